Source: an optimization exercise on an open RTL-to-GDS flow (aim: small area and a short achievable clock period). Production flows keep margins and buffers that such runs may drop.
RTL that was checked went through simulation tests only; none was proved equivalent to the original.
Order is by start time. A run may have started before the one above it ended, and the first run may already hold edits.
Not every run is shown, and edits may drop behaviour that the tests do not exercise.
For runs 2, 3, 9 and 18, only the layout was checked, not whether the RTL still works.
The clock cells of runs 5 to 22 come from the design's own scripts or RTL, not from TritonCTS.
The flow treats the clock pin as an ideal source. Dropping or thinning the clock tree relies on that and would not hold on a real chip.
Power and IR drop assume default switching activity.

==> design/flow/design.v <==
module alu_top (
    input             iClk,
    input      [31:0] iDataA,
    input      [31:0] iDataB,
    input      [3:0]  iAluOp,
    output reg [31:0] oData,
    output reg        oZero
  );
  reg [31:0] rDataA;
  reg [31:0] rDataB;
  reg [3:0]  rAluOp;
  wire [31:0] wData;
  wire        wZero;
  ALU u_alu (
        .iDataA(rDataA),
        .iDataB(rDataB),
        .iAluOp(rAluOp),
        .oData(wData),
        .oZero(wZero)
      );
  always @(posedge iClk)
  begin
    rDataA <= iDataA;
    rDataB <= iDataB;
    rAluOp <= iAluOp;
    oData  <= wData;
    oZero  <= wZero;
  end
endmodule

module AND (
    input [31:0] iDataA,
    input [31:0] iDataB,
    output [31:0] oData
    );
    assign oData = iDataA & iDataB;
    endmodule
module OR (
    input [31:0] iDataA,
    input [31:0] iDataB,
    output [31:0] oData
    );
    assign oData = iDataA | iDataB;
endmodule
module XOR (
    input [31:0] iDataA,
    input [31:0] iDataB,
    output [31:0] oData
    );
    assign oData = iDataA ^ iDataB;
endmodule
/*verilator lint_off DECLFILENAME*/
module mux2 (input wire i0, i1, j, output wire o);
  wire not_j, w1, w2;
  not (not_j, j);  
  and (w1, i0, not_j);
  and (w2, i1, j);
  or  (o, w1, w2);  
endmodule
module shifter_stage #(parameter DIST = 1) (
    input  wire [31:0]  i,
    input  wire         s,        
    /*verilator lint_off UNUSED*/
    input  wire [2:0]   func3,  
    /*verilator lint_on UNUSED*/
    input  wire         is_sra,   
    output wire [31:0] o
  );
  wire fill_bit;
  and (fill_bit, is_sra, i[31]);
  genvar k;
  generate
    for (k = 0; k < 32; k = k + 1)
    begin : bit_logic
      wire left_val, right_val, target_val;
      if (k < DIST)
        assign left_val = 1'b0;  
      else
        assign left_val = i[k - DIST];  
      if (k >= 32 - DIST)
        assign right_val = fill_bit;  
      else
        assign right_val = i[k + DIST];
      mux2 dir_mux (left_val, right_val, func3[2], target_val);  
      mux2 final_mux (i[k], target_val, s, o[k]);
    end
  endgenerate
endmodule
module barrelshifter32(
    input  wire [31:0] i,
    /*verilator lint_off UNUSED*/
    input  wire [31:0]  s,  
    /*verilator lint_on UNUSED*/
    input  wire [2:0]   func3,  
    input  wire         is_sra,  
    output wire [31:0] o
  );
  wire [31:0] t16, t8, t4, t2;
  shifter_stage #(.DIST(16)) s16 (i,   s[4], func3, is_sra, t16);
  shifter_stage #(.DIST(8))  s8  (t16, s[3], func3, is_sra, t8);
  shifter_stage #(.DIST(4))  s4  (t8,  s[2], func3, is_sra, t4);
  shifter_stage #(.DIST(2))  s2  (t4,  s[1], func3, is_sra, t2);
  shifter_stage #(.DIST(1))  s1  (t2,  s[0], func3, is_sra, o);
endmodule
/*verilator lint_on DECLFILENAME*/
/*verilator lint_off DECLFILENAME*/
module Comparator (
    input [31:0] iDataA,
    input [31:0] iDataB,
    output [2:0] oData
  );
  assign oData[0] = (iDataA > iDataB) ? 1'b1 : 1'b0;
  assign oData[1] = (iDataA == iDataB) ? 1'b1 : 1'b0;
  assign oData[2] = (iDataA < iDataB) ? 1'b1 : 1'b0;
endmodule
/*verilator lint_on DECLFILENAME*/
module LCA (
    input [31:0] iDataA,
    input [31:0] iDataB,
    input iCin,           
    output [31:0] oData,
    output oCout,         
    output oZero
  );
  wire [31:0] sum;
  wire c4, c8, c12, c16, c20, c24, c28;
  LCA4 bit0_3   (iDataA[3:0],   iDataB[3:0],   iCin, sum[3:0],   c4);
  LCA4 bit4_7   (iDataA[7:4],   iDataB[7:4],   c4,   sum[7:4],   c8);
  LCA4 bit8_11  (iDataA[11:8],  iDataB[11:8],  c8,   sum[11:8],  c12);
  LCA4 bit12_15 (iDataA[15:12], iDataB[15:12], c12,  sum[15:12], c16);
  LCA4 bit16_19 (iDataA[19:16], iDataB[19:16], c16,  sum[19:16], c20);
  LCA4 bit20_23 (iDataA[23:20], iDataB[23:20], c20,  sum[23:20], c24);
  LCA4 bit24_27 (iDataA[27:24], iDataB[27:24], c24,  sum[27:24], c28);
  LCA4 bit28_31 (iDataA[31:28], iDataB[31:28], c28,  sum[31:28], oCout);
  assign oData = sum;
  assign oZero = ~|sum;
endmodule
/*verilator lint_off DECLFILENAME*/
module LCA4 (
    input [3:0] a,
    input [3:0] b,
    input cin,
    output [3:0] s,
    output cout
  );
  wire [3:0] p, g;
  /*verilator lint_off UNOPTFLAT*/
  wire [4:0] c;
  assign g = a & b;
  assign p = a ^ b;
  assign c[0] = cin;
  assign c[1] = g[0] | (p[0] & c[0]);
  assign c[2] = g[1] | (p[1] & c[1]);
  assign c[3] = g[2] | (p[2] & c[2]);
  assign c[4] = g[3] | (p[3] & c[3]);  
  assign s = p ^ c[3:0];
  assign cout = c[4];
  /*verilator lint_on UNOPTFLAT*/
endmodule
/*verilator lint_on DECLFILENAME*/
module slt (
    input [31:0] iDataA,
    input [31:0] iDataB,
    output [31:0] oData
  );
  wire [31:0] invertB;
  wire [31:0] diff;
  /*verilator lint_off UNUSED*/
  wire oCout;  
  wire oZero;  
  assign invertB = ~iDataB;
  /*verilator lint_on UNUSED*/
  LCA sub (
        .iDataA(iDataA),
        .iDataB(invertB),
        .iCin(1'b1),
        .oData(diff),
        .oCout(oCout),
        .oZero(oZero)
    );
    /*verilator lint_off UNUSED*/
    wire [31:0] diff_unused = diff; 
    /*verilator lint_on UNUSED*/
    wire overflow;
    assign overflow = (iDataA[31] & !iDataB[31] & !diff[31]) | (!iDataA[31] & iDataB[31] & diff[31]);
  assign oData = {31'b0, diff[31] ^ overflow};  
endmodule
/*verilator lint_off DECLFILENAME*/
module setLessThanUnsigned (
    input [31:0] iDataA,
    input [31:0] iDataB,
    output [31:0] oData
  );
  /*verilator lint_off UNUSED*/
  wire [2:0] iSet;  
  /*verilator lint_on UNUSED*/
  Comparator SLTUcomp(
               .iDataA(iDataA),
               .iDataB(iDataB),
               .oData(iSet)
             );
  assign oData = (iSet[2] == 1) ? 32'b1 : 32'b0;
endmodule
/*verilator lint_on DECLFILENAME*/
module ALU (
    input [31:0] iDataA,  
    input [31:0] iDataB,  
    input [3:0] iAluOp,   
    output reg [31:0] oData,  
    output reg oZero
  );
  localparam ADD  = 4'b0000;
  localparam SUB  = 4'b1000;
  localparam SLL  = 4'b0001;
  localparam SRL  = 4'b1001;
  localparam SRA  = 4'b1101;
  localparam SLT  = 4'b0010;
  localparam SLTU = 4'b0011;
  localparam XOR  = 4'b0100;
  localparam OR   = 4'b0110;
  localparam AND  = 4'b0111;
  localparam BEQ  = 4'b1000;
  localparam BNE  = 4'b1100;
  localparam BLT  = 4'b1010;
  localparam BGE  = 4'b1110;
  wire is_sub = (iAluOp == SUB) || (iAluOp == BNE) || (iAluOp == BLT) || (iAluOp == BGE);
  wire [31:0] adder_b = is_sub ? ~iDataB : iDataB;   
  wire [31:0] wSum;
  /*verilator lint_off UNUSED*/
  wire wCout;  
  wire wAdderZero;  
  /*verilator lint_on UNUSED*/
  LCA u_adder (
        .iDataA(iDataA),
        .iDataB(adder_b),
        .iCin(is_sub),
        .oData(wSum),
        .oCout(wCout),
        .oZero(wAdderZero)
      );
  wire [31:0] shiftedRes;  
  wire [31:0] shamt;
  wire overflow;  
  assign overflow =| iDataB[31:5];  
  assign shamt = overflow ? 32'd31 : iDataB;  
  wire is_sra;  
  assign is_sra = (iAluOp == SRA);
  wire [2:0] derived_funct3 = (iAluOp == SLL) ? 3'b001 : 3'b101;
  barrelshifter32 shifting (
                    .i(iDataA),
                    .s(shamt),
                    .func3(derived_funct3),
                    .is_sra(is_sra),
                    .o(shiftedRes)
                  );
  wire [31:0] slt_res;
  slt SLTmod(
                .iDataA(iDataA),
                .iDataB(iDataB),
                .oData(slt_res)
              );
  wire [31:0] sltu_res;
  setLessThanUnsigned SLTUmod(
                        .iDataA(iDataA),
                        .iDataB(iDataB),
                        .oData(sltu_res)
                      );
  wire [31:0] wAnd;
  AND u_and (
        .iDataA(iDataA),
        .iDataB(iDataB),
        .oData(wAnd)
      );
  wire [31:0] wOr;
  OR u_or (
       .iDataA(iDataA),
       .iDataB(iDataB),
       .oData(wOr)
     );
  wire [31:0] wXor;
  XOR u_xor (
        .iDataA(iDataA),
        .iDataB(iDataB),
        .oData(wXor)
      );
  always @(*)
  begin
    oData = 32'b0;
    oZero = 1'b0;  
    case (iAluOp)
      ADD, SUB:
      begin
        oData = wSum;            
        oZero = ~|oData;
      end
      SLL, SRL, SRA:
      begin
        oData = shiftedRes;      
        oZero = ~|oData;
      end
      SLT:
      begin
        oData = slt_res;         
        oZero = ~|oData;
      end
      SLTU:
      begin
        oData = sltu_res;        
        oZero = ~|oData;
      end
      XOR:
      begin
        oData = wXor;            
        oZero = ~|oData;
      end
      OR:
      begin
        oData = wOr;             
        oZero = ~|oData;
      end
      AND:
      begin
        oData = wAnd;            
        oZero = ~|oData;
      end
      BNE:
      begin
        oData = wSum;     
        oZero = |oData;   
      end
      BLT:
      begin
        oData = wSum;        
        oZero = slt_res[0];  
      end
      BGE:
      begin
        oData = wSum;         
        oZero = ~slt_res[0];  
      end
      default:
      begin
        oData = 32'b0;
        oZero = ~|oData;
      end
    endcase
  end
endmodule
==> design/flow/run.sh <==
#!/bin/bash
# synth_recipe.tcl (not shown) runs the flow's synth.tcl, then flattens the netlist and writes it again
# the make line also repeats each setting of config.mk as NAME=value (left out here)
make -C /OpenROAD-flow-scripts/flow DESIGN_CONFIG=/design/flow/config.mk WORK_HOME=/design/flow/orfs CLKGATE_MAP_FILE= SYNTH_SCRIPT=/design/flow/synth_recipe.tcl finish
==> design/flow/config.mk <==
export PLATFORM = sky130hd
export DESIGN_NAME = alu_top
export DESIGN_NICKNAME = alu_top
export VERILOG_FILES = /design/flow/design.v
export SDC_FILE = /design/flow/constraint.sdc
export NUM_CORES = 4
export LEC_CHECK = 0
export CAP_MARGIN = 20
export CORE_MARGIN = 2
export CORE_UTILIZATION = 40
export SLEW_MARGIN = 20
==> design/flow/constraint.sdc <==
create_clock -name core_clock -period 15.0 [get_ports {iClk}]
set_input_delay 3.0000 -clock core_clock [delete_from_list [all_inputs] [get_ports {iClk}]]
set_output_delay 3.0000 -clock core_clock [all_outputs]
set_load 0.01 [all_outputs]
==> results of run 1 <==
==> layer usage <==
metal	track usage	routed length, um
met1	0.579	26200
met2	0.554	24400
met3	0.130	9260
met4	0.187	3830
met5	0	0
==> sequential cells by signal, indices dropped and copies added (netlist names) <==
name / cells
rDataB: 32
oData: 32
rAluOp: 4
rDataA: 32
oZero: 1
==> kinds of logic after synthesis <==
family | after synthesis
flip-flops | 101
XOR/XNOR | 34
AO/OA/AOI/OAI | 535
AND/OR/NAND/NOR | 546
adder cells (fa/ha/maj) | 127
multiplexers | 21
buffers and inverters | 208
==> worst max-delay path by stage <==
stage,from,to,slack (ps),cells past startpoint
2_1_floorplan,rAluOp[3]$_DFF_P_,oZero$_DFF_P_,20,46
3_3_place_gp,rAluOp[0]$_DFF_P_,oZero$_DFF_P_,270,42
3_5_place_dp,rAluOp[0]$_DFF_P_,oZero$_DFF_P_,80,42
4_1_cts,rAluOp[0]$_DFF_P_,oZero$_DFF_P_,20,42
5_1_grt,rAluOp[0]$_DFF_P_,oZero$_DFF_P_,-80,42
6_report,rAluOp[0]$_DFF_P_,oZero$_DFF_P_,470,41
==> power by group <==
| group | leakage (nW) | total, mW | internal (mW) | switching (mW) |
|---|---|---|---|---|
| sequential | 0.849 | 0.317 | 0.292 | 0.0250 |
| combinational | 4.01 | 0.334 | 0.132 | 0.202 |
| clock | 0.148 | 0.250 | 0.134 | 0.117 |
==> per-stage QoR <==
step	setup TNS, ps	std cells
global route	-77.3	1992
detailed placement	0	1975
floorplan	0	1572
finish	0	1993
CTS	0	1991
global placement	0	1975
==> what timing repair did <==
item	CTS	global route
gates resized for setup	0	8
endpoints found under the hold margin	0	0
hold buffers	0	0
buffers inserted	0	1
setup endpoints to repair	0	1
==> worst max-delay path: cells and delay by family (launching register included) <==
kind	cells	cell delay (ps)
XOR/XNOR	1	180
adder cells (fa/ha/maj)	30	12530
AO/OA/AOI/OAI	4	600
buffers and inverters	2	210
AND/OR/NAND/NOR	4	570
flip-flops	1	310
==> cells in the final DEF, fill, tap and decap left out, types with 32 or more instances in the layout <==
| cell type | instances |
|---|---|
| a211oi_1 | 32 |
| a21oi_1 | 136 |
| buf_4 | 48 |
| clkdlybuf4s50_1 | 101 |
| dfxtp_1 | 99 |
| ha_1 | 97 |
| inv_1 | 85 |
| nand2_1 | 155 |
| nand3_1 | 62 |
| nor2_1 | 130 |
| nor3_1 | 58 |
| nor4_1 | 32 |
| o21ai_0 | 119 |
| xnor2_1 | 33 |
==> cell type report <==
cell class                      count  area share
Antenna cell                        1    0.000191
Tap cell                          378      0.0361
Clock inverter                      7     0.00668
Sequential cell                   101       0.154
Inverter                           85      0.0243
Multi-Input combinational cell   1263       0.657
Timing Repair Buffer              149       0.105
Clock buffer                        9      0.0172
==> flow_metrics.tcl, run 1 <==
set metrics [dict create \
    h-tree-depth 3 \
    final-hold-violation-count 0 \
    synth_top_family_by_area "compound AO/OA/AOI/OAI gates" \
    nNetsFinal 1805 \
    grt_use_total 0.408 \
    cts_tree "done" \
    yosysUniqueCellTypes 94 \
    synthesis.area_sq_um 11500 \
    timing.fmax_mhz 68.8 \
    worst_slew_pin_slew_ps 1210 \
    synth_seq_cells 101 \
    dp_worst_setup_slack_ps 84.8 \
    p_leak_nw 5.01 \
    synth.area.mux_share 0.0214 \
    worstHoldPathType "register to register" \
    yosysTopAreaCell "dfxtp_1" \
    grt_pass1_vias 12500 \
    synth.most_common_cell "nand2_1" \
    num_rows 61 \
    synth_fp_nets 1768 \
    grt_overflow 0 \
    slew_viol_final 0 \
    seqCellArea_sq_um 2020 \
    boundaryPins 102 \
    r2r_end "oZero$_DFF_P_" \
    final_antenna_net_count 0 \
    end_kind "register" \
    ys_seq_area_frac 0.176 \
    cp.arrival_ps 14750 \
    synth-simple-area-share 0.234 \
    clock-root-buffer "clkbuf_16" \
    yosys.area_share.adder 0.158 \
    viasPerCell 6.98 \
    drt_pass1_iterations 7 \
    power.density_nw_per_um2 68.8 \
    die_area_sq_um 30000 \
    clk_path_buf_depth 2 \
    fin_crit_sh 0.969 \
    multi_input_area_sq_um 8610 \
    setup_slack_ps 472 \
    ys_top_cells_by_count "155 x nand2_1, 136 x a21oi_1, 130 x nor2_1, 119 x o21ai_0, 101 x dfxtp_1" \
    critPathSlowestCell "fa_1" \
    dr.first_iter.drc_count 2751 \
    synth_top_area_frac 0.176 \
    crit_required_ps 15220 \
    io_buffers 101 \
    place_area_sq_um 12800 \
    totalWireLength_um 63700 \
    drc 0 \
    initial_core_util 0.409 \
    start_kind "register" \
    clk_pin_slew_ps 70 \
    status "complete, no violations" \
    clkSinkCount 101 \
    dieWidth_um 173 \
    dp.final_hpwl_um 48700 \
    yosysWarnings 2 \
    slowest_delay_ps 450 \
    min_period_ps 14530 \
    fin_area_sq_um 13100 \
    finalSetupViolCount 0 \
    die_h_um 173 \
    crit_fanout 4 \
    synth-edff-count 0 \
    synthArstFlopShare 0 \
    slew-limit-headroom 0.192 \
    crit_type "register to register" \
    drive_above_1_share 0.0750 \
    crit_top_cell "fa_1" \
    clk_latency_ps 360 \
    coreArea_sq_um 28000 \
    antenna_found_initial 1 \
    vias 13900 \
    totalPowerFinal_uw 902 \
    timing.hold.ws_ps 820 \
    skew_ps 14.6 \
    synth_ff_type "dfxtp_1" \
    rr_startpoint "rAluOp[0]$_DFF_P_" \
    ys_top_cells_by_area "dfxtp_1 18%, ha_1 11%, a21oi_1 5.9%" \
    syn_to_final_growth_pct 14.4 \
    syn_avg_cell_area_sq_um 7.29 \
    drt-wirelength-per-cell_um 32.0 \
    holdPathEnd "oData[0]$_DFF_P_" \
    grt_max_degree 59 \
    r2r_cells 41 \
    holdCritStartpoint "rAluOp[1]$_DFF_P_" \
    r2r_slack_ps 470 \
    synth-xor-area-share 0.0260 \
    ir_drop_uv 49.7 \
    cap_viol_max_count 0 \
    synth_cells 1572 \
    place.gp.congestion 1.04 \
    utilization 0.468 \
    cts-buffers-inserted 9 \
    grt_pass1_wl_um 90400 \
    nFillCells 2878 \
    holdPathStages 3 \
    synth_compound_area_frac 0.307 \
]
==> run 2, diff against run 1 <==
==> design/flow/design.v (replaced) <==
module alu_top (
    input             iClk,
    input      [31:0] iDataA,
    input      [31:0] iDataB,
    input      [3:0]  iAluOp,
    output reg [31:0] oData,
    output reg        oZero
  );
  reg [31:0] rDataA;
  reg [31:0] rDataB;
  reg [3:0]  rAluOp;
  wire [31:0] wData;
  wire        wZero;
  ALU u_alu (
        .iDataA(rDataA),
        .iDataB(rDataB),
        .iAluOp(rAluOp),
        .oData(wData),
        .oZero(wZero)
      );
  always @(posedge iClk)
  begin
    rDataA <= iDataA;
    rDataB <= iDataB;
    rAluOp <= iAluOp;
    oData  <= wData;
    oZero  <= wZero;
  end
endmodule

module ALU (
    input  [31:0] iDataA,  
    input  [31:0] iDataB,  
    input  [3:0]  iAluOp,  
    output [31:0] oData,   
    output        oZero
  );
  wire [31:0] a  = iDataA;
  wire [31:0] b  = iDataB;
  wire [3:0]  op = iAluOp;
  wire op_sum  = ~op[0] & (op[3] | (~op[2] & ~op[1]));
  wire op_sll  = (op == 4'b0001);
  wire op_sr   = op[3] & ~op[1] & op[0];           
  wire op_sra  = (op == 4'b1101);
  wire op_slt  = (op == 4'b0010);
  wire op_sltu = (op == 4'b0011);
  wire op_xor  = (op == 4'b0100);
  wire op_or   = (op == 4'b0110);
  wire op_and  = (op == 4'b0111);
  wire op_eqz  = ~op[2] & ~op[1] & ~op[0];          
  wire op_bne  = (op == 4'b1100);
  wire op_blt  = (op == 4'b1010);
  wire op_bge  = (op == 4'b1110);
  wire op_none = (op == 4'b0101) | (op == 4'b1011) | (op == 4'b1111);
  wire sub = op[3] | (~op[2] & op[1]);
  wire [31:0] bx = b ^ {32{sub}};
  wire [31:0] p  = a ^ bx;
  wire [31:0] g  = a & bx;
  wire [31:0] gl [0:5];
  wire [31:0] pl [0:5];
  assign gl[0] = {g[31:1], g[0] | (p[0] & sub)};
  assign pl[0] = p;
  genvar l, i;
  generate
    for (l = 0; l < 5; l = l + 1) begin : lvl
      for (i = 0; i < 32; i = i + 1) begin : bit_
        if (((i >> l) & 1) == 1) begin : comb
          localparam integer J = ((i >> l) << l) - 1;
          assign gl[l+1][i] = gl[l][i] | (pl[l][i] & gl[l][J]);
          assign pl[l+1][i] = pl[l][i] & pl[l][J];
        end else begin : pass
          assign gl[l+1][i] = gl[l][i];
          assign pl[l+1][i] = pl[l][i];
        end
      end
    end
  endgenerate
  wire [31:0] cgen = gl[5];                  
  wire [31:0] cin_v = {cgen[30:0], sub};     
  wire [31:0] sum = p ^ cin_v;
  wire cout = cgen[31];
  wire ltu = ~cout;
  wire lts = (a[31] ^ b[31]) ? a[31] : ltu;
  wire [31:0] kz = {a[30:0] | bx[30:0], sub};
  wire sum_zero = ~|(p ^ kz);
  wire ovf = |b[31:5];
  wire [31:0] r;
  generate
    for (i = 0; i < 32; i = i + 1) begin : rev_in
      assign r[i] = op_sll ? a[31-i] : a[i];
    end
  endgenerate
  wire fill = op_sra & a[31];
  wire [31:0] s0 = b[0] ? {fill,       r[31:1]}  : r;
  wire [31:0] s1 = b[1] ? {{2{fill}},  s0[31:2]} : s0;
  wire [31:0] s2 = b[2] ? {{4{fill}},  s1[31:4]} : s1;
  wire [31:0] s3 = b[3] ? {{8{fill}},  s2[31:8]} : s2;
  wire [31:0] sr = b[4] ? {{16{fill}}, s3[31:16]} : s3;
  wire shift_zero = ovf ? ~(fill | r[31]) : ~|sr;
  wire sel_p = op_xor | op_or;
  wire sel_g = op_or | op_and;
  wire [31:0] lg = ({32{sel_p}} & p) | ({32{sel_g}} & g);
  wire logic_zero = ~|lg;
  wire sel_r  = op_sr  & ~ovf;
  wire sel_l  = op_sll & ~ovf;
  wire [31:0] sr_rev;
  generate
    for (i = 0; i < 32; i = i + 1) begin : rev_out
      assign sr_rev[i] = sr[31-i];
    end
  endgenerate
  wire ov_r  = op_sr  & ovf;    
  wire ov_l  = op_sll & ovf;    
  wire lt_bit = (op_slt & lts) | (op_sltu & ltu);
  wire [31:0] other = ({32{sel_r}} & sr) | ({32{sel_l}} & sr_rev) | lg
                    | {32{ov_r & fill}}
                    | {ov_l & a[0], 30'b0, (ov_r & a[31]) | lt_bit};
  assign oData = ({32{op_sum}} & sum) | other;
  assign oZero = (op_eqz & sum_zero)
               | (op_bne & ~sum_zero)
               | (op_blt & lts)
               | (op_bge & ~lts)
               | (op_slt & ~lts)
               | (op_sltu & ~ltu)
               | ((op_sll | op_sr) & shift_zero)
               | ((op_xor | op_or | op_and) & logic_zero)
               | op_none;
endmodule
--- a/design/flow/config.mk
+++ b/design/flow/config.mk
@@ -5,6 +5,7 @@
 export SDC_FILE = /design/flow/constraint.sdc
 export NUM_CORES = 4
 export LEC_CHECK = 0
+export ABC_AREA = 1
 export CAP_MARGIN = 20
 export CORE_MARGIN = 2
 export CORE_UTILIZATION = 40
==> run 2 against run 1 <==
Sequential share of layout area is 4.2 points higher. Count of clock-buffer cells in the layout stayed put. Routed wire length is 49% lower. Synthesized area is 23% lower. Global-route usage is 13 points lower. Flip-flop and latch count stayed put. Clock skew is 6.6 ps higher. Setup slack better by 10000 ps. Largest cell class unchanged.
==> flow_metrics.tcl, run 2 <==
set metrics [dict create \
    ir_drop_uv 58.4 \
    final_antenna_net_count 0 \
    grt_pass1_vias 8534 \
    yosysTopAreaCell "dfxtp_1" \
    io_buffers 101 \
    status "complete, no violations" \
    synth_seq_cells 101 \
    grt_use_total 0.274 \
    synth-edff-count 0 \
    tns_ps 0 \
    clk_pin_slew_ps 100 \
    cts_tree "done" \
    pwr-share-clk 0.272 \
    min_period_ps 4270 \
    synth.most_common_cell "nand2_1" \
    place_inst 1651 \
    fin_crit_sh 0.285 \
    switchingPower_uw 373 \
    cts.hold.buffers_added 0 \
    vias 9490 \
    final-hold-violation-count 0 \
    slew-limit-headroom 0.258 \
    end_kind "output port" \
    rr_startpoint "rAluOp[3]$_DFF_P_" \
    yosysUniqueCellTypes 51 \
    drt-wirelength-per-cell_um 19.6 \
    die_area_sq_um 23400 \
    endpoint "oData[0]" \
    clock-root-buffer "clkbuf_16" \
    top_regs "oData x32, rDataA x32, rDataB x32" \
    synth_fp_nets 1458 \
    skew_ps 21.2 \
    combPwrFrac 0.392 \
    worst_slew_pin_slew_ps 1110 \
    crit_chain "clkdlybuf4s50_1" \
    rsz0062_at_grt "false" \
    diodes 0 \
    synthesis.area_sq_um 8870 \
    path_delay_family "buffers and inverters" \
    totalWireLength_um 32700 \
    post_cts_buffers 0 \
    dp.final_hpwl_um 26100 \
    synthArstFlopShare 0 \
    r2r_cells 19 \
    dieWidth_um 153 \
    cts-buffers-inserted 9 \
    ys_top_cells_by_count "288 x nand2_1, 275 x nand3_1, 144 x inv_1, 101 x dfxtp_1, 65 x nor2_1" \
    cts_resized 0 \
    drt_pass1_iterations 6 \
    grt_pass1_wl_um 49400 \
    worstHoldPathType "register to register" \
    antenna_found_initial 0 \
    dr.first_iter.drc_count 1282 \
    coreArea_sq_um 21800 \
    p_leak_nw 4.98 \
    drive_above_1_share 0.0756 \
    swShare 0.401 \
    die_h_um 153 \
    crit_fanout 1 \
    internal_power_uw 557 \
    r2r_end "oData[17]$_DFF_P_" \
    boundaryPins 102 \
    power_frac_seq 0.336 \
    ys_top_cells_by_area "dfxtp_1 23%, nand3_1 16%, nand2_1 12%" \
    ys_seq_area_frac 0.228 \
    stdcell_count 1668 \
    totalPowerFinal_uw 929 \
    critPathBufInv 1 \
    slew_viol_final 0 \
    initial_core_util 0.406 \
    crit_required_ps 12000 \
    syn_avg_cell_area_sq_um 6.71 \
    path_depth 1 \
    place_area_sq_um 9960 \
    nNetsFinal 1520 \
    critPathSlowestCell "clkdlybuf4s50_1" \
    fin_area_sq_um 10300 \
    cp.arrival_ps 1270 \
    synth_ff_type "dfxtp_1" \
    crit_type "register to output port" \
    timing.fmax_mhz 234 \
    final_cell_mix "288 x nand2_1, 275 x nand3_1, 144 x inv_1, 101 x clkdlybuf4s50_1, 101 x dfxtp_1" \
    place.gp.congestion 1.04 \
    grt_overflow 0 \
    final_common_cell "nand2_1" \
    start_kind "register" \
    drc 0 \
    synth_top_area_frac 0.228 \
    synth_cells 1321 \
    num_rows 54 \
    clk_path_buf_depth 2 \
    clkSinkCount 101 \
    h-tree-depth 3 \
    startpoint "oData[0]$_DFF_P_" \
    clk_latency_ps 380 \
    cap_viol_max_count 0 \
    finalSetupViolCount 0 \
    viasPerCell 5.69 \
    r2r_slack_ps 10800 \
    syn_to_final_growth_pct 16.2 \
    grt_max_degree 41 \
    yosysWarnings 2 \
    power.density_nw_per_um2 90.2 \
    slowest_delay_ps 540 \
]
[run 2: per-layer routing]
layer  up-vias  wire [um]  GRT usage
met5         -          0          0
met4         0       2010      0.152
met3        96       3300     0.0567
met2       564      12800      0.382
met1      4267      14600      0.392
li1       4563          -          -
[run 2: power groups by stage]
stage	clock network [mW]	registers [mW]	logic [mW]
6_report	0.252	0.312	0.364
5_1_grt	0.268	0.315	0.399
4_1_cts	0.257	0.313	0.355
3_5_place_dp	0	0.319	0.354
3_3_place_gp	0	0.318	0.352
2_1_floorplan	0	0.321	0.223
[run 2: metrics by stage]
step	worst slack, ps	hold slack (ps)	utilization
2_1_floorplan	11210	567	-
3_3_place_gp	10950	709	0.457
3_5_place_dp	10860	692	0.457
4_1_cts	10720	712	0.471
5_1_grt	10470	768	0.472
6_report	10730	705	0.472
[run 2: worst min-delay path by stage]
stage / startpoint / end / slack (ps) / cells after the start
after global routing: rDataB[31]$_DFF_P_ / oZero$_DFF_P_ / 770 / 5
after floorplan: rDataA[0]$_DFF_P_ / oData[31]$_DFF_P_ / 570 / 2
final: rDataB[31]$_DFF_P_ / oZero$_DFF_P_ / 710 / 5
after global placement: rDataB[31]$_DFF_P_ / oZero$_DFF_P_ / 710 / 5
after detailed placement: rAluOp[0]$_DFF_P_ / oZero$_DFF_P_ / 690 / 4
after CTS: rAluOp[0]$_DFF_P_ / oZero$_DFF_P_ / 710 / 4
[run 2: cells by family (layout without fill, tap and decap cells)]
family                     Yosys count  count (layout)  share of synthesized area
and+or+nand+nor                    737             737                      0.405
buffers and inverters              211             278                      0.102
adders and majority gates           68              68                      0.100
AOI/OAI and AO/OA                  147             147                      0.108
DFF                                101             101                      0.228
xor gates and xnor gates            57              57                     0.0563
[run 2: cell type report]
cell class	count	area [sq um]
inverters	150	563
multi-input cells	1009	5940
well taps	280	350
flip-flops and latches	101	2020
clock buffers	9	225
fillers	2240	11500
clock inverters	7	88.8
repair buffers	112	1110
==> run 3, diff against run 2 <==
--- a/design/flow/config.mk
+++ b/design/flow/config.mk
@@ -5,7 +5,6 @@
 export SDC_FILE = /design/flow/constraint.sdc
 export NUM_CORES = 4
 export LEC_CHECK = 0
-export ABC_AREA = 1
 export CAP_MARGIN = 20
 export CORE_MARGIN = 2
 export CORE_UTILIZATION = 40
==> run 3 against run 2 <==
Flip-flop and latch count unchanged. Global-route usage fell by 0.96 points. Critical path type is now register to register. Critical endpoint is now oZero$_DFF_P_. Clock power shrank 4%. Largest power group unchanged.
==> flow_metrics.tcl, run 3 <==
set metrics [dict create \
    status "complete, no violations" \
    die_area_sq_um 22200 \
    skew_ps 15.2 \
    clock-root-buffer "clkbuf_16" \
    cap_viol_max_count 0 \
    ir_drop_uv 53.5 \
    grt_pass1_vias 6929 \
    slew_viol_final 0 \
    start_kind "register" \
    grt_pass1_wl_um 43500 \
    place_area_sq_um 9450 \
    drt-wirelength-per-cell_um 23.2 \
    path_delay_family "compound AO/OA/AOI/OAI gates" \
    io_buffers 101 \
    yosysTopAreaCell "dfxtp_1" \
    worstHoldPathType "register to register" \
    cts_tree "done" \
    synth-edff-count 0 \
    post_cts_buffers 0 \
    synth_top_area_frac 0.240 \
    crit_top_cell "a31oi_1" \
    stdcell_count 1251 \
    dp_worst_setup_slack_ps 10160 \
    synth_cells 918 \
    crit_type "register to register" \
    grt_use_total 0.265 \
    crit_fanout 32 \
    syn_avg_cell_area_sq_um 9.16 \
    cts-buffers-inserted 9 \
    crit_chain "and2b_2 -> nor2_4 -> buf_4 -> xnor2_1 -> inv_1 -> ha_1 -> a211oi_1 -> o21ai_0 -> a21o_1 -> a2bb2oi_1 -> o211ai_1 -> a31oi_1 -> a21oi_1 -> a31oi_1 -> nor2_1 -> or4_1" \
    rsz0062_at_grt "false" \
    syn_to_final_growth_pct 15.9 \
    h-tree-depth 3 \
    die_h_um 149 \
    grt_max_degree 40 \
    yosysUniqueCellTypes 78 \
    seqCellArea_sq_um 2020 \
    synth.most_common_cell "dfxtp_1" \
    diodes 0 \
    initial_core_util 0.404 \
    boundaryPins 102 \
    slowest_delay_ps 590 \
    totalWireLength_um 29000 \
    viasPerCell 6.02 \
    place_inst 1236 \
    vias 7525 \
    yosysWarnings 2 \
    cp.arrival_ps 5180 \
    drc 0 \
    dr.first_iter.drc_count 854 \
    critPathSlowestCell "dfxtp_1" \
    tns_ps 0 \
    cts.hold.buffers_added 0 \
    ys_top_cells_by_count "101 x dfxtp_1, 71 x xnor2_1, 69 x inv_1, 63 x ha_1, 62 x mux2i_1" \
    clkSinkCount 101 \
    timing.fmax_mhz 202 \
    fin_crit_sh 0.330 \
    synth_ff_type "dfxtp_1" \
    place.gp.congestion 0.979 \
    finalSetupViolCount 0 \
    worst_slew_pin_slew_ps 1130 \
    end_kind "register" \
    num_rows 53 \
    critPathBufInv 2 \
    nFillCells 2047 \
    drive_above_1_share 0.0707 \
    final_cell_mix "101 x clkdlybuf4s50_1, 99 x dfxtp_1, 71 x xnor2_1, 69 x inv_1, 63 x ha_1" \
    multi_input_area_sq_um 5730 \
    power.density_nw_per_um2 94.7 \
    ys_seq_area_frac 0.240 \
    crit_required_ps 15230 \
    nNetsFinal 1109 \
    final_antenna_net_count 0 \
    final-hold-violation-count 0 \
    top_regs "oData x32, rDataA x32, rDataB x32" \
    setup_slack_ps 10050 \
    grt_overflow 0 \
    clk_pin_slew_ps 70 \
    dp.final_hpwl_um 23100 \
    cts_resized 0 \
    r2r_slack_ps 10050 \
    coreArea_sq_um 20800 \
    clk_latency_ps 360 \
    min_period_ps 4950 \
    antenna_found_initial 0 \
    clk_path_buf_depth 2 \
    slew-limit-headroom 0.246 \
    fin_area_sq_um 9750 \
    ys_top_cells_by_area "dfxtp_1 24%, ha_1 9.4%, xnor2_1 7.4%" \
    drt_pass1_iterations 8 \
    final_common_cell "clkdlybuf4s50_1" \
    synth_seq_cells 101 \
    synthArstFlopShare 0 \
    synth_fp_nets 1055 \
    dieWidth_um 149 \
    synthesis.area_sq_um 8410 \
    p_leak_nw 3.98 \
]
run 3: cell count changes in the layout (fill, tap and decap cells not counted), moves of 15 or more:
cell     change
nand3_1    -263
nand2_1    -244
inv_1       -75
xnor2_1     +69
mux2i_1     +62
xor2_1      -47
nand3_2     -44
a21oi_1     +21
mux4_1      +19
nor2_1      -16
nand2_2     -15
run 3: worst register-to-register path, delay by kind of cell, from the launching register on:
kind / cells / cell delay, ps
flops: 1 / 590
simple gates: 4 / 950
xor+xnor: 1 / 300
buf+inv: 2 / 520
fa+ha+maj: 1 / 350
compound gates: 8 / 2090
run 3: path summary, 6_finish.rpt:
kind / from / end / cells after the start
max: rAluOp[2]$_DFF_P_ / oZero$_DFF_P_ / 16
min: rAluOp[1]$_DFF_P_ / oZero$_DFF_P_ / 2
min reg2reg: rAluOp[1]$_DFF_P_ / oZero$_DFF_P_ / 2
max reg2reg: rAluOp[2]$_DFF_P_ / oZero$_DFF_P_ / 16
run 3: where the power goes:
group          leakage [nW]  internal [mW]  switching [mW]  total, mW
Clock                 0.150          0.134           0.107      0.241
Sequential            0.850          0.295          0.0201      0.315
Combinational          2.98          0.163           0.204      0.367
run 3: per-stage QoR:
stage	hold WS [ps]	util	power (mW)
after global placement	710	0.454	0.680
after floorplan	648	-	0.545
after detailed placement	723	0.454	0.679
after CTS	733	0.468	0.923
after global routing	772	0.468	0.970
final	728	0.468	0.923
run 3: logic make-up after synthesis:
family / share of synthesized area
AO/OA/AOI/OAI: 0.190
AND/OR/NAND/NOR: 0.125
buffers and inverters: 0.0809
flip-flops: 0.240
multiplexers: 0.172
XOR/XNOR: 0.0855
adder cells (fa/ha/maj): 0.106
run 3: cell type report:
class	instances	area share
multi-input cells	679	0.587
repair buffers	112	0.112
flip-flops and latches	101	0.208
inverters	69	0.0266
clock inverters	5	0.00616
well taps	275	0.0353
clock buffers	10	0.0245
run 3: metal layers:
layer | track usage | vias up | routed length (um)
met4 | 0.111 | 0 | 1270
met1 | 0.372 | 3556 | 12900
met3 | 0.0459 | 65 | 2370
met2 | 0.401 | 409 | 12500
met5 | 0 | - | 0
li1 | - | 3495 | -
==> run 4, diff against run 3 <==
--- a/design/flow/design.v
+++ b/design/flow/design.v
@@ -53,38 +53,165 @@
   wire op_bge  = (op == 4'b1110);
   wire op_none = (op == 4'b0101) | (op == 4'b1011) | (op == 4'b1111);
   wire sub = op[3] | (~op[2] & op[1]);
+  wire [31:0] x  = a ^ b;
+  wire [31:0] p  = x ^ {32{sub}};
+  wire [31:0] g  = a & ~p;
   wire [31:0] bx = b ^ {32{sub}};
-  wire [31:0] p  = a ^ bx;
-  wire [31:0] g  = a & bx;
-  wire [31:0] gl [0:5];
-  wire [31:0] pl [0:5];
-  assign gl[0] = {g[31:1], g[0] | (p[0] & sub)};
-  assign pl[0] = p;
-  genvar l, i;
-  generate
-    for (l = 0; l < 5; l = l + 1) begin : lvl
-      for (i = 0; i < 32; i = i + 1) begin : bit_
-        if (((i >> l) & 1) == 1) begin : comb
-          localparam integer J = ((i >> l) << l) - 1;
-          assign gl[l+1][i] = gl[l][i] | (pl[l][i] & gl[l][J]);
-          assign pl[l+1][i] = pl[l][i] & pl[l][J];
-        end else begin : pass
-          assign gl[l+1][i] = gl[l][i];
-          assign pl[l+1][i] = pl[l][i];
-        end
-      end
-    end
-  endgenerate
-  wire [31:0] cgen = gl[5];                  
-  wire [31:0] cin_v = {cgen[30:0], sub};     
-  wire [31:0] sum = p ^ cin_v;
+  wire g0_0 = g[0] | (p[0] & sub);
+  wire p0_0 = p[0];
+  wire g0_1 = g[1];
+  wire p0_1 = p[1];
+  wire g0_2 = g[2];
+  wire p0_2 = p[2];
+  wire g0_3 = g[3];
+  wire p0_3 = p[3];
+  wire g0_4 = g[4];
+  wire p0_4 = p[4];
+  wire g0_5 = g[5];
+  wire p0_5 = p[5];
+  wire g0_6 = g[6];
+  wire p0_6 = p[6];
+  wire g0_7 = g[7];
+  wire p0_7 = p[7];
+  wire g0_8 = g[8];
+  wire p0_8 = p[8];
+  wire g0_9 = g[9];
+  wire p0_9 = p[9];
+  wire g0_10 = g[10];
+  wire p0_10 = p[10];
+  wire g0_11 = g[11];
+  wire p0_11 = p[11];
+  wire g0_12 = g[12];
+  wire p0_12 = p[12];
+  wire g0_13 = g[13];
+  wire p0_13 = p[13];
+  wire g0_14 = g[14];
+  wire p0_14 = p[14];
+  wire g0_15 = g[15];
+  wire p0_15 = p[15];
+  wire g0_16 = g[16];
+  wire p0_16 = p[16];
+  wire g0_17 = g[17];
+  wire p0_17 = p[17];
+  wire g0_18 = g[18];
+  wire p0_18 = p[18];
+  wire g0_19 = g[19];
+  wire p0_19 = p[19];
+  wire g0_20 = g[20];
+  wire p0_20 = p[20];
+  wire g0_21 = g[21];
+  wire p0_21 = p[21];
+  wire g0_22 = g[22];
+  wire p0_22 = p[22];
+  wire g0_23 = g[23];
+  wire p0_23 = p[23];
+  wire g0_24 = g[24];
+  wire p0_24 = p[24];
+  wire g0_25 = g[25];
+  wire p0_25 = p[25];
+  wire g0_26 = g[26];
+  wire p0_26 = p[26];
+  wire g0_27 = g[27];
+  wire p0_27 = p[27];
+  wire g0_28 = g[28];
+  wire p0_28 = p[28];
+  wire g0_29 = g[29];
+  wire p0_29 = p[29];
+  wire g0_30 = g[30];
+  wire p0_30 = p[30];
+  wire g0_31 = g[31];
+  wire p0_31 = p[31];
+  wire gn1 = g0_1 | (p0_1 & g0_0);
+  wire gn2 = g0_3 | (p0_3 & g0_2);
+  wire pn2 = p0_3 & p0_2;
+  wire gn3 = g0_5 | (p0_5 & g0_4);
+  wire pn3 = p0_5 & p0_4;
+  wire gn4 = g0_7 | (p0_7 & g0_6);
+  wire pn4 = p0_7 & p0_6;
+  wire gn5 = g0_9 | (p0_9 & g0_8);
+  wire pn5 = p0_9 & p0_8;
+  wire gn6 = g0_11 | (p0_11 & g0_10);
+  wire pn6 = p0_11 & p0_10;
+  wire gn7 = g0_13 | (p0_13 & g0_12);
+  wire pn7 = p0_13 & p0_12;
+  wire gn8 = g0_15 | (p0_15 & g0_14);
+  wire pn8 = p0_15 & p0_14;
+  wire gn9 = g0_17 | (p0_17 & g0_16);
+  wire pn9 = p0_17 & p0_16;
+  wire gn10 = g0_19 | (p0_19 & g0_18);
+  wire pn10 = p0_19 & p0_18;
+  wire gn11 = g0_21 | (p0_21 & g0_20);
+  wire pn11 = p0_21 & p0_20;
+  wire gn12 = g0_23 | (p0_23 & g0_22);
+  wire pn12 = p0_23 & p0_22;
+  wire gn13 = g0_25 | (p0_25 & g0_24);
+  wire pn13 = p0_25 & p0_24;
+  wire gn14 = g0_27 | (p0_27 & g0_26);
+  wire pn14 = p0_27 & p0_26;
+  wire gn15 = g0_29 | (p0_29 & g0_28);
+  wire pn15 = p0_29 & p0_28;
+  wire gn16 = g0_31 | (p0_31 & g0_30);
+  wire pn16 = p0_31 & p0_30;
+  wire gn17 = gn2 | (pn2 & gn1);
+  wire gn18 = gn4 | (pn4 & gn3);
+  wire pn18 = pn4 & pn3;
+  wire gn19 = gn6 | (pn6 & gn5);
+  wire pn19 = pn6 & pn5;
+  wire gn20 = gn8 | (pn8 & gn7);
+  wire pn20 = pn8 & pn7;
+  wire gn21 = gn10 | (pn10 & gn9);
+  wire pn21 = pn10 & pn9;
+  wire gn22 = gn12 | (pn12 & gn11);
+  wire pn22 = pn12 & pn11;
+  wire gn23 = gn14 | (pn14 & gn13);
+  wire pn23 = pn14 & pn13;
+  wire gn24 = gn16 | (pn16 & gn15);
+  wire pn24 = pn16 & pn15;
+  wire gn25 = gn18 | (pn18 & gn17);
+  wire gn26 = gn20 | (pn20 & gn19);
+  wire pn26 = pn20 & pn19;
+  wire gn27 = gn22 | (pn22 & gn21);
+  wire pn27 = pn22 & pn21;
+  wire gn28 = gn24 | (pn24 & gn23);
+  wire pn28 = pn24 & pn23;
+  wire gn29 = gn26 | (pn26 & gn25);
+  wire gn30 = gn28 | (pn28 & gn27);
+  wire pn30 = pn28 & pn27;
+  wire gn31 = gn30 | (pn30 & gn29);
+  wire gn32 = gn27 | (pn27 & gn29);
+  wire gn33 = gn19 | (pn19 & gn25);
+  wire gn34 = gn21 | (pn21 & gn29);
+  wire gn35 = gn23 | (pn23 & gn32);
+  wire gn36 = gn3 | (pn3 & gn17);
+  wire gn37 = gn5 | (pn5 & gn25);
+  wire gn38 = gn7 | (pn7 & gn33);
+  wire gn39 = gn9 | (pn9 & gn29);
+  wire gn40 = gn11 | (pn11 & gn34);
+  wire gn41 = gn13 | (pn13 & gn32);
+  wire gn42 = gn15 | (pn15 & gn35);
+  wire gn43 = g0_2 | (p0_2 & gn1);
+  wire gn44 = g0_4 | (p0_4 & gn17);
+  wire gn45 = g0_6 | (p0_6 & gn36);
+  wire gn46 = g0_8 | (p0_8 & gn25);
+  wire gn47 = g0_10 | (p0_10 & gn37);
+  wire gn48 = g0_12 | (p0_12 & gn33);
+  wire gn49 = g0_14 | (p0_14 & gn38);
+  wire gn50 = g0_16 | (p0_16 & gn29);
+  wire gn51 = g0_18 | (p0_18 & gn39);
+  wire gn52 = g0_20 | (p0_20 & gn34);
+  wire gn53 = g0_22 | (p0_22 & gn40);
+  wire gn54 = g0_24 | (p0_24 & gn32);
+  wire gn55 = g0_26 | (p0_26 & gn41);
+  wire gn56 = g0_28 | (p0_28 & gn35);
+  wire gn57 = g0_30 | (p0_30 & gn42);
+  wire [31:0] cgen = {gn31, gn57, gn42, gn56, gn35, gn55, gn41, gn54, gn32, gn53, gn40, gn52, gn34, gn51, gn39, gn50, gn29, gn49, gn38, gn48, gn33, gn47, gn37, gn46, gn25, gn45, gn36, gn44, gn17, gn43, gn1, g0_0};
+  wire [31:0] sum = p ^ {cgen[30:0], sub};
   wire cout = cgen[31];
   wire ltu = ~cout;
   wire lts = (a[31] ^ b[31]) ? a[31] : ltu;
-  wire [31:0] kz = {a[30:0] | bx[30:0], sub};
-  wire sum_zero = ~|(p ^ kz);
   wire ovf = |b[31:5];
   wire [31:0] r;
+  genvar i;
   generate
     for (i = 0; i < 32; i = i + 1) begin : rev_in
       assign r[i] = op_sll ? a[31-i] : a[i];
@@ -96,11 +223,9 @@
   wire [31:0] s2 = b[2] ? {{4{fill}},  s1[31:4]} : s1;
   wire [31:0] s3 = b[3] ? {{8{fill}},  s2[31:8]} : s2;
   wire [31:0] sr = b[4] ? {{16{fill}}, s3[31:16]} : s3;
-  wire shift_zero = ovf ? ~(fill | r[31]) : ~|sr;
   wire sel_p = op_xor | op_or;
   wire sel_g = op_or | op_and;
   wire [31:0] lg = ({32{sel_p}} & p) | ({32{sel_g}} & g);
-  wire logic_zero = ~|lg;
   wire sel_r  = op_sr  & ~ovf;
   wire sel_l  = op_sll & ~ovf;
   wire [31:0] sr_rev;
@@ -116,13 +241,6 @@
                     | {32{ov_r & fill}}
                     | {ov_l & a[0], 30'b0, (ov_r & a[31]) | lt_bit};
   assign oData = ({32{op_sum}} & sum) | other;
-  assign oZero = (op_eqz & sum_zero)
-               | (op_bne & ~sum_zero)
-               | (op_blt & lts)
-               | (op_bge & ~lts)
-               | (op_slt & ~lts)
-               | (op_sltu & ~ltu)
-               | ((op_sll | op_sr) & shift_zero)
-               | ((op_xor | op_or | op_and) & logic_zero)
-               | op_none;
+  wire dz = ~|oData;
+  assign oZero = op_bne ? ~dz : (op_blt | op_bge) ? (lts ^ op[2]) : dz;
 endmodule
==> design/flow/flow/run.sh (new file) <==
#!/bin/bash
# Own layout flow: the standard ORFS flow (standard.sh) with three changes:
#  - Yosys's final ABC mapping uses flow/map.abc (delay-targeted map with area
#    recovery) instead of ORFS's abc_speed script;
#  - ports are buffered with buf_1 instead of the default buffer cell;
#  - repair_timing aims for extra setup slack (SETUP_SLACK_MARGIN).
# Everything else (synthesis script, register names, SDC, clock period, PDN,
# tap cells, CTS, routing) is the standard flow. The make output goes to
# flow_make.log; ORFS writes each tool's own log under orfs/logs/.
set -euo pipefail
HERE=$(pwd)
cat > "$HERE/own_synth.tcl" <<EOT
# Same synthesis as synth_recipe.tcl; only the script given to the final abc call differs.
proc abc {args} {
  set i [lsearch -exact \$args -script]
  if {\$i >= 0} { lset args [expr {\$i + 1}] $HERE/flow/map.abc }
  yosys abc {*}\$args
}
source $HERE/synth_recipe.tcl
EOT
MARGIN=$(cat "$HERE/flow/margin.txt")
bash standard.sh "SYNTH_SCRIPT=$HERE/own_synth.tcl" \
  "BUFFER_PORTS_ARGS=-buffer_cell sky130_fd_sc_hd__buf_1" \
  "SETUP_SLACK_MARGIN=$MARGIN" finish > "$HERE/flow_make.log" 2>&1
==> design/flow/flow/map.abc (new file) <==
strash
dch
map -D 2500
topo
stime -c
buffer -c
upsize -D 2500
dnsize -D 2500
==> design/flow/flow/margin.txt (new file) <==
11.5
==> design/flow/standard.sh (new file) <==
#!/bin/bash
# synth_recipe.tcl (not shown) runs the flow's synth.tcl, then flattens the netlist and writes it again
# the make line also repeats each setting of config.mk as NAME=value (left out here)
make -C /OpenROAD-flow-scripts/flow DESIGN_CONFIG=/design/flow/config.mk WORK_HOME=/design/flow/orfs CLKGATE_MAP_FILE= SYNTH_SCRIPT=/design/flow/synth_recipe.tcl "${@:-finish}"
removed: design/flow/run.sh
==> run 4 against run 3 <==
First-iteration DRC count is 11% higher. Register-to-register slack better by 1200 ps. Cell area is 15% lower. Critical endpoint is now oData[11]. Setup slack better by 1200 ps. Sequential share of layout area is 3.9 points higher. Non-clock buffer count is 18 higher. Count of clock-buffer cells in the layout is 1 higher. Worst hold slack worse by 100 ps. Sequential power is 2% lower. Synthesized area is 18% lower. Maximum frequency is 30% higher.
==> flow_metrics.tcl, run 4 <==
set metrics [dict create \
    num_rows 47 \
    path_delay_family "flip-flops" \
    cp.arrival_ps 800 \
    synth_cells 1061 \
    synth-edff-count 0 \
    grt_pass1_wl_um 37500 \
    end_kind "output port" \
    crit_fanout 1 \
    synthesis.area_sq_um 6860 \
    grt_overflow 0 \
    startpoint "oData[11]$_DFF_P_" \
    multi_input_area_sq_um 4510 \
    boundaryPins 102 \
    dr.first_iter.drc_count 952 \
    start_kind "register" \
    clock-root-buffer "clkbuf_16" \
    die_h_um 135 \
    drt_pass1_iterations 5 \
    place_area_sq_um 7370 \
    antenna_found_initial 0 \
    synth_ff_type "dfxtp_1" \
    tns_ps 0 \
    final_cell_mix "258 x nand2_1, 96 x nor2_1, 92 x o21ai_0, 90 x dfxtp_1, 82 x inv_1" \
    slowest_delay_ps 330 \
    final_antenna_net_count 0 \
    r2r_end "oZero$_DFF_P_" \
    viasPerCell 5.55 \
    final-hold-violation-count 0 \
    drc 0 \
    clk_path_buf_depth 2 \
    timing.fmax_mhz 263 \
    synth_top_area_frac 0.295 \
    h-tree-depth 3 \
    top_regs "oData x32, rDataA x32, rDataB x32" \
    clkSinkCount 101 \
    holdCritStartpoint "rAluOp[3]$_DFF_P_" \
    cap_viol_max_count 0 \
    synthArstFlopShare 0 \
    synth_seq_cells 101 \
    grt_use_total 0.274 \
    dp.final_hpwl_um 19200 \
    crit_chain "buf_6" \
    yosysUniqueCellTypes 59 \
    slew-limit-headroom 0.454 \
    stdcell_count 1373 \
    rr_startpoint "rAluOp[1]$_DFF_P_" \
    io_buffers 101 \
    place.gp.congestion 1.01 \
    fin_area_sq_um 8240 \
    synth.most_common_cell "nand2_1" \
    dieWidth_um 135 \
    cts.hold.buffers_added 0 \
    ys_top_cells_by_area "dfxtp_1 29%, nand2_1 14%, o21ai_0 9.6%" \
    p_leak_nw 3.65 \
    totalPowerFinal_uw 817 \
    crit_type "register to output port" \
    syn_avg_cell_area_sq_um 6.47 \
    endpoint "oData[11]" \
    yosysTopAreaCell "dfxtp_1" \
    yosysWarnings 1 \
    syn_to_final_growth_pct 20.1 \
    cts_tree "done" \
    grt_pass1_vias 6577 \
    initial_core_util 0.411 \
    min_period_ps 3800 \
    worstHoldPathType "register to register" \
    grt_max_degree 67 \
    skew_ps 11.1 \
    finalSetupViolCount 0 \
    die_area_sq_um 18200 \
    drive_above_1_share 0.143 \
    fin_crit_sh 0.253 \
    nFillCells 1750 \
    seqCellArea_sq_um 2040 \
    worst_slew_pin_slew_ps 809 \
    rsz0062_at_grt "true" \
    ys_seq_area_frac 0.295 \
    r2r_cells 19 \
    cts-buffers-inserted 9 \
    path_depth 1 \
    ys_top_cells_by_count "263 x nand2_1, 131 x o21ai_0, 102 x nor2_1, 101 x dfxtp_1, 86 x inv_1" \
    r2r_slack_ps 11210 \
    vias 7624 \
    diodes 0 \
    coreArea_sq_um 16700 \
    drt-wirelength-per-cell_um 19.0 \
    power.density_nw_per_um2 99.1 \
    slew_viol_final 0 \
    status "complete, no violations" \
    critPathBufInv 1 \
    totalWireLength_um 26000 \
    crit_required_ps 12000 \
    synth_fp_nets 1130 \
    final_common_cell "nand2_1" \
    ir_drop_uv 83.4 \
    nNetsFinal 1217 \
    critPathSlowestCell "dfxtp_2" \
    clk_pin_slew_ps 70 \
    place_inst 1338 \
    clk_latency_ps 360 \
]
[run 4: cell count changes in the layout (fill, tap and decap cells not counted), moves of 17 or more]
| cell | previous run | this run |
|---|---|---|
| mux4_1 | 19 | 0 |
| nor2_1 | 49 | 96 |
| o21ai_1 | 1 | 35 |
| buf_1 | 0 | 68 |
| clkdlybuf4s50_1 | 101 | 0 |
| nand2_1 | 44 | 258 |
| buf_2 | 0 | 27 |
| o21ai_0 | 40 | 92 |
| mux2i_1 | 62 | 5 |
| o22ai_1 | 4 | 21 |
| ha_1 | 63 | 0 |
| xnor2_1 | 71 | 23 |
| nand3_1 | 12 | 33 |
[run 4: worst min path at each step]
| stage | endpoint | slack [ps] | cells past startpoint |
|---|---|---|---|
| floorplan | oZero$_DFF_P_ | 560 | 2 |
| finish | oZero$_DFF_P_ | 620 | 2 |
| global placement | oZero$_DFF_P_ | 620 | 2 |
| global route | oZero$_DFF_P_ | 710 | 2 |
| CTS | oZero$_DFF_P_ | 600 | 2 |
| detailed placement | oZero$_DFF_P_ | 620 | 2 |
[run 4: per-layer routing]
| layer | global-route usage | vias up | wire length [um] |
|---|---|---|---|
| li1 | - | 3762 | - |
| met1 | 0.386 | 3415 | 11500 |
| met2 | 0.403 | 394 | 10900 |
| met3 | 0.0571 | 53 | 2460 |
| met4 | 0.123 | 0 | 1090 |
| met5 | 0 | - | 0 |
[run 4: logic make-up after synthesis]
family | Yosys count | share of synthesized area
AND/OR/NAND/NOR | 453 | 0.272
AO/OA/AOI/OAI | 295 | 0.259
buffers and inverters | 149 | 0.0866
flip-flops | 101 | 0.295
XOR/XNOR | 58 | 0.0801
multiplexers | 5 | 0.00729
[run 4: metrics by stage]
step	utilization	hold WS [ps]	worst slack, ps
2_1_floorplan	-	561	11670
3_3_place_gp	0.441	619	10410
3_5_place_dp	0.441	620	10410
4_1_cts	0.473	596	11200
5_1_grt	0.494	705	10930
6_report	0.494	624	11200
[run 4: power by group]
group	internal (mW)	leakage (nW)	switching, mW
clock	0.113	0.134	0.101
sequential	0.294	0.850	0.0160
combinational	0.105	2.67	0.188
[run 4: repair_timing]
action,4_1_cts,5_1_grt
pin swaps,1,16
gates resized for setup,81,81
cloned,1,4
buffers inserted,5,9
setup endpoints to repair,55,42
[run 4: cell type report]
class                   instances  area share
clock buffers                  11      0.0282
well taps                     220      0.0334
inverters                      93      0.0448
flip-flops and latches        101       0.247
multi-input cells             811       0.547
repair inverters                2     0.00121
clock inverters                 5     0.00440
repair buffers                130      0.0946
==> run 5, diff against run 4 <==
--- a/design/flow/flow/run.sh
+++ b/design/flow/flow/run.sh
@@ -3,9 +3,12 @@
 #  - Yosys's final ABC mapping uses flow/map.abc (delay-targeted map with area
 #    recovery) instead of ORFS's abc_speed script;
 #  - ports are buffered with buf_1 instead of the default buffer cell;
-#  - repair_timing aims for extra setup slack (SETUP_SLACK_MARGIN).
+#  - repair_timing aims for extra setup slack (SETUP_SLACK_MARGIN);
+#  - the clock is distributed by flow/own_cts.tcl (run as the CTS step's
+#    PRE_CTS_TCL hook) instead of TritonCTS: four clkbuf_16, each driving a
+#    quarter of the flip-flops, so every flip-flop sees one buffer stage.
 # Everything else (synthesis script, register names, SDC, clock period, PDN,
-# tap cells, CTS, routing) is the standard flow. The make output goes to
+# tap cells, placement, routing) is the standard flow. The make output goes to
 # flow_make.log; ORFS writes each tool's own log under orfs/logs/.
 set -euo pipefail
 HERE=$(pwd)
@@ -21,4 +24,4 @@
 MARGIN=$(cat "$HERE/flow/margin.txt")
 bash standard.sh "SYNTH_SCRIPT=$HERE/own_synth.tcl" \
   "BUFFER_PORTS_ARGS=-buffer_cell sky130_fd_sc_hd__buf_1" \
-  "SETUP_SLACK_MARGIN=$MARGIN" finish > "$HERE/flow_make.log" 2>&1
+  "SETUP_SLACK_MARGIN=$MARGIN" "PRE_CTS_TCL=$HERE/flow/own_cts.tcl" finish > "$HERE/flow_make.log" 2>&1
==> design/flow/flow/margin.txt (replaced) <==
11.4
==> design/flow/flow/own_cts.tcl (new file) <==
# Clock distribution without TritonCTS. The flip-flops are split into NCLK
# groups by position (halves in x, then halves in y); the clock port drives one
# clkbuf_16 per group, placed at the group's centre, and each buffer drives its
# group's clock pins. All flip-flops see one buffer stage, so skew stays small.
set nclk 4
set block [ord::get_db_block]
set dbu [$block getDbUnitsPerMicron]
set flops {}
foreach inst [$block getInsts] {
  if {[[$inst getMaster] isSequential]} {
    set loc [$inst getLocation]
    lappend flops [list [$inst getName] [lindex $loc 0] [lindex $loc 1]]
  }
}
proc split_half {items idx} {
  set s [lsort -integer -index $idx $items]
  set h [expr {[llength $s] / 2}]
  return [list [lrange $s 0 [expr {$h - 1}]] [lrange $s $h end]]
}
set groups {}
foreach half [split_half $flops 1] {
  if {$nclk == 4} {
    foreach q [split_half $half 2] { lappend groups $q }
  } else {
    lappend groups $half
  }
}
set k 0
foreach g $groups {
  set xs 0; set ys 0; set pins {}
  foreach f $g {
    set xs [expr {$xs + [lindex $f 1]}]; set ys [expr {$ys + [lindex $f 2]}]
    lappend pins [get_pins "[lindex $f 0]/CLK"]
  }
  set cx [expr {double($xs) / [llength $g] / $dbu}]
  set cy [expr {double($ys) / [llength $g] / $dbu}]
  set b [insert_buffer -buffer_cell sky130_fd_sc_hd__clkbuf_16 -net iClk -load_pins $pins \
           -location [list $cx $cy] -buffer_name clkbuf_own_$k -net_name clknet_own_$k]
  set buf [$block findInst [get_full_name $b]]
  foreach it [$buf getITerms] {
    set nt [$it getNet]
    if {$nt ne "NULL"} { $nt setSigType CLOCK }
  }
  puts "own clock buffer [$buf getName] at $cx $cy drives [llength $g] flip-flops"
  incr k
}
proc clock_tree_synthesis {args} { puts "clock_tree_synthesis skipped: clock buffered by the own flow" }
==> run 5 against run 4 <==
Still clean on timing, DRC and antenna. Worst hold slack improved by 22 ps. Register-to-register slack got worse by 40 ps. Critical path depth rose by 22. Combinational power rose by 6.8%. Critical endpoint is now oZero$_DFF_P_. Largest power group is now combinational cells. Highest routed layer unchanged.
==> flow_metrics.tcl, run 5 <==
set metrics [dict create \
    syn_avg_cell_area_sq_um 6.47 \
    holdPathStages 2 \
    synth.most_common_cell "nand2_1" \
    slew-limit-headroom 0.425 \
    worst_slew_pin_slew_ps 851 \
    holdPathEnd "oZero$_DFF_P_" \
    worstHoldPathType "register to register" \
    io_buffers 101 \
    totalWireLength_um 25900 \
    grt_pass1_vias 6502 \
    ir_drop_uv 97.9 \
    grt_max_degree 67 \
    die_area_sq_um 18200 \
    clk_pin_slew_ps 90 \
    tns_ps 0 \
    place.gp.congestion 1.01 \
    min_period_ps 3830 \
    dp.final_hpwl_um 19200 \
    cts.hold.buffers_added 0 \
    num_rows 47 \
    syn_to_final_growth_pct 21.8 \
    r2r_cells 23 \
    viasPerCell 5.63 \
    rsz0062_at_grt "true" \
    end_kind "register" \
    r2r_end "oZero$_DFF_P_" \
    drt_pass1_iterations 5 \
    ys_top_cells_by_count "263 x nand2_1, 131 x o21ai_0, 102 x nor2_1, 101 x dfxtp_1, 86 x inv_1" \
    antenna_found_initial 0 \
    nNetsFinal 1222 \
    dr.first_iter.drc_count 893 \
    vias 7716 \
    swShare 0.373 \
    boundaryPins 102 \
    yosysWarnings 1 \
    synth_fp_nets 1130 \
    timing.fmax_mhz 261 \
    drive_above_1_share 0.163 \
    nFillCells 1730 \
    crit_type "register to register" \
    place_area_sq_um 7370 \
    clk_latency_ps 160 \
    top_regs "oData x32, rDataA x32, rDataB x32" \
    cap_viol_max_count 0 \
    fin_crit_sh 0.255 \
    drt-wirelength-per-cell_um 18.9 \
    totalPowerFinal_uw 736 \
    final_common_cell "nand2_1" \
    drc 0 \
    r2r_slack_ps 11170 \
    p_leak_nw 3.66 \
    holdCritStartpoint "rAluOp[3]$_DFF_P_" \
    synth_seq_cells 101 \
    slew_viol_final 0 \
    synthArstFlopShare 0 \
    die_h_um 135 \
    synth_ff_type "dfxtp_1" \
    synth_cells 1061 \
    crit_fanout 6 \
    cp.arrival_ps 3910 \
    pwr-share-clk 0.152 \
    power_frac_seq 0.423 \
    power.density_nw_per_um2 88.0 \
    synth-edff-count 0 \
    initial_core_util 0.411 \
    combPwrFrac 0.425 \
    status "complete, no violations" \
    timing.hold.ws_ps 646 \
    synthesis.area_sq_um 6860 \
    internal_power_uw 461 \
    final_cell_mix "255 x nand2_1, 93 x nor2_1, 91 x o21ai_0, 82 x inv_1, 81 x dfxtp_1" \
    final_antenna_net_count 0 \
    dieWidth_um 135 \
    synth_top_area_frac 0.295 \
    yosysUniqueCellTypes 59 \
    grt_pass1_wl_um 37100 \
    utilization 0.500 \
    final-hold-violation-count 0 \
    grt_use_total 0.263 \
    fin_area_sq_um 8360 \
    start_kind "register" \
    switchingPower_uw 275 \
    ys_seq_area_frac 0.295 \
    rr_startpoint "rAluOp[1]$_DFF_P_" \
    diodes 0 \
    coreArea_sq_um 16700 \
    grt_overflow 0 \
    skew_ps 16.2 \
    crit_required_ps 15090 \
    finalSetupViolCount 0 \
    yosysTopAreaCell "dfxtp_1" \
    ys_top_cells_by_area "dfxtp_1 29%, nand2_1 14%, o21ai_0 9.6%" \
]
run 5: cell counts after synthesis:
Identical to the previous run, type by type.
run 5: timing repair:
item                                   4_1_cts  5_1_grt
gates cloned                                 1        4
gates resized for setup                     49      188
pin swaps                                    1       25
endpoints found under the hold margin        0        0
setup endpoints to repair                   17       35
setup buffers                                4       20
run 5: cell type report, clock buffers not listed:
| class | count | area [sq um] | share of cell area |
|---|---|---|---|
| multi-input cells | 811 | 4630 | 0.555 |
| flip-flops and latches | 101 | 2050 | 0.245 |
| repair buffers | 140 | 918 | 0.110 |
| inverters | 93 | 369 | 0.0442 |
| well taps | 220 | 275 | 0.0329 |
| repair inverters | 2 | 10.0 | 0.00120 |
run 5: critical path, cell delays in order, from the launching register on:
cell,delay [ps]
dfxtp_2,370
inv_2,80
o21ai_4,180
buf_12,170
clkinvlp_4,160
o21ai_2,210
nand2_2,100
o21ai_4,90
nand3_2,110
o211ai_4,140
nand3_2,130
nand2_4,110
inv_1,80
o21ai_0,320
a21oi_1,110
o21ai_0,130
o2111ai_1,230
nor4_1,310
nand3_1,130
nor2_2,130
nand4_1,120
nor2_2,150
a21oi_1,50
o22ai_1,130
run 5: power by group through the flow:
stage                     clock, mW  combinational, mW  sequential [mW]
after floorplan                   0              0.170            0.317
after global placement            0              0.249            0.314
after detailed placement          0              0.248            0.314
after CTS                    0.0889              0.260            0.315
after global routing          0.126              0.339            0.313
final                         0.112              0.313            0.311
run 5: logic make-up after synthesis:
logic type             Yosys count  synth area share
AO/OA/AOI/OAI                  295             0.259
AND/OR/NAND/NOR                453             0.272
XOR/XNOR                        58            0.0801
buffers and inverters          149            0.0866
multiplexers                     5           0.00729
flip-flops                     101             0.295
run 5: worst max-delay path by stage:
stage / slack [ps] / startpoint / endpoint
after floorplan: 11670 / oData[0]$_DFF_P_ / oData[0]
after global placement: 10410 / rDataB[4]$_DFF_P_ / oZero$_DFF_P_
after global routing: 10880 / rAluOp[1]$_DFF_P_ / oZero$_DFF_P_
after detailed placement: 10410 / rDataB[4]$_DFF_P_ / oZero$_DFF_P_
final: 11170 / rAluOp[1]$_DFF_P_ / oZero$_DFF_P_
after CTS: 11230 / rAluOp[0]$_DFF_P_ / oZero$_DFF_P_
run 5: stage by stage:
stage | setup WS [ps] | std cells
finish | 11170 | 1371
global placement | 10410 | 1338
floorplan | 11670 | 1061
detailed placement | 10410 | 1338
CTS | 11230 | 1347
global route | 10880 | 1371
run 5: layer usage:
layer | vias to the layer above | global-route usage | wire length (um)
li1 | 3764 | - | -
met1 | 3467 | 0.388 | 11300
met2 | 425 | 0.397 | 11000
met3 | 60 | 0.0315 | 2540
met4 | 0 | 0.0926 | 1090
met5 | - | 0 | 0
==> run 6, diff against run 5 <==
==> design/flow/flow/run.sh (replaced) <==
#!/bin/bash
# Own layout flow: the standard ORFS flow (standard.sh) with these changes:
#  - Yosys's final ABC mapping uses flow/map.abc (delay-targeted map with area
#    recovery) instead of ORFS's abc_speed script;
#  - ports are buffered with buf_1 instead of the default buffer cell;
#  - repair_timing aims for extra setup slack (SETUP_SLACK_MARGIN);
#  - the clock is distributed by flow/own_cts.tcl (run as the CTS step's
#    PRE_CTS_TCL hook) instead of TritonCTS: four clkbuf_16, each driving a
#    quarter of the flip-flops, so every flip-flop sees one buffer stage;
#  - the repair after global routing is skipped (SKIP_INCREMENTAL_REPAIR), as
#    it mostly upsized cells for paths it could not speed up.
# Everything else (synthesis script, register names, SDC, clock period, PDN,
# tap cells, placement, routing) is the standard flow. The make output goes to
# flow_make.log; ORFS writes each tool's own log under orfs/logs/.
set -euo pipefail
HERE=$(pwd)
cat > "$HERE/own_synth.tcl" <<EOT
# Same synthesis as synth_recipe.tcl; only the script given to the final abc call differs.
proc abc {args} {
  set i [lsearch -exact \$args -script]
  if {\$i >= 0} { lset args [expr {\$i + 1}] $HERE/flow/map.abc }
  yosys abc {*}\$args
}
source $HERE/synth_recipe.tcl
EOT
MARGIN=$(cat "$HERE/flow/margin.txt")
bash standard.sh "SYNTH_SCRIPT=$HERE/own_synth.tcl" \
  "BUFFER_PORTS_ARGS=-buffer_cell sky130_fd_sc_hd__buf_1" \
  "SETUP_SLACK_MARGIN=$MARGIN" "PRE_CTS_TCL=$HERE/flow/own_cts.tcl" \
  SKIP_INCREMENTAL_REPAIR=1 finish > "$HERE/flow_make.log" 2>&1
==> run 6 against run 5 <==
Still clean. Sequential power is essentially flat. Register-to-register slack lost 40 ps. Combinational power shrank 14%. Clock skew shrank 3.0 ps. Synthesized area is the same. Cell area shrank 7.9%. Setup slack lost 38 ps. Die area is the same. Flip-flop and latch count is the same. Highest routed layer unchanged.
==> flow_metrics.tcl, run 6 <==
set metrics [dict create \
    status "complete, no violations" \
    grt_max_degree 67 \
    timing.fmax_mhz 259 \
    viasPerCell 5.47 \
    worstHoldPathType "register to register" \
    slowest_delay_ps 390 \
    r2r_cells 25 \
    grt_overflow 0 \
    crit_top_cell "nor2_1" \
    synth_ff_type "dfxtp_1" \
    syn_avg_cell_area_sq_um 6.47 \
    critPathSlowestCell "dfxtp_1" \
    synth_cells 1061 \
    final_common_cell "nand2_1" \
    drt_pass1_iterations 5 \
    final_cell_mix "260 x nand2_1, 116 x o21ai_0, 101 x nor2_1, 101 x buf_1, 98 x dfxtp_1" \
    start_kind "register" \
    skew_ps 13.2 \
    multi_input_area_sq_um 4370 \
    drt-wirelength-per-cell_um 18.3 \
    diodes 0 \
    grt_pass1_wl_um 37100 \
    vias 7371 \
    dr.first_iter.drc_count 826 \
    switchingPower_uw 257 \
    seqCellArea_sq_um 2030 \
    coreArea_sq_um 16700 \
    min_period_ps 3860 \
    final_antenna_net_count 0 \
    yosysUniqueCellTypes 59 \
    drc 0 \
    synth_fp_nets 1130 \
    cp.arrival_ps 3950 \
    timing.hold.ws_ps 599 \
    ys_seq_area_frac 0.295 \
    synth_seq_cells 101 \
    finalSetupViolCount 0 \
    cts_resized 49 \
    power.density_nw_per_um2 89.2 \
    combPwrFrac 0.390 \
    yosysWarnings 1 \
    holdCritStartpoint "rAluOp[3]$_DFF_P_" \
    worst_slew_pin_slew_ps 896 \
    critPathBufInv 4 \
    crit_type "register to register" \
    power_frac_seq 0.448 \
    boundaryPins 102 \
    swShare 0.374 \
    slew-limit-headroom 0.402 \
    holdPathEnd "oZero$_DFF_P_" \
    internal_power_uw 430 \
    synthArstFlopShare 0 \
    tns_ps 0 \
    r2r_slack_ps 11140 \
    final-hold-violation-count 0 \
    end_kind "register" \
    initial_core_util 0.411 \
    ir_drop_uv 97.8 \
    rr_startpoint "rAluOp[0]$_DFF_P_" \
    die_area_sq_um 18200 \
    ys_top_cells_by_count "263 x nand2_1, 131 x o21ai_0, 102 x nor2_1, 101 x dfxtp_1, 86 x inv_1" \
    synth_top_area_frac 0.295 \
    clk_latency_ps 160 \
    synth-edff-count 0 \
    totalPowerFinal_uw 687 \
    cts.hold.buffers_added 0 \
    fin_crit_sh 0.258 \
    die_h_um 135 \
    r2r_end "oZero$_DFF_P_" \
    io_buffers 101 \
    drive_above_1_share 0.0630 \
    clk_pin_slew_ps 90 \
    dieWidth_um 135 \
    dp.final_hpwl_um 19200 \
    ys_top_cells_by_area "dfxtp_1 29%, nand2_1 14%, o21ai_0 9.6%" \
    grt_pass1_vias 6502 \
    cap_viol_max_count 0 \
    grt_use_total 0.263 \
    holdPathStages 2 \
    syn_to_final_growth_pct 12.2 \
    antenna_found_initial 0 \
    place.gp.congestion 1.01 \
    top_regs "oData x32, rDataA x32, rDataB x32" \
    p_leak_nw 3.31 \
    path_delay_family "simple AND/OR/NAND/NOR gates" \
    synth.most_common_cell "nand2_1" \
    num_rows 47 \
    slew_viol_final 0 \
    yosysTopAreaCell "dfxtp_1" \
    totalWireLength_um 24600 \
    nFillCells 1780 \
    crit_fanout 66 \
    pwr-share-clk 0.162 \
    crit_required_ps 15090 \
    nNetsFinal 1198 \
    post_cts_buffers 4 \
    synthesis.area_sq_um 6860 \
]
[run 6: cell counts after synthesis]
No cell type changed its count.
[run 6: per-layer routing]
layer / up-vias / global-route usage / wire length, um
met5: - / 0 / 0
met4: 0 / 0.0926 / 1010
met3: 50 / 0.0315 / 2120
met2: 355 / 0.397 / 10200
met1: 3255 / 0.388 / 11300
li1: 3711 / - / -
[run 6: stage by stage]
stage,cells,util,setup WS (ps),cell area [sq um]
6_report,1347,0.461,11140,7700
5_1_grt,1347,0.461,10550,7700
4_1_cts,1347,0.461,11230,7700
3_5_place_dp,1338,0.441,10410,7370
3_3_place_gp,1338,0.441,10410,7370
2_1_floorplan,1061,-,11670,6860
[run 6: final cells by class, clock buffers not listed]
| type | instances | share of cell area |
|---|---|---|
| repair buffers | 118 | 0.0739 |
| multi-input cells | 811 | 0.568 |
| inverters | 93 | 0.0466 |
| flip-flops and latches | 101 | 0.263 |
| well taps | 220 | 0.0357 |
[run 6: cells by family (layout without fill, tap and decap cells)]
kind of cell           Yosys count  in the layout  share of synthesized area
AND/OR/NAND/NOR                453            453                      0.272
buffers and inverters          149            215                     0.0866
AO/OA/AOI/OAI                  295            295                      0.259
flip-flops                     101            101                      0.295
multiplexers                     5              5                    0.00729
XOR/XNOR                        58             58                     0.0801
[run 6: worst max path at each step]
stage / cells past startpoint / end / from
4_1_cts: 23 / oZero$_DFF_P_ / rAluOp[0]$_DFF_P_
2_1_floorplan: 0 / oData[0] / oData[0]$_DFF_P_
3_5_place_dp: 14 / oZero$_DFF_P_ / rDataB[4]$_DFF_P_
5_1_grt: 19 / oZero$_DFF_P_ / rAluOp[0]$_DFF_P_
3_3_place_gp: 14 / oZero$_DFF_P_ / rDataB[4]$_DFF_P_
6_report: 25 / oZero$_DFF_P_ / rAluOp[0]$_DFF_P_
[run 6: power by group through the flow]
stage                     clock [mW]  sequential, mW  combinational, mW
final                          0.111           0.308              0.268
after global placement             0           0.314              0.249
after CTS                     0.0889           0.315              0.260
after global routing           0.126           0.311              0.294
after floorplan                    0           0.317              0.170
after detailed placement           0           0.314              0.248
[run 6: worst min-delay path: cells and delay by family, from the launching register on]
| family | cells | cell delay [ps] |
|---|---|---|
| flip-flops | 1 | 360 |
| AO/OA/AOI/OAI | 2 | 190 |
==> run 7, diff against run 6 <==
==> design/flow/flow/run.sh (replaced) <==
#!/bin/bash
# Own layout flow: the standard ORFS flow (standard.sh) with these changes:
#  - Yosys's final ABC mapping uses flow/map.abc (delay-targeted map with area
#    recovery) instead of ORFS's abc_speed script;
#  - ports are buffered with buf_1 instead of the default buffer cell;
#  - repair_timing aims for extra setup slack (SETUP_SLACK_MARGIN), with the
#    margins in flow/params.sh: one up to CTS, one for the repair after global
#    routing (which works on the worst path only, or is skipped);
#  - the clock is distributed by flow/own_cts.tcl (run as the CTS step's
#    PRE_CTS_TCL hook) instead of TritonCTS: four clkbuf_16, each driving a
#    quarter of the flip-flops, so every flip-flop sees one buffer stage.
# Everything else (synthesis script, register names, SDC, clock period, PDN,
# tap cells, placement, routing) is the standard flow. The make output goes to
# flow_make_*.log; ORFS writes each tool's own log under orfs/logs/.
set -euo pipefail
HERE=$(pwd)
source "$HERE/flow/params.sh"
cat > "$HERE/own_synth.tcl" <<EOT
# Same synthesis as synth_recipe.tcl; only the script given to the final abc call differs.
proc abc {args} {
  set i [lsearch -exact \$args -script]
  if {\$i >= 0} { lset args [expr {\$i + 1}] $HERE/flow/map.abc }
  yosys abc {*}\$args
}
source $HERE/synth_recipe.tcl
EOT
COMMON=("SYNTH_SCRIPT=$HERE/own_synth.tcl"
  "BUFFER_PORTS_ARGS=-buffer_cell sky130_fd_sc_hd__buf_1"
  "PRE_CTS_TCL=$HERE/flow/own_cts.tcl")
bash standard.sh "${COMMON[@]}" "SETUP_SLACK_MARGIN=$MARGIN_CTS" cts > "$HERE/flow_make_cts.log" 2>&1
if [[ "$MARGIN_GRT" == skip ]]; then
  bash standard.sh "${COMMON[@]}" "SETUP_SLACK_MARGIN=$MARGIN_CTS" SKIP_INCREMENTAL_REPAIR=1 finish > "$HERE/flow_make_finish.log" 2>&1
else
  bash standard.sh "${COMMON[@]}" "SETUP_SLACK_MARGIN=$MARGIN_GRT" TNS_END_PERCENT=0 finish > "$HERE/flow_make_finish.log" 2>&1
fi
==> design/flow/flow/params.sh (new file) <==
MARGIN_CTS=11.6
MARGIN_GRT=11.0
--- a/design/flow/config.mk
+++ b/design/flow/config.mk
@@ -7,5 +7,5 @@
 export LEC_CHECK = 0
 export CAP_MARGIN = 20
 export CORE_MARGIN = 2
-export CORE_UTILIZATION = 40
+export CORE_UTILIZATION = 50
 export SLEW_MARGIN = 20
removed: design/flow/flow/margin.txt
==> run 7 against run 6 <==
Register-to-register slack improved by 120 ps. First-iteration DRC count rose by 12%. Global-route usage rose by 6.3 points. Cell area is 2.7% higher. Via count increased by 3.4%. Worst hold slack gained 9.1 ps. Maximum frequency is 3.3% higher. Combinational power rose by 7%. Synthesized area unchanged. Largest power group unchanged. Highest routed layer unchanged.
==> flow_metrics.tcl, run 7 <==
set metrics [dict create \
    synthesis.area_sq_um 6860 \
    place_inst 1292 \
    final-hold-violation-count 0 \
    slowest_delay_ps 420 \
    tns_ps 0 \
    combPwrFrac 0.404 \
    top_regs "oData x32, rDataA x32, rDataB x32" \
    io_buffers 101 \
    drive_above_1_share 0.123 \
    rr_startpoint "rAluOp[0]$_DFF_P_" \
    nNetsFinal 1205 \
    fin_crit_sh 0.249 \
    p_leak_nw 3.51 \
    initial_core_util 0.514 \
    synth.most_common_cell "nand2_1" \
    worst_slew_pin_slew_ps 868 \
    dieWidth_um 121 \
    stdcell_count 1310 \
    power_frac_seq 0.440 \
    final_cell_mix "260 x nand2_1, 102 x o21ai_0, 97 x nor2_1, 91 x dfxtp_1, 84 x inv_1" \
    finalSetupViolCount 0 \
    grt_use_total 0.326 \
    place.gp.congestion 1.04 \
    cts.hold.buffers_added 0 \
    crit_required_ps 15090 \
    syn_to_final_growth_pct 15.3 \
    ys_seq_area_frac 0.295 \
    place_area_sq_um 7300 \
    vias 7621 \
    synth_ff_type "dfxtp_1" \
    r2r_cells 21 \
    dp.final_hpwl_um 19100 \
    diodes 0 \
    synth_top_area_frac 0.295 \
    grt_pass1_wl_um 37100 \
    final_common_cell "nand2_1" \
    synth_seq_cells 101 \
    synth_fp_nets 1130 \
    boundaryPins 102 \
    ys_top_cells_by_count "263 x nand2_1, 131 x o21ai_0, 102 x nor2_1, 101 x dfxtp_1, 86 x inv_1" \
    skew_ps 13.6 \
    yosysTopAreaCell "dfxtp_1" \
    setup_slack_ps 11260 \
    cp.arrival_ps 3830 \
    rsz0062_at_grt "false" \
    synth-edff-count 0 \
    drt-wirelength-per-cell_um 18.9 \
    synthArstFlopShare 0 \
    min_period_ps 3740 \
    slew_viol_final 0 \
    viasPerCell 5.82 \
    r2r_end "oZero$_DFF_P_" \
    yosysWarnings 1 \
    power.density_nw_per_um2 89.4 \
    dp_worst_setup_slack_ps 10430 \
    syn_avg_cell_area_sq_um 6.47 \
    timing.fmax_mhz 267 \
    num_rows 42 \
    holdCritStartpoint "rAluOp[3]$_DFF_P_" \
    nFillCells 1339 \
    grt_max_degree 67 \
    die_h_um 121 \
    pwr-share-clk 0.156 \
    drt_pass1_iterations 6 \
    crit_fanout 66 \
    yosysUniqueCellTypes 59 \
    timing.hold.ws_ps 608 \
    slew-limit-headroom 0.414 \
    switchingPower_uw 264 \
    worstHoldPathType "register to register" \
    start_kind "register" \
    totalWireLength_um 24800 \
    grt_pass1_vias 6733 \
    coreArea_sq_um 13300 \
    critPathSlowestCell "o21ai_0" \
    ys_top_cells_by_area "dfxtp_1 29%, nand2_1 14%, o21ai_0 9.6%" \
    dr.first_iter.drc_count 927 \
    die_area_sq_um 14700 \
    drc 0 \
    swShare 0.374 \
    holdPathEnd "oZero$_DFF_P_" \
    r2r_slack_ps 11260 \
    end_kind "register" \
    synth_cells 1061 \
    crit_type "register to register" \
    clk_pin_slew_ps 90 \
    clk_latency_ps 160 \
    cap_viol_max_count 0 \
    ir_drop_uv 110 \
    holdPathStages 2 \
    grt_overflow 0 \
    antenna_found_initial 0 \
    crit_chain "inv_1 -> nor2_2 -> nand2_2 -> buf_12 -> nand2_1 -> o21ai_0 -> mux2i_1 -> nand2_1 -> o21ai_1 -> o21ai_0 -> o21ai_0 -> nand2_1 -> nand3_1 -> o2111ai_1 -> nor4_1 -> nand3_1 -> nor2_1 -> nand4_1 -> nor2_2 -> a21oi_1 -> o22ai_1" \
    final_antenna_net_count 0 \
    fin_area_sq_um 7910 \
    status "complete, no violations" \
    internal_power_uw 443 \
]
[run 7: worst max-delay path, delay by kind of cell (launching register included)]
family	cells	cell delay, ps
AOI/OAI and AO/OA	7	1230
muxes	1	190
DFF	1	370
buffers and inverters	2	280
and+or+nand+nor	11	1590
[run 7: cell type report, clock buffers not listed]
class                      count  area (sq um)  area share
multi-input combinational    811          4490       0.567
timing repair buffer         123           689      0.0871
sequential                   101          2040       0.257
inverter                      93           365      0.0462
tap                          176           220      0.0278
timing repair inverter         2          10.0     0.00127
[run 7: how the worst max path moves through the flow]
stage / endpoint / slack [ps] / start / cells past startpoint
after floorplan: oData[0] / 11670 / oData[0]$_DFF_P_ / 0
after global placement: oZero$_DFF_P_ / 10250 / rDataB[4]$_DFF_P_ / 15
after detailed placement: oZero$_DFF_P_ / 10430 / rDataB[4]$_DFF_P_ / 15
after CTS: oZero$_DFF_P_ / 11310 / rAluOp[2]$_DFF_P_ / 23
after global routing: oZero$_DFF_P_ / 11000 / rAluOp[0]$_DFF_P_ / 23
final: oZero$_DFF_P_ / 11260 / rAluOp[0]$_DFF_P_ / 21
[run 7: kinds of logic after synthesis]
| group | share of synthesized area |
|---|---|
| AO/OA/AOI/OAI | 0.259 |
| XOR/XNOR | 0.0801 |
| buffers and inverters | 0.0866 |
| flip-flops | 0.295 |
| multiplexers | 0.00729 |
| AND/OR/NAND/NOR | 0.272 |
[run 7: what timing repair did]
| item | CTS | global route |
|---|---|---|
| cloned | 2 | 1 |
| endpoints found under the setup margin | 64 | 1 |
| pin swaps | 4 | 7 |
| setup buffers | 6 | 5 |
| resized for setup | 103 | 40 |
[run 7: per-layer routing]
metal  share of wire  GRT usage
met5               0          0
met4           0.050      0.127
met3           0.095     0.0489
met2            0.42      0.509
met1            0.43      0.454
[run 7: per-stage QoR]
stage	util	total power [mW]
4_1_cts	0.579	0.671
5_1_grt	0.593	0.745
3_3_place_gp	0.547	0.564
3_5_place_dp	0.547	0.562
2_1_floorplan	-	0.487
6_report	0.593	0.707
[run 7: power groups by stage]
stage,combinational (mW),sequential (mW),clock [mW]
6_report,0.286,0.311,0.110
5_1_grt,0.311,0.314,0.120
4_1_cts,0.265,0.317,0.0889
3_3_place_gp,0.247,0.316,0
3_5_place_dp,0.245,0.317,0
2_1_floorplan,0.170,0.317,0
==> run 8, diff against run 7 <==
==> design/flow/flow/params.sh (replaced) <==
MARGIN_CTS=11.6
MARGIN_GRT=skip
==> run 8 against run 7 <==
Largest power group unchanged. First-iteration DRC count grew 0.86%. Synthesized area unchanged. Core utilization decreased by 1.4 points. Flip-flop and latch count unchanged. Die area stayed put. Register-to-register slack got worse by 130 ps. Via count fell by 0.45%. Global-route usage is the same. Power decreased by 1.8%. Critical endpoint unchanged. Highest routed layer unchanged. Critical path depth rose by 1.
==> flow_metrics.tcl, run 8 <==
set metrics [dict create \
    status "complete, no violations" \
    grt_overflow 0 \
    nNetsFinal 1199 \
    syn_to_final_growth_pct 12.6 \
    initial_core_util 0.514 \
    startpoint "rAluOp[2]$_DFF_P_" \
    synth-edff-count 0 \
    final-hold-violation-count 0 \
    final_cell_mix "260 x nand2_1, 110 x o21ai_0, 100 x nor2_1, 94 x dfxtp_1, 85 x inv_1" \
    drive_above_1_share 0.0966 \
    ys_seq_area_frac 0.295 \
    synth_fp_nets 1130 \
    crit_fanout 66 \
    vias 7587 \
    grt_use_total 0.326 \
    slowest_delay_ps 390 \
    diodes 0 \
    synthesis.area_sq_um 6860 \
    p_leak_nw 3.45 \
    synth_seq_cells 101 \
    rr_startpoint "rAluOp[2]$_DFF_P_" \
    syn_avg_cell_area_sq_um 6.47 \
    final_common_cell "nand2_1" \
    endpoint "oZero$_DFF_P_" \
    dr.first_iter.drc_count 935 \
    crit_chain "nor2_1 -> nand2_2 -> buf_12 -> nand2_1 -> o21ai_0 -> nand2_1 -> o21ai_0 -> nand2_1 -> o21ai_0 -> o21ai_0 -> nand2_1 -> a31oi_2 -> o22ai_1 -> a2111oi_1 -> o21ai_1 -> nor4_2 -> nand4_1 -> nor2_1 -> nand4_1 -> nor2_1 -> a21oi_1 -> o22ai_1" \
    synth.most_common_cell "nand2_1" \
    slew_viol_final 0 \
    power.density_nw_per_um2 89.9 \
    skew_ps 11.7 \
    critPathBufInv 1 \
    ir_drop_uv 109 \
    grt_pass1_wl_um 37100 \
    end_kind "register" \
    fin_area_sq_um 7730 \
    critPathSlowestCell "dfxtp_1" \
    clk_pin_slew_ps 90 \
    fin_crit_sh 0.258 \
    min_period_ps 3870 \
    die_area_sq_um 14700 \
    slew-limit-headroom 0.391 \
    num_rows 42 \
    path_delay_family "compound AO/OA/AOI/OAI gates" \
    crit_required_ps 15090 \
    drt_pass1_iterations 6 \
    ys_top_cells_by_area "dfxtp_1 29%, nand2_1 14%, o21ai_0 9.6%" \
    top_regs "oData x32, rDataA x32, rDataB x32" \
    final_antenna_net_count 0 \
    r2r_cells 22 \
    worst_slew_pin_slew_ps 902 \
    place_area_sq_um 7300 \
    yosysTopAreaCell "dfxtp_1" \
    timing.fmax_mhz 258 \
    die_h_um 121 \
    drt-wirelength-per-cell_um 18.8 \
    dieWidth_um 121 \
    coreArea_sq_um 13300 \
    worstHoldPathType "register to register" \
    totalWireLength_um 24500 \
    post_cts_buffers 6 \
    start_kind "register" \
    antenna_found_initial 0 \
    holdCritStartpoint "rAluOp[3]$_DFF_P_" \
    place.gp.congestion 1.04 \
    crit_type "register to register" \
    synth_top_area_frac 0.295 \
    path_depth 22 \
    drc 0 \
    r2r_slack_ps 11130 \
    cts.hold.buffers_added 0 \
    synthArstFlopShare 0 \
    cp.arrival_ps 3960 \
    grt_pass1_vias 6733 \
    yosysUniqueCellTypes 59 \
    cts_resized 103 \
    clk_latency_ps 160 \
    cap_viol_max_count 0 \
    synth_ff_type "dfxtp_1" \
    yosysWarnings 1 \
    ys_top_cells_by_count "263 x nand2_1, 131 x o21ai_0, 102 x nor2_1, 101 x dfxtp_1, 86 x inv_1" \
    r2r_end "oZero$_DFF_P_" \
    finalSetupViolCount 0 \
    synth_cells 1061 \
    tns_ps 0 \
    io_buffers 101 \
    boundaryPins 102 \
    grt_max_degree 67 \
    dp.final_hpwl_um 19100 \
    viasPerCell 5.82 \
]
==> run 8: cell counts after synthesis <==
No cell type changed its count.
==> run 8: cell type report, clock buffers not listed <==
| cell class | count | area, sq um |
|---|---|---|
| fill | 1347 | 5620 |
| inverter | 93 | 359 |
| multi-input combinational | 811 | 4370 |
| sequential | 101 | 2030 |
| tap | 176 | 220 |
| timing repair buffer | 118 | 643 |
| timing repair inverter | 1 | 5.00 |
==> run 8: logic make-up after synthesis <==
group	synth area share
AOI/OAI and AO/OA	0.259
DFF	0.295
muxes	0.00729
buffers and inverters	0.0866
xor gates and xnor gates	0.0801
and+or+nand+nor	0.272
==> run 8: metal layers <==
| metal | vias up | track usage | part of all wire |
|---|---|---|---|
| met5 | - | 0 | 0 |
| met4 | 0 | 0.127 | 0.048 |
| met3 | 63 | 0.0489 | 0.10 |
| met2 | 416 | 0.509 | 0.42 |
| met1 | 3379 | 0.454 | 0.43 |
| li1 | 3729 | - | - |
==> run 8: worst min path at each step <==
stage | endpoint | slack, ps | depth (start not counted)
after detailed placement | oZero$_DFF_P_ | 620 | 2
after floorplan | oZero$_DFF_P_ | 560 | 2
after global placement | oZero$_DFF_P_ | 620 | 2
final | oZero$_DFF_P_ | 600 | 2
after global routing | oZero$_DFF_P_ | 620 | 2
after CTS | oZero$_DFF_P_ | 580 | 2
==> run 8: metrics by stage <==
step                      setup slack [ps]   util  power [mW]  hold slack [ps]  cells
after global placement               10250  0.547       0.564              618   1292
after global routing                 10760  0.579       0.733              622   1304
after floorplan                      11670      -       0.487              561   1061
final                                11130  0.579       0.694              605   1304
after detailed placement             10430  0.547       0.562              622   1292
after CTS                            11310  0.579       0.671              583   1304
==> run 8: worst min-delay path: cells and delay by family, from the launching register on <==
kind | cells | cell delay [ps]
DFF | 1 | 370
AOI/OAI and AO/OA | 2 | 200
==> run 8: power breakdown <==
group	switching [mW]	leakage [nW]	total, mW	internal [mW]
combinational	0.179	2.55	0.274	0.0953
sequential	0.0179	0.850	0.311	0.293
clock	0.0607	0.0493	0.109	0.0488
total	0.257	3.45	0.694	0.437
==> run 9, diff against run 8 <==
--- a/design/flow/design.v
+++ b/design/flow/design.v
@@ -209,6 +209,8 @@
   wire cout = cgen[31];
   wire ltu = ~cout;
   wire lts = (a[31] ^ b[31]) ? a[31] : ltu;
+  wire [31:0] kz = {a[30:0] | bx[30:0], sub};
+  wire sum_zero = ~|(p ^ kz);
   wire ovf = |b[31:5];
   wire [31:0] r;
   genvar i;
@@ -223,9 +225,11 @@
   wire [31:0] s2 = b[2] ? {{4{fill}},  s1[31:4]} : s1;
   wire [31:0] s3 = b[3] ? {{8{fill}},  s2[31:8]} : s2;
   wire [31:0] sr = b[4] ? {{16{fill}}, s3[31:16]} : s3;
+  wire shift_zero = ovf ? ~(fill | r[31]) : ~|sr;
   wire sel_p = op_xor | op_or;
   wire sel_g = op_or | op_and;
   wire [31:0] lg = ({32{sel_p}} & p) | ({32{sel_g}} & g);
+  wire logic_zero = ~|lg;
   wire sel_r  = op_sr  & ~ovf;
   wire sel_l  = op_sll & ~ovf;
   wire [31:0] sr_rev;
@@ -241,6 +245,13 @@
                     | {32{ov_r & fill}}
                     | {ov_l & a[0], 30'b0, (ov_r & a[31]) | lt_bit};
   assign oData = ({32{op_sum}} & sum) | other;
-  wire dz = ~|oData;
-  assign oZero = op_bne ? ~dz : (op_blt | op_bge) ? (lts ^ op[2]) : dz;
+  assign oZero = (op_eqz & sum_zero)
+               | (op_bne & ~sum_zero)
+               | (op_blt & lts)
+               | (op_bge & ~lts)
+               | (op_slt & ~lts)
+               | (op_sltu & ~ltu)
+               | ((op_sll | op_sr) & shift_zero)
+               | ((op_xor | op_or | op_and) & logic_zero)
+               | op_none;
 endmodule
==> design/flow/flow/params.sh (replaced) <==
MARGIN_CTS=11.4
MARGIN_GRT=skip
--- a/design/flow/config.mk
+++ b/design/flow/config.mk
@@ -7,5 +7,5 @@
 export LEC_CHECK = 0
 export CAP_MARGIN = 20
 export CORE_MARGIN = 2
-export CORE_UTILIZATION = 50
+export CORE_UTILIZATION = 40
 export SLEW_MARGIN = 20
==> run 9 against run 8 <==
Critical endpoint is now oData[23]$_DFF_P_. Sequential power hardly changed. Still clean on timing, DRC and antenna. Sequential share of layout area is 1.6 points lower. Routed wire length is 11% higher.
==> flow_metrics.tcl, run 9 <==
set metrics [dict create \
    skew_ps 18.9 \
    synthesis.area_sq_um 7470 \
    yosysWarnings 1 \
    slew_viol_final 0 \
    r2r_slack_ps 11300 \
    cts_resized 17 \
    yosysTopAreaCell "dfxtp_1" \
    tns_ps 0 \
    ir_drop_uv 101 \
    final_cell_mix "232 x nand2_1, 142 x o21ai_0, 134 x nor2_1, 130 x inv_1, 101 x buf_1" \
    synth.most_common_cell "nand2_1" \
    synth_top_area_frac 0.271 \
    syn_to_final_growth_pct 9.56 \
    p_leak_nw 3.60 \
    grt_pass1_vias 7390 \
    die_h_um 141 \
    drc 0 \
    status "complete, no violations" \
    synth-edff-count 0 \
    synth_seq_cells 101 \
    multi_input_area_sq_um 4690 \
    r2r_end "oData[23]$_DFF_P_" \
    viasPerCell 5.57 \
    crit_required_ps 15000 \
    ys_seq_area_frac 0.271 \
    timing.fmax_mhz 271 \
    coreArea_sq_um 18100 \
    grt_max_degree 67 \
    drive_above_1_share 0.0638 \
    yosysUniqueCellTypes 63 \
    clk_latency_ps 170 \
    r2r_cells 18 \
    syn_avg_cell_area_sq_um 6.38 \
    grtUsageMet3 0.0425 \
    fin_crit_sh 0.246 \
    synth_ff_type "dfxtp_1" \
    drt-wirelength-per-cell_um 18.6 \
    ys_top_cells_by_area "dfxtp_1 27%, nand2_1 12%, o21ai_0 9.8%" \
    cap_viol_max_count 0 \
    die_area_sq_um 19800 \
    grt_overflow 0 \
    worst_slew_pin_slew_ps 875 \
    crit_fanout 15 \
    busiest_layer "met2" \
    dieWidth_um 141 \
    synth_cells 1172 \
    final_common_cell "nand2_1" \
    totalWireLength_um 27200 \
    vias 8173 \
    worstHoldPathType "register to register" \
    post_cts_buffers 6 \
    slew-limit-headroom 0.416 \
    timing.hold.ws_ps 730 \
    top_regs "oData x32, rDataA x32, rDataB x32" \
    nFillCells 1991 \
    initial_core_util 0.412 \
    synth_fp_nets 1241 \
    use_met2 0.398 \
    synthArstFlopShare 0 \
    diodes 0 \
    cp.arrival_ps 3690 \
    end_kind "register" \
    use_met1 0.389 \
    min_period_ps 3700 \
    start_kind "register" \
    nNetsFinal 1310 \
    grt_use_total 0.268 \
    cts.hold.buffers_added 0 \
    clk_pin_slew_ps 100 \
    antenna_found_initial 0 \
    num_rows 49 \
    crit_type "register to register" \
    final-hold-violation-count 0 \
    finalSetupViolCount 0 \
    dp.final_hpwl_um 21800 \
    seqCellArea_sq_um 2020 \
    place.gp.congestion 1.01 \
    rr_startpoint "rAluOp[1]$_DFF_P_" \
    power.density_nw_per_um2 85.7 \
    boundaryPins 102 \
    drt_pass1_iterations 6 \
    endpoint "oData[23]$_DFF_P_" \
    ys_top_cells_by_count "233 x nand2_1, 147 x o21ai_0, 134 x nor2_1, 131 x inv_1, 101 x dfxtp_1" \
    dr.first_iter.drc_count 971 \
    io_buffers 101 \
    final_antenna_net_count 0 \
    grt_pass1_wl_um 41700 \
    startpoint "rAluOp[1]$_DFF_P_" \
]
## run 9: final cells by class, clock buffers not listed
cell class | count | share of cell area
inverter | 142 | 0.0662
multi-input combinational | 874 | 0.572
sequential | 101 | 0.247
tap | 229 | 0.0350
timing repair buffer | 117 | 0.0665
timing repair inverter | 1 | 0.000611
## run 9: worst max-delay path, cell delays in order, from the launching register on
cell and delay (ps):
dfxtp_1 420, inv_2 90, o21ai_4 230, buf_12 210, buf_4 130, xor2_2 140, inv_1 50, nor2_1 240
nor2_1 180, nand2_1 130, nor2_2 60, a211oi_2 270, nand2_2 120, a31oi_1 310, nor3_1 90, nor2_1 220
a31oi_1 110, a21oi_1 290, o221ai_1 230
## run 9: report_power, final
group / switching (mW) / total (mW) / leakage, nW / internal (mW)
logic: 0.189 / 0.279 / 2.70 / 0.0902
registers: 0.0158 / 0.309 / 0.850 / 0.293
clock network: 0.0644 / 0.113 / 0.0493 / 0.0489
total: 0.269 / 0.702 / 3.60 / 0.432
## run 9: kinds of logic after synthesis
kind of cell              after synthesis  share of synthesized area
DFF                                   101                      0.271
and+or+nand+nor                       490                      0.286
xor gates and xnor gates               57                     0.0748
buffers and inverters                 197                      0.105
AOI/OAI and AO/OA                     322                      0.257
muxes                                   5                    0.00670
## run 9: per-stage QoR
step	util	area [sq um]	total power, mW	setup WS [ps]	instances
after floorplan	-	7470	0.501	11670	1172
after global placement	0.439	7960	0.582	10980	1456
after detailed placement	0.439	7960	0.581	10850	1456
after CTS	0.451	8190	0.677	11400	1468
after global routing	0.451	8190	0.749	10930	1468
final	0.451	8190	0.702	11300	1468
## run 9: worst min path at each step
stage | startpoint | endpoint | slack, ps | cells after the start
6_report | rAluOp[3]$_DFF_P_ | oData[0]$_DFF_P_ | 730 | 3
5_1_grt | rAluOp[3]$_DFF_P_ | oData[0]$_DFF_P_ | 760 | 3
4_1_cts | rAluOp[3]$_DFF_P_ | oData[0]$_DFF_P_ | 710 | 3
3_5_place_dp | rAluOp[1]$_DFF_P_ | oZero$_DFF_P_ | 750 | 3
3_3_place_gp | rAluOp[2]$_DFF_P_ | oData[0]$_DFF_P_ | 740 | 3
2_1_floorplan | rDataA[0]$_DFF_P_ | oData[31]$_DFF_P_ | 550 | 2
## run 9: routing by layer
layer | wire, um | part of all wire
met1 | 12300 | 0.45
met4 | 1280 | 0.047
met3 | 2580 | 0.095
met2 | 11100 | 0.41
met5 | 0 | 0
==> run 10, diff against run 9 <==
--- a/design/flow/design.v
+++ b/design/flow/design.v
@@ -209,8 +209,7 @@
   wire cout = cgen[31];
   wire ltu = ~cout;
   wire lts = (a[31] ^ b[31]) ? a[31] : ltu;
-  wire [31:0] kz = {a[30:0] | bx[30:0], sub};
-  wire sum_zero = ~|(p ^ kz);
+  wire sum_zero = ~|sum;
   wire ovf = |b[31:5];
   wire [31:0] r;
   genvar i;
@@ -225,7 +224,14 @@
   wire [31:0] s2 = b[2] ? {{4{fill}},  s1[31:4]} : s1;
   wire [31:0] s3 = b[3] ? {{8{fill}},  s2[31:8]} : s2;
   wire [31:0] sr = b[4] ? {{16{fill}}, s3[31:16]} : s3;
-  wire shift_zero = ovf ? ~(fill | r[31]) : ~|sr;
+  wire [4:0] sh = b[4:0] | {5{ovf}};
+  wire [31:0] keep;
+  generate
+    for (i = 0; i < 32; i = i + 1) begin : keep_m
+      assign keep[i] = (sh <= i);
+    end
+  endgenerate
+  wire shift_zero = ~|(r & keep);
   wire sel_p = op_xor | op_or;
   wire sel_g = op_or | op_and;
   wire [31:0] lg = ({32{sel_p}} & p) | ({32{sel_g}} & g);
==> run 10 against run 9 <==
Still clean. Register-to-register slack improved by 40 ps. Setup slack got worse by 2.7 ps. Synthesized cell count decreased by 3.2%. Critical path depth decreased by 17. Core utilization decreased by 0.28 points. Critical path type is now register to output port. Critical endpoint is now oData[25].
==> flow_metrics.tcl, run 10 <==
set metrics [dict create \
    yosysTopAreaCell "dfxtp_1" \
    grt_use_total 0.270 \
    final_cell_mix "253 x nand2_1, 172 x o21ai_0, 103 x inv_1, 101 x buf_1, 100 x dfxtp_1" \
    viasPerCell 5.66 \
    grt_pass1_vias 7045 \
    fin_crit_sh 0.247 \
    cp.arrival_ps 700 \
    cts.hold.buffers_added 0 \
    startpoint "oData[25]$_DFF_P_" \
    critPathSlowestCell "dfxtp_1" \
    coreArea_sq_um 17900 \
    die_area_sq_um 19300 \
    ir_drop_uv 101 \
    finalSetupViolCount 0 \
    drive_above_1_share 0.0485 \
    ys_top_cells_by_area "dfxtp_1 28%, nand2_1 13%, o21ai_0 12%" \
    syn_avg_cell_area_sq_um 6.42 \
    grt_pass1_wl_um 41000 \
    vias 8076 \
    initial_core_util 0.407 \
    final-hold-violation-count 0 \
    synth_cells 1134 \
    antenna_found_initial 0 \
    clk_latency_ps 160 \
    crit_type "register to output port" \
    place_inst 1415 \
    path_depth 1 \
    timing.fmax_mhz 270 \
    ys_seq_area_frac 0.278 \
    slew-limit-headroom 0.347 \
    min_period_ps 3700 \
    r2r_slack_ps 11340 \
    io_buffers 101 \
    slew_viol_final 0 \
    nFillCells 1931 \
    final_common_cell "nand2_1" \
    yosysUniqueCellTypes 52 \
    ys_top_cells_by_count "256 x nand2_1, 173 x o21ai_0, 103 x inv_1, 101 x dfxtp_1, 101 x nor2_1" \
    slowest_delay_ps 370 \
    yosysWarnings 1 \
    crit_required_ps 12000 \
    status "complete, no violations" \
    cap_viol_max_count 0 \
    worstHoldPathType "register to register" \
    rr_startpoint "rAluOp[2]$_DFF_P_" \
    crit_chain "buf_1" \
    synth_seq_cells 101 \
    tns_ps 0 \
    dieWidth_um 139 \
    start_kind "register" \
    r2r_end "oZero$_DFF_P_" \
    top_regs "oData x32, rDataA x32, rDataB x32" \
    drt-wirelength-per-cell_um 19.2 \
    place.gp.congestion 1.01 \
    skew_ps 15.1 \
    setup_slack_ps 11300 \
    synth.most_common_cell "nand2_1" \
    dr.first_iter.drc_count 1020 \
    endpoint "oData[25]" \
    power.density_nw_per_um2 89.7 \
    r2r_cells 16 \
    synth_ff_type "dfxtp_1" \
    synth-edff-count 0 \
    final_antenna_net_count 0 \
    p_leak_nw 3.48 \
    totalPowerFinal_uw 720 \
    synthesis.area_sq_um 7280 \
    synthArstFlopShare 0 \
    diodes 0 \
    post_cts_buffers 6 \
    syn_to_final_growth_pct 10.2 \
    drt_pass1_iterations 7 \
    end_kind "output port" \
    synth_fp_nets 1203 \
    dp_worst_setup_slack_ps 10960 \
    drc 0 \
    stdcell_count 1426 \
    worst_slew_pin_slew_ps 976 \
    boundaryPins 102 \
    synth_top_area_frac 0.278 \
    clk_pin_slew_ps 100 \
    crit_fanout 1 \
    cts_resized 19 \
    num_rows 49 \
    totalWireLength_um 27300 \
    critPathBufInv 1 \
    dp.final_hpwl_um 21800 \
    die_h_um 139 \
    grt_overflow 0 \
    nNetsFinal 1268 \
    grt_max_degree 66 \
    path_delay_family "flip-flops" \
]
run 10: changes by cell type in the layout (fill, tap and decap cells not counted), moves of 17 or more:
cell     change
a21oi_1     -17
xor2_1      +27
inv_1       -27
nand2_1     +21
o21ai_0     +30
nor2_1      -37
run 10: area by class of cell, clock buffers not listed:
class	count	area [sq um]	share of cell area
multi-input cells	865	4660	0.581
flip-flops and latches	101	2020	0.252
inverters	110	413	0.0514
repair buffers	117	541	0.0673
well taps	229	287	0.0357
run 10: routing by layer:
layer / track usage / vias up / part of all wire
met5: 0 / - / 0
met4: 0.106 / 0 / 0.049
met3: 0.0497 / 66 / 0.11
met2: 0.396 / 497 / 0.40
met1: 0.391 / 3542 / 0.44
li1: - / 3971 / -
run 10: through the flow:
step / utilization / hold slack (ps) / cell area [sq um]
2_1_floorplan: - / 571 / 7280
3_3_place_gp: 0.434 / 637 / 7770
3_5_place_dp: 0.434 / 626 / 7770
4_1_cts: 0.448 / 629 / 8030
5_1_grt: 0.448 / 691 / 8030
6_report: 0.448 / 638 / 8030
run 10: logic make-up (layout without fill, tap and decap cells):
family / Yosys count / in the layout / synth area share
compound gates: 326 / 326 / 0.265
xor+xnor: 77 / 77 / 0.0972
buf+inv: 168 / 231 / 0.0907
simple gates: 458 / 458 / 0.264
mux: 4 / 4 / 0.00550
flops: 101 / 101 / 0.278
run 10: worst register-to-register path: stages (launching register included):
cell and delay [ps]:
dfxtp_1 410, inv_2 80, a21oi_4 210, buf_12 200, xnor2_1 260, nor2_1 120, a21oi_1 220, o221ai_1 170
a221oi_1 300, and2_4 240, o21ai_1 140, a21oi_1 240, xor2_1 150, nor4_1 380, nand4_1 160, nor2_1 170
o2111ai_1 110
run 10: report_power, final:
part           internal (mW)  total, mW  switching [mW]
registers              0.296      0.312          0.0160
clock network         0.0489      0.113          0.0636
logic                 0.0943      0.296           0.202
total                  0.439      0.720           0.281
run 10: worst min path at each step:
stage	start	to	slack, ps	depth (start not counted)
after floorplan	rAluOp[2]$_DFF_P_	oZero$_DFF_P_	570	2
after global placement	rAluOp[2]$_DFF_P_	oZero$_DFF_P_	640	2
after detailed placement	rAluOp[2]$_DFF_P_	oZero$_DFF_P_	630	2
after CTS	rAluOp[2]$_DFF_P_	oZero$_DFF_P_	630	2
after global routing	rAluOp[2]$_DFF_P_	oZero$_DFF_P_	690	2
final	rAluOp[2]$_DFF_P_	oZero$_DFF_P_	640	2
==> run 11, diff against run 10 <==
==> design/flow/flow/params.sh (replaced) <==
MARGIN_CTS=11.4
MARGIN_GRT=11.3
==> run 11 against run 10 <==
Largest cell class unchanged. Synthesized cell count is the same. Routed wire length rose by 2.1%. Power increased by 2.8%. Critical path depth unchanged. Still clean on timing, DRC and antenna. Register-to-register slack improved by 70 ps. Synthesized area did not move. Final cell count is 1.1% higher. Maximum frequency is 0.26% lower.
==> flow_metrics.tcl, run 11 <==
set metrics [dict create \
    holdPathStages 3 \
    ys_top_cells_by_area "dfxtp_1 28%, nand2_1 13%, o21ai_0 12%" \
    r2r_slack_ps 11410 \
    min_period_ps 3710 \
    vias 8216 \
    viasPerCell 5.70 \
    yosys.area_share.adder 0 \
    io_buffers 101 \
    holdCritStartpoint "rAluOp[2]$_DFF_P_" \
    synth_seq_cells 101 \
    synth-simple-area-share 0.264 \
    yosysWarnings 1 \
    power.density_nw_per_um2 88.9 \
    die_area_sq_um 19300 \
    coreArea_sq_um 17900 \
    synth_cells 1134 \
    final-hold-violation-count 0 \
    clk_latency_ps 160 \
    crit_fanout 1 \
    grt_overflow 0 \
    crit_required_ps 12000 \
    end_kind "output port" \
    ir_drop_uv 101 \
    yosysUniqueCellTypes 52 \
    yosysTopAreaCell "dfxtp_1" \
    r2r_cells 20 \
    ys_top_cells_by_count "256 x nand2_1, 173 x o21ai_0, 103 x inv_1, 101 x dfxtp_1, 101 x nor2_1" \
    finalSetupViolCount 0 \
    slowest_delay_ps 380 \
    initial_core_util 0.407 \
    synth.area.mux_share 0.00550 \
    synth_top_area_frac 0.278 \
    synth_compound_area_frac 0.265 \
    totalWireLength_um 27900 \
    die_h_um 139 \
    dieWidth_um 139 \
    slew-limit-headroom 0.330 \
    num_rows 49 \
    nNetsFinal 1283 \
    rsz0062_at_grt "true" \
    p_leak_nw 3.60 \
    worst_slew_pin_slew_ps 1000 \
    final_cell_mix "246 x nand2_1, 171 x o21ai_0, 103 x inv_1, 101 x buf_1, 98 x dfxtp_1" \
    synth.most_common_cell "nand2_1" \
    cp.arrival_ps 710 \
    path_delay_family "flip-flops" \
    timing.fmax_mhz 270 \
    syn_avg_cell_area_sq_um 6.42 \
    synth_fp_nets 1203 \
    skew_ps 16.6 \
    synth-xor-area-share 0.0972 \
    cap_viol_max_count 0 \
    ys_seq_area_frac 0.278 \
    critPathBufInv 1 \
    start_kind "register" \
    r2r_end "oZero$_DFF_P_" \
    final_common_cell "nand2_1" \
    drive_above_1_share 0.0833 \
    holdPathEnd "oZero$_DFF_P_" \
    slew_viol_final 0 \
    grt_use_total 0.270 \
    synthArstFlopShare 0 \
    synth_top_family_by_area "compound AO/OA/AOI/OAI gates" \
    final_antenna_net_count 0 \
    crit_chain "buf_1" \
    synth-edff-count 0 \
    fin_crit_sh 0.247 \
    synthesis.area_sq_um 7280 \
    grt_pass1_vias 7045 \
    dr.first_iter.drc_count 1022 \
    tns_ps 0 \
    top_regs "oData x32, rDataA x32, rDataB x32" \
    diodes 0 \
    dp.final_hpwl_um 21800 \
    status "complete, no violations" \
    totalPowerFinal_uw 740 \
    worstHoldPathType "register to register" \
    grt_pass1_wl_um 41000 \
    critPathSlowestCell "dfxtp_1" \
    grt_max_degree 66 \
    synth_ff_type "dfxtp_1" \
    rr_startpoint "rAluOp[2]$_DFF_P_" \
    clk_pin_slew_ps 100 \
    drt-wirelength-per-cell_um 19.4 \
    place.gp.congestion 1.01 \
    antenna_found_initial 0 \
    drt_pass1_iterations 6 \
    boundaryPins 102 \
    drc 0 \
    crit_type "register to output port" \
    syn_to_final_growth_pct 14.3 \
]
-- run 11: cell counts after synthesis --
No cell type changed its count.
-- run 11: worst max path at each step --
stage	from	endpoint	slack (ps)	cells past startpoint
2_1_floorplan	oData[0]$_DFF_P_	oData[0]	11670	0
3_3_place_gp	rAluOp[2]$_DFF_P_	oZero$_DFF_P_	10910	19
3_5_place_dp	rAluOp[2]$_DFF_P_	oZero$_DFF_P_	10960	22
4_1_cts	rAluOp[2]$_DFF_P_	oZero$_DFF_P_	11410	19
5_1_grt	rAluOp[2]$_DFF_P_	oZero$_DFF_P_	11210	18
6_report	oData[25]$_DFF_P_	oData[25]	11290	1
-- run 11: where the power goes --
part / switching, mW / internal (mW)
logic: 0.211 / 0.104
clock network: 0.0642 / 0.0489
registers: 0.0165 / 0.296
-- run 11: kinds of logic (layout without fill, tap and decap cells) --
kind of cell           Yosys count  after routing
buffers and inverters          168            246
XOR/XNOR                        77             77
AND/OR/NAND/NOR                458            458
multiplexers                     4              4
AO/OA/AOI/OAI                  326            326
flip-flops                     101            101
-- run 11: area by class of cell, clock buffers not listed --
type | instances | area, sq um
tap | 229 | 287
multi-input combinational | 865 | 4820
inverter | 110 | 415
fill | 1907 | 9580
sequential | 101 | 2030
timing repair buffer | 132 | 673
-- run 11: repair_timing --
| action | 4_1_cts | 5_1_grt |
|---|---|---|
| buffers inserted | 6 | 14 |
| gates cloned | 1 | 1 |
| resized for setup | 19 | 39 |
| endpoints found under the setup margin | 31 | 29 |
| endpoints found under the hold margin | 0 | 0 |
| hold buffers | 0 | 0 |
| pin swaps | 5 | 15 |
-- run 11: through the flow --
| stage | utilization | instances | hold WS (ps) | area, sq um | setup slack, ps |
|---|---|---|---|---|---|
| final | 0.465 | 1441 | 662 | 8320 | 11290 |
| after global routing | 0.465 | 1441 | 690 | 8320 | 11210 |
| after CTS | 0.448 | 1426 | 629 | 8030 | 11410 |
| after detailed placement | 0.434 | 1415 | 626 | 7770 | 10960 |
| after global placement | 0.434 | 1415 | 637 | 7770 | 10910 |
| after floorplan | - | 1134 | 571 | 7280 | 11670 |
-- run 11: layer usage --
layer	vias up	wire, um	GRT usage
li1	4000	-	-
met3	65	2840	0.0497
met2	480	11500	0.396
met4	0	1270	0.106
met1	3671	12200	0.391
met5	-	0	0
-- run 11: worst register-to-register path, cell delays in order, from the launching register on --
cell and delay (ps):
dfxtp_4 390, inv_4 50, a21oi_4 270, buf_12 180, buf_4 120, xor2_2 250, nand2_2 100, o211ai_2 100
nand4_1 120, nand2_2 110, nand3_1 70, and2_4 170, buf_4 150, o21ai_1 300, xor2_1 230, nor2b_1 150
nand4_1 120, nor3_1 230, nand4_1 110, nor2_1 160, o2111ai_1 110
==> run 12, diff against run 11 <==
==> design/flow/flow/params.sh (replaced) <==
MARGIN_CTS=11.2
MARGIN_GRT=skip
==> run 12 against run 11 <==
Still clean on timing, DRC and antenna. Clock skew about the same. Worst hold slack got worse by 31 ps. Flip-flop and latch count unchanged. Global-route usage shrank 0.19 points. Die area did not move. Largest cell class unchanged.
==> flow_metrics.tcl, run 12 <==
set metrics [dict create \
    status "complete, no violations" \
    synth_cells 1134 \
    boundaryPins 102 \
    final-hold-violation-count 0 \
    fin_crit_sh 0.263 \
    totalPowerFinal_uw 710 \
    io_buffers 101 \
    end_kind "register" \
    fin_area_sq_um 7910 \
    dieWidth_um 139 \
    totalWireLength_um 27200 \
    power_frac_seq 0.439 \
    initial_core_util 0.407 \
    ys_seq_area_frac 0.278 \
    pwr-share-clk 0.158 \
    rr_startpoint "rAluOp[1]$_DFF_P_" \
    switchingPower_uw 278 \
    coreArea_sq_um 17900 \
    swShare 0.392 \
    place_area_sq_um 7770 \
    die_h_um 139 \
    synth_top_area_frac 0.278 \
    synthArstFlopShare 0 \
    start_kind "register" \
    startpoint "rAluOp[1]$_DFF_P_" \
    ys_top_cells_by_area "dfxtp_1 28%, nand2_1 13%, o21ai_0 12%" \
    path_delay_family "simple AND/OR/NAND/NOR gates" \
    nNetsFinal 1263 \
    yosysWarnings 1 \
    holdCritStartpoint "rAluOp[2]$_DFF_P_" \
    dr.first_iter.drc_count 1107 \
    finalSetupViolCount 0 \
    num_rows 49 \
    p_leak_nw 3.44 \
    post_cts_buffers 2 \
    syn_to_final_growth_pct 8.61 \
    final_common_cell "nand2_1" \
    grt_max_degree 66 \
    drc 0 \
    nFillCells 1944 \
    yosysUniqueCellTypes 52 \
    grt_pass1_wl_um 40800 \
    internal_power_uw 432 \
    viasPerCell 5.62 \
    drt-wirelength-per-cell_um 19.1 \
    top_regs "oData x32, rDataA x32, rDataB x32" \
    grt_overflow 0 \
    crit_fanout 36 \
    synth_fp_nets 1203 \
    cap_viol_max_count 0 \
    ys_top_cells_by_count "256 x nand2_1, 173 x o21ai_0, 103 x inv_1, 101 x dfxtp_1, 101 x nor2_1" \
    grt_use_total 0.268 \
    crit_type "register to register" \
    synthesis.area_sq_um 7280 \
    power.density_nw_per_um2 89.8 \
    slew-limit-headroom 0.333 \
    worst_slew_pin_slew_ps 997 \
    slowest_delay_ps 460 \
    grt_pass1_vias 7033 \
    cp.arrival_ps 3990 \
    drt_pass1_iterations 5 \
    dp.final_hpwl_um 21800 \
    min_period_ps 3940 \
    ir_drop_uv 101 \
    synth-edff-count 0 \
    cts_resized 7 \
    timing.fmax_mhz 254 \
    worstHoldPathType "register to register" \
    clk_pin_slew_ps 100 \
    crit_top_cell "nand2_1" \
    combPwrFrac 0.403 \
    vias 7982 \
    stdcell_count 1421 \
    yosysTopAreaCell "dfxtp_1" \
    slew_viol_final 0 \
    synth_seq_cells 101 \
    synth.most_common_cell "nand2_1" \
    die_area_sq_um 19300 \
    tns_ps 0 \
    clk_latency_ps 160 \
    place_inst 1415 \
    synth_ff_type "dfxtp_1" \
    diodes 0 \
    cts.hold.buffers_added 0 \
    antenna_found_initial 0 \
    place.gp.congestion 1.01 \
    crit_required_ps 15050 \
    drive_above_1_share 0.0369 \
    critPathBufInv 1 \
    final_antenna_net_count 0 \
    final_cell_mix "255 x nand2_1, 172 x o21ai_0, 103 x inv_1, 101 x buf_1, 101 x dfxtp_1" \
    critPathSlowestCell "xnor2_1" \
    syn_avg_cell_area_sq_um 6.42 \
    skew_ps 16.3 \
    crit_chain "a21oi_4 -> buf_8 -> or2_2 -> nand2_1 -> nand2_1 -> nand2_1 -> nand3_1 -> o211ai_2 -> nand4_1 -> nand2_1 -> nand3_1 -> and2_4 -> xnor2_1 -> nand2_1 -> nor4_1 -> nand4_1 -> nor3_1 -> nand4_1 -> nor2_1 -> o2111ai_1" \
]
## run 12: worst paths after layout
check,slack [ps],depth (start not counted),to
worst min register to register,630,2,oZero$_DFF_P_
worst max register to register,11060,20,oZero$_DFF_P_
worst max-delay path,11060,20,oZero$_DFF_P_
worst min-delay path,630,2,oZero$_DFF_P_
## run 12: per-stage QoR
stage / hold slack, ps / utilization / setup WS [ps]
floorplan: 571 / - / 11670
global placement: 637 / 0.434 / 10910
detailed placement: 626 / 0.434 / 10960
CTS: 629 / 0.442 / 11170
global route: 691 / 0.442 / 10660
finish: 632 / 0.442 / 11060
## run 12: layout make-up, clock buffers not listed
cell class | instances | area (sq um) | area share
Sequential cell | 101 | 2020 | 0.256
Tap cell | 229 | 287 | 0.0362
Inverter | 110 | 413 | 0.0522
Timing Repair Buffer | 112 | 469 | 0.0593
Multi-Input combinational cell | 865 | 4620 | 0.584
## run 12: worst reg2reg max path: cells and delay by family (launching register included)
kind | cells | cell delay [ps]
AO/OA/AOI/OAI | 3 | 320
XOR/XNOR | 1 | 460
buffers and inverters | 1 | 210
flip-flops | 1 | 450
AND/OR/NAND/NOR | 15 | 2370
## run 12: kinds of logic (layout without fill, tap and decap cells)
logic type / count (synthesis) / count (layout) / synth area share
flip-flops: 101 / 101 / 0.278
buffers and inverters: 168 / 226 / 0.0907
XOR/XNOR: 77 / 77 / 0.0972
AO/OA/AOI/OAI: 326 / 326 / 0.265
multiplexers: 4 / 4 / 0.00550
AND/OR/NAND/NOR: 458 / 458 / 0.264
## run 12: power by group through the flow
stage | clock network [mW] | registers [mW] | logic (mW)
2_1_floorplan | 0 | 0.322 | 0.178
6_report | 0.112 | 0.312 | 0.286
3_3_place_gp | 0 | 0.318 | 0.277
4_1_cts | 0.0889 | 0.318 | 0.276
3_5_place_dp | 0 | 0.318 | 0.274
5_1_grt | 0.129 | 0.315 | 0.312
## run 12: routing by layer
layer | track usage | wire length [um] | part of all wire | up-vias
met4 | 0.109 | 1290 | 0.048 | 0
met1 | 0.391 | 12300 | 0.45 | 3525
li1 | - | - | - | 3961
met3 | 0.0466 | 2550 | 0.094 | 66
met5 | 0 | 0 | 0 | -
met2 | 0.390 | 11000 | 0.40 | 430
==> run 13, diff against run 12 <==
==> design/flow/flow/params.sh (replaced) <==
MARGIN_CTS=11.8
MARGIN_GRT=skip
==> run 13 against run 12 <==
Still clean on timing, DRC and antenna. Setup slack improved by 290 ps. Critical path depth fell by 8. First-iteration DRC count fell by 2.6%. Sequential power rose by 3%. Synthesized area did not move. Cell area rose by 11%. Die area did not move. Via count rose by 3.6%. Critical path type unchanged. Largest power group is now combinational cells.
==> flow_metrics.tcl, run 13 <==
set metrics [dict create \
    synthArstFlopShare 0 \
    clk_pin_slew_ps 100 \
    cap_viol_max_count 0 \
    drc 0 \
    yosysTopAreaCell "dfxtp_1" \
    yosysWarnings 1 \
    num_rows 49 \
    crit_chain "inv_1 -> nand2_1 -> nor2_1 -> clkinv_2 -> o22ai_1 -> nor4_1 -> nand4_1 -> o31ai_1 -> a41oi_1 -> o21ai_0 -> nor2_1 -> o2111ai_1" \
    cts_resized 146 \
    fin_crit_sh 0.243 \
    clk_latency_ps 170 \
    syn_to_final_growth_pct 20.3 \
    synth_cells 1134 \
    drt-wirelength-per-cell_um 19.9 \
    synthesis.area_sq_um 7280 \
    cp.arrival_ps 3690 \
    tns_ps 0 \
    fin_area_sq_um 8760 \
    diodes 0 \
    post_cts_buffers 24 \
    final_common_cell "nand2_1" \
    initial_core_util 0.407 \
    dp_worst_setup_slack_ps 10810 \
    timing.fmax_mhz 274 \
    antenna_found_initial 0 \
    worst_slew_pin_slew_ps 1030 \
    syn_avg_cell_area_sq_um 6.42 \
    finalSetupViolCount 0 \
    yosysUniqueCellTypes 52 \
    start_kind "register" \
    synth-edff-count 0 \
    final-hold-violation-count 0 \
    grt_pass1_wl_um 43800 \
    crit_type "register to register" \
    grt_max_degree 66 \
    grt_pass1_vias 7539 \
    dr.first_iter.drc_count 1078 \
    synth_top_area_frac 0.278 \
    synth.most_common_cell "nand2_1" \
    vias 8269 \
    ys_seq_area_frac 0.278 \
    crit_top_cell "nor2_1" \
    final_antenna_net_count 0 \
    critPathBufInv 2 \
    min_period_ps 3650 \
    status "complete, no violations" \
    final_cell_mix "246 x nand2_1, 166 x o21ai_0, 101 x inv_1, 94 x nor2_1, 68 x buf_1" \
    boundaryPins 102 \
    place.gp.congestion 0.997 \
    dieWidth_um 139 \
    holdCritStartpoint "rAluOp[1]$_DFF_P_" \
    top_regs "oData x32, rDataA x32, rDataB x32" \
    path_delay_family "simple AND/OR/NAND/NOR gates" \
    r2r_slack_ps 11350 \
    power.density_nw_per_um2 89.3 \
    coreArea_sq_um 17900 \
    die_area_sq_um 19300 \
    slowest_delay_ps 730 \
    startpoint "rAluOp[3]$_DFF_P_" \
    viasPerCell 5.73 \
    ir_drop_uv 106 \
    worstHoldPathType "register to register" \
    ys_top_cells_by_area "dfxtp_1 28%, nand2_1 13%, o21ai_0 12%" \
    end_kind "register" \
    grt_overflow 0 \
    crit_required_ps 15040 \
    slew-limit-headroom 0.311 \
    nNetsFinal 1286 \
    synth_fp_nets 1203 \
    ys_top_cells_by_count "256 x nand2_1, 173 x o21ai_0, 103 x inv_1, 101 x dfxtp_1, 101 x nor2_1" \
    p_leak_nw 3.81 \
    drt_pass1_iterations 6 \
    drive_above_1_share 0.147 \
    setup_slack_ps 11350 \
    rr_startpoint "rAluOp[3]$_DFF_P_" \
    skew_ps 19.9 \
    grt_use_total 0.287 \
    dp.final_hpwl_um 22300 \
    slew_viol_final 0 \
    synth_seq_cells 101 \
    synth_ff_type "dfxtp_1" \
    crit_fanout 25 \
    die_h_um 139 \
    place_area_sq_um 7800 \
    cts.hold.buffers_added 0 \
    io_buffers 101 \
    critPathSlowestCell "nor2_1" \
    totalWireLength_um 28700 \
]
==> run 13: cell counts after synthesis <==
Identical to the previous run, type by type.
==> run 13: worst paths after layout <==
kind                                 endpoint  depth (start not counted)
worst min register to register  oZero$_DFF_P_                          3
worst max register to register  oZero$_DFF_P_                         12
worst min-delay path            oZero$_DFF_P_                          3
worst max-delay path            oZero$_DFF_P_                         12
==> run 13: routing by layer <==
| metal | vias to the layer above | routed length, um | GRT usage |
|---|---|---|---|
| li1 | 4006 | - | - |
| met1 | 3743 | 13000 | 0.427 |
| met2 | 464 | 12200 | 0.442 |
| met3 | 56 | 2620 | 0.0307 |
| met4 | 0 | 962 | 0.0787 |
| met5 | - | 0 | 0 |
==> run 13: report_power, final <==
part           switching (mW)  total [mW]  internal (mW)
clock                  0.0652       0.114         0.0490
combinational           0.213       0.348          0.134
sequential             0.0208       0.320          0.300
==> run 13: cell families after synthesis <==
family | count (synthesis) | share of synthesized area
compound gates | 326 | 0.265
xor+xnor | 77 | 0.0972
buf+inv | 168 | 0.0907
flops | 101 | 0.278
mux | 4 | 0.00550
simple gates | 458 | 0.264
==> run 13: through the flow <==
step	utilization	power [mW]	std cells	hold slack (ps)
floorplan	-	0.504	1134	563
global placement	0.436	0.597	1413	618
detailed placement	0.436	0.596	1413	618
CTS	0.489	0.751	1444	643
global route	0.489	0.824	1444	720
finish	0.489	0.782	1444	665
==> run 13: final cells by class, clock buffers not listed <==
| type | count | area (sq um) |
|---|---|---|
| flip-flops and latches | 101 | 2070 |
| inverters | 110 | 418 |
| fillers | 1851 | 9140 |
| multi-input cells | 865 | 4880 |
| repair buffers | 135 | 1010 |
| well taps | 229 | 287 |
==> run 13: worst min-delay path, stage by stage (launching register included) <==
cell,delay (ps)
dfxtp_4,400
nor3_1,70
nand2_1,60
o2111ai_1,90
==> run 14, diff against run 13 <==
==> design/flow/flow/params.sh (replaced) <==
MARGIN_CTS=12.0
MARGIN_GRT=skip
==> run 14 against run 13 <==
Core utilization shrank 0.36 points. Cell area down 0.73%. Combinational power about the same. Global-route usage decreased by 0.87 points. Largest cell class unchanged. Critical endpoint unchanged. Clock skew fell by 11 ps. Flip-flop and latch count is the same. First-iteration DRC count grew 3.8%. Highest routed layer unchanged. Setup slack got worse by 52 ps.
==> flow_metrics.tcl, run 14 <==
set metrics [dict create \
    power.density_nw_per_um2 89.4 \
    coreArea_sq_um 17900 \
    drt_pass1_iterations 6 \
    r2r_slack_ps 11300 \
    cts_resized 153 \
    worstHoldPathType "register to register" \
    final_cell_mix "248 x nand2_1, 149 x o21ai_0, 101 x inv_1, 97 x nor2_1, 68 x buf_1" \
    antenna_found_initial 0 \
    tns_ps 0 \
    yosysWarnings 1 \
    synthesis.area_sq_um 7280 \
    fin_crit_sh 0.247 \
    dieWidth_um 139 \
    ys_top_cells_by_area "dfxtp_1 28%, nand2_1 13%, o21ai_0 12%" \
    utilization 0.486 \
    vias 8235 \
    dp_worst_setup_slack_ps 10920 \
    worst_slew_pin_slew_ps 1010 \
    synth_top_area_frac 0.278 \
    syn_to_final_growth_pct 19.4 \
    crit_fanout 9 \
    initial_core_util 0.407 \
    synth_fp_nets 1203 \
    synthArstFlopShare 0 \
    top_regs "oData x32, rDataA x32, rDataB x32" \
    diodes 0 \
    status "complete, no violations" \
    crit_type "register to register" \
    post_cts_buffers 21 \
    min_period_ps 3700 \
    ys_top_cells_by_count "256 x nand2_1, 173 x o21ai_0, 103 x inv_1, 101 x dfxtp_1, 101 x nor2_1" \
    synth_cells 1134 \
    startpoint "rDataB[8]$_DFF_P_" \
    r2r_end "oZero$_DFF_P_" \
    final-hold-violation-count 0 \
    grt_pass1_vias 7369 \
    yosysUniqueCellTypes 52 \
    totalWireLength_um 28100 \
    grt_use_total 0.279 \
    boundaryPins 102 \
    p_leak_nw 3.79 \
    syn_avg_cell_area_sq_um 6.42 \
    slew-limit-headroom 0.327 \
    dr.first_iter.drc_count 1119 \
    end_kind "register" \
    die_area_sq_um 19300 \
    skew_ps 9.17 \
    cp.arrival_ps 3770 \
    num_rows 49 \
    grt_overflow 0 \
    drt-wirelength-per-cell_um 19.5 \
    start_kind "register" \
    slew_viol_final 0 \
    synth_ff_type "dfxtp_1" \
    rr_startpoint "rDataB[8]$_DFF_P_" \
    drive_above_1_share 0.144 \
    final_common_cell "nand2_1" \
    cts.hold.buffers_added 0 \
    synth-edff-count 0 \
    synth.most_common_cell "nand2_1" \
    timing.fmax_mhz 270 \
    ir_drop_uv 101 \
    finalSetupViolCount 0 \
    grt_max_degree 66 \
    setup_slack_ps 11300 \
    viasPerCell 5.71 \
    r2r_cells 15 \
    cap_viol_max_count 0 \
    drc 0 \
    ys_seq_area_frac 0.278 \
    io_buffers 101 \
    grt_pass1_wl_um 42700 \
    nNetsFinal 1284 \
    yosysTopAreaCell "dfxtp_1" \
    clk_latency_ps 160 \
    clk_pin_slew_ps 90 \
    crit_required_ps 15070 \
    endpoint "oZero$_DFF_P_" \
    die_h_um 139 \
    dp.final_hpwl_um 22100 \
    place.gp.congestion 1.02 \
    synth_seq_cells 101 \
    final_antenna_net_count 0 \
]
## run 14: cell type report, clock buffers not listed
cell class                      count  area (sq um)
Fill cell                        1875          9210
Multi-Input combinational cell    865          4860
Sequential cell                   101          2070
Timing Repair Buffer              133           961
Inverter                          110           415
Tap cell                          229           287
## run 14: critical path: stages, from the launching register on
cell and delay [ps]:
dfxtp_1 330, nor4_1 270, inv_1 70, nor4_1 150, nand4_1 510, nor2_2 480
nor2_1 100, nand4_1 80, nand2_1 60, a21oi_1 130, o221ai_1 120, nor4_1 700
a41oi_1 300, o21ai_0 150, nor2_1 70, o2111ai_1 80
## run 14: worst min-delay path by stage
stage / from / endpoint / cells after the start
finish: rAluOp[2]$_DFF_P_ / oData[0]$_DFF_P_ / 3
floorplan: rAluOp[2]$_DFF_P_ / oZero$_DFF_P_ / 2
CTS: rAluOp[2]$_DFF_P_ / oData[0]$_DFF_P_ / 3
detailed placement: rAluOp[2]$_DFF_P_ / oZero$_DFF_P_ / 2
global placement: rAluOp[2]$_DFF_P_ / oZero$_DFF_P_ / 2
global route: rAluOp[2]$_DFF_P_ / oData[0]$_DFF_P_ / 3
## run 14: report_power, final
group | internal (mW) | leakage, nW | switching (mW) | total [mW]
logic | 0.133 | 2.88 | 0.214 | 0.347
registers | 0.300 | 0.858 | 0.0193 | 0.319
clock network | 0.0489 | 0.0493 | 0.0626 | 0.112
## run 14: layer usage
layer | part of all wire | global-route usage | wire (um) | up-vias
met5 | 0 | 0 | 0 | -
met4 | 0.037 | 0.0776 | 1050 | 0
met3 | 0.096 | 0.0297 | 2710 | 67
met2 | 0.42 | 0.423 | 11800 | 489
met1 | 0.45 | 0.418 | 12600 | 3667
li1 | - | - | - | 4012
## run 14: metrics by stage
| step | total power [mW] | instances | cell area, sq um | hold WS (ps) |
|---|---|---|---|---|
| floorplan | 0.507 | 1134 | 7350 | 550 |
| global placement | 0.602 | 1415 | 7840 | 594 |
| detailed placement | 0.598 | 1415 | 7840 | 594 |
| CTS | 0.749 | 1442 | 8700 | 669 |
| global route | 0.818 | 1442 | 8700 | 742 |
| finish | 0.777 | 1442 | 8700 | 689 |
## run 14: cells by family after synthesis
| family | synth area share |
|---|---|
| AO/OA/AOI/OAI | 0.265 |
| XOR/XNOR | 0.0972 |
| buffers and inverters | 0.0907 |
| AND/OR/NAND/NOR | 0.264 |
| multiplexers | 0.00550 |
| flip-flops | 0.278 |
==> run 15, diff against run 14 <==
==> design/flow/flow/params.sh (replaced) <==
MARGIN_CTS=11.6
MARGIN_GRT=skip
==> run 15 against run 14 <==
Still clean. Power shrank 5.7%. Flip-flop and latch count unchanged. Routed wire length down 2.1%. Core utilization is 2.9 points lower. Cell area fell by 6.0%. Critical path depth fell by 14. Critical path type is now register to output port. Largest power group is now sequential cells.
==> flow_metrics.tcl, run 15 <==
set metrics [dict create \
    place_area_sq_um 7770 \
    critPathSlowestCell "dfxtp_2" \
    fin_crit_sh 0.242 \
    boundaryPins 102 \
    fin_area_sq_um 8170 \
    crit_fanout 1 \
    switchingPower_uw 285 \
    cap_viol_max_count 0 \
    grt_max_degree 66 \
    grt_pass1_wl_um 41300 \
    swShare 0.388 \
    dieWidth_um 139 \
    num_rows 49 \
    die_area_sq_um 19300 \
    synth_top_area_frac 0.278 \
    dp.final_hpwl_um 21800 \
    internal_power_uw 448 \
    ys_top_cells_by_count "256 x nand2_1, 173 x o21ai_0, 103 x inv_1, 101 x dfxtp_1, 101 x nor2_1" \
    synth_cells 1134 \
    vias 8099 \
    grt_pass1_vias 7090 \
    crit_type "register to output port" \
    nFillCells 1911 \
    dr.first_iter.drc_count 1043 \
    top_regs "oData x32, rDataA x32, rDataB x32" \
    totalWireLength_um 27500 \
    p_leak_nw 3.64 \
    tns_ps 0 \
    pwr-share-clk 0.155 \
    final-hold-violation-count 0 \
    path_depth 1 \
    synth.most_common_cell "nand2_1" \
    cp.arrival_ps 630 \
    place_inst 1415 \
    cts.hold.buffers_added 0 \
    initial_core_util 0.407 \
    path_delay_family "flip-flops" \
    final_common_cell "nand2_1" \
    slowest_delay_ps 360 \
    multi_input_area_sq_um 4690 \
    cts_resized 70 \
    final_cell_mix "251 x nand2_1, 172 x o21ai_0, 103 x inv_1, 96 x nor2_1, 93 x dfxtp_1" \
    synthArstFlopShare 0 \
    end_kind "output port" \
    slew-limit-headroom 0.315 \
    place.gp.congestion 1.01 \
    yosysWarnings 1 \
    drc 0 \
    ys_top_cells_by_area "dfxtp_1 28%, nand2_1 13%, o21ai_0 12%" \
    synth_fp_nets 1203 \
    r2r_cells 20 \
    crit_required_ps 12000 \
    synthesis.area_sq_um 7280 \
    worstHoldPathType "register to register" \
    stdcell_count 1431 \
    ys_seq_area_frac 0.278 \
    viasPerCell 5.66 \
    timing.fmax_mhz 275 \
    final_antenna_net_count 0 \
    post_cts_buffers 11 \
    yosysTopAreaCell "dfxtp_1" \
    coreArea_sq_um 17900 \
    nNetsFinal 1273 \
    totalPowerFinal_uw 733 \
    combPwrFrac 0.419 \
    grt_overflow 0 \
    syn_to_final_growth_pct 12.2 \
    synth_ff_type "dfxtp_1" \
    drt-wirelength-per-cell_um 19.2 \
    diodes 0 \
    die_h_um 139 \
    crit_chain "buf_6" \
    worst_slew_pin_slew_ps 1020 \
    status "complete, no violations" \
    power.density_nw_per_um2 89.7 \
    clk_pin_slew_ps 100 \
    power_frac_seq 0.426 \
    grt_use_total 0.271 \
    skew_ps 17.0 \
    synth_seq_cells 101 \
    start_kind "register" \
    yosysUniqueCellTypes 52 \
    min_period_ps 3630 \
    holdPathStages 2 \
    syn_avg_cell_area_sq_um 6.42 \
    io_buffers 101 \
    seqCellArea_sq_um 2030 \
    drive_above_1_share 0.0907 \
    critPathBufInv 1 \
    finalSetupViolCount 0 \
    drt_pass1_iterations 6 \
    synth-edff-count 0 \
    ir_drop_uv 101 \
    slew_viol_final 0 \
    antenna_found_initial 0 \
    clk_latency_ps 160 \
]
[run 15: changes by cell type in the layout (fill, tap and decap cells not counted), moves of 6 or more]
cell	before	now
buf_6	36	6
buf_2	0	28
dfxtp_1	65	93
dfxtp_2	35	8
o21ai_0	149	172
o21ai_1	23	3
buf_4	24	18
[run 15: path summary, 6_finish.rpt]
kind / startpoint / endpoint / slack, ps
setup / recovery: oData[25]$_DFF_P_ / oData[25] / 11370
setup reg to reg: rAluOp[2]$_DFF_P_ / oZero$_DFF_P_ / 11390
hold reg to reg: rAluOp[2]$_DFF_P_ / oZero$_DFF_P_ / 630
hold / removal: rAluOp[2]$_DFF_P_ / oZero$_DFF_P_ / 630
[run 15: stage by stage]
stage | hold WS (ps) | util | setup slack [ps]
final | 633 | 0.457 | 11370
after global routing | 682 | 0.457 | 11080
after CTS | 615 | 0.457 | 11500
after detailed placement | 626 | 0.434 | 10960
after global placement | 637 | 0.434 | 10910
after floorplan | 571 | - | 11670
[run 15: cell type report, clock buffers not listed]
class,count,area share
multi-input cells,865,0.574
well taps,229,0.0351
flip-flops and latches,101,0.249
inverters,110,0.0505
repair buffers,122,0.0796
[run 15: logic make-up after synthesis]
logic type             share of synthesized area
AO/OA/AOI/OAI                              0.265
XOR/XNOR                                  0.0972
buffers and inverters                     0.0907
flip-flops                                 0.278
multiplexers                             0.00550
AND/OR/NAND/NOR                            0.264
[run 15: routing by layer]
layer / global-route usage / up-vias / wire length [um]
met1: 0.395 / 3629 / 12400
met4: 0.0925 / 0 / 1130
met5: 0 / - / 0
met3: 0.0452 / 66 / 2670
met2: 0.404 / 430 / 11300
li1: - / 3974 / -
[run 15: power by group through the flow]
stage	combinational (mW)	sequential (mW)	clock [mW]
2_1_floorplan	0.178	0.322	0
6_report	0.307	0.312	0.114
3_5_place_dp	0.274	0.318	0
4_1_cts	0.295	0.319	0.0889
3_3_place_gp	0.277	0.318	0
5_1_grt	0.332	0.315	0.127
==> run 16, diff against run 15 <==
==> design/flow/flow/map.abc (replaced) <==
strash
dch
map -D 2500
topo
stime -c
==> run 16 against run 15 <==
Routed wire length up 4.9%. Global-route usage up 3.6 points. Clock power about the same. Final cell count up 0.42%. Highest routed layer is now met5. Core utilization up 4.0 points. Flip-flop and latch count unchanged. First-iteration DRC count up 1.6%. Worst hold slack better by 44 ps. Maximum frequency down 6.8%. Sequential power about the same. Combinational power up 7.2%.
==> flow_metrics.tcl, run 16 <==
set metrics [dict create \
    status "complete, no violations" \
    die_h_um 136 \
    min_period_ps 3900 \
    grt_use_total 0.307 \
    synth.most_common_cell "nand2_1" \
    grt_max_degree 66 \
    drc 0 \
    crit_type "register to register" \
    dr.first_iter.drc_count 1060 \
    clk_pin_slew_ps 90 \
    start_kind "register" \
    synth_ff_type "dfxtp_1" \
    synth-edff-count 0 \
    rr_startpoint "rAluOp[2]$_DFF_P_" \
    grt_pass1_vias 7402 \
    crit_fanout 65 \
    power.density_nw_per_um2 89.2 \
    die_area_sq_um 18500 \
    ys_top_cells_by_area "dfxtp_1 29%, nand2_1 14%, o21ai_0 13%" \
    totalWireLength_um 28900 \
    grt_pass1_wl_um 43500 \
    cap_viol_max_count 0 \
    yosysWarnings 1 \
    skew_ps 19.6 \
    initial_core_util 0.406 \
    p_leak_nw 3.44 \
    final-hold-violation-count 0 \
    synth_top_area_frac 0.290 \
    cts_resized 120 \
    stdcell_count 1437 \
    r2r_slack_ps 11100 \
    place_inst 1412 \
    yosysUniqueCellTypes 34 \
    cts.hold.buffers_added 0 \
    boundaryPins 102 \
    synthesis.area_sq_um 6970 \
    holdCritStartpoint "rAluOp[0]$_DFF_P_" \
    clk_latency_ps 170 \
    diodes 0 \
    slew_viol_final 0 \
    viasPerCell 5.83 \
    cp.arrival_ps 3910 \
    drt-wirelength-per-cell_um 20.1 \
    num_rows 48 \
    vias 8382 \
    drive_above_1_share 0.122 \
    yosysTopAreaCell "dfxtp_1" \
    worstHoldPathType "register to register" \
    final_common_cell "nand2_1" \
    tns_ps 0 \
    drt_pass1_iterations 6 \
    dieWidth_um 136 \
    setup_slack_ps 11100 \
    finalSetupViolCount 0 \
    startpoint "rAluOp[2]$_DFF_P_" \
    grt_overflow 0 \
    dp.final_hpwl_um 22100 \
    timing.fmax_mhz 257 \
    coreArea_sq_um 17200 \
    syn_avg_cell_area_sq_um 6.48 \
    io_buffers 101 \
    dp_worst_setup_slack_ps 10650 \
    nNetsFinal 1283 \
    synth_cells 1076 \
    crit_required_ps 15020 \
    syn_to_final_growth_pct 22.3 \
    post_cts_buffers 18 \
    synthArstFlopShare 0 \
    synth_seq_cells 101 \
    ir_drop_uv 99.8 \
    ys_seq_area_frac 0.290 \
    final_antenna_net_count 0 \
    slew-limit-headroom 0.379 \
    ys_top_cells_by_count "257 x nand2_1, 176 x o21ai_0, 110 x clkinv_1, 101 x dfxtp_1, 101 x nor2_1" \
    fin_crit_sh 0.260 \
    worst_slew_pin_slew_ps 928 \
    synth_fp_nets 1145 \
    place.gp.congestion 1.02 \
    top_regs "oData x32, rDataA x32, rDataB x32" \
    final_cell_mix "249 x nand2_1, 166 x o21ai_0, 104 x clkinv_1, 97 x nor2_1, 89 x dfxtp_1" \
    end_kind "register" \
    antenna_found_initial 1 \
]
run 16: logic make-up (layout without fill, tap and decap cells):
group | count (synthesis) | in the layout | synth area share
AND/OR/NAND/NOR | 458 | 458 | 0.274
AO/OA/AOI/OAI | 326 | 326 | 0.274
buffers and inverters | 110 | 246 | 0.0592
multiplexers | 4 | 4 | 0.00574
flip-flops | 101 | 101 | 0.290
XOR/XNOR | 77 | 77 | 0.0968
run 16: power breakdown:
part | internal (mW) | switching, mW | total (mW)
combinational | 0.117 | 0.211 | 0.329
clock | 0.0491 | 0.0673 | 0.116
sequential | 0.297 | 0.0186 | 0.315
run 16: area by class of cell, clock buffers not listed:
type	count	area, sq um
Fill cell	1787	8650
Multi-Input combinational cell	865	4850
Sequential cell	101	2040
Timing Repair Buffer	132	830
Inverter	110	424
Tap cell	225	282
run 16: critical path, stage by stage (launching register included):
cell and delay [ps]:
dfxtp_4 360, buf_4 130, nor2_1 330, nand2_4 440, nand2_1 300, o21ai_0 180
clkinv_1 90, o21ai_0 130, o21ai_0 280, o21ai_0 210, nand2_1 90, o21ai_0 170
o21ai_0 380, nor2_1 90, nor4_1 370, o211ai_1 170
run 16: metal layers:
| metal | GRT usage | routed length, um | part of all wire | vias to the layer above |
|---|---|---|---|---|
| li1 | - | - | - | 4027 |
| met1 | 0.443 | 12700 | 0.44 | 3815 |
| met2 | 0.473 | 12400 | 0.43 | 463 |
| met3 | 0.0343 | 2480 | 0.086 | 75 |
| met4 | 0.108 | 1320 | 0.046 | 2 |
| met5 | 0 | 12 | 0.00042 | - |
run 16: through the flow:
step / cell area, sq um / util / power, mW / hold WS, ps
6_report: 8520 / 0.496 / 0.761 / 676
5_1_grt: 8520 / 0.496 / 0.801 / 744
4_1_cts: 8520 / 0.496 / 0.728 / 660
3_5_place_dp: 7780 / 0.453 / 0.595 / 624
3_3_place_gp: 7770 / 0.453 / 0.597 / 636
2_1_floorplan: 7040 / - / 0.498 / 584
run 16: path summary, 6_finish.rpt:
| kind | cells after the start | end |
|---|---|---|
| worst min-delay path | 3 | oData[0]$_DFF_P_ |
| worst max-delay path | 15 | oData[0]$_DFF_P_ |
| worst max register to register | 15 | oData[0]$_DFF_P_ |
| worst min register to register | 3 | oData[0]$_DFF_P_ |
==> run 17, diff against run 16 <==
--- a/design/flow/design.v
+++ b/design/flow/design.v
@@ -209,7 +209,6 @@
   wire cout = cgen[31];
   wire ltu = ~cout;
   wire lts = (a[31] ^ b[31]) ? a[31] : ltu;
-  wire sum_zero = ~|sum;
   wire ovf = |b[31:5];
   wire [31:0] r;
   genvar i;
@@ -224,18 +223,9 @@
   wire [31:0] s2 = b[2] ? {{4{fill}},  s1[31:4]} : s1;
   wire [31:0] s3 = b[3] ? {{8{fill}},  s2[31:8]} : s2;
   wire [31:0] sr = b[4] ? {{16{fill}}, s3[31:16]} : s3;
-  wire [4:0] sh = b[4:0] | {5{ovf}};
-  wire [31:0] keep;
-  generate
-    for (i = 0; i < 32; i = i + 1) begin : keep_m
-      assign keep[i] = (sh <= i);
-    end
-  endgenerate
-  wire shift_zero = ~|(r & keep);
   wire sel_p = op_xor | op_or;
   wire sel_g = op_or | op_and;
   wire [31:0] lg = ({32{sel_p}} & p) | ({32{sel_g}} & g);
-  wire logic_zero = ~|lg;
   wire sel_r  = op_sr  & ~ovf;
   wire sel_l  = op_sll & ~ovf;
   wire [31:0] sr_rev;
@@ -251,13 +241,6 @@
                     | {32{ov_r & fill}}
                     | {ov_l & a[0], 30'b0, (ov_r & a[31]) | lt_bit};
   assign oData = ({32{op_sum}} & sum) | other;
-  assign oZero = (op_eqz & sum_zero)
-               | (op_bne & ~sum_zero)
-               | (op_blt & lts)
-               | (op_bge & ~lts)
-               | (op_slt & ~lts)
-               | (op_sltu & ~ltu)
-               | ((op_sll | op_sr) & shift_zero)
-               | ((op_xor | op_or | op_and) & logic_zero)
-               | op_none;
+  wire dz = ~|oData;
+  assign oZero = op_bne ? ~dz : (op_blt | op_bge) ? (lts ^ op[2]) : dz;
 endmodule
==> design/flow/flow/map.abc (replaced) <==
strash
dch
map -D 2500
topo
stime -c
buffer -c
upsize -D 2500
dnsize -D 2500
==> run 17 against run 16 <==
Largest power group is now sequential cells. Critical path type unchanged. Combinational power fell by 17%. Maximum frequency rose by 0.48%. Register-to-register slack improved by 20 ps. Synthesized cell count fell by 1.4%. Die area fell by 1.5%. Critical endpoint is now oZero$_DFF_P_. Clock skew fell by 6.5 ps. Via count fell by 12%. Still clean on timing, DRC and antenna.
==> flow_metrics.tcl, run 17 <==
set metrics [dict create \
    status "complete, no violations" \
    swShare 0.371 \
    slew_viol_final 0 \
    drive_above_1_share 0.0949 \
    worst_slew_pin_slew_ps 876 \
    grt_pass1_wl_um 37100 \
    die_h_um 135 \
    ys_top_cells_by_area "dfxtp_1 29%, nand2_1 14%, o21ai_0 9.6%" \
    ys_top_cells_by_count "263 x nand2_1, 131 x o21ai_0, 102 x nor2_1, 101 x dfxtp_1, 86 x inv_1" \
    yosysUniqueCellTypes 59 \
    syn_to_final_growth_pct 13.1 \
    num_rows 47 \
    combPwrFrac 0.394 \
    diodes 0 \
    final_common_cell "nand2_1" \
    nNetsFinal 1198 \
    fin_crit_sh 0.259 \
    vias 7410 \
    cts_resized 88 \
    finalSetupViolCount 0 \
    dr.first_iter.drc_count 822 \
    place_area_sq_um 7370 \
    timing.fmax_mhz 258 \
    cts.hold.buffers_added 0 \
    fin_area_sq_um 7760 \
    power_frac_seq 0.445 \
    coreArea_sq_um 16700 \
    slew-limit-headroom 0.416 \
    p_leak_nw 3.43 \
    cp.arrival_ps 3970 \
    crit_chain "inv_2 -> o21ai_4 -> buf_12 -> clkinvlp_4 -> o21ai_1 -> nand2_1 -> o21ai_2 -> nand3_2 -> o211ai_2 -> nand3_1 -> nand2_2 -> inv_1 -> o21ai_0 -> a21oi_1 -> o21ai_0 -> o2111ai_1 -> nor4_1 -> nand3_1 -> nor2_1 -> nand4_1 -> nor2_1 -> a21oi_1 -> o22ai_1" \
    worstHoldPathType "register to register" \
    synthesis.area_sq_um 6860 \
    viasPerCell 5.50 \
    crit_type "register to register" \
    place.gp.congestion 1.01 \
    syn_avg_cell_area_sq_um 6.47 \
    final_antenna_net_count 0 \
    grt_max_degree 67 \
    synthArstFlopShare 0 \
    final-hold-violation-count 0 \
    synth-edff-count 0 \
    io_buffers 101 \
    boundaryPins 102 \
    clk_pin_slew_ps 90 \
    utilization 0.465 \
    synth.most_common_cell "nand2_1" \
    dieWidth_um 135 \
    crit_required_ps 15090 \
    post_cts_buffers 4 \
    totalWireLength_um 24600 \
    power.density_nw_per_um2 89.1 \
    skew_ps 13.1 \
    yosysTopAreaCell "dfxtp_1" \
    grt_overflow 0 \
    initial_core_util 0.411 \
    antenna_found_initial 0 \
    switchingPower_uw 256 \
    drt_pass1_iterations 6 \
    grt_use_total 0.263 \
    cap_viol_max_count 0 \
    synth_fp_nets 1130 \
    slowest_delay_ps 350 \
    tns_ps 0 \
    totalPowerFinal_uw 692 \
    crit_fanout 6 \
    drc 0 \
    start_kind "register" \
    die_area_sq_um 18200 \
    end_kind "register" \
    drt-wirelength-per-cell_um 18.3 \
    min_period_ps 3880 \
    synth_cells 1061 \
    yosysWarnings 1 \
    timing.hold.ws_ps 607 \
    internal_power_uw 436 \
    ir_drop_uv 97.8 \
    grt_pass1_vias 6502 \
    synth_seq_cells 101 \
    synth_top_area_frac 0.295 \
    critPathSlowestCell "dfxtp_1" \
    top_regs "oData x32, rDataA x32, rDataB x32" \
    ys_seq_area_frac 0.295 \
    dp.final_hpwl_um 19200 \
    pwr-share-clk 0.161 \
    final_cell_mix "260 x nand2_1, 116 x o21ai_0, 101 x nor2_1, 95 x dfxtp_1, 85 x inv_1" \
    clk_latency_ps 160 \
    synth_ff_type "dfxtp_1" \
]
==> run 17: cell families (layout without fill, tap and decap cells) <==
group / after synthesis / count (layout) / synth area share
XOR/XNOR: 58 / 58 / 0.0801
AND/OR/NAND/NOR: 453 / 453 / 0.272
flip-flops: 101 / 101 / 0.295
buffers and inverters: 149 / 215 / 0.0866
AO/OA/AOI/OAI: 295 / 295 / 0.259
multiplexers: 5 / 5 / 0.00729
==> run 17: final cells by class, clock buffers not listed <==
class / instances / area [sq um]
fill: 1769 / 8940
inverter: 93 / 359
multi-input combinational: 811 / 4370
sequential: 101 / 2030
tap: 220 / 275
timing repair buffer: 118 / 629
==> run 17: final timing paths <==
| path | cells past startpoint | end | startpoint | slack, ps |
|---|---|---|---|---|
| worst max-delay path | 23 | oZero$_DFF_P_ | rAluOp[1]$_DFF_P_ | 11120 |
| worst max register to register | 23 | oZero$_DFF_P_ | rAluOp[1]$_DFF_P_ | 11120 |
| worst min-delay path | 2 | oZero$_DFF_P_ | rAluOp[3]$_DFF_P_ | 610 |
| worst min register to register | 2 | oZero$_DFF_P_ | rAluOp[3]$_DFF_P_ | 610 |
==> run 17: power by group through the flow <==
stage / Sequential [mW] / Combinational, mW / Clock [mW]
global placement: 0.314 / 0.249 / 0
finish: 0.308 / 0.273 / 0.111
global route: 0.311 / 0.300 / 0.126
CTS: 0.315 / 0.265 / 0.0889
detailed placement: 0.314 / 0.248 / 0
floorplan: 0.317 / 0.170 / 0
==> run 17: critical path, delay by kind of cell (launching register included) <==
family	cells	cell delay [ps]
AND/OR/NAND/NOR	9	1300
AO/OA/AOI/OAI	10	1640
flip-flops	1	350
buffers and inverters	4	490
==> run 17: stage by stage <==
step | cells | setup WS [ps]
global placement | 1338 | 10410
global route | 1347 | 10550
CTS | 1347 | 11230
floorplan | 1061 | 11670
finish | 1347 | 11120
detailed placement | 1338 | 10410
==> run 17: routing by layer <==
layer  global-route usage  wire [um]
met1                0.388      11300
met2                0.397      10200
met5                    0          0
met4               0.0926       1020
met3               0.0315       2070
==> run 18, diff against run 17 <==
--- a/design/flow/design.v
+++ b/design/flow/design.v
@@ -209,6 +209,7 @@
   wire cout = cgen[31];
   wire ltu = ~cout;
   wire lts = (a[31] ^ b[31]) ? a[31] : ltu;
+  wire sum_zero = ~|sum;
   wire ovf = |b[31:5];
   wire [31:0] r;
   genvar i;
@@ -223,9 +224,11 @@
   wire [31:0] s2 = b[2] ? {{4{fill}},  s1[31:4]} : s1;
   wire [31:0] s3 = b[3] ? {{8{fill}},  s2[31:8]} : s2;
   wire [31:0] sr = b[4] ? {{16{fill}}, s3[31:16]} : s3;
+  wire shift_zero = ovf ? ~(fill | r[31]) : ~|sr;
   wire sel_p = op_xor | op_or;
   wire sel_g = op_or | op_and;
   wire [31:0] lg = ({32{sel_p}} & p) | ({32{sel_g}} & g);
+  wire logic_zero = ~|lg;
   wire sel_r  = op_sr  & ~ovf;
   wire sel_l  = op_sll & ~ovf;
   wire [31:0] sr_rev;
@@ -241,6 +244,13 @@
                     | {32{ov_r & fill}}
                     | {ov_l & a[0], 30'b0, (ov_r & a[31]) | lt_bit};
   assign oData = ({32{op_sum}} & sum) | other;
-  wire dz = ~|oData;
-  assign oZero = op_bne ? ~dz : (op_blt | op_bge) ? (lts ^ op[2]) : dz;
+  assign oZero = (op_eqz & sum_zero)
+               | (op_bne & ~sum_zero)
+               | (op_blt & lts)
+               | (op_bge & ~lts)
+               | (op_slt & ~lts)
+               | (op_sltu & ~ltu)
+               | ((op_sll | op_sr) & shift_zero)
+               | ((op_xor | op_or | op_and) & logic_zero)
+               | op_none;
 endmodule
==> run 18 against run 17 <==
Largest cell class unchanged. Synthesized area up 5.1%. Register-to-register slack gained 110 ps. Synthesized cell count up 2.7%. First-iteration DRC count decreased by 1.9%. Combinational power increased by about 30%. Flip-flop and latch count unchanged. Maximum frequency rose by 2.8%. Final cell count is 4.7% higher.
==> flow_metrics.tcl, run 18 <==
set metrics [dict create \
    status "complete, no violations" \
    timing.fmax_mhz 265 \
    seqCellArea_sq_um 2030 \
    vias 7937 \
    synth.most_common_cell "nand2_1" \
    synth_top_family_by_area "compound AO/OA/AOI/OAI gates" \
    final_cell_mix "261 x nand2_1, 115 x o21ai_0, 95 x dfxtp_1, 94 x inv_1, 88 x nor2_1" \
    worst_slew_pin_slew_ps 976 \
    cap_viol_max_count 0 \
    crit_fanout 66 \
    clk_pin_slew_ps 100 \
    yosysWarnings 1 \
    synth_ff_type "dfxtp_1" \
    synth_seq_cells 101 \
    die_area_sq_um 19100 \
    synthArstFlopShare 0 \
    cts_resized 98 \
    slew_viol_final 0 \
    dp.final_hpwl_um 21400 \
    cts.hold.buffers_added 0 \
    skew_ps 12.4 \
    synth_top_area_frac 0.280 \
    tns_ps 0 \
    place_area_sq_um 7710 \
    final_antenna_net_count 0 \
    drt_pass1_iterations 6 \
    place_inst 1374 \
    nNetsFinal 1252 \
    yosys.area_share.adder 0 \
    nFillCells 1873 \
    io_buffers 101 \
    drc 0 \
    dr.first_iter.drc_count 806 \
    syn_to_final_growth_pct 17.5 \
    final-hold-violation-count 0 \
    final_common_cell "nand2_1" \
    synth_compound_area_frac 0.262 \
    synth-edff-count 0 \
    slew-limit-headroom 0.341 \
    end_kind "register" \
    p_leak_nw 3.77 \
    start_kind "register" \
    crit_required_ps 15080 \
    synthesis.area_sq_um 7210 \
    viasPerCell 5.63 \
    top_regs "oData x32, rDataA x32, rDataB x32" \
    synth_cells 1090 \
    num_rows 49 \
    fin_area_sq_um 8470 \
    place.gp.congestion 0.969 \
    dieWidth_um 138 \
    clk_latency_ps 160 \
    stdcell_count 1410 \
    multi_input_area_sq_um 4770 \
    totalWireLength_um 27300 \
    fin_crit_sh 0.252 \
    totalPowerFinal_uw 778 \
    drt-wirelength-per-cell_um 19.4 \
    crit_type "register to register" \
    ir_drop_uv 94.1 \
    syn_avg_cell_area_sq_um 6.62 \
    worstHoldPathType "register to register" \
    grt_overflow 0 \
    yosysUniqueCellTypes 61 \
    synth_fp_nets 1159 \
    post_cts_buffers 27 \
    grt_pass1_vias 7157 \
    ys_top_cells_by_area "dfxtp_1 28%, nand2_1 14%, o21ai_0 8.5%" \
    synth-simple-area-share 0.256 \
    die_h_um 138 \
    synth-xor-area-share 0.109 \
    synth.area.mux_share 0.00416 \
    grt_use_total 0.272 \
    grt_max_degree 67 \
    antenna_found_initial 0 \
    min_period_ps 3770 \
    timing.hold.ws_ps 655 \
    ys_top_cells_by_count "269 x nand2_1, 123 x o21ai_0, 101 x dfxtp_1, 95 x inv_1, 92 x nor2_1" \
    power.density_nw_per_um2 91.8 \
    boundaryPins 102 \
    yosysTopAreaCell "dfxtp_1" \
    ys_seq_area_frac 0.280 \
    coreArea_sq_um 17800 \
    cp.arrival_ps 3860 \
    grt_pass1_wl_um 41100 \
    finalSetupViolCount 0 \
    diodes 0 \
    initial_core_util 0.404 \
    drive_above_1_share 0.126 \
]
-- run 18: cell types whose count changed after synthesis, moves of 9 or more --
cell and change:
a22oi_1 +10, a211oi_1 +12, nand3_1 -13, xor2_1 +30, inv_1 +9, a21oi_1 -11, nor2_1 -10
-- run 18: metal layers --
metal | vias up | wire length (um) | GRT usage
met4 | 0 | 981 | 0.0811
met1 | 3660 | 11800 | 0.382
met5 | - | 0 | 0
met3 | 49 | 2230 | 0.0357
met2 | 376 | 12400 | 0.437
li1 | 3852 | - | -
-- run 18: worst paths after layout --
check | depth (start not counted) | slack [ps] | to | startpoint
worst max register to register | 16 | 11230 | oZero$_DFF_P_ | rAluOp[0]$_DFF_P_
worst min register to register | 3 | 650 | oData[0]$_DFF_P_ | rAluOp[2]$_DFF_P_
worst min-delay path | 3 | 650 | oData[0]$_DFF_P_ | rAluOp[2]$_DFF_P_
worst max-delay path | 16 | 11230 | oZero$_DFF_P_ | rAluOp[0]$_DFF_P_
-- run 18: area by class of cell, clock buffers not listed --
type / instances / share of cell area
repair buffers: 142 / 0.105
well taps: 229 / 0.0338
repair inverters: 1 / 0.000591
multi-input cells: 829 / 0.563
flip-flops and latches: 101 / 0.240
inverters: 104 / 0.0465
-- run 18: worst max-delay path, stage by stage (launching register included) --
cell and delay (ps):
dfxtp_1 390, inv_1 110, nor2_4 220, nand2_8 240, nand2_1 120, o21ai_0 110
nand2_1 70, o21ai_0 110, mux2i_1 270, nand2_1 80, o21ai_0 170, o21ai_0 180
o21ai_0 590, nand4_1 230, o41ai_2 480, a311oi_2 150, o211ai_1 130
-- run 18: cells by family (layout without fill, tap and decap cells) --
logic type | Yosys count | in the layout
flip-flops | 101 | 101
XOR/XNOR | 82 | 82
AND/OR/NAND/NOR | 443 | 443
multiplexers | 3 | 3
AO/OA/AOI/OAI | 301 | 301
buffers and inverters | 160 | 251
-- run 18: report_power, final --
part	internal (mW)	switching, mW
registers	0.296	0.0147
logic	0.128	0.227
clock network	0.0489	0.0634
-- run 18: through the flow --
stage | utilization | worst slack [ps]
2_1_floorplan | - | 11670
3_3_place_gp | 0.432 | 10570
3_5_place_dp | 0.432 | 10550
4_1_cts | 0.475 | 11460
5_1_grt | 0.475 | 11010
6_report | 0.475 | 11230
==> run 19, diff against run 18 <==
--- a/design/flow/design.v
+++ b/design/flow/design.v
@@ -224,7 +224,14 @@
   wire [31:0] s2 = b[2] ? {{4{fill}},  s1[31:4]} : s1;
   wire [31:0] s3 = b[3] ? {{8{fill}},  s2[31:8]} : s2;
   wire [31:0] sr = b[4] ? {{16{fill}}, s3[31:16]} : s3;
-  wire shift_zero = ovf ? ~(fill | r[31]) : ~|sr;
+  wire [4:0] sh = b[4:0] | {5{ovf}};
+  wire [31:0] keep;
+  generate
+    for (i = 0; i < 32; i = i + 1) begin : keep_m
+      assign keep[i] = (sh <= i);
+    end
+  endgenerate
+  wire shift_zero = ~|(r & keep);
   wire sel_p = op_xor | op_or;
   wire sel_g = op_or | op_and;
   wire [31:0] lg = ({32{sel_p}} & p) | ({32{sel_g}} & g);
==> design/flow/flow/params.sh (replaced) <==
MARGIN_CTS=11.5
MARGIN_GRT=skip
==> run 19 against run 18 <==
Synthesized area increased by 0.99%. Synthesized cell count increased by 4.0%. Via count increased by 2.0%. Global-route usage decreased by 0.15 points. Maximum frequency increased by 2.7%. Flip-flop and latch count unchanged. Cell area decreased by 4.7%. Register-to-register slack improved by 120 ps. First-iteration DRC count increased by 19%. Worst hold slack got worse by 10 ps. Still clean on timing, DRC and antenna. Final cell count increased by 1.3%. Clock power about the same.
==> flow_metrics.tcl, run 19 <==
set metrics [dict create \
    synth_fp_nets 1203 \
    crit_required_ps 12000 \
    final_common_cell "nand2_1" \
    power.density_nw_per_um2 89.5 \
    drc 0 \
    drt_pass1_iterations 6 \
    end_kind "output port" \
    synthesis.area_sq_um 7280 \
    cts_resized 26 \
    drive_above_1_share 0.0567 \
    ys_top_cells_by_count "256 x nand2_1, 173 x o21ai_0, 103 x inv_1, 101 x dfxtp_1, 101 x nor2_1" \
    crit_chain "buf_2" \
    start_kind "register" \
    dp.final_hpwl_um 21800 \
    synthArstFlopShare 0 \
    synth_ff_type "dfxtp_1" \
    startpoint "oData[20]$_DFF_P_" \
    dr.first_iter.drc_count 958 \
    slew_viol_final 0 \
    p_leak_nw 3.51 \
    skew_ps 16.6 \
    boundaryPins 102 \
    nNetsFinal 1271 \
    place.gp.congestion 1.01 \
    timing.fmax_mhz 272 \
    coreArea_sq_um 17900 \
    io_buffers 101 \
    synth_top_area_frac 0.278 \
    synth.most_common_cell "nand2_1" \
    syn_avg_cell_area_sq_um 6.42 \
    grt_use_total 0.270 \
    syn_to_final_growth_pct 10.9 \
    grt_pass1_vias 7046 \
    stdcell_count 1429 \
    critPathBufInv 1 \
    antenna_found_initial 0 \
    synth-xor-area-share 0.0972 \
    min_period_ps 3670 \
    fin_crit_sh 0.245 \
    final-hold-violation-count 0 \
    grt_overflow 0 \
    cap_viol_max_count 0 \
    grt_pass1_wl_um 41100 \
    yosys.area_share.adder 0 \
    clk_pin_slew_ps 100 \
    finalSetupViolCount 0 \
    clk_latency_ps 160 \
    r2r_end "oData[27]$_DFF_P_" \
    ir_drop_uv 101 \
    cp.arrival_ps 670 \
    slowest_delay_ps 370 \
    yosysUniqueCellTypes 52 \
    drt-wirelength-per-cell_um 19.1 \
    diodes 0 \
    totalWireLength_um 27300 \
    synth_compound_area_frac 0.265 \
    path_depth 1 \
    timing.hold.ws_ps 645 \
    num_rows 49 \
    top_regs "oData x32, rDataA x32, rDataB x32" \
    die_area_sq_um 19300 \
    critPathSlowestCell "dfxtp_1" \
    viasPerCell 5.66 \
    tns_ps 0 \
    initial_core_util 0.407 \
    slew-limit-headroom 0.329 \
    synth.area.mux_share 0.00550 \
    grt_max_degree 66 \
    worstHoldPathType "register to register" \
    final_antenna_net_count 0 \
    yosysTopAreaCell "dfxtp_1" \
    post_cts_buffers 9 \
    synth_top_family_by_area "compound AO/OA/AOI/OAI gates" \
    worst_slew_pin_slew_ps 1000 \
    ys_seq_area_frac 0.278 \
    synth_cells 1134 \
    status "complete, no violations" \
    crit_type "register to output port" \
    r2r_slack_ps 11350 \
    vias 8095 \
    synth-simple-area-share 0.264 \
    final_cell_mix "252 x nand2_1, 172 x o21ai_0, 103 x inv_1, 99 x buf_1, 99 x dfxtp_1" \
    synth-edff-count 0 \
    crit_fanout 1 \
    place_inst 1415 \
    cts.hold.buffers_added 0 \
    endpoint "oData[20]" \
    yosysWarnings 1 \
    ys_top_cells_by_area "dfxtp_1 28%, nand2_1 13%, o21ai_0 12%" \
    rr_startpoint "rAluOp[3]$_DFF_P_" \
    dieWidth_um 139 \
    synth_seq_cells 101 \
    die_h_um 139 \
    r2r_cells 16 \
    path_delay_family "flip-flops" \
]
[run 19: report_power, final]
group	switching [mW]	total [mW]	internal (mW)
sequential	0.0160	0.312	0.296
clock	0.0637	0.113	0.0489
combinational	0.202	0.298	0.0957
[run 19: worst min path at each step]
stage                                 start  cells past startpoint            end  slack [ps]
after global placement    rAluOp[2]$_DFF_P_                      2  oZero$_DFF_P_         640
final                     rAluOp[2]$_DFF_P_                      2  oZero$_DFF_P_         640
after global routing      rAluOp[2]$_DFF_P_                      2  oZero$_DFF_P_         690
after floorplan           rAluOp[2]$_DFF_P_                      2  oZero$_DFF_P_         570
after detailed placement  rAluOp[2]$_DFF_P_                      2  oZero$_DFF_P_         630
after CTS                 rAluOp[2]$_DFF_P_                      2  oZero$_DFF_P_         630
[run 19: cell type report, clock buffers not listed]
type / instances / area (sq um)
inverter: 110 / 413
multi-input combinational: 865 / 4690
sequential: 101 / 2020
tap: 229 / 287
fill: 1931 / 9830
timing repair buffer: 120 / 566
[run 19: per-stage QoR]
stage          setup WS [ps]  instance area, sq um  utilization  power (mW)
2_1_floorplan          11670                  7280            -       0.501
3_3_place_gp           10910                  7770        0.434       0.595
3_5_place_dp           10960                  7770        0.434       0.592
4_1_cts                11440                  8080        0.451       0.695
5_1_grt                10990                  8080        0.451       0.767
6_report               11330                  8080        0.451       0.723
[run 19: logic make-up after synthesis]
family,count (synthesis)
xor gates and xnor gates,77
DFF,101
buffers and inverters,168
muxes,4
and+or+nand+nor,458
AOI/OAI and AO/OA,326
[run 19: per-layer routing]
metal / vias to the layer above / global-route usage / routed length, um
met2: 446 / 0.402 / 11300
li1: 3979 / - / -
met4: 0 / 0.0978 / 1150
met5: - / 0 / 0
met1: 3613 / 0.391 / 12200
met3: 57 / 0.0494 / 2780
==> run 20, diff against run 19 <==
==> design/flow/flow/params.sh (replaced) <==
MARGIN_CTS=11.7
MARGIN_GRT=skip
==> run 20 against run 19 <==
Sequential power grew 3%. Register-to-register slack lost 30 ps. Sequential share of layout area shrank 1.4 points. Critical path depth grew 11. Still clean. Largest power group is now combinational cells. Critical endpoint is now oZero$_DFF_P_. Critical path type is now register to register. Routed wire length grew 5.3%. Worst hold slack gained 22 ps. Synthesized area is the same. Clock skew grew 2.8 ps.
==> flow_metrics.tcl, run 20 <==
set metrics [dict create \
    switchingPower_uw 299 \
    final_common_cell "nand2_1" \
    drive_above_1_share 0.146 \
    p_leak_nw 3.81 \
    synthesis.area_sq_um 7280 \
    synth_seq_cells 101 \
    grt_pass1_wl_um 43800 \
    drc 0 \
    dr.first_iter.drc_count 1099 \
    ys_top_cells_by_count "256 x nand2_1, 173 x o21ai_0, 103 x inv_1, 101 x dfxtp_1, 101 x nor2_1" \
    grt_overflow 0 \
    cts.hold.buffers_added 0 \
    diodes 0 \
    power.density_nw_per_um2 89.3 \
    slowest_delay_ps 730 \
    internal_power_uw 483 \
    worst_slew_pin_slew_ps 1040 \
    pwr-share-clk 0.146 \
    timing.fmax_mhz 272 \
    nNetsFinal 1286 \
    crit_fanout 25 \
    min_period_ps 3680 \
    final_antenna_net_count 0 \
    crit_type "register to register" \
    combPwrFrac 0.444 \
    totalPowerFinal_uw 782 \
    final-hold-violation-count 0 \
    coreArea_sq_um 17900 \
    synth_cells 1134 \
    drt_pass1_iterations 6 \
    grt_pass1_vias 7536 \
    swShare 0.382 \
    utilization 0.489 \
    skew_ps 19.3 \
    io_buffers 101 \
    die_area_sq_um 19300 \
    path_depth 12 \
    synth-edff-count 0 \
    antenna_found_initial 0 \
    syn_to_final_growth_pct 20.2 \
    yosysTopAreaCell "dfxtp_1" \
    yosysWarnings 1 \
    crit_top_cell "nor2_1" \
    finalSetupViolCount 0 \
    post_cts_buffers 24 \
    end_kind "register" \
    final_cell_mix "246 x nand2_1, 167 x o21ai_0, 101 x inv_1, 94 x nor2_1, 68 x buf_1" \
    viasPerCell 5.73 \
    synth_ff_type "dfxtp_1" \
    fin_crit_sh 0.245 \
    cts_resized 144 \
    r2r_cells 12 \
    ys_seq_area_frac 0.278 \
    ys_top_cells_by_area "dfxtp_1 28%, nand2_1 13%, o21ai_0 12%" \
    crit_chain "inv_1 -> nand2_1 -> nor2_1 -> clkinv_2 -> o22ai_1 -> nor4_1 -> nand4_1 -> o31ai_1 -> a41oi_1 -> o21ai_0 -> nor2_1 -> o2111ai_1" \
    clk_pin_slew_ps 100 \
    dieWidth_um 139 \
    slew-limit-headroom 0.304 \
    place.gp.congestion 0.997 \
    totalWireLength_um 28800 \
    cp.arrival_ps 3720 \
    critPathSlowestCell "nor2_1" \
    worstHoldPathType "register to register" \
    holdPathStages 3 \
    num_rows 49 \
    initial_core_util 0.407 \
    synth_top_area_frac 0.278 \
    yosysUniqueCellTypes 52 \
    crit_required_ps 15040 \
    clk_latency_ps 160 \
    slew_viol_final 0 \
    synth.most_common_cell "nand2_1" \
    drt-wirelength-per-cell_um 19.9 \
    boundaryPins 102 \
    grt_use_total 0.287 \
    critPathBufInv 2 \
    ir_drop_uv 106 \
    vias 8271 \
    synthArstFlopShare 0 \
    power_frac_seq 0.410 \
    synth_fp_nets 1203 \
    die_h_um 139 \
    path_delay_family "simple AND/OR/NAND/NOR gates" \
    cap_viol_max_count 0 \
    syn_avg_cell_area_sq_um 6.42 \
    grt_max_degree 66 \
    tns_ps 0 \
    start_kind "register" \
    status "complete, no violations" \
    dp.final_hpwl_um 22300 \
    top_regs "oData x32, rDataA x32, rDataB x32" \
]
-- run 20: cell counts after synthesis --
No cell type changed its count.
-- run 20: power by group through the flow --
| stage | clock (mW) | sequential, mW | combinational (mW) |
|---|---|---|---|
| 6_report | 0.114 | 0.321 | 0.347 |
| 3_3_place_gp | 0 | 0.322 | 0.275 |
| 5_1_grt | 0.127 | 0.323 | 0.375 |
| 4_1_cts | 0.0889 | 0.327 | 0.336 |
| 3_5_place_dp | 0 | 0.322 | 0.274 |
| 2_1_floorplan | 0 | 0.326 | 0.178 |
-- run 20: layout make-up, clock buffers not listed --
class,instances,area (sq um)
fill,1852,9150
inverter,110,418
multi-input combinational,865,4870
sequential,101,2070
tap,229,287
timing repair buffer,135,1010
-- run 20: logic make-up after synthesis --
group / synth area share
simple gates: 0.264
compound gates: 0.265
buf+inv: 0.0907
flops: 0.278
xor+xnor: 0.0972
mux: 0.00550
-- run 20: routing by layer --
| layer | share of wire | vias to the layer above | GRT usage |
|---|---|---|---|
| li1 | - | 4002 | - |
| met2 | 0.42 | 437 | 0.442 |
| met3 | 0.087 | 57 | 0.0307 |
| met4 | 0.036 | 0 | 0.0787 |
| met1 | 0.45 | 3775 | 0.427 |
| met5 | 0 | - | 0 |
-- run 20: final timing paths --
kind	from	end	slack (ps)
worst max-delay path	rAluOp[3]$_DFF_P_	oZero$_DFF_P_	11320
worst min-delay path	rAluOp[1]$_DFF_P_	oZero$_DFF_P_	670
worst max register to register	rAluOp[3]$_DFF_P_	oZero$_DFF_P_	11320
worst min register to register	rAluOp[1]$_DFF_P_	oZero$_DFF_P_	670
-- run 20: tightest hold or removal path, delay by kind of cell, from the launching register on --
| kind | cells | cell delay (ps) |
|---|---|---|
| DFF | 1 | 400 |
| AOI/OAI and AO/OA | 1 | 90 |
| and+or+nand+nor | 2 | 140 |
-- run 20: stage by stage --
stage	setup slack (ps)	hold WS [ps]	instances	instance area [sq um]
floorplan	11680	563	1134	7320
global placement	10780	618	1413	7800
detailed placement	10810	618	1413	7800
CTS	11540	643	1444	8750
global route	11110	720	1444	8750
finish	11320	667	1444	8750
==> run 21, diff against run 20 <==
==> design/flow/flow/map.abc (replaced) <==
strash
dch
map -D 2000
topo
stime -c
buffer -c
upsize -D 2000
dnsize -D 2000
==> design/flow/flow/params.sh (replaced) <==
MARGIN_CTS=11.6
MARGIN_GRT=skip
==> run 21 against run 20 <==
Global-route usage shrank 0.84 points. Synthesized cell count grew 9.8%. Final cell count grew 8.2%. Synthesized area grew 6.6%. Highest routed layer unchanged. Largest cell class unchanged. Via count grew 5.7%.
==> flow_metrics.tcl, run 21 <==
set metrics [dict create \
    status "complete, no violations" \
    antenna_found_initial 0 \
    io_buffers 101 \
    ys_seq_area_frac 0.261 \
    synthesis.area_sq_um 7760 \
    synthArstFlopShare 0 \
    grt_use_total 0.279 \
    dp.final_hpwl_um 24100 \
    cap_viol_max_count 0 \
    boundaryPins 102 \
    viasPerCell 5.60 \
    synth-edff-count 0 \
    grt_overflow 0 \
    crit_required_ps 15110 \
    fin_area_sq_um 8500 \
    finalSetupViolCount 0 \
    yosysTopAreaCell "dfxtp_1" \
    timing.fmax_mhz 276 \
    dieWidth_um 143 \
    grt_pass1_vias 7562 \
    final-hold-violation-count 0 \
    diodes 0 \
    drc 0 \
    clk_latency_ps 160 \
    synth_fp_nets 1314 \
    initial_core_util 0.411 \
    final_antenna_net_count 0 \
    yosysUniqueCellTypes 56 \
    setup_slack_ps 11380 \
    end_kind "register" \
    skew_ps 14.2 \
    dp_worst_setup_slack_ps 11220 \
    ys_top_cells_by_count "312 x nand2_1, 167 x o21ai_0, 112 x inv_1, 106 x nor2_1, 101 x dfxtp_1" \
    syn_avg_cell_area_sq_um 6.23 \
    synth_ff_type "dfxtp_1" \
    coreArea_sq_um 18900 \
    die_h_um 143 \
    place.gp.congestion 0.992 \
    crit_fanout 8 \
    start_kind "register" \
    cts_resized 48 \
    final_cell_mix "311 x nand2_1, 165 x o21ai_0, 112 x inv_1, 105 x nor2_1, 100 x dfxtp_1" \
    ys_top_cells_by_area "dfxtp_1 26%, nand2_1 15%, o21ai_0 11%" \
    place_inst 1559 \
    syn_to_final_growth_pct 9.51 \
    top_regs "oData x32, rDataA x32, rDataB x32" \
    worst_slew_pin_slew_ps 1010 \
    totalWireLength_um 29500 \
    drt_pass1_iterations 6 \
    nNetsFinal 1374 \
    cts.hold.buffers_added 0 \
    yosysWarnings 1 \
    ir_drop_uv 129 \
    synth.area.mux_share 0.00516 \
    post_cts_buffers 0 \
    stdcell_count 1563 \
    p_leak_nw 3.79 \
    drt-wirelength-per-cell_um 18.9 \
    slew_viol_final 0 \
    synth_seq_cells 101 \
    power.density_nw_per_um2 87.2 \
    vias 8746 \
    drive_above_1_share 0.0760 \
    final_common_cell "nand2_1" \
    die_area_sq_um 20500 \
    grt_max_degree 66 \
    num_rows 50 \
    synth.most_common_cell "nand2_1" \
    worstHoldPathType "register to register" \
    dr.first_iter.drc_count 1070 \
    cp.arrival_ps 3730 \
    crit_type "register to register" \
    synth-simple-area-share 0.307 \
    tns_ps 0 \
    min_period_ps 3620 \
    synth-xor-area-share 0.0684 \
    slew-limit-headroom 0.326 \
    yosys.area_share.adder 0 \
    synth_top_area_frac 0.261 \
    grt_pass1_wl_um 43800 \
    fin_crit_sh 0.241 \
    synth_cells 1245 \
    place_area_sq_um 8300 \
    synth_top_family_by_area "simple AND/OR/NAND/NOR gates" \
    clk_pin_slew_ps 100 \
    synth_compound_area_frac 0.267 \
    r2r_slack_ps 11380 \
]
==> run 21: cell count changes in the layout (fill, tap and decap cells not counted), moves of 7 or more <==
cell,delta
a21oi_1,+8
buf_2,+32
buf_4,-15
buf_6,-33
dfxtp_1,+35
dfxtp_2,-34
inv_1,+11
nand2_1,+65
nand3_1,+26
nand4_1,+7
nor2_1,+11
o21ai_1,+8
xor2_1,-20
==> run 21: kinds of logic after synthesis <==
group / Yosys count
DFF: 101
buffers and inverters: 181
muxes: 4
and+or+nand+nor: 558
AOI/OAI and AO/OA: 349
xor gates and xnor gates: 52
==> run 21: final timing paths <==
path                                          from       endpoint  depth (start not counted)
worst max register to register  rDataB[28]$_DFF_P_  oZero$_DFF_P_                         14
worst min-delay path             rAluOp[2]$_DFF_P_  oZero$_DFF_P_                          3
worst min register to register   rAluOp[2]$_DFF_P_  oZero$_DFF_P_                          3
worst max-delay path            rDataB[28]$_DFF_P_  oZero$_DFF_P_                         14
==> run 21: cell type report, clock buffers not listed <==
type                            count  area (sq um)
Fill cell                        2129         10400
Inverter                          123           463
Multi-Input combinational cell    963          5060
Sequential cell                   101          2020
Tap cell                          260           325
Timing Repair Buffer              112           526
==> run 21: metal layers <==
metal,track usage,wire (um),vias to the layer above
met5,0,0,-
met4,0.0681,833,0
met3,0.0437,2700,48
met2,0.420,12200,424
met1,0.415,13700,3934
li1,-,-,4340
==> run 21: critical path, stage by stage, from the launching register on <==
cell      delay [ps]
dfxtp_1          350
nor4_2           400
nand4_1          160
nor3_1           300
inv_1            270
nor2_1           390
inv_1            170
nand4_1          100
o21ai_0          100
a21oi_1          190
o221ai_1         160
nor4_2           410
a41oi_1          300
o2111a_1         200
nand3_1           70
==> run 21: through the flow <==
step / util / total power, mW / hold slack (ps)
4_1_cts: 0.450 / 0.714 / 697
5_1_grt: 0.450 / 0.786 / 770
3_5_place_dp: 0.439 / 0.617 / 696
2_1_floorplan: - / 0.522 / 607
6_report: 0.450 / 0.741 / 717
3_3_place_gp: 0.439 / 0.618 / 686
==> run 21: power by group <==
| group | total [mW] | internal [mW] | switching [mW] | leakage, nW |
|---|---|---|---|---|
| logic | 0.318 | 0.0988 | 0.219 | 2.89 |
| clock network | 0.114 | 0.0490 | 0.0646 | 0.0493 |
| registers | 0.310 | 0.294 | 0.0157 | 0.850 |
==> run 22, diff against run 21 <==
==> design/flow/flow/map.abc (replaced) <==
strash
dch
map -D 3000
topo
stime -c
buffer -c
upsize -D 3000
dnsize -D 3000
==> run 22 against run 21 <==
Cell area rose by 0.90%. Core utilization rose by 3.1 points. Setup slack got worse by 3.3 ps. Sequential share of layout area barely moved. Power rose by 0.52%. Global-route usage rose by 0.41 points. Clock power barely moved. Critical path depth rose by 11. Via count fell by 4.0%. Register-to-register slack barely moved. Clock skew barely moved. Critical path type unchanged. Critical endpoint unchanged. Highest routed layer unchanged.
==> flow_metrics.tcl, run 22 <==
set metrics [dict create \
    status "complete, no violations" \
    die_area_sq_um 19200 \
    totalWireLength_um 28300 \
    r2r_cells 25 \
    synth_cells 1146 \
    grt_overflow 0 \
    worst_slew_pin_slew_ps 1020 \
    worstHoldPathType "register to register" \
    rr_startpoint "rAluOp[1]$_DFF_P_" \
    top_regs "oData x32, rDataA x32, rDataB x32" \
    holdCritStartpoint "rAluOp[1]$_DFF_P_" \
    grt_pass1_wl_um 43200 \
    synth_top_area_frac 0.279 \
    viasPerCell 5.73 \
    cap_viol_max_count 0 \
    yosysUniqueCellTypes 38 \
    final_common_cell "nand2_1" \
    cts_resized 124 \
    clk_pin_slew_ps 90 \
    cts.hold.buffers_added 0 \
    ys_top_cells_by_count "237 x nand2_1, 175 x o21ai_0, 116 x nor2_1, 113 x inv_1, 101 x dfxtp_1" \
    place_inst 1427 \
    antenna_found_initial 0 \
    yosysWarnings 1 \
    ys_seq_area_frac 0.279 \
    power.density_nw_per_um2 86.9 \
    dr.first_iter.drc_count 1168 \
    initial_core_util 0.406 \
    stdcell_count 1464 \
    num_rows 49 \
    synthesis.area_sq_um 7250 \
    final_cell_mix "230 x nand2_1, 170 x o21ai_0, 111 x nor2_1, 104 x inv_1, 92 x dfxtp_1" \
    totalPowerFinal_uw 745 \
    ys_top_cells_by_area "dfxtp_1 28%, nand2_1 12%, o21ai_0 12%" \
    drc 0 \
    vias 8396 \
    tns_ps 0 \
    holdPathStages 2 \
    min_period_ps 3620 \
    start_kind "register" \
    r2r_end "oZero$_DFF_P_" \
    final-hold-violation-count 0 \
    boundaryPins 102 \
    skew_ps 13.9 \
    place.gp.congestion 1.01 \
    drive_above_1_share 0.120 \
    nNetsFinal 1306 \
    synth_ff_type "dfxtp_1" \
    finalSetupViolCount 0 \
    grtUsageMet3 0.0687 \
    crit_type "register to register" \
    slowest_delay_ps 380 \
    drt-wirelength-per-cell_um 19.4 \
    io_buffers 101 \
    slew_viol_final 0 \
    ir_drop_uv 97.0 \
    syn_avg_cell_area_sq_um 6.32 \
    yosysTopAreaCell "dfxtp_1" \
    fin_crit_sh 0.242 \
    synthArstFlopShare 0 \
    crit_fanout 6 \
    post_cts_buffers 28 \
    use_met2 0.413 \
    synth-edff-count 0 \
    holdPathEnd "oZero$_DFF_P_" \
    synth.most_common_cell "nand2_1" \
    path_delay_family "compound AO/OA/AOI/OAI gates" \
    busiest_layer "met2" \
    grt_pass1_vias 7703 \
    synth_fp_nets 1215 \
    synth_seq_cells 101 \
    diodes 0 \
    clk_latency_ps 160 \
    r2r_slack_ps 11380 \
    critPathSlowestCell "dfxtp_4" \
    crit_required_ps 15030 \
    crit_top_cell "a21oi_2" \
    final_antenna_net_count 0 \
    grt_use_total 0.283 \
    die_h_um 139 \
    dp_worst_setup_slack_ps 10090 \
    use_met1 0.391 \
    syn_to_final_growth_pct 18.3 \
    slew-limit-headroom 0.319 \
    drt_pass1_iterations 6 \
    timing.fmax_mhz 276 \
    dieWidth_um 139 \
    critPathBufInv 5 \
    grt_max_degree 36 \
    nFillCells 1910 \
    cp.arrival_ps 3650 \
    coreArea_sq_um 17800 \
    dp.final_hpwl_um 21300 \
    setup_slack_ps 11380 \
    p_leak_nw 3.85 \
    end_kind "register" \
]
run 22: final cells by class, clock buffers not listed:
cell class                 instances  area (sq um)  share of cell area
inverter                         118           453              0.0528
sequential                       101          2040               0.238
timing repair buffer             141           873               0.102
tap                              229           287              0.0334
multi-input combinational        870          4820               0.562
timing repair inverter             1          5.00            0.000584
run 22: stage by stage:
step	hold slack, ps	util	area, sq um
after floorplan	553	-	7250
after global placement	593	0.434	7750
after detailed placement	597	0.434	7750
after CTS	595	0.481	8580
after global routing	645	0.481	8580
final	613	0.481	8580
run 22: logic make-up after synthesis:
kind of cell           share of synthesized area
AND/OR/NAND/NOR                            0.271
AO/OA/AOI/OAI                              0.264
buffers and inverters                     0.0936
flip-flops                                 0.279
XOR/XNOR                                  0.0870
multiplexers                             0.00553
run 22: power by group:
| group | total [mW] | internal [mW] | switching [mW] |
|---|---|---|---|
| Sequential | 0.312 | 0.296 | 0.0156 |
| Combinational | 0.320 | 0.117 | 0.204 |
| Clock | 0.113 | 0.0490 | 0.0643 |
run 22: how the worst max path moves through the flow:
stage	from	to	depth (start not counted)
after floorplan	oData[0]$_DFF_P_	oData[0]	0
final	rAluOp[1]$_DFF_P_	oZero$_DFF_P_	25
after global placement	rDataB[0]$_DFF_P_	oZero$_DFF_P_	21
after global routing	rAluOp[2]$_DFF_P_	oZero$_DFF_P_	28
after detailed placement	rDataB[0]$_DFF_P_	oZero$_DFF_P_	21
after CTS	rAluOp[1]$_DFF_P_	oZero$_DFF_P_	19
run 22: routing by layer:
metal  share of wire  wire (um)
met1            0.43      12200
met2            0.40      11400
met3            0.11       3050
met4           0.061       1720
met5               0          0
run 22: worst register-to-register path, cell delays in order, from the launching register on:
cell	delay, ps
dfxtp_4	380
nand2_2	90
nand2_4	80
buf_12	140
buf_16	140
buf_4	170
xnor2_4	220
inv_2	80
a21oi_2	160
nor3_1	70
a211oi_2	270
nand2_2	100
nand4_1	110
nand3_2	120
nand3_2	90
nand3_2	70
nand3_1	70
nand2_1	80
nor2_1	130
a21oi_2	70
a21oi_2	190
inv_1	80
a21oi_2	150
nor2_1	50
a311oi_1	250
o2111ai_1	140

==> port drivers added, routing unchanged <==
No port has a modelled driver above. Below, the same layouts with a new extraction and two added sets of constraints.
Step 1, drivers: a clkbuf_16 drives iClk and a buf_2 each remaining input, both assumed.
Step 2 times the ports against the registers' clock, not the clock port: input delays grow and output delays shrink by t, the midpoint of the rising clock arrivals with the driver on.
Slacks: ideal / step 1 / step 2; pairs: ideal / step 1.
run	t (ns)	setup WS [ns]	worst data-port slew with drivers (ns)	cell pins on the clock port's net
run 1	0.397	0.472 / 0.472 / 0.472	0.06	1
run 2	0.419	10.730 / 10.681 / 10.800	0.04	1
run 3	0.400	10.051 / 10.051 / 10.051	0.04	1
run 4	0.395	11.204 / 11.160 / 11.215	0.04	1
run 5	0.246	11.174 / 11.174 / 11.174	0.04	4
run 6	0.242	11.136 / 11.136 / 11.136	0.04	4
run 7	0.247	11.259 / 11.259 / 11.259	0.04	4
run 8	0.246	11.131 / 11.131 / 11.131	0.04	4
run 9	0.256	11.304 / 11.246 / 11.304	0.03	4
run 10	0.247	11.301 / 11.208 / 11.340	0.03	4
run 11	0.247	11.291 / 11.201 / 11.405	0.03	4
run 12	0.248	11.060 / 11.060 / 11.060	0.03	4
run 13	0.244	11.352 / 11.284 / 11.352	0.03	4
run 14	0.245	11.300 / 11.300 / 11.300	0.04	4
run 15	0.249	11.369 / 11.275 / 11.391	0.03	4
run 16	0.256	11.101 / 11.101 / 11.101	0.03	4
run 17	0.243	11.120 / 11.120 / 11.120	0.04	4
run 18	0.253	11.227 / 11.227 / 11.227	0.04	4
run 19	0.249	11.326 / 11.235 / 11.347	0.03	4
run 20	0.244	11.320 / 11.282 / 11.320	0.03	4
run 21	0.255	11.380 / 11.288 / 11.380	0.04	4
run 22	0.251	11.377 / 11.289 / 11.377	0.04	4
After both steps setup and hold are still met in every run listed.
